This is an optimization exercise on Yosys and OpenROAD, whose aim is small area and a short achievable clock period, not a production implementation.
In this exercise RTL edits were held to simulation tests only and were not proved equivalent to the original.
The runs stand in the order in which they began. Some may have run side by side, so a run need not build on the results above it, and the first need not be the original design.
Not every run is shown, and edits may drop behaviour that the tests do not exercise.
The flow treats the clock pin as an ideal source, which a real chip does not have.
No activity file was given, so power comes from the tool's default toggle rates.

==> run.sh <==
#!/bin/bash
# synth_recipe.tcl (not shown) runs the flow's synth.tcl, then flattens the netlist and writes it again
# the make line also repeats each setting of config.mk as NAME=value (left out here)
make -C /OpenROAD-flow-scripts/flow DESIGN_CONFIG=/design/flow/config.mk WORK_HOME=/design/flow/orfs CLKGATE_MAP_FILE= SYNTH_SCRIPT=/design/flow/synth_recipe.tcl finish
==> config.mk <==
export PLATFORM = sky130hd
export DESIGN_NAME = CPU_Top
export DESIGN_NICKNAME = CPU_Top
export VERILOG_FILES = /design/flow/design.v
export SDC_FILE = /design/flow/constraint.sdc
export NUM_CORES = 8
export LEC_CHECK = 0
export CAP_MARGIN = 20
export CORE_MARGIN = 2
export CORE_UTILIZATION = 40
export SLEW_MARGIN = 20
==> constraint.sdc <==
create_clock -name core_clock -period 20.0 [get_ports {clk}]
set_input_delay 4.0000 -clock core_clock [delete_from_list [all_inputs] [get_ports {clk}]]
set_output_delay 4.0000 -clock core_clock [all_outputs]
set_load 0.01 [all_outputs]
==> design.v <==
module Adder #(
    parameter ADDR_WIDTH = 32
) (
    input   [ADDR_WIDTH - 1 : 0]    in1,
    input   [ADDR_WIDTH - 1 : 0]    in2,
    output  [ADDR_WIDTH - 1 : 0]    adder_o
);
assign adder_o = in1 + in2;
endmodule
module AdderPC#(
    parameter ADDR_WIDTH = 32
) (
    input [ADDR_WIDTH - 1 : 0] PC_o,
    output [ADDR_WIDTH - 1 : 0] adder_o
);
assign adder_o = PC_o + 4;
endmodule
module ALU_Control #(
) (
    input   [1:0]   ALUOp,
    input           func7,
    input   [2:0]   func3,
    output  [3:0]   control_o
);
logic [3:0] control_o_reg;
always_comb begin
    case (ALUOp)
        2'b00: begin
            case (func3)
                3'b000: control_o_reg = 4'b0010;  
                3'b110: control_o_reg = 4'b0001;  
                3'b100: control_o_reg = 4'b0100;  
                3'b111: control_o_reg = 4'b0000;
                default: control_o_reg = 4'b1111;
            endcase
        end
        2'b01: control_o_reg = 4'b0110;  
        2'b10: begin
            case ({func7, func3})
                4'b0_000: control_o_reg = 4'b0010;  
                4'b1_000: control_o_reg = 4'b0110;  
                4'b0_111: control_o_reg = 4'b0000;  
                4'b0_110: control_o_reg = 4'b0001;  
                4'b0_100: control_o_reg = 4'b0100;  
                default:  control_o_reg = 4'b1111;
            endcase
        end
        default: control_o_reg = 4'b1111;
    endcase
end
assign control_o = control_o_reg;
endmodule
module ALU #(
) (
    input           [31:0]  in1,
    input           [31:0]  in2,
    input           [3:0]   control_i,
    output signed   [31:0]  ALU_o,
    output                  zero
);
logic   [31:0]  ALU_o_reg;
logic           zero_reg;
always @(control_i or in1 or in2) begin
    case (control_i)
        4'b0000: begin
            ALU_o_reg = in1 & in2;
            zero_reg = 0;
        end
        4'b0001: begin
            ALU_o_reg = in1 | in2;
            zero_reg = 0;
        end
        4'b0010: begin
            ALU_o_reg = in1 + in2;
            zero_reg = 0;
        end
        4'b0110: begin
            ALU_o_reg = in1 - in2;
            zero_reg = (in1 == in2) ? 1 : 0;
        end
        4'b0100: begin
            ALU_o_reg = in1 ^ in2;
            zero_reg = 0;
        end
        default: begin
            zero_reg = 0;
            ALU_o_reg = 0;
        end
    endcase
end
assign ALU_o = ALU_o_reg;
assign zero = zero_reg;
endmodule
module AND (
    input [2:0] func3,  
    input       jump,   
    input       branch,
    input       zero,
    output      and_o
);
assign and_o =  (func3 == 3'b000 & !jump) ? (branch & zero) :    
                (func3 == 3'b001 & !jump) ? (branch & !zero) :   
                (jump) ? 1'b1 : 1'b0;                            
endmodule
module Control_Unit#(
) (
    input  [6:0] instruction,
    output       Branch,
    output       MemRead,
    output       MemtoReg,
    output [1:0] ALUOp,
    output       MemWrite,
    output       ALUSrc,
    output       RegWrite,
    output       Jump            
);
logic        Branch_reg;
logic        MemRead_reg;
logic        MemtoReg_reg;
logic [1:0]  ALUOp_reg;
logic        MemWrite_reg;
logic        ALUSrc_reg;
logic        RegWrite_reg;
logic        Jump_reg;  
always_comb begin
    case (instruction)
        7'b0110011: begin
            {ALUSrc_reg, MemtoReg_reg, RegWrite_reg, MemRead_reg, MemWrite_reg, Branch_reg, ALUOp_reg[1], ALUOp_reg[0], Jump_reg} = 9'b001000100;
        end
        7'b0010011: begin
            {ALUSrc_reg, MemtoReg_reg, RegWrite_reg, MemRead_reg, MemWrite_reg, Branch_reg, ALUOp_reg[1], ALUOp_reg[0], Jump_reg} = 9'b101000000;
        end
        7'b0000011: begin
            {ALUSrc_reg, MemtoReg_reg, RegWrite_reg, MemRead_reg, MemWrite_reg, Branch_reg, ALUOp_reg[1], ALUOp_reg[0], Jump_reg} = 9'b111100000;
        end
        7'b0100011: begin
            {ALUSrc_reg, MemtoReg_reg, RegWrite_reg, MemRead_reg, MemWrite_reg, Branch_reg, ALUOp_reg[1], ALUOp_reg[0], Jump_reg} = 9'b100010000;
        end
        7'b1100011: begin
            {ALUSrc_reg, MemtoReg_reg, RegWrite_reg, MemRead_reg, MemWrite_reg, Branch_reg, ALUOp_reg[1], ALUOp_reg[0], Jump_reg} = 9'b000001010;
        end
        7'b1101111: begin
            {ALUSrc_reg, MemtoReg_reg, RegWrite_reg, MemRead_reg, MemWrite_reg, Branch_reg, ALUOp_reg[1], ALUOp_reg[0], Jump_reg} = 9'b001000001;
        end
        default: begin
            {ALUSrc_reg, MemtoReg_reg, RegWrite_reg, MemRead_reg, MemWrite_reg, Branch_reg, ALUOp_reg[1], ALUOp_reg[0], Jump_reg} = 9'b0;
        end
    endcase
end
assign Branch   = Branch_reg;
assign MemRead  = MemRead_reg;
assign MemtoReg = MemtoReg_reg;
assign ALUOp    = ALUOp_reg;
assign MemWrite = MemWrite_reg;
assign ALUSrc   = ALUSrc_reg;
assign RegWrite = RegWrite_reg;
assign Jump     = Jump_reg;
endmodule
module Data_Memory #(
    parameter ADDR_WIDTH = 32,
    parameter DAT_WIDTH = 32
) (
    input                           clk,
    input                           rst_n,
    input   [ADDR_WIDTH - 1 : 0]    addr,
    input   [DAT_WIDTH - 1 : 0]     wdata,
    input                           MemWrite,
    input                           MemRead,
    output  [DAT_WIDTH - 1 : 0]     rdata
);
reg [DAT_WIDTH - 1 : 0] cpu_mem [0 : 63];
always @(posedge clk or negedge rst_n) begin
    if (!rst_n) begin
        for (int i = 0; i < 64; i++) begin
            cpu_mem[i] <= i%64;
        end
    end else if (MemWrite) begin
        cpu_mem[addr%64] <= wdata;
    end
end
assign rdata = (MemRead) ? cpu_mem[addr%64] : 0;
endmodule
module Immediate_Generator#(
    parameter ADDR_WIDTH = 32
) (
    input   [ADDR_WIDTH - 1 : 0]    instruction,
    input   [6:0]                   opcode,
    output  [31:0]                  ImmExt
);
logic   [31:0]  ImmExt_reg;
always @(*) begin
    case (opcode)
        7'b0010011: begin
            ImmExt_reg = {{20{instruction[31]}}, instruction[31:20]};
        end 
        7'b0000011: begin
            ImmExt_reg = {{20{instruction[31]}}, instruction[31:20]};                     
        end
        7'b0100011: begin
            ImmExt_reg = {{20{instruction[31]}}, instruction[31:25], instruction[11:7]};  
        end
        7'b1100011: begin
            ImmExt_reg = {{19{instruction[31]}}, instruction[31], instruction[7], instruction[30:25], instruction[11:8], 1'b0};  
        end
        7'b1101111: begin
            ImmExt_reg = {{12{instruction[31]}}, instruction[19:12], instruction[20], instruction[30:21], 1'b0};
        end
        default: begin
            ImmExt_reg = 32'b0;
        end
    endcase
end
assign ImmExt = ImmExt_reg;
endmodule
module Mux #(
    parameter DAT_WIDTH = 32   
) (
    input                           sel,
    input       [DAT_WIDTH - 1 : 0] a,
    input       [DAT_WIDTH - 1 : 0] b,
    output      [DAT_WIDTH - 1 : 0] mux_o
);
assign mux_o = (!sel) ? a : b;
endmodule
module Mem_Mux #(
    parameter DAT_WIDTH = 32   
) (
    input       [1:0]               sel,
    input       [DAT_WIDTH - 1 : 0] a,
    input       [DAT_WIDTH - 1 : 0] b,
    input       [DAT_WIDTH - 1 : 0] c,
    output      [DAT_WIDTH - 1 : 0] mux_o
);
assign mux_o = (sel == 2'b00) ? a : (sel == 2'b01) ? b : c;
endmodule
module Program_Counter#(
    parameter ADDR_WIDTH = 32  
) (
    input                           clk,
    input                           rst_n,
    input   [ADDR_WIDTH - 1 : 0]    PC_i,
    output  [ADDR_WIDTH - 1 : 0]    PC_o
);
logic   [ADDR_WIDTH - 1 : 0]    PC_o_reg;
always @(posedge clk or negedge rst_n) begin
    if (!rst_n) begin
        PC_o_reg <= -4;
    end else begin
        PC_o_reg <= PC_i;
    end
end 
assign PC_o = PC_o_reg;
endmodule
module Register_File #(
    parameter ADDR_WIDTH = 32,
    parameter DAT_WIDTH = 32
) (
    input                       clk,
    input                       rst_n,
    input   [4:0]               rs1,
    input   [4:0]               rs2,
    input   [4:0]               rd,
    input                       RegWrite,
    input   [DAT_WIDTH - 1 : 0] wdata,
    output  [DAT_WIDTH - 1 : 0] rdata1, 
    output  [DAT_WIDTH - 1 : 0] rdata2 
);
logic [DAT_WIDTH - 1 : 0] reg_mem [0:31];
always @(posedge clk or negedge rst_n) begin
    if (!rst_n) begin
        for (int i = 0; i < 32; i++) begin
            reg_mem[i] <= i;
        end
    end else if (RegWrite) begin
        reg_mem[rd] <= wdata;
    end
end
assign rdata1 = reg_mem[rs1];
assign rdata2 = reg_mem[rs2];
endmodule
module CPU_Top #(
    parameter ADDR_WIDTH = 32,
    parameter DAT_WIDTH = 32
) (
    input   clk,
    input   rst_n,
    output  [ADDR_WIDTH - 1 : 0]    im_PC_o,
    output  [ADDR_WIDTH - 1 : 0]    im_next_PC_o,
    input   [ADDR_WIDTH - 1 : 0]    im_wdata_i,
    output  [4 : 0]                 rs1_o,
    output  [4 : 0]                 rs2_o,
    output  [4 : 0]                 rd_o,
    output  [ADDR_WIDTH - 1 : 0]    ALU_o,
    output  [ADDR_WIDTH - 1 : 0]    memory_data_o,
    output  [ADDR_WIDTH - 1 : 0]    store_data_o
);
logic   [ADDR_WIDTH - 1 : 0]    PC_top;
logic   [ADDR_WIDTH - 1 : 0]    im_top;
logic   [ADDR_WIDTH - 1 : 0]    ImmExt_top;
logic   [ADDR_WIDTH - 1 : 0]    adder1_o_top;
logic   [ADDR_WIDTH - 1 : 0]    adder2_o_top;
logic   [ADDR_WIDTH - 1 : 0]    ALU_o_top;
logic   [DAT_WIDTH - 1 : 0]     rdata1_top;
logic   [DAT_WIDTH - 1 : 0]     rdata2_top;
logic   [DAT_WIDTH - 1 : 0]     mux_o_ALU_top;
logic   [DAT_WIDTH - 1 : 0]     mux_o_PC_top;
logic   [DAT_WIDTH - 1 : 0]     rdata_mem_top;
logic   [DAT_WIDTH - 1 : 0]     mem_mux_data_o;
logic                           RegWrite_top;
logic                           ALUSrc_top;
logic                           zero_top;
logic                           and_o_top;
logic                           Branch_top;
logic                           MemRead_top;
logic                           MemWrite_top;
logic   [1:0]                   MemtoReg_top;
logic                           Jump_top;
logic   [1:0]                   ALUOp_top;
logic   [3:0]                   control_o_top;
Program_Counter PC (
    .clk(clk),
    .rst_n(rst_n),
    .PC_i(mux_o_PC_top),
    .PC_o(PC_top)
);
AdderPC Add1 (
    .PC_o(PC_top),
    .adder_o(adder1_o_top)
);
assign im_PC_o = PC_top;
assign im_next_PC_o = mux_o_PC_top;  
assign im_top = im_wdata_i;
Register_File Registers (
    .clk(clk),
    .rst_n(rst_n),
    .rs1(im_top[19:15]),
    .rs2(im_top[24:20]),
    .rd(im_top[11:7]),
    .RegWrite(RegWrite_top),
    .wdata(mem_mux_data_o),
    .rdata1(rdata1_top),
    .rdata2(rdata2_top)
);
assign store_data_o = rdata2_top;
assign rs1_o    = im_top[19:15];
assign rs2_o    = im_top[24:20];
assign rd_o     = im_top[11:7];
Immediate_Generator ImmGen (
    .instruction(im_top),
    .opcode(im_top[6:0]),
    .ImmExt(ImmExt_top)
);
Control_Unit Control(
    .instruction(im_top[6:0]),
    .Branch(Branch_top),
    .MemRead(MemRead_top),
    .MemtoReg(MemtoReg_top[0]),
    .ALUOp(ALUOp_top),
    .MemWrite(MemWrite_top),
    .ALUSrc(ALUSrc_top),
    .RegWrite(RegWrite_top),
    .Jump(MemtoReg_top[1])
);
ALU_Control ALU_Control(
    .ALUOp(ALUOp_top),
    .func7(im_top[30]),
    .func3(im_top[14:12]),
    .control_o(control_o_top)
);
ALU ALU(
    .in1(rdata1_top),
    .in2(mux_o_ALU_top),
    .control_i(control_o_top),
    .ALU_o(ALU_o_top),
    .zero(zero_top)
);
assign ALU_o = ALU_o_top;
assign memory_data_o = mem_mux_data_o;
Mux ALU_mux (
    .sel(ALUSrc_top),
    .a(rdata2_top),
    .b(ImmExt_top),
    .mux_o(mux_o_ALU_top)
);
Adder Add2 (
    .in1(PC_top),
    .in2(ImmExt_top),
    .adder_o(adder2_o_top)
);
AND AND (
    .func3(im_top[14:12]),
    .jump(MemtoReg_top[1]),
    .branch(Branch_top),
    .zero(zero_top),
    .and_o(and_o_top)
);
Mux Adder_mux (
    .sel(and_o_top),
    .a(adder1_o_top),
    .b(adder2_o_top),
    .mux_o(mux_o_PC_top)
);
Data_Memory Data_Memory (
    .clk(clk),
    .rst_n(rst_n),
    .addr(ALU_o_top),
    .wdata(rdata2_top),
    .MemWrite(MemWrite_top),
    .MemRead(MemRead_top),
    .rdata(rdata_mem_top)
);
Mem_Mux Memory_mux (
    .sel(MemtoReg_top),
    .a(ALU_o_top),
    .b(rdata_mem_top),
    .c(adder1_o_top),
    .mux_o(mem_mux_data_o)
);
endmodule
==> results of run 1 <==
## stage by stage
step / instance area (um2) / utilization [%] / std cells
after floorplan: 144500 / - / 15630
after global placement: 153900 / 42.81 / 19760
after detailed placement: 154000 / 42.83 / 19770
after CTS: 165500 / 46.03 / 20390
after global routing: 165700 / 46.09 / 20410
final: 165900 / 46.14 / 20480
## power by group through the flow
stage	sequential [W]	combinational (W)	clock, W
2_1_floorplan	0.00650	0.000430	0
5_1_grt	0.00641	0.00121	0.00687
3_3_place_gp	0.00652	0.00113	0
6_report	0.00641	0.00120	0.00666
4_1_cts	0.00641	0.00114	0.00661
3_5_place_dp	0.00652	0.00113	0
## metal layers
layer	share of wire (%)	routed length [um]	GRT usage, %	vias to the layer above
met4	12	96780	40.05	60
met1	34	279800	51.42	68040
met2	39	321500	59.76	13150
li1	-	-	-	55480
met3	15	127000	21.14	4762
met5	0.11	892	0.8362	-
## worst max-delay path by stage
stage | from | to
after global routing | im_wdata_i[22] | memory_data_o[23]
after global placement | im_wdata_i[22] | memory_data_o[6]
after detailed placement | im_wdata_i[22] | memory_data_o[26]
final | im_wdata_i[22] | memory_data_o[17]
after CTS | im_wdata_i[22] | memory_data_o[26]
after floorplan | im_wdata_i[23] | memory_data_o[1]
## logic make-up after synthesis
| logic type | synth area share, % |
|---|---|
| compound gates | 25.19 |
| simple gates | 13.80 |
| flops | 54.00 |
| buf+inv | 4.589 |
| fa+ha+maj | 1.148 |
| mux | 0.8449 |
| xor+xnor | 0.4181 |
## critical path: stages
cell	delay (ns)
clkdlybuf4s50_1	0.88
nand2b_1	0.62
nor2_4	0.95
buf_4	0.48
a221oi_1	0.16
nand4_1	0.23
o22ai_4	0.14
nand2_1	0.13
o21ai_0	0.11
a21o_1	0.23
ha_1	0.46
inv_1	0.19
nor2_1	0.06
o211ai_1	0.23
nand2_1	0.25
a21oi_4	0.27
clkinv_2	0.68
nand2_2	1.02
nor3_2	0.10
buf_4	0.35
a2111oi_0	0.51
o211ai_1	0.23
a221oi_1	0.75
nand4_1	0.87
o31ai_4	0.97
inv_1	0.11
clkdlybuf4s50_1	0.51
## final cells by class
cell class / instances / area share (%)
flip-flops and latches: 3104 / 47.05
well taps: 4773 / 3.600
repair buffers: 838 / 4.312
clock buffers: 503 / 6.043
diodes: 88 / 0.1328
multi-input cells: 10870 / 37.53
clock inverters: 118 / 0.8931
inverters: 189 / 0.4382
## cell usage after synthesis, types with 68 or more instances
cell type  count
clkbuf_1    1236
dfrtp_1     2802
nor2_1       297
buf_1         76
o21ai_0     3195
ha_1         127
nor3_1       103
mux2i_1       95
inv_1        181
and3_1        73
a221o_1       68
buf_2        118
a22oi_1      725
nand4_1      203
nand2_1     3600
dfstp_2      302
o22ai_1       75
nand3_1      213
a221oi_1     408
a21oi_1      252
a22o_1       444
==> run_results.csv, run 1 <==
group,metric,value,unit
run_status,status,"no timing/DRC/antenna violations",
critical_path,r2r-start,"Registers.reg_mem[19][2]$_DFFE_PN0P_",
hold_path,min_to,"Data_Memory.cpu_mem[23][31]$_DFFE_PN0P_",
clocking,cts_sinks,3104,
synthesis,yosys-top-cells-area,"dfrtp_1, o21ai_0, nand2_1",
layout,fillers,34750,
critical_path,endpoint_kind,"output pin",
global_routing,overflow,0,
global_routing,grt_pass1_wl,1118000,um
die,start_util,40.20,%
power,p_clk_share,46.7,%
clocking,path_clk_slew,0.06,ns
power,internal_power,0.01045,W
synthesis,yosysWarnings,9,
power,total_power,0.01427,W
sta,setup_ws,0.4201,ns
die,die_y,605.1,um
synthesis,synth.avg_cell_area,9.245,um2
layout,area_growth,14.77,%
global_routing,grt_max_degree,173,
critical_path,cp.arrival,15.58,ns
sta,hold_viol_final,0,
placement,portBuffers,208,
hold_path,hold_path.class,"flop to flop",
sta,hold-worst-slack,0.4746,ns
critical_path,reg2reg_to,"Registers.reg_mem[21][17]$_DFFE_PN0P_",
clocking,cts-buffers-inserted,336,
synthesis,yosysSeqAreaShare,54.00,%
sta,setup_tns,0,ns
detailed_routing,num_vias,141500,
critical_path,worstSetupStartpointType,"primary input",
clocking,post_cts_buffers,0,
layout,seq_area,78050,um2
synthesis,synth_top_area_share,48.51,%
synthesis,ys.flop_type,"dfrtp_1",
clocking,h-tree-depth,5,
synthesis,synthDistinctLibCells,106,
layout,drive_gt1_share,12.31,%
detailed_routing,via_per_inst,6.909,
power,power_frac_comb,8.4,%
layout,final_nets,15500,
sta,drv_slew,0,
synthesis,ys_ff_latch,3104,
detailed_routing,wl,826000,um
clocking,clk_latency,1.05,ns
layout,final_cell_mix,"nand2_1, o21ai_0, dfrtp_1",
layout,mostFrequentLayoutCell,"nand2_1",
placement,place.detailed.hpwl,530800,um
detailed_routing,detail_route.wl_per_cell,40.34,um
placement,place_ws,1.313,ns
power,power.leakage,70.37,nW
sta,max-slew-margin-rel,8.570,%
placement,routabilityCongestion,1.081,
critical_path,reg2regPathDepth,22,
synthesis,async_flop_share,100.0,%
synthesis,synth_area_leader_cell,"dfrtp_1",
die,core.rowCount,220,
global_routing,antenna_found_initial,110,
synthesis,synth_edf_count,0,
critical_path,required,16.00,ns
detailed_routing,dr.pass1.iters,11,
synthesis,syn-cell-area,144500,um2
die,dieArea,366100,um2
clocking,ctsResizeCount,0,
sta,fin_skew,0.1163,ns
detailed_routing,drc,0,
sta,max_freq,0.05107,GHz
synthesis,synthCells,15630,
sta,setup_violations,0,
global_routing,grt_pass1_vias,129700,
power,p_sw,0.003823,W
power,irDropWorstVdd,0.00006959,V
flow_run,drv_cap,0,
sta,layout_min_cycle_time,19.58,ns
power,seqPwrFrac,44.9,%
power,p_per_area,86.02,nW/um2
hold_path,worst_hold_startpoint,"Data_Memory.cpu_mem[23][31]$_DFFE_PN0P_",
sta,worst_pin_slew,1.371,ns
clocking,holdBufCountCts,0,
critical_path,ff2ff_setup_slack,9.94,ns
synthesis,syn_nets,15800,
die,io-pin-count,209,
clocking,clockBufferDepth,4,
layout,multi_input_area,62250,um2
power,sw_frac_of_total,26.79,%
detailed_routing,drt_first_iter_violations,25580,
clocking,cts_tree,"built",
clocking,root_buffer,"clkbuf_16",
hold_path,holdPathStages,2,
sta,post-route-period-util,97.90,%
critical_path,path_class,"primary input to output pin",
detailed_routing,ant_nets,0,
sta,rsz0062_at_grt,"false",
layout,largest_reg_flops,2048,
die,fp.dieW,605.1,um
die,coreArea,359500,um2
global_routing,grtUsageTotal,44.21,%
critical_path,path_max_fanout,27,
==> run 2: changes to the inputs <==
==> design.v (replaced) <==
module cpu_ks32 (
    input  [31:0] g,
    input  [31:0] p,
    input         cin,
    output [31:0] s
);
wire [31:0] G [0:5];
wire [31:0] P [0:5];
assign G[0] = g;
assign P[0] = p;
genvar l, i;
generate
    for (l = 0; l < 5; l++) begin : g_l
        localparam int D = 1 << l;
        for (i = 0; i < 32; i++) begin : g_i
            if (i >= D) begin : g_node
                if (l % 2 == 0) begin : g_inv
                    cpu_aoi21 ug (.a1(P[l][i]), .a2(G[l][i-D]), .b(G[l][i]), .y(G[l+1][i]));
                    if (i >= 2*D) begin : g_p
                        cpu_nand2 up (.a(P[l][i]), .b(P[l][i-D]), .y(P[l+1][i]));
                    end else begin : g_np
                        assign P[l+1][i] = 1'b1;
                    end
                end else begin : g_true
                    cpu_oai21 ug (.a1(P[l][i]), .a2(G[l][i-D]), .b(G[l][i]), .y(G[l+1][i]));
                    if (i >= 2*D) begin : g_p
                        cpu_nor2 up (.a(P[l][i]), .b(P[l][i-D]), .y(P[l+1][i]));
                    end else begin : g_np
                        assign P[l+1][i] = 1'b0;
                    end
                end
            end else begin : g_pass
                cpu_inv ug (.a(G[l][i]), .y(G[l+1][i]));
                assign P[l+1][i] = (l % 2 == 0) ? 1'b1 : 1'b0;
            end
        end
    end
endgenerate
cpu_xor2 us0 (.a(p[0]), .b(cin), .y(s[0]));
generate
    for (i = 1; i < 32; i++) begin : g_s
        cpu_xnor2 us (.a(p[i]), .b(G[5][i-1]), .y(s[i]));
    end
endgenerate
endmodule
module cpu_aoi222 (input a0, b0, a1, b1, a2, b2, output y);
assign y = ~((a0 & b0) | (a1 & b1) | (a2 & b2));
endmodule
module cpu_aoi22 (input a0, b0, a1, b1, output y);
assign y = ~((a0 & b0) | (a1 & b1));
endmodule
module cpu_aoi21 (input a1, a2, b, output y);
assign y = ~((a1 & a2) | b);
endmodule
module cpu_oai21 (input a1, a2, b, output y);
assign y = ~((a1 | a2) & b);
endmodule
module cpu_ao21 (input a1, a2, b, output y);
assign y = (a1 & a2) | b;
endmodule
module cpu_nand2 (input a, b, output y);
assign y = ~(a & b);
endmodule
module cpu_nand3 (input a, b, c, output y);
assign y = ~(a & b & c);
endmodule
module cpu_nand3_dup (input a, b, c, output y);
assign y = ~(a & b & c);
endmodule
module cpu_nand2_dup (input a, b, output y);
assign y = ~(a & b);
endmodule
module cpu_nand4 (input a, b, c, d, output y);
assign y = ~(a & b & c & d);
endmodule
module cpu_nand4_dup (input a, b, c, d, output y);
assign y = ~(a & b & c & d);
endmodule
module cpu_nor2 (input a, b, output y);
assign y = ~(a | b);
endmodule
module cpu_nor3 (input a, b, c, output y);
assign y = ~(a | b | c);
endmodule
module cpu_nor4 (input a, b, c, d, output y);
assign y = ~(a | b | c | d);
endmodule
module cpu_and2 (input a, b, output y);
assign y = a & b;
endmodule
module cpu_inv (input a, output y);
assign y = ~a;
endmodule
module cpu_xor2 (input a, b, output y);
assign y = a ^ b;
endmodule
module cpu_xnor2 (input a, b, output y);
assign y = ~(a ^ b);
endmodule
module cpu_mux2 (input d0, d1, s, output y);
assign y = s ? d1 : d0;
endmodule
module cpu_mux4 (input d0, d1, d2, d3, s0, s1, output y);
assign y = s1 ? (s0 ? d3 : d2) : (s0 ? d1 : d0);
endmodule
module cpu_hold (input we, nwe, d, q, output y);
assign y = (we & d) | (nwe & q);
endmodule
module cpu_rd32 #(
    parameter NRV = 16
) (
    input  [31:0] sel,
    input  [31:0] d,
    input  [15:0] rv,
    output        y,
    output        y2
);
wire [15:0] n;
wire [3:0]  o;
wire [1:0]  m;
wire        nx;
genvar k;
generate
    for (k = 0; k < 16; k++) begin : g_a
        cpu_aoi22 u (.a0(sel[2*k]), .b0(d[2*k]), .a1(sel[2*k+1]), .b1(d[2*k+1]), .y(n[k]));
    end
    for (k = 0; k < 4; k++) begin : g_o
        cpu_nand4 u (.a(n[4*k]), .b(n[4*k+1]), .c(n[4*k+2]), .d(n[4*k+3]), .y(o[k]));
    end
    for (k = 0; k < 2; k++) begin : g_m
        cpu_nor2 u (.a(o[2*k]), .b(o[2*k+1]), .y(m[k]));
    end
    if (NRV == 16) begin : g_rv
        wire [3:0] r1;
        wire [1:0] r2;
        for (k = 0; k < 4; k++) begin : g_r1
            cpu_nor4 u (.a(rv[4*k]), .b(rv[4*k+1]), .c(rv[4*k+2]), .d(rv[4*k+3]), .y(r1[k]));
        end
        for (k = 0; k < 2; k++) begin : g_r2
            cpu_nand2 u (.a(r1[2*k]), .b(r1[2*k+1]), .y(r2[k]));
        end
        cpu_nor2 u_nx (.a(r2[0]), .b(r2[1]), .y(nx));
        cpu_nand3     u_y  (.a(m[0]), .b(m[1]), .c(nx), .y(y));
        cpu_nand3_dup u_y2 (.a(m[0]), .b(m[1]), .c(nx), .y(y2));
    end else begin : g_norv
        cpu_nand2     u_y  (.a(m[0]), .b(m[1]), .y(y));
        cpu_nand2_dup u_y2 (.a(m[0]), .b(m[1]), .y(y2));
    end
endgenerate
endmodule
module cpu_rd64 #(
    parameter NRV = 32
) (
    input  [63:0] sel,
    input  [63:0] d,
    input  [31:0] rv,
    input         nx,
    output        y,
    output        y2
);
wire [21:0] n;
wire [5:0]  o;
wire [1:0]  m;
genvar k;
generate
    for (k = 0; k < 21; k++) begin : g_a
        cpu_aoi222 u (.a0(sel[3*k]), .b0(d[3*k]), .a1(sel[3*k+1]), .b1(d[3*k+1]),
                      .a2(sel[3*k+2]), .b2(d[3*k+2]), .y(n[k]));
    end
    for (k = 0; k < 5; k++) begin : g_o
        cpu_nand4 u (.a(n[4*k]), .b(n[4*k+1]), .c(n[4*k+2]), .d(n[4*k+3]), .y(o[k]));
    end
    for (k = 0; k < 2; k++) begin : g_m
        cpu_nor3 u (.a(o[3*k]), .b(o[3*k+1]), .c(o[3*k+2]), .y(m[k]));
    end
    if (NRV == 32) begin : g_rv
        wire [7:0] r1;
        wire [1:0] r2;
        wire       t;
        for (k = 0; k < 8; k++) begin : g_r1
            cpu_nor4 u (.a(rv[4*k]), .b(rv[4*k+1]), .c(rv[4*k+2]), .d(rv[4*k+3]), .y(r1[k]));
        end
        for (k = 0; k < 2; k++) begin : g_r2
            cpu_nand4 u (.a(r1[4*k]), .b(r1[4*k+1]), .c(r1[4*k+2]), .d(r1[4*k+3]), .y(r2[k]));
        end
        cpu_nor2 u_t (.a(r2[0]), .b(r2[1]), .y(t));
        cpu_nand4     u_y  (.a(m[0]), .b(m[1]), .c(t), .d(nx), .y(y));
        cpu_nand4_dup u_y2 (.a(m[0]), .b(m[1]), .c(t), .d(nx), .y(y2));
    end else begin : g_norv
        cpu_nand3     u_y  (.a(m[0]), .b(m[1]), .c(nx), .y(y));
        cpu_nand3_dup u_y2 (.a(m[0]), .b(m[1]), .c(nx), .y(y2));
    end
endgenerate
cpu_nand2 u_l  (.a(sel[63]), .b(d[63]), .y(n[21]));
cpu_nand2 u_o5 (.a(n[20]), .b(n[21]), .y(o[5]));
endmodule
module CPU_Top #(
    parameter ADDR_WIDTH = 32,
    parameter DAT_WIDTH = 32
) (
    input   clk,
    input   rst_n,
    output  [ADDR_WIDTH - 1 : 0]    im_PC_o,
    output  [ADDR_WIDTH - 1 : 0]    im_next_PC_o,
    input   [ADDR_WIDTH - 1 : 0]    im_wdata_i,
    output  [4 : 0]                 rs1_o,
    output  [4 : 0]                 rs2_o,
    output  [4 : 0]                 rd_o,
    output  [ADDR_WIDTH - 1 : 0]    ALU_o,
    output  [ADDR_WIDTH - 1 : 0]    memory_data_o,
    output  [ADDR_WIDTH - 1 : 0]    store_data_o
);
genvar gi, gb;
wire [31:0] instr  = im_wdata_i;
wire [6:0]  opcode = instr[6:0];
wire [2:0]  f3     = instr[14:12];
wire [4:0]  rs1    = instr[19:15];
wire [4:0]  rs2    = instr[24:20];
wire [4:0]  rd     = instr[11:7];
assign rs1_o = rs1;
assign rs2_o = rs2;
assign rd_o  = rd;
wire op_r  = opcode == 7'b0110011;
wire op_i  = opcode == 7'b0010011;
wire op_ld = opcode == 7'b0000011;
wire op_st = opcode == 7'b0100011;
wire op_br = opcode == 7'b1100011;
wire op_j  = opcode == 7'b1101111;
wire alu_src   = op_i | op_ld | op_st;
wire reg_write = op_r | op_i | op_ld | op_j;
wire [31:0] imm_i = {{20{instr[31]}}, instr[31:20]};
logic [31:0] imm;
always_comb begin
    case (1'b1)
        op_i, op_ld: imm = imm_i;
        op_st:       imm = {{20{instr[31]}}, instr[31:25], instr[11:7]};
        op_br:       imm = {{19{instr[31]}}, instr[31], instr[7], instr[30:25], instr[11:8], 1'b0};
        op_j:        imm = {{12{instr[31]}}, instr[19:12], instr[20], instr[30:21], 1'b0};
        default:     imm = 32'b0;
    endcase
end
logic alu_add, alu_sub, alu_and, alu_or, alu_xor;
always_comb begin
    {alu_add, alu_sub, alu_and, alu_or, alu_xor} = 5'b0;
    if (op_br) begin
        alu_sub = 1'b1;
    end else if (op_r) begin
        case ({instr[30], f3})
            4'b0000: alu_add = 1'b1;
            4'b1000: alu_sub = 1'b1;
            4'b0111: alu_and = 1'b1;
            4'b0110: alu_or  = 1'b1;
            4'b0100: alu_xor = 1'b1;
            default: ;
        endcase
    end else begin
        case (f3)
            3'b000: alu_add = 1'b1;
            3'b111: alu_and = 1'b1;
            3'b110: alu_or  = 1'b1;
            3'b100: alu_xor = 1'b1;
            default: ;
        endcase
    end
end
wire alu_arith = alu_add | alu_sub;
logic [31:0] pc;
wire  [31:0] pc_plus4 = pc + 32'd4;
wire  [31:0] pc_imm   = pc + imm;
logic [31:0] rf   [0:31];
logic [31:0] rf_v;
wire  [31:0] rf_wdata;
wire [31:0] rf_sel1 = 32'b1 << rs1;
wire [31:0] rf_sel2 = 32'b1 << rs2;
wire [31:0] rf_we   = reg_write ? (32'b1 << rd) : 32'b0;
generate
    for (gi = 0; gi < 32; gi++) begin : g_rf
        wire        nwe = ~rf_we[gi];
        wire [31:0] nxt;
        for (gb = 0; gb < 32; gb++) begin : g_h
            cpu_hold u (.we(rf_we[gi]), .nwe(nwe), .d(rf_wdata[gb]), .q(rf[gi][gb]), .y(nxt[gb]));
        end
        always_ff @(posedge clk) rf[gi] <= nxt;
        always_ff @(posedge clk or negedge rst_n) begin
            if (!rst_n)         rf_v[gi] <= 1'b0;
            else if (rf_we[gi]) rf_v[gi] <= 1'b1;
        end
    end
endgenerate
wire [31:0] rf_dsel1 = rf_sel1 & rf_v;
wire [31:0] rf_dsel2 = rf_sel2 & rf_v;
wire [31:0] rf_rsel1 = rf_sel1 & ~rf_v;
wire [31:0] rf_rsel2 = rf_sel2 & ~rf_v;
wire [31:0] rdata1, rdata2, rdata2_w, rdata1_unused;
generate
    for (gb = 0; gb < 32; gb++) begin : g_rd
        wire [31:0] col;
        for (gi = 0; gi < 32; gi++) begin : g_c
            assign col[gi] = rf[gi][gb];
        end
        if (gb < 5) begin : g_lo
            wire [15:0] rv1, rv2;
            for (gi = 0; gi < 16; gi++) begin : g_r
                localparam int W = ((gi >> gb) << (gb + 1)) | (1 << gb) | (gi & ((1 << gb) - 1));
                assign rv1[gi] = rf_rsel1[W];
                assign rv2[gi] = rf_rsel2[W];
            end
            cpu_rd32 #(.NRV(16)) u1 (.sel(rf_dsel1), .d(col), .rv(rv1), .y(rdata1[gb]), .y2(rdata1_unused[gb]));
            cpu_rd32 #(.NRV(16)) u2 (.sel(rf_dsel2), .d(col), .rv(rv2), .y(rdata2[gb]), .y2(rdata2_w[gb]));
        end else begin : g_hi
            cpu_rd32 #(.NRV(0)) u1 (.sel(rf_dsel1), .d(col), .rv(16'b0), .y(rdata1[gb]), .y2(rdata1_unused[gb]));
            cpu_rd32 #(.NRV(0)) u2 (.sel(rf_dsel2), .d(col), .rv(16'b0), .y(rdata2[gb]), .y2(rdata2_w[gb]));
        end
    end
endgenerate
assign store_data_o = rdata2;
wire [31:0] in2 = alu_src ? imm : rdata2;
wire [31:0] alu_b, alu_g, alu_p, alu_sum;
generate
    for (gb = 0; gb < 32; gb++) begin : g_gp
        wire e1 = alu_src ? imm[gb] ^ alu_sub : ~alu_sub;
        wire e0 = alu_src ? imm[gb] ^ alu_sub : alu_sub;
        cpu_mux2 ub (.d0(e0), .d1(e1), .s(rdata2[gb]), .y(alu_b[gb]));
        cpu_xor2 up (.a(rdata1[gb]), .b(alu_b[gb]), .y(alu_p[gb]));
        if (gb == 0) begin : g_0
            assign alu_g[0] = (rdata1[0] & alu_b[0]) | (alu_p[0] & alu_sub);
        end else begin : g_n
            cpu_and2 ug (.a(rdata1[gb]), .b(alu_b[gb]), .y(alu_g[gb]));
        end
    end
endgenerate
cpu_ks32 u_add (.g(alu_g), .p(alu_p), .cin(alu_sub), .s(alu_sum));
wire [31:0] alu_lg = alu_and ? (rdata1 & in2) :
                     alu_or  ? (rdata1 | in2) :
                     alu_xor ? (rdata1 ^ in2) : 32'b0;
wire [31:0] alu_res;
generate
    for (gb = 0; gb < 32; gb++) begin : g_res
        cpu_ao21 u (.a1(alu_arith), .a2(alu_sum[gb]), .b(alu_lg[gb]), .y(alu_res[gb]));
    end
endgenerate
assign ALU_o = alu_res;
logic [31:0] dm   [0:63];
logic [63:0] dm_v;
wire  [63:0] dm_we = op_st ? (64'b1 << alu_res[5:0]) : 64'b0;
generate
    for (gi = 0; gi < 64; gi++) begin : g_dm
        wire        nwe = ~dm_we[gi];
        wire [31:0] nxt;
        for (gb = 0; gb < 32; gb++) begin : g_h
            cpu_hold u (.we(dm_we[gi]), .nwe(nwe), .d(rdata2_w[gb]), .q(dm[gi][gb]), .y(nxt[gb]));
        end
        always_ff @(posedge clk) dm[gi] <= nxt;
        always_ff @(posedge clk or negedge rst_n) begin
            if (!rst_n)         dm_v[gi] <= 1'b0;
            else if (dm_we[gi]) dm_v[gi] <= 1'b1;
        end
    end
endgenerate
wire [5:0] la = rdata1[5:0];
wire [5:0] lb = imm_i[5:0];
wire ld_add = f3 == 3'b000;
wire ld_or  = f3 == 3'b110;
wire ld_xor = f3 == 3'b100;
wire ld_and = f3 == 3'b111;
wire [5:0] s1 = ld_add ? ~lb : ld_or ? 6'h3f : ld_xor ? ~lb : ld_and ? lb : 6'h00;
wire [5:0] s0 = (ld_add | ld_or | ld_xor) ? lb : 6'h00;
wire [5:0] g1 = {6{ld_add}} & lb;
wire [5:0] p1 = {6{ld_add}};
wire [5:0] p0 = {6{ld_add}} & lb;
logic [3:0] lt_d [0:5][0:3];    
always_comb begin
    for (int i = 0; i < 6; i++)
        for (int k = 0; k < 4; k++)
            for (int x = 0; x < 2; x++)
                for (int y = 0; y < 2; y++) begin
                    logic sx, sy, gy, py, c;
                    sx = x ? s1[i] : s0[i];
                    if (i == 0) begin
                        c = 1'b0;
                    end else begin
                        sy = y ? s1[i-1] : s0[i-1];
                        gy = y ? g1[i-1] : 1'b0;
                        py = y ? p1[i-1] : p0[i-1];
                        c  = gy | (py & (sy ^ k[0]));
                    end
                    lt_d[i][k][{x[0], y[0]}] = ~(sx ^ k[1] ^ c);
                end
end
wire [3:0] lt [0:5];
generate
    for (gi = 0; gi < 6; gi++) begin : g_lt
        for (gb = 0; gb < 4; gb++) begin : g_k
            if (gi == 0) begin : g_0
                if (gb < 2) begin : g_u
                    cpu_mux2 u (.d0(lt_d[0][2*gb][0]), .d1(lt_d[0][2*gb][2]), .s(la[0]), .y(lt[0][2*gb]));
                end
            end else begin : g_n
                cpu_mux4 u (.d0(lt_d[gi][gb][0]), .d1(lt_d[gi][gb][1]), .d2(lt_d[gi][gb][2]),
                            .d3(lt_d[gi][gb][3]), .s0(la[gi-1]), .s1(la[gi]), .y(lt[gi][gb]));
            end
        end
    end
endgenerate
wire [63:0] vld  = dm_v & {64{op_ld}};
wire [63:0] nvld = ~dm_v & {64{op_ld}};
wire [63:0] dm_dsel, dm_rsel;
generate
    for (gi = 0; gi < 64; gi++) begin : g_sel
        wire a, bd, br;
        cpu_nand4 ua (.a(lt[0][{gi[0], 1'b0}]), .b(lt[1][{gi[1], gi[0]}]),
                      .c(lt[2][{gi[2], gi[1]}]), .d(lt[3][{gi[3], gi[2]}]), .y(a));
        cpu_nand3 ud (.a(lt[4][{gi[4], gi[3]}]), .b(lt[5][{gi[5], gi[4]}]), .c(vld[gi]), .y(bd));
        cpu_nand3 ur (.a(lt[4][{gi[4], gi[3]}]), .b(lt[5][{gi[5], gi[4]}]), .c(nvld[gi]), .y(br));
        cpu_nor2  usd (.a(a), .b(bd), .y(dm_dsel[gi]));
        cpu_nor2  usr (.a(a), .b(br), .y(dm_rsel[gi]));
    end
endgenerate
wire        wb_a = ~op_ld & ~op_j & alu_arith;
wire [31:0] wb_b = op_ld ? 32'b0 : op_j ? pc_plus4 : alu_lg;
wire [31:0] wb_data;
generate
    for (gb = 0; gb < 32; gb++) begin : g_dmrd
        wire [63:0] col;
        for (gi = 0; gi < 64; gi++) begin : g_c
            assign col[gi] = dm[gi][gb];
        end
        wire nx;
        cpu_aoi21 ux (.a1(wb_a), .a2(alu_sum[gb]), .b(wb_b[gb]), .y(nx));
        if (gb < 6) begin : g_lo
            wire [31:0] rv;
            for (gi = 0; gi < 32; gi++) begin : g_r
                localparam int W = ((gi >> gb) << (gb + 1)) | (1 << gb) | (gi & ((1 << gb) - 1));
                assign rv[gi] = dm_rsel[W];
            end
            cpu_rd64 #(.NRV(32)) u (.sel(dm_dsel), .d(col), .rv(rv), .nx(nx), .y(wb_data[gb]), .y2(rf_wdata[gb]));
        end else begin : g_hi
            cpu_rd64 #(.NRV(0)) u (.sel(dm_dsel), .d(col), .rv(32'b0), .nx(nx), .y(wb_data[gb]), .y2(rf_wdata[gb]));
        end
    end
endgenerate
assign memory_data_o = wb_data;
wire [31:0] ne0;
wire [15:0] eq1;
wire [7:0]  ne2;
wire [3:0]  eq3;
wire [1:0]  ne4;
wire        eq;
generate
    for (gb = 0; gb < 32; gb++) begin : g_ne0
        cpu_xor2 u (.a(rdata1[gb]), .b(rdata2[gb]), .y(ne0[gb]));
    end
    for (gb = 0; gb < 16; gb++) begin : g_eq1
        cpu_nor2 u (.a(ne0[2*gb]), .b(ne0[2*gb+1]), .y(eq1[gb]));
    end
    for (gb = 0; gb < 8; gb++) begin : g_ne2
        cpu_nand2 u (.a(eq1[2*gb]), .b(eq1[2*gb+1]), .y(ne2[gb]));
    end
    for (gb = 0; gb < 4; gb++) begin : g_eq3
        cpu_nor2 u (.a(ne2[2*gb]), .b(ne2[2*gb+1]), .y(eq3[gb]));
    end
    for (gb = 0; gb < 2; gb++) begin : g_ne4
        cpu_nand2 u (.a(eq3[2*gb]), .b(eq3[2*gb+1]), .y(ne4[gb]));
    end
endgenerate
cpu_nor2 u_eq (.a(ne4[0]), .b(ne4[1]), .y(eq));
wire        tk1 = op_j | (op_br & f3 == 3'b000);
wire        tk0 = op_j | (op_br & f3 == 3'b001);
wire [31:0] npc1 = tk1 ? pc_imm : pc_plus4;
wire [31:0] npc0 = tk0 ? pc_imm : pc_plus4;
wire [31:0] next_pc;
generate
    for (gb = 0; gb < 32; gb++) begin : g_npc
        cpu_mux2 u (.d0(npc0[gb]), .d1(npc1[gb]), .s(eq), .y(next_pc[gb]));
    end
endgenerate
always_ff @(posedge clk or negedge rst_n) begin
    if (!rst_n) pc <= 32'hFFFF_FFFC;
    else        pc <= next_pc;
end
assign im_PC_o      = pc;
assign im_next_PC_o = next_pc;
endmodule
==> flow/run.sh (new file) <==
#!/bin/bash
# Layout flow: the standard synthesis unchanged, then the ORFS stages
# with stronger setup repair, a lighter clock tree (no dummy loads, larger
# sink clusters), footprint-free resizing, and combinational cells set to
# their smallest size before floorplanning (flow/downsize.tcl). Each stage's output goes to its
# own log file here; ORFS's own logs stay under orfs/logs.
set -euo pipefail
bash standard.sh synth > log_1_synth.txt 2>&1
EXTRA=(
  SETUP_SLACK_MARGIN=6
  MATCH_CELL_FOOTPRINT=0
  "PRE_FLOORPLAN_TCL=$PWD/flow/downsize.tcl"
  "BUFFER_PORTS_ARGS=-buffer_cell sky130_fd_sc_hd__buf_4"
  "CTS_ARGS=-sink_clustering_enable -repair_clock_nets -dont_use_dummy_load -sink_clustering_size 25 -sink_clustering_max_diameter 100"
)
STAGES=${FLOW_STAGES:-floorplan place cts route finish}
n=2
for s in $STAGES; do
  bash standard.sh "${EXTRA[@]}" $s > log_${n}_$s.txt 2>&1
  n=$((n+1))
done
==> flow/downsize.tcl (new file) <==
# Hook run before floorplanning (PRE_FLOORPLAN_TCL): set every combinational
# cell to the smallest-area variant of its function (the strongest one among
# equal areas). Synthesis sizes cells without knowing their real loads;
# repair_design and repair_timing upsize the ones that need it later.
set n_changed 0
set area_before 0.0
set area_after 0.0
set variants [dict create]
foreach lc [get_lib_cells sky130_fd_sc_hd__*] {
  set name [get_name $lc]
  if {![regexp {^sky130_fd_sc_hd__([a-z0-9]+)_([0-9]+)$} $name -> base size]} { continue }
  if {[regexp {^(df|edf|sdf|sed|dl|clk|conb|tap|fill|decap|probe|lpflow|diode|einv|ebuf|bufbuf|bufinv|dly|lp)} $base]} { continue }
  if {[get_property $lc dont_use]} { continue }
  dict lappend variants $base [list $size [get_property $lc area] $name]
}
foreach inst [get_cells *] {
  set m [get_property $inst ref_name]
  if {![regexp {^sky130_fd_sc_hd__([a-z0-9]+)_([0-9]+)$} $m -> base size]} { continue }
  if {![dict exists $variants $base]} { continue }
  set best ""
  set best_area 1e9
  set best_size -1
  foreach v [dict get $variants $base] {
    lassign $v vs va vn
    if {$va < $best_area - 1e-6 || ($va < $best_area + 1e-6 && $vs > $best_size)} {
      set best $vn; set best_area $va; set best_size $vs
    }
  }
  set cur_area [get_property [get_lib_cells $m] area]
  set area_before [expr {$area_before + $cur_area}]
  if {$best ne "" && $best ne $m && $best_area <= $cur_area + 1e-6} {
    replace_cell $inst $best
    incr n_changed
    set area_after [expr {$area_after + $best_area}]
  } else {
    set area_after [expr {$area_after + $cur_area}]
  }
}
puts "downsize: replaced $n_changed cells, combinational area $area_before -> $area_after"
==> standard.sh (new file) <==
#!/bin/bash
# synth_recipe.tcl (not shown) runs the flow's synth.tcl, then flattens the netlist and writes it again
# the make line also repeats each setting of config.mk as NAME=value (left out here)
make -C /OpenROAD-flow-scripts/flow DESIGN_CONFIG=/design/flow/config.mk WORK_HOME=/design/flow/orfs CLKGATE_MAP_FILE= SYNTH_SCRIPT=/design/flow/synth_recipe.tcl "${@:-finish}"
--- a/config.mk
+++ b/config.mk
@@ -5,7 +5,11 @@
 export SDC_FILE = /design/flow/constraint.sdc
 export NUM_CORES = 8
 export LEC_CHECK = 0
+export ABC_CLOCK_PERIOD_IN_PS = 3000
 export CAP_MARGIN = 20
 export CORE_MARGIN = 2
-export CORE_UTILIZATION = 40
+export CORE_UTILIZATION = 55
+export PLACE_DENSITY = 0.65
 export SLEW_MARGIN = 20
+export SYNTH_HIERARCHICAL = 1
+export SYNTH_MINIMUM_KEEP_SIZE = 0
removed: run.sh
==> run 2 against run 1 <==
Compared with the run above:
- still clean on timing, DRC and antenna
- wire length decreased by 28%
- cell area decreased by 16%
- register-to-register slack improved by 2.7 ns
- hold slack improved by 0.0036 ns
- fmax increased by 38%
- synthesized cell count decreased by 26%
- clock skew increased by 0.028 ns
- sequential power increased by 2%
- combinational power decreased by 18%
- via count decreased by 14%
- critical path depth decreased by 6
- core utilization increased by 15 points
- critical endpoint is now memory_data_o[5]
- largest power group is now registers
==> run_results.csv, run 2 <==
group,metric,value,unit
critical_path,path_max_fanout,32,
clocking,cts-buffers-inserted,150,
clocking,clk_latency,0.90,ns
global_routing,grt_max_degree,78,
placement,place.detailed.hpwl,366600,um
clocking,clockBufferDepth,3,
sta,rsz0062_at_grt,"true",
sta,hold_viol_final,0,
global_routing,grtUsageTotal,48.40,%
layout,drive_gt1_share,11.22,%
die,fp.dieW,483.5,um
synthesis,syn-cell-area,126500,um2
power,power.leakage,53.96,nW
layout,mostFrequentLayoutCell,"a22o_1",
layout,top_register,"dm",
synthesis,synthCells,11630,
hold_path,min_to,"dm[40][17]$_DFF_P_",
sta,layout_min_cycle_time,14.16,ns
critical_path,endpoint_kind,"output pin",
synthesis,syn_nets,11770,
layout,area_growth,10.72,%
placement,dp.cells,15090,
placement,dpl_cell_area,134800,um2
die,io-pin-count,209,
die,dieArea,233800,um2
sta,setup_violations,0,
placement,portBuffers,208,
hold_path,holdPathStages,1,
die,die_y,483.5,um
critical_path,ff2ff_setup_slack,12.63,ns
detailed_routing,wl_met2,237900,um
detailed_routing,met1_length,208500,um
synthesis,synth.avg_cell_area,10.87,um2
sta,max-slew-margin-rel,14.23,%
global_routing,grt_pass1_vias,113400,
clocking,path_clk_slew,0.09,ns
detailed_routing,wl_met3,88010,um
detailed_routing,ant_nets,0,
sta,worst_pin_slew,1.287,ns
layout,fin_area,140000,um2
power,total_power,0.01092,W
sta,drv_slew,0,
hold_path,hold_path.class,"flop to flop",
critical_path,required,16.00,ns
clocking,holdBufCountCts,0,
clocking,h-tree-depth,4,
detailed_routing,wl,595300,um
critical_path,cp.arrival,10.16,ns
critical_path,r2r-start,"rf_v[1]$_DFFE_PN0P_",
layout,final_nets,12400,
detailed_routing,num_vias,121300,
layout,largest_reg_flops,2048,
detailed_routing,drc,0,
detailed_routing,via_per_inst,7.923,
global_routing,overflow,0,
detailed_routing,drt_first_iter_violations,22890,
sta,max_freq,0.07061,GHz
die,start_util,55.17,%
power,irDropWorstVdd,0.0001126,V
die,core.rowCount,176,
die,coreArea,229200,um2
clocking,root_buffer,"clkbuf_16",
layout,fin_util,61.09,%
critical_path,reg2regPathDepth,21,
detailed_routing,dr.pass1.iters,13,
detailed_routing,top_layer,"met5",
global_routing,antenna_found_initial,19,
critical_path,worstSetupStartpointType,"primary input",
layout,final_cell_mix,"a22o_1, dfxtp_1, a22oi_1",
clocking,cts_sinks,3200,
sta,post-route-period-util,70.81,%
clocking,cts_tree,"built",
critical_path,path_class,"primary input to output pin",
sta,fin_skew,0.1442,ns
critical_path,reg2reg_to,"dm[24][8]$_DFF_P_",
detailed_routing,detail_route.wl_per_cell,38.90,um
power,p_per_area,77.98,nW/um2
layout,final_cells,15300,
sta,setup_tns,0,ns
hold_path,worst_hold_startpoint,"dm[40][17]$_DFF_P_",
global_routing,grt_pass1_wl,837800,um
synthesis,yosysWarnings,14,
run_status,status,"no timing/DRC/antenna violations",
flow_run,drv_cap,0,
placement,routabilityCongestion,1.088,
run 2: changes by cell type in the layout (fill, tap and decap cells not counted), moves of 257 or more:
cell      previous run  this run
dfstp_2            302        30
o21ai_0           3189         0
dfrtp_1           2802        98
a222oi_1            32       672
nand4_1            203       511
a22oi_1            725      1042
nand2_1           3509       554
a221oi_1           408         0
a22o_1             444      3080
inv_2                3       261
nor2_1             185       442
dfxtp_1              0      3072
run 2: worst max-delay path by stage:
stage | end | slack [ns] | startpoint | cells after the start
final | memory_data_o[5] | 5.84 | im_wdata_i[17] | 21
after global routing | memory_data_o[5] | 5.90 | im_wdata_i[17] | 21
after CTS | memory_data_o[5] | 5.92 | im_wdata_i[17] | 19
after detailed placement | memory_data_o[5] | 4.86 | im_wdata_i[18] | 17
after global placement | memory_data_o[18] | 4.59 | im_wdata_i[18] | 17
after floorplan | memory_data_o[0] | 7.39 | im_wdata_i[18] | 14
run 2: cell type report:
| class | count | area (um2) |
|---|---|---|
| Antenna cell | 13 | 32.53 |
| Sequential cell | 3200 | 64740 |
| Timing Repair Buffer | 601 | 4857 |
| Tap cell | 3026 | 3786 |
| Inverter | 261 | 979.7 |
| Multi-Input combinational cell | 8053 | 61900 |
| Fill cell | 18860 | 89200 |
| Clock buffer | 150 | 3754 |
run 2: timing repair:
action | in CTS | in global routing
endpoints found under the setup margin | 32 | 32
cloned | 7 | 3
setup buffers | 27 | 18
resized for setup | 65 | 71
pin swaps | 16 | 21
run 2: stage by stage:
step | hold WS (ns) | setup slack (ns)
3_3_place_gp | 0.4505 | 4.588
6_report | 0.4782 | 5.838
3_5_place_dp | 0.4515 | 4.859
2_1_floorplan | 0.4252 | 7.393
5_1_grt | 0.4872 | 5.901
4_1_cts | 0.4744 | 5.920
run 2: worst max-delay path, cell delays in order:
cell and delay, ns:
buf_4 0.16, nor2b_1 0.32, buf_4 0.29, and3_1 0.21, buf_6 0.32, a22oi_1 0.15, nand4_1 0.21, nor2_1 0.17
nand3_1 0.20, buf_6 0.28, mux4_2 0.58, buf_12 0.17, nand3_1 0.10, nor2_2 0.04, buf_4 0.32, a222oi_1 0.51
nand4_1 0.68, nor3_4 0.36, buf_4 0.18, nand4_1 0.44, buf_4 0.34
run 2: report_power, final:
group	internal [W]	switching (W)	total, W
clock	0.00134	0.00206	0.00340
sequential	0.00644	0.000101	0.00654
combinational	0.000318	0.000663	0.000981
run 2: metal layers:
layer	track usage [%]	vias up
li1	-	49530
met1	60.06	59240
met2	67.66	10360
met3	16.69	2117
met4	39.56	6
met5	0.8573	-
==> run 3: changes to the inputs <==
--- a/design.v
+++ b/design.v
@@ -55,6 +55,9 @@
 module cpu_oai21 (input a1, a2, b, output y);
 assign y = ~((a1 | a2) & b);
 endmodule
+module cpu_ao21_dup (input a1, a2, b, output y);
+assign y = (a1 & a2) | b;
+endmodule
 module cpu_ao21 (input a1, a2, b, output y);
 assign y = (a1 & a2) | b;
 endmodule
@@ -154,45 +157,42 @@
     input  [63:0] sel,
     input  [63:0] d,
     input  [31:0] rv,
-    input         nx,
+    input         wx,
+    input         nwx,
     output        y,
     output        y2
 );
-wire [21:0] n;
-wire [5:0]  o;
-wire [1:0]  m;
+wire [31:0] n;
+wire [7:0]  o;
+wire [2:0]  m;
+wire        tn;
 genvar k;
 generate
-    for (k = 0; k < 21; k++) begin : g_a
-        cpu_aoi222 u (.a0(sel[3*k]), .b0(d[3*k]), .a1(sel[3*k+1]), .b1(d[3*k+1]),
-                      .a2(sel[3*k+2]), .b2(d[3*k+2]), .y(n[k]));
+    for (k = 0; k < 32; k++) begin : g_a
+        cpu_aoi22 u (.a0(sel[2*k]), .b0(d[2*k]), .a1(sel[2*k+1]), .b1(d[2*k+1]), .y(n[k]));
     end
-    for (k = 0; k < 5; k++) begin : g_o
+    for (k = 0; k < 8; k++) begin : g_o
         cpu_nand4 u (.a(n[4*k]), .b(n[4*k+1]), .c(n[4*k+2]), .d(n[4*k+3]), .y(o[k]));
     end
-    for (k = 0; k < 2; k++) begin : g_m
-        cpu_nor3 u (.a(o[3*k]), .b(o[3*k+1]), .c(o[3*k+2]), .y(m[k]));
-    end
     if (NRV == 32) begin : g_rv
         wire [7:0] r1;
         wire [1:0] r2;
-        wire       t;
         for (k = 0; k < 8; k++) begin : g_r1
             cpu_nor4 u (.a(rv[4*k]), .b(rv[4*k+1]), .c(rv[4*k+2]), .d(rv[4*k+3]), .y(r1[k]));
         end
         for (k = 0; k < 2; k++) begin : g_r2
             cpu_nand4 u (.a(r1[4*k]), .b(r1[4*k+1]), .c(r1[4*k+2]), .d(r1[4*k+3]), .y(r2[k]));
         end
-        cpu_nor2 u_t (.a(r2[0]), .b(r2[1]), .y(t));
-        cpu_nand4     u_y  (.a(m[0]), .b(m[1]), .c(t), .d(nx), .y(y));
-        cpu_nand4_dup u_y2 (.a(m[0]), .b(m[1]), .c(t), .d(nx), .y(y2));
+        cpu_nor3 u_t (.a(r2[0]), .b(r2[1]), .c(wx), .y(tn));
     end else begin : g_norv
-        cpu_nand3     u_y  (.a(m[0]), .b(m[1]), .c(nx), .y(y));
-        cpu_nand3_dup u_y2 (.a(m[0]), .b(m[1]), .c(nx), .y(y2));
+        assign tn = nwx;
     end
 endgenerate
-cpu_nand2 u_l  (.a(sel[63]), .b(d[63]), .y(n[21]));
-cpu_nand2 u_o5 (.a(n[20]), .b(n[21]), .y(o[5]));
+cpu_nor3 u_m0 (.a(o[0]), .b(o[1]), .c(o[2]), .y(m[0]));
+cpu_nor3 u_m1 (.a(o[3]), .b(o[4]), .c(o[5]), .y(m[1]));
+cpu_nor2 u_m2 (.a(o[6]), .b(o[7]), .y(m[2]));
+cpu_nand4     u_y  (.a(m[0]), .b(m[1]), .c(m[2]), .d(tn), .y(y));
+cpu_nand4_dup u_y2 (.a(m[0]), .b(m[1]), .c(m[2]), .d(tn), .y(y2));
 endmodule
 module CPU_Top #(
     parameter ADDR_WIDTH = 32,
@@ -407,13 +407,12 @@
 wire [63:0] dm_dsel, dm_rsel;
 generate
     for (gi = 0; gi < 64; gi++) begin : g_sel
-        wire a, bd, br;
+        wire a, b;
         cpu_nand4 ua (.a(lt[0][{gi[0], 1'b0}]), .b(lt[1][{gi[1], gi[0]}]),
                       .c(lt[2][{gi[2], gi[1]}]), .d(lt[3][{gi[3], gi[2]}]), .y(a));
-        cpu_nand3 ud (.a(lt[4][{gi[4], gi[3]}]), .b(lt[5][{gi[5], gi[4]}]), .c(vld[gi]), .y(bd));
-        cpu_nand3 ur (.a(lt[4][{gi[4], gi[3]}]), .b(lt[5][{gi[5], gi[4]}]), .c(nvld[gi]), .y(br));
-        cpu_nor2  usd (.a(a), .b(bd), .y(dm_dsel[gi]));
-        cpu_nor2  usr (.a(a), .b(br), .y(dm_rsel[gi]));
+        cpu_nand2 ub (.a(lt[4][{gi[4], gi[3]}]), .b(lt[5][{gi[5], gi[4]}]), .y(b));
+        cpu_nor3  usd (.a(a), .b(b), .c(~vld[gi]), .y(dm_dsel[gi]));
+        cpu_nor3  usr (.a(a), .b(b), .c(~nvld[gi]), .y(dm_rsel[gi]));
     end
 endgenerate
 wire        wb_a = ~op_ld & ~op_j & alu_arith;
@@ -425,17 +424,23 @@
         for (gi = 0; gi < 64; gi++) begin : g_c
             assign col[gi] = dm[gi][gb];
         end
-        wire nx;
-        cpu_aoi21 ux (.a1(wb_a), .a2(alu_sum[gb]), .b(wb_b[gb]), .y(nx));
+        wire wx, nwx;
+        if (gb < 6) begin : g_wx
+            cpu_ao21_dup ux (.a1(wb_a), .a2(alu_sum[gb]), .b(wb_b[gb]), .y(wx));
+            assign nwx = 1'b1;
+        end else begin : g_nwx
+            cpu_aoi21 ux (.a1(wb_a), .a2(alu_sum[gb]), .b(wb_b[gb]), .y(nwx));
+            assign wx = 1'b0;
+        end
         if (gb < 6) begin : g_lo
             wire [31:0] rv;
             for (gi = 0; gi < 32; gi++) begin : g_r
                 localparam int W = ((gi >> gb) << (gb + 1)) | (1 << gb) | (gi & ((1 << gb) - 1));
                 assign rv[gi] = dm_rsel[W];
             end
-            cpu_rd64 #(.NRV(32)) u (.sel(dm_dsel), .d(col), .rv(rv), .nx(nx), .y(wb_data[gb]), .y2(rf_wdata[gb]));
+            cpu_rd64 #(.NRV(32)) u (.sel(dm_dsel), .d(col), .rv(rv), .wx(wx), .nwx(nwx), .y(wb_data[gb]), .y2(rf_wdata[gb]));
         end else begin : g_hi
-            cpu_rd64 #(.NRV(0)) u (.sel(dm_dsel), .d(col), .rv(32'b0), .nx(nx), .y(wb_data[gb]), .y2(rf_wdata[gb]));
+            cpu_rd64 #(.NRV(0)) u (.sel(dm_dsel), .d(col), .rv(32'b0), .wx(wx), .nwx(nwx), .y(wb_data[gb]), .y2(rf_wdata[gb]));
         end
     end
 endgenerate
==> flow/run.sh (replaced) <==
#!/bin/bash
# Layout flow: the standard synthesis unchanged, then the ORFS stages
# with these changes:
# - combinational cells set to their smallest size before floorplanning
#   (flow/downsize.tcl); repair_design and the sizing below grow them back
#   where timing needs it;
# - a lighter clock tree (no dummy loads, larger sink clusters);
# - ORFS's setup repair left at its default margin, and instead a greedy
#   sizing of the worst paths (flow/gsize.tcl) after CTS and after global
#   routing (flow/post_cts.tcl, flow/post_grt.tcl).
# Each stage's output goes to its own log file here; ORFS's own logs stay
# under orfs/logs.
set -euo pipefail
export FLOW_FLOW_DIR=$PWD/flow

bash standard.sh synth > log_1_synth.txt 2>&1
EXTRA=(
  MATCH_CELL_FOOTPRINT=0
  "PRE_FLOORPLAN_TCL=$PWD/flow/downsize.tcl"
  "POST_CTS_TCL=$PWD/flow/post_cts.tcl"
  "POST_GLOBAL_ROUTE_TCL=$PWD/flow/post_grt.tcl"
  "BUFFER_PORTS_ARGS=-buffer_cell sky130_fd_sc_hd__buf_4"
  "CTS_ARGS=-sink_clustering_enable -repair_clock_nets -dont_use_dummy_load -sink_clustering_size 25 -sink_clustering_max_diameter 100"
)
STAGES=${FLOW_STAGES:-floorplan place cts route finish}
n=2
for s in $STAGES; do
  bash standard.sh "${EXTRA[@]}" $s > log_${n}_$s.txt 2>&1
  n=$((n+1))
done
==> flow/gsize.tcl (new file) <==
# Greedy path sizing. Rounds over the endpoints whose slack is within a
# window of the worst one, worst first: for each, resize the one cell on its
# worst path that most improves that endpoint's slack without lowering the
# design's worst slack. Only changes a cell's size within its function.
# replace_cell drops the estimated parasitics of the nets on the cell's pins,
# so they are estimated again after every change.

if {![info exists ::gs_est_mode]} { set ::gs_est_mode -placement }

proc gs_variants {} {
  set vars [dict create]
  foreach lc [get_lib_cells sky130_fd_sc_hd__*] {
    set name [get_name $lc]
    if {![regexp {^sky130_fd_sc_hd__([a-z0-9]+)_([0-9]+)$} $name -> base size]} { continue }
    if {[regexp {^(df|edf|sdf|sed|dl|clk|conb|tap|fill|decap|probe|lpflow|diode|dly)} $base]} { continue }
    if {[get_property $lc dont_use]} { continue }
    dict lappend vars $base [list $size [get_property $lc area] $name]
  }
  return $vars
}

proc gs_est {n} {
  if {[catch {est::estimate_parasitic_net $n} err]} {
    estimate_parasitics $::gs_est_mode
  }
}

proc gs_replace {inst cell} {
  replace_cell $inst $cell
  foreach p [get_pins -of_objects $inst] {
    set n [get_nets -quiet -of_objects $p]
    if {$n ne {}} { gs_est $n }
  }
}

proc gs_area {} {
  set a 0
  foreach i [[ord::get_db_block] getInsts] {
    set m [$i getMaster]
    if {[$m getType] == "CORE"} { set a [expr {$a + [$m getWidth] * [$m getHeight] / 1e6}] }
  }
  return $a
}

proc gs_ep_slack {ep} {
  return [get_property [lindex [find_timing_paths -to $ep -path_delay max] 0] slack]
}

# Try to improve the worst path to endpoint ep by one resize; returns the gain.
proc gs_improve {vars ep} {
  set wns [sta::worst_slack -max]
  set path [lindex [find_timing_paths -to $ep -path_delay max] 0]
  set ep_slack [get_property $path slack]
  set insts {}
  foreach pt [get_property $path points] {
    set pin [get_property $pt pin]
    if {[get_property $pin direction] ne "output"} { continue }
    set inst [get_cells -quiet -of_objects $pin]
    if {$inst ne ""} { lappend insts [get_full_name $inst] }
  }
  set best_inst ""; set best_cell ""; set best_gain 0.0
  foreach iname $insts {
    set inst [get_cells $iname]
    set m [get_property $inst ref_name]
    if {![regexp {^sky130_fd_sc_hd__([a-z0-9]+)_([0-9]+)$} $m -> base size]} { continue }
    if {![dict exists $vars $base]} { continue }
    set cur_area [get_property [get_lib_cells $m] area]
    foreach v [dict get $vars $base] {
      lassign $v vs va vn
      if {$vn eq $m} { continue }
      if {$va <= $cur_area + 1e-6 && $vs <= $size} { continue }
      gs_replace $inst $vn
      set gain [expr {[gs_ep_slack $ep] - $ep_slack}]
      set w [sta::worst_slack -max]
      if {$w >= $wns - 1e-4 && $gain > $best_gain + 1e-3} {
        set best_gain $gain; set best_inst $iname; set best_cell $vn
      }
      gs_replace $inst $m
    }
  }
  if {$best_inst ne ""} { gs_replace [get_cells $best_inst] $best_cell }
  return $best_gain
}

proc gs_run {max_rounds max_area_frac window budget {npaths 400}} {
  set t0 [clock seconds]
  set vars [gs_variants]
  set a0 [gs_area]
  set moves 0
  for {set r 0} {$r < $max_rounds} {incr r} {
    set wns [sta::worst_slack -max]
    set eps {}
    foreach p [find_timing_paths -path_delay max -group_path_count $npaths -endpoint_path_count 1 -sort_by_slack] {
      set s [get_property $p slack]
      if {$s <= $wns + $window + 1e-6} { lappend eps [list $s [get_property $p endpoint]] }
    }
    set eps [lsort -real -index 0 $eps]
    set moved 0
    foreach e $eps {
      set ep [lindex $e 1]
      # several moves on the same endpoint while they keep helping
      for {set k 0} {$k < 8} {incr k} {
        set g [gs_improve $vars $ep]
        if {$g <= 0.0} { break }
        incr moved; incr moves
      }
      if {[clock seconds] - $t0 > $budget} { break }
      if {[gs_area] > $a0 * (1.0 + $max_area_frac)} { break }
    }
    puts "gsize: round $r: [llength $eps] endpoints, $moved moves, wns [format %.3f [sta::worst_slack -max]] area [format %.0f [gs_area]] time [expr {[clock seconds] - $t0}]"
    if {$moved == 0} { break }
    if {[clock seconds] - $t0 > $budget} { puts "gsize: time budget used"; break }
    if {[gs_area] > $a0 * (1.0 + $max_area_frac)} { puts "gsize: area limit"; break }
  }
  puts "gsize: done, $moves moves, wns [sta::worst_slack -max] area [gs_area]"
}
==> flow/post_cts.tcl (new file) <==
# Hook after CTS (POST_CTS_TCL): greedy sizing of the worst setup paths
# (flow/gsize.tcl) on placement parasitics, then re-legalize.
source $::env(FLOW_FLOW_DIR)/gsize.tcl
set ::gs_est_mode -placement
set_propagated_clock [all_clocks]
estimate_parasitics -placement
puts "post_cts: worst slack before sizing [sta::worst_slack -max]"
gs_run 300 0.10 0.0 1200
detailed_placement
check_placement -verbose
estimate_parasitics -placement
puts "post_cts: worst slack after sizing [sta::worst_slack -max]"
==> flow/post_grt.tcl (new file) <==
# Hook after global routing (POST_GLOBAL_ROUTE_TCL): greedy sizing of the
# paths near the worst one (flow/gsize.tcl) on global-route parasitics, then
# re-legalize and re-route the changed nets; twice, so the second pass sees
# the effect of the first one's legalization.
source $::env(FLOW_FLOW_DIR)/gsize.tcl
set ::gs_est_mode -global_routing
set_propagated_clock [all_clocks]
for {set pass 0} {$pass < 2} {incr pass} {
  global_route -start_incremental
  estimate_parasitics -global_routing
  puts "post_grt: pass $pass worst slack before sizing [sta::worst_slack -max]"
  gs_run 100 0.05 0.15 600
  detailed_placement
  global_route -end_incremental -congestion_report_file $::env(REPORTS_DIR)/congestion_post_gsize.rpt
  check_placement -verbose
  estimate_parasitics -global_routing
  puts "post_grt: pass $pass worst slack after sizing [sta::worst_slack -max]"
}
write_guides $::env(RESULTS_DIR)/route.guide
--- a/config.mk
+++ b/config.mk
@@ -8,8 +8,8 @@
 export ABC_CLOCK_PERIOD_IN_PS = 3000
 export CAP_MARGIN = 20
 export CORE_MARGIN = 2
-export CORE_UTILIZATION = 55
-export PLACE_DENSITY = 0.65
+export CORE_UTILIZATION = 65
+export PLACE_DENSITY = 0.72
 export SLEW_MARGIN = 20
 export SYNTH_HIERARCHICAL = 1
 export SYNTH_MINIMUM_KEEP_SIZE = 0
==> run 3 against run 2 <==
Compared with the run above:
- the layout now fails its checks (max-capacitance violations, max-slew violations)
- critical path type unchanged
- global-route usage grew 6.8 points
- fmax grew 6.2%
- clock power shrank 1%
- register-to-register slack gained 0.13 ns
- first-iteration DRC count grew 6.5%
- non-clock buffer count shrank 40
- largest power group unchanged
- via count grew 4.2%
==> run_results.csv, run 3 <==
group,metric,value,unit
run_status,status,"failed layout checks",
run_status,failed_checks,"max-capacitance violations, max-slew violations",
sta,max-slew-margin-rel,-0.3638,%
critical_path,required,16.00,ns
die,die_y,447.5,um
synthesis,syn_nets,12150,
hold_path,min_to,"dm[41][12]$_DFF_P_",
clocking,clk_latency,0.89,ns
global_routing,grt_max_degree,77,
detailed_routing,drc,0,
power,total_power,0.01078,W
hold_path,holdPathStages,1,
power,power_frac_comb,8.6,%
placement,place.detailed.hpwl,350500,um
die,coreArea,195200,um2
synthesis,yosysWarnings,14,
hold_path,worst_hold_startpoint,"dm[41][12]$_DFF_P_",
critical_path,worstSetupStartpointType,"primary input",
die,dieArea,200300,um2
global_routing,overflow,0,
layout,final_cell_mix,"a22o_1, dfxtp_1, a22oi_1",
critical_path,reg2regPathDepth,23,
clocking,cts_tree,"built",
sta,setup_tns,0,ns
sta,hold_viol_final,0,
detailed_routing,dr.pass1.iters,12,
detailed_routing,wl,582500,um
power,seqPwrFrac,60.3,%
layout,mostFrequentLayoutCell,"a22o_1",
layout,area_growth,15.21,%
global_routing,grt_pass1_wl,821000,um
layout,fillers,13200,
critical_path,r2r-start,"rf_v[22]$_DFFE_PN0P_",
flow_run,drv_cap,1,
detailed_routing,detail_route.wl_per_cell,38.26,um
critical_path,endpoint_kind,"output pin",
sta,max_freq,0.07499,GHz
sta,post-route-period-util,66.68,%
synthesis,synthCells,12020,
power,p_clk_share,31.1,%
global_routing,grt_pass1_vias,118700,
hold_path,hold_path.class,"flop to flop",
critical_path,reg2reg_to,"dm[6][26]$_DFF_P_",
die,fp.dieW,447.5,um
synthesis,synth.avg_cell_area,10.64,um2
layout,fin_util,75.47,%
power,p_per_area,73.20,nW/um2
detailed_routing,drt_first_iter_violations,24370,
die,start_util,65.51,%
global_routing,antenna_found_initial,33,
placement,portBuffers,208,
sta,drv_slew,1,
layout,largest_reg_flops,2048,
power,internal_power,0.008065,W
critical_path,ff2ff_setup_slack,12.76,ns
placement,routabilityCongestion,1.083,
power,irDropWorstVdd,0.0001041,V
power,power.leakage,56.07,nW
layout,drive_gt1_share,15.29,%
synthesis,syn-cell-area,127900,um2
sta,worst_pin_slew,1.499,ns
global_routing,grtUsageTotal,55.19,%
clocking,path_clk_slew,0.09,ns
clocking,cts_sinks,3200,
critical_path,path_class,"primary input to output pin",
sta,setup_violations,0,
die,io-pin-count,209,
layout,top_register,"dm",
detailed_routing,via_per_inst,8.299,
die,core.rowCount,162,
detailed_routing,num_vias,126400,
sta,hold-worst-slack,0.4758,ns
layout,final_cells,15230,
layout,final_nets,12730,
power,sw_frac_of_total,25.20,%
sta,layout_min_cycle_time,13.34,ns
critical_path,path_max_fanout,32,
placement,dp.cells,15060,
sta,fin_skew,0.09244,ns
critical_path,cp.arrival,9.34,ns
power,p_sw,0.002717,W
detailed_routing,ant_nets,0,
-- run 3: cell types whose count changed in the layout (fill, tap and decap cells not counted), sizes merged, moves of 40 or more --
| cell | before | now |
|---|---|---|
| nand2 | 586 | 669 |
| or3 | 2 | 65 |
| and2 | 107 | 58 |
| nand3 | 218 | 40 |
| nor2 | 536 | 403 |
| nand4 | 511 | 661 |
| a222oi | 672 | 0 |
| buf | 600 | 560 |
| nor3 | 85 | 220 |
| a22oi | 1042 | 2083 |
-- run 3: how the worst max path moves through the flow --
| stage | to | slack (ns) | start |
|---|---|---|---|
| 6_report | memory_data_o[22] | 6.66 | im_wdata_i[17] |
| 3_3_place_gp | memory_data_o[18] | 4.73 | im_wdata_i[16] |
| 3_5_place_dp | memory_data_o[2] | 5.34 | im_wdata_i[16] |
| 2_1_floorplan | memory_data_o[0] | 6.74 | im_wdata_i[18] |
-- run 3: per-layer routing --
metal / up-vias / share of wire [%] / global-route usage, %
met1: 60510 / 32 / 64.18
met5: - / 0.099 / 2.637
met4: 32 / 12 / 50.82
met2: 12020 / 39 / 75.71
li1: 50250 / - / -
met3: 3560 / 16 / 23.94
-- run 3: power by group through the flow --
stage,logic (W),registers (W),clock network [W]
6_report,0.000927,0.00650,0.00336
2_1_floorplan,0.000397,0.00661,0
3_5_place_dp,0.000753,0.00663,0
3_3_place_gp,0.000738,0.00663,0
-- run 3: critical path, cell delays in order --
cell     delay (ns)
buf_12         0.13
nor2b_4        0.13
buf_12         0.15
and3_1         0.20
buf_12         0.18
a22oi_1        0.20
nand4_1        0.30
nor2_1         1.01
nand2_1        0.48
xor2_1         0.58
nand2_1        0.25
nor2_1         0.30
nand2_1        0.14
nor2_1         0.16
a21oi_2        0.09
xnor2_2        0.20
a21oi_4        0.33
nand4_4        0.21
buf_8          0.21
-- run 3: area by class of cell --
class | instances | area, um2 | share of cell area, %
diodes | 9 | 22.52 | 0.01529
clock buffers | 149 | 3729 | 2.531
inverters | 226 | 863.3 | 0.5861
multi-input cells | 8458 | 68050 | 46.19
flip-flops and latches | 3200 | 64740 | 43.95
well taps | 2624 | 3283 | 2.229
repair buffers | 561 | 6628 | 4.499
-- run 3: through the flow --
step	setup slack [ns]	cell area, um2
6_report	6.664	147300
3_5_place_dp	5.343	135600
3_3_place_gp	4.732	135400
2_1_floorplan	6.740	127900
==> run 4: changes to the inputs <==
--- a/design.v
+++ b/design.v
@@ -2,7 +2,8 @@
     input  [31:0] g,
     input  [31:0] p,
     input         cin,
-    output [31:0] s
+    output [31:0] s,
+    output [31:0] nc
 );
 wire [31:0] G [0:5];
 wire [31:0] P [0:5];
@@ -36,6 +37,12 @@
         end
     end
 endgenerate
+assign nc[0] = ~cin;
+generate
+    for (i = 1; i < 32; i++) begin : g_nc
+        assign nc[i] = G[5][i-1];
+    end
+endgenerate
 cpu_xor2 us0 (.a(p[0]), .b(cin), .y(s[0]));
 generate
     for (i = 1; i < 32; i++) begin : g_s
@@ -194,6 +201,9 @@
 cpu_nand4     u_y  (.a(m[0]), .b(m[1]), .c(m[2]), .d(tn), .y(y));
 cpu_nand4_dup u_y2 (.a(m[0]), .b(m[1]), .c(m[2]), .d(tn), .y(y2));
 endmodule
+module cpu_mux2_dup (input d0, d1, s, output y);
+assign y = s ? d1 : d0;
+endmodule
 module CPU_Top #(
     parameter ADDR_WIDTH = 32,
     parameter DAT_WIDTH = 32
@@ -315,7 +325,7 @@
 endgenerate
 assign store_data_o = rdata2;
 wire [31:0] in2 = alu_src ? imm : rdata2;
-wire [31:0] alu_b, alu_g, alu_p, alu_sum;
+wire [31:0] alu_b, alu_g, alu_p, alu_sum, alu_nc;
 generate
     for (gb = 0; gb < 32; gb++) begin : g_gp
         wire e1 = alu_src ? imm[gb] ^ alu_sub : ~alu_sub;
@@ -329,14 +339,16 @@
         end
     end
 endgenerate
-cpu_ks32 u_add (.g(alu_g), .p(alu_p), .cin(alu_sub), .s(alu_sum));
+cpu_ks32 u_add (.g(alu_g), .p(alu_p), .cin(alu_sub), .s(alu_sum), .nc(alu_nc));
 wire [31:0] alu_lg = alu_and ? (rdata1 & in2) :
                      alu_or  ? (rdata1 | in2) :
                      alu_xor ? (rdata1 ^ in2) : 32'b0;
 wire [31:0] alu_res;
 generate
     for (gb = 0; gb < 32; gb++) begin : g_res
-        cpu_ao21 u (.a1(alu_arith), .a2(alu_sum[gb]), .b(alu_lg[gb]), .y(alu_res[gb]));
+        wire r1 = (alu_arith & ~alu_p[gb]) | alu_lg[gb];
+        wire r0 = (alu_arith & alu_p[gb]) | alu_lg[gb];
+        cpu_mux2 u (.d0(r1), .d1(r0), .s(alu_nc[gb]), .y(alu_res[gb]));
     end
 endgenerate
 assign ALU_o = alu_res;
@@ -425,11 +437,13 @@
             assign col[gi] = dm[gi][gb];
         end
         wire wx, nwx;
+        wire x1 = (wb_a & ~alu_p[gb]) | wb_b[gb];
+        wire x0 = (wb_a & alu_p[gb]) | wb_b[gb];
         if (gb < 6) begin : g_wx
-            cpu_ao21_dup ux (.a1(wb_a), .a2(alu_sum[gb]), .b(wb_b[gb]), .y(wx));
+            cpu_mux2_dup ux (.d0(x1), .d1(x0), .s(alu_nc[gb]), .y(wx));
             assign nwx = 1'b1;
         end else begin : g_nwx
-            cpu_aoi21 ux (.a1(wb_a), .a2(alu_sum[gb]), .b(wb_b[gb]), .y(nwx));
+            cpu_mux2_dup ux (.d0(~x1), .d1(~x0), .s(alu_nc[gb]), .y(nwx));
             assign wx = 1'b0;
         end
         if (gb < 6) begin : g_lo
--- a/flow/run.sh
+++ b/flow/run.sh
@@ -12,7 +12,7 @@
 # under orfs/logs.
 set -euo pipefail
 export FLOW_FLOW_DIR=$PWD/flow
-
+export FLOW_GS_ITER=${FLOW_GS_ITER:-800}
 bash standard.sh synth > log_1_synth.txt 2>&1
 EXTRA=(
   MATCH_CELL_FOOTPRINT=0
==> flow/post_cts.tcl (replaced) <==
# Hook after CTS (POST_CTS_TCL): greedy sizing of the worst setup paths
# (flow/gsize.tcl) on placement parasitics, repair of the slew and
# capacitance limits the larger cells may have broken, then re-legalize.
source $::env(FLOW_FLOW_DIR)/gsize.tcl
set ::gs_est_mode -placement
set_propagated_clock [all_clocks]
estimate_parasitics -placement
puts "post_cts: worst slack before sizing [sta::worst_slack -max]"
gs_run 300 0.10 0.0 1200
repair_design_helper
detailed_placement
check_placement -verbose
estimate_parasitics -placement
puts "post_cts: worst slack after sizing [sta::worst_slack -max]"
==> flow/post_grt.tcl (replaced) <==
# Hook after global routing (POST_GLOBAL_ROUTE_TCL): greedy sizing of the
# worst setup paths (flow/gsize.tcl) on global-route parasitics, repair of
# the slew and capacitance limits, then re-legalize and re-route the
# changed nets.
source $::env(FLOW_FLOW_DIR)/gsize.tcl
set ::gs_est_mode -global_routing
set_propagated_clock [all_clocks]
global_route -start_incremental
estimate_parasitics -global_routing
puts "post_grt: worst slack before sizing [sta::worst_slack -max]"
gs_run 100 0.05 0.0 400
repair_design_helper
detailed_placement
global_route -end_incremental -congestion_report_file $::env(REPORTS_DIR)/congestion_post_gsize.rpt
check_placement -verbose
estimate_parasitics -global_routing
puts "post_grt: worst slack after sizing [sta::worst_slack -max]"
report_check_types -max_slew -max_capacitance -violators
write_guides $::env(RESULTS_DIR)/route.guide
==> run 4 against run 3 <==
Compared with the run above:
- the run now fails in clock tree synthesis (4_1_cts)
- synthesized cell count up 0.72%
- area after synthesis up 0.60%
==> run_results.csv, run 4 <==
group,metric,value,unit
synthesis,syn-cell-area,128600,um2
die,core.rowCount,163,
run_status,stop_stage,"clock tree synthesis (4_1_cts)",
placement,place.detailed.hpwl,360200,um
placement,routabilityCongestion,1.090,
die,die_y,448.9,um
placement,portBuffers,208,
synthesis,syn_nets,12240,
placement,dp.cells,15140,
placement,dpl_cell_area,136200,um2
synthesis,yosysWarnings,14,
synthesis,synth.avg_cell_area,10.63,um2
synthesis,synthCells,12110,
run_status,tool.error,"[ERROR EST-0104] inconsistent parasitics state",
run_status,status,"aborted with a tool error",
die,fp.dieW,448.9,um
die,start_util,65.29,%
placement,place_ws,5.673,ns
die,io-pin-count,209,
[run 4: worst max-delay path by stage]
stage,to,slack [ns],depth (start not counted)
after floorplan,memory_data_o[0],6.74,14
after global placement,memory_data_o[23],5.78,17
after detailed placement,memory_data_o[31],5.67,17
[run 4: power groups by stage]
stage          Combinational (W)  Sequential, W  Clock [W]
2_1_floorplan           0.000480        0.00665          0
3_3_place_gp            0.000876        0.00666          0
3_5_place_dp            0.000888        0.00666          0
[run 4: through the flow]
| step | total power, W | util [%] |
|---|---|---|
| 2_1_floorplan | 0.007127 | - |
| 3_3_place_gp | 0.007539 | 69.13 |
| 3_5_place_dp | 0.007551 | 69.13 |
==> run 5: changes to the inputs <==
==> design.v: back to that of run 3 <==
==> run 5 against run 4 <==
Compared with the run above:
- the run again fails in clock tree synthesis (4_1_cts)
- area after synthesis is 0.60% lower
- synthesized cell count is 0.72% lower
==> run_results.csv, run 5 <==
group,metric,value,unit
placement,portBuffers,208,
placement,routabilityCongestion,1.083,
die,io-pin-count,209,
die,fp.dieW,447.5,um
placement,place.detailed.hpwl,350500,um
placement,dpl_cell_area,135600,um2
die,start_util,65.51,%
synthesis,synth.avg_cell_area,10.64,um2
synthesis,synthCells,12020,
synthesis,syn_nets,12150,
die,die_y,447.5,um
synthesis,syn-cell-area,127900,um2
die,core.rowCount,162,
run_status,tool.error,"[ERROR EST-0104] inconsistent parasitics state",
synthesis,yosysWarnings,14,
run_status,stop_stage,"clock tree synthesis (4_1_cts)",
run_status,status,"aborted with a tool error",
run 5: worst min path at each step:
| stage | start | to | cells after the start |
|---|---|---|---|
| 2_1_floorplan | dm_v[0]$_DFFE_PN0P_ | dm_v[0]$_DFFE_PN0P_ | 1 |
| 3_3_place_gp | dm[42][0]$_DFF_P_ | dm[42][0]$_DFF_P_ | 1 |
| 3_5_place_dp | dm[54][25]$_DFF_P_ | dm[54][25]$_DFF_P_ | 1 |
run 5: power by group through the flow:
| stage | clock, W | sequential (W) | combinational (W) |
|---|---|---|---|
| after detailed placement | 0 | 0.00663 | 0.000753 |
| after global placement | 0 | 0.00663 | 0.000738 |
| after floorplan | 0 | 0.00661 | 0.000397 |
run 5: metrics by stage:
stage	cells	setup WS, ns
floorplan	12020	6.740
global placement	15050	4.732
detailed placement	15060	5.343
==> run 6: changes to the inputs <==
==> design.v: back to that of run 4 <==
--- a/flow/post_cts.tcl
+++ b/flow/post_cts.tcl
@@ -7,6 +7,7 @@
 estimate_parasitics -placement
 puts "post_cts: worst slack before sizing [sta::worst_slack -max]"
 gs_run 300 0.10 0.0 1200
+estimate_parasitics $::gs_est_mode
 repair_design_helper
 detailed_placement
 check_placement -verbose
--- a/flow/post_grt.tcl
+++ b/flow/post_grt.tcl
@@ -9,6 +9,7 @@
 estimate_parasitics -global_routing
 puts "post_grt: worst slack before sizing [sta::worst_slack -max]"
 gs_run 100 0.05 0.0 400
+estimate_parasitics $::gs_est_mode
 repair_design_helper
 detailed_placement
 global_route -end_incremental -congestion_report_file $::env(REPORTS_DIR)/congestion_post_gsize.rpt
==> run 6 against run 5 <==
Compared with the run above:
- synthesized cell count grew 0.72%
- the run fails in global routing (5_1_grt)
- area after synthesis grew 0.60%
==> run_results.csv, run 6 <==
group,metric,value,unit
die,fp.dieW,448.9,um
die,die_y,448.9,um
global_routing,antenna_found_initial,38,
die,core.rowCount,163,
synthesis,synth.avg_cell_area,10.63,um2
die,start_util,65.29,%
placement,place_ws,5.673,ns
run_status,stop_stage,"global routing (5_1_grt)",
placement,routabilityCongestion,1.090,
global_routing,grt_max_degree,90,
run_status,status,"aborted with a tool error",
run_status,tool.error,"[ERROR EST-0104] inconsistent parasitics state",
die,io-pin-count,209,
synthesis,syn-cell-area,128600,um2
placement,place.detailed.hpwl,360200,um
placement,portBuffers,208,
synthesis,synthCells,12110,
synthesis,yosysWarnings,14,
synthesis,syn_nets,12240,
-- run 6: power by group through the flow --
stage | sequential (W) | combinational (W) | clock, W
after floorplan | 0.00665 | 0.000480 | 0
after detailed placement | 0.00666 | 0.000888 | 0
after global placement | 0.00666 | 0.000876 | 0
-- run 6: through the flow --
stage	hold slack [ns]	instances	area (um2)	utilization, %
global placement	0.4520	15140	136200	69.13
detailed placement	0.4528	15140	136200	69.13
floorplan	0.4394	12110	128600	-
-- run 6: worst max-delay path by stage --
| stage | start | to | slack, ns | cells past startpoint |
|---|---|---|---|---|
| 3_3_place_gp | im_wdata_i[15] | memory_data_o[23] | 5.78 | 17 |
| 2_1_floorplan | im_wdata_i[18] | memory_data_o[0] | 6.74 | 14 |
| 3_5_place_dp | im_wdata_i[15] | memory_data_o[31] | 5.67 | 17 |
==> run 7: changes to the inputs <==
==> design.v: back to that of run 3 <==
==> run 7 against run 6 <==
Compared with the run above:
- the run again fails in global routing (5_1_grt)
- synthesized cell count decreased by 0.72%
- area after synthesis decreased by 0.60%
==> run_results.csv, run 7 <==
group,metric,value,unit
placement,place.detailed.hpwl,350500,um
synthesis,syn_nets,12150,
global_routing,antenna_found_initial,33,
die,start_util,65.51,%
die,fp.dieW,447.5,um
synthesis,yosysWarnings,14,
synthesis,syn-cell-area,127900,um2
placement,portBuffers,208,
run_status,tool.error,"[ERROR EST-0104] inconsistent parasitics state",
run_status,stop_stage,"global routing (5_1_grt)",
synthesis,synth.avg_cell_area,10.64,um2
placement,routabilityCongestion,1.083,
die,io-pin-count,209,
die,core.rowCount,162,
die,die_y,447.5,um
run_status,status,"aborted with a tool error",
synthesis,synthCells,12020,
global_routing,grt_max_degree,77,
-- run 7: stage by stage --
step | cells | setup slack, ns | hold slack [ns] | total power, W | instance area [um2]
floorplan | 12020 | 6.740 | 0.4346 | 0.007010 | 127900
global placement | 15050 | 4.732 | 0.4519 | 0.007370 | 135400
detailed placement | 15060 | 5.343 | 0.4528 | 0.007386 | 135600
-- run 7: power groups by stage --
stage / Sequential (W) / Clock [W] / Combinational (W)
3_3_place_gp: 0.00663 / 0 / 0.000738
2_1_floorplan: 0.00661 / 0 / 0.000397
3_5_place_dp: 0.00663 / 0 / 0.000753
-- run 7: worst min path at each step --
stage | startpoint | to | cells after the start
floorplan | dm_v[0]$_DFFE_PN0P_ | dm_v[0]$_DFFE_PN0P_ | 1
global placement | dm[42][0]$_DFF_P_ | dm[42][0]$_DFF_P_ | 1
detailed placement | dm[54][25]$_DFF_P_ | dm[54][25]$_DFF_P_ | 1
==> run 8: changes to the inputs <==
==> flow/post_grt.tcl (replaced) <==
# Hook after global routing (POST_GLOBAL_ROUTE_TCL): greedy sizing of the
# worst setup paths (flow/gsize.tcl) on global-route parasitics, then
# re-legalize and re-route the changed nets, repair the slew and capacitance
# limits the larger cells may have broken, and re-legalize and re-route
# once more.
source $::env(FLOW_FLOW_DIR)/gsize.tcl
set ::gs_est_mode -global_routing
set_propagated_clock [all_clocks]
global_route -start_incremental
estimate_parasitics -global_routing
puts "post_grt: worst slack before sizing [sta::worst_slack -max]"
gs_run 100 0.05 0.0 400
detailed_placement
global_route -end_incremental -congestion_report_file $::env(REPORTS_DIR)/congestion_post_gsize.rpt
estimate_parasitics -global_routing
puts "post_grt: worst slack after sizing [sta::worst_slack -max]"
global_route -start_incremental
repair_design_helper
detailed_placement
global_route -end_incremental -congestion_report_file $::env(REPORTS_DIR)/congestion_post_gsize_rd.rpt
check_placement -verbose
estimate_parasitics -global_routing
puts "post_grt: worst slack after repair_design [sta::worst_slack -max]"
report_check_types -max_slew -max_capacitance -violators
write_guides $::env(RESULTS_DIR)/route.guide
==> run 8 against run 7 <==
Compared with the run above:
- the run again fails in global routing (5_1_grt)
- synthesized cell count unchanged
- area after synthesis unchanged
==> run_results.csv, run 8 <==
group,metric,value,unit
run_status,stop_stage,"global routing (5_1_grt)",
die,fp.dieW,447.5,um
synthesis,yosysWarnings,14,
synthesis,syn-cell-area,127900,um2
synthesis,synthCells,12020,
global_routing,grt_max_degree,77,
placement,place_ws,5.343,ns
placement,portBuffers,208,
run_status,tool.error,"[ERROR EST-0104] inconsistent parasitics state",
synthesis,synth.avg_cell_area,10.64,um2
placement,place.detailed.hpwl,350500,um
synthesis,syn_nets,12150,
die,io-pin-count,209,
die,core.rowCount,162,
global_routing,antenna_found_initial,33,
die,start_util,65.51,%
placement,routabilityCongestion,1.083,
die,die_y,447.5,um
run_status,status,"aborted with a tool error",
placement,dpl_cell_area,135600,um2
## run 8: worst min path at each step
stage	start	endpoint	cells after the start
3_3_place_gp	dm[42][0]$_DFF_P_	dm[42][0]$_DFF_P_	1
2_1_floorplan	dm_v[0]$_DFFE_PN0P_	dm_v[0]$_DFFE_PN0P_	1
3_5_place_dp	dm[54][25]$_DFF_P_	dm[54][25]$_DFF_P_	1
## run 8: metrics by stage
step | cells | hold slack [ns]
global placement | 15050 | 0.4519
detailed placement | 15060 | 0.4528
floorplan | 12020 | 0.4346
## run 8: power groups by stage
| stage | logic (W) | registers, W | clock network, W |
|---|---|---|---|
| 2_1_floorplan | 0.000397 | 0.00661 | 0 |
| 3_5_place_dp | 0.000753 | 0.00663 | 0 |
| 3_3_place_gp | 0.000738 | 0.00663 | 0 |
==> run 9: changes to the inputs <==
--- a/design.v
+++ b/design.v
@@ -88,6 +88,12 @@
 module cpu_nor4 (input a, b, c, d, output y);
 assign y = ~(a | b | c | d);
 endmodule
+module cpu_nor3_dup (input a, b, c, output y);
+assign y = ~(a | b | c);
+endmodule
+module cpu_nor2_dup (input a, b, output y);
+assign y = ~(a | b);
+endmodule
 module cpu_and2 (input a, b, output y);
 assign y = a & b;
 endmodule
@@ -191,8 +197,12 @@
 cpu_nor3 u_m0 (.a(o[0]), .b(o[1]), .c(o[2]), .y(m[0]));
 cpu_nor3 u_m1 (.a(o[3]), .b(o[4]), .c(o[5]), .y(m[1]));
 cpu_nor2 u_m2 (.a(o[6]), .b(o[7]), .y(m[2]));
-cpu_nand4     u_y  (.a(m[0]), .b(m[1]), .c(m[2]), .d(tn), .y(y));
-cpu_nand4_dup u_y2 (.a(m[0]), .b(m[1]), .c(m[2]), .d(tn), .y(y2));
+cpu_nand4 u_y (.a(m[0]), .b(m[1]), .c(m[2]), .d(tn), .y(y));
+wire [2:0] m2;
+cpu_nor3_dup  u_n0 (.a(o[0]), .b(o[1]), .c(o[2]), .y(m2[0]));
+cpu_nor3_dup  u_n1 (.a(o[3]), .b(o[4]), .c(o[5]), .y(m2[1]));
+cpu_nor2_dup  u_n2 (.a(o[6]), .b(o[7]), .y(m2[2]));
+cpu_nand4_dup u_y2 (.a(m2[0]), .b(m2[1]), .c(m2[2]), .d(tn), .y(y2));
 endmodule
 module CPU_Top #(
     parameter ADDR_WIDTH = 32,
==> run 9 against run 8 <==
Compared with the run above:
- the flow again stops in global routing (5_1_grt)
- synthesized cell count rose by 0.80%
- area after synthesis rose by 0.34%
==> run_results.csv, run 9 <==
group,metric,value,unit
die,start_util,65.19,%
global_routing,antenna_found_initial,13,
die,core.rowCount,163,
placement,portBuffers,208,
synthesis,syn-cell-area,128300,um2
placement,routabilityCongestion,1.074,
placement,place.detailed.hpwl,358100,um
synthesis,synth.avg_cell_area,10.59,um2
run_status,status,"aborted with a tool error",
synthesis,yosysWarnings,14,
die,io-pin-count,209,
placement,dpl_cell_area,136100,um2
die,die_y,448.3,um
run_status,tool.error,"[ERROR EST-0104] inconsistent parasitics state",
global_routing,grt_max_degree,70,
synthesis,syn_nets,12250,
run_status,stop_stage,"global routing (5_1_grt)",
die,fp.dieW,448.3,um
synthesis,synthCells,12120,
## run 9: power groups by stage
| stage | Sequential (W) | Combinational [W] | Clock, W |
|---|---|---|---|
| after detailed placement | 0.00663 | 0.000752 | 0 |
| after global placement | 0.00663 | 0.000736 | 0 |
| after floorplan | 0.00661 | 0.000397 | 0 |
## run 9: worst max path at each step
stage                        start  cells past startpoint                end
detailed placement  im_wdata_i[17]                     18  memory_data_o[21]
global placement    im_wdata_i[16]                     18   memory_data_o[9]
floorplan           im_wdata_i[18]                     14   memory_data_o[0]
## run 9: metrics by stage
stage / instances / setup slack [ns] / hold slack, ns
2_1_floorplan: 12120 / 6.722 / 0.4346
3_3_place_gp: 15180 / 5.159 / 0.4519
3_5_place_dp: 15180 / 5.214 / 0.4528
==> run 10: changes to the inputs <==
--- a/flow/gsize.tcl
+++ b/flow/gsize.tcl
@@ -78,7 +78,17 @@
       gs_replace $inst $m
     }
   }
-  if {$best_inst ne ""} { gs_replace [get_cells $best_inst] $best_cell }
+  if {$best_inst ne ""} {
+    set inst [get_cells $best_inst]
+    set old [get_property $inst ref_name]
+    gs_replace $inst $best_cell
+    # a larger cell loads its drivers more: keep no move that breaks a
+    # max-slew or max-capacitance limit
+    if {[sta::max_slew_violation_count] > $::gs_slew_viol || [sta::max_capacitance_violation_count] > $::gs_cap_viol} {
+      gs_replace $inst $old
+      return 0.0
+    }
+  }
   return $best_gain
 }
 
@@ -87,6 +97,8 @@
   set vars [gs_variants]
   set a0 [gs_area]
   set moves 0
+  set ::gs_slew_viol [sta::max_slew_violation_count]
+  set ::gs_cap_viol [sta::max_capacitance_violation_count]
   for {set r 0} {$r < $max_rounds} {incr r} {
     set wns [sta::worst_slack -max]
     set eps {}
==> flow/post_grt.tcl (replaced) <==
# Hook after global routing (POST_GLOBAL_ROUTE_TCL): greedy sizing of the
# worst setup paths (flow/gsize.tcl) on global-route parasitics, keeping the
# slew and capacitance limits, then re-legalize and re-route the changed
# nets.
source $::env(FLOW_FLOW_DIR)/gsize.tcl
set ::gs_est_mode -global_routing
set_propagated_clock [all_clocks]
global_route -start_incremental
estimate_parasitics -global_routing
puts "post_grt: worst slack before sizing [sta::worst_slack -max]"
gs_run 100 0.05 0.0 400
detailed_placement
global_route -end_incremental -congestion_report_file $::env(REPORTS_DIR)/congestion_post_gsize.rpt
check_placement -verbose
estimate_parasitics -global_routing
puts "post_grt: worst slack after sizing [sta::worst_slack -max]"
report_check_types -max_slew -max_capacitance -violators
write_guides $::env(RESULTS_DIR)/route.guide
==> run 10 against run 9 <==
Compared with the run above:
- the run now finishes clean
- area after synthesis unchanged
- synthesized cell count unchanged
==> run_results.csv, run 10 <==
group,metric,value,unit
run_status,status,"no timing/DRC/antenna violations",
power,p_sw,0.002699,W
clocking,clk_latency,0.91,ns
power,sw_frac_of_total,25.15,%
hold_path,holdPathStages,1,
clocking,cts_tree,"built",
die,start_util,65.19,%
power,p_per_area,74.58,nW/um2
sta,setup_violations,0,
sta,post-route-period-util,67.58,%
detailed_routing,via_per_inst,8.287,
flow_run,drv_cap,0,
placement,place_ws,5.214,ns
placement,portBuffers,208,
sta,setup_tns,0,ns
synthesis,yosysWarnings,14,
critical_path,required,16.00,ns
global_routing,use_met2,75.82,%
sta,hold_viol_final,0,
detailed_routing,drc,0,
power,power_frac_comb,8.0,%
clocking,path_clk_slew,0.06,ns
critical_path,reg2regPathDepth,21,
power,irDropWorstVdd,0.00009656,V
detailed_routing,dr.pass1.iters,13,
detailed_routing,num_vias,127100,
synthesis,synthCells,12120,
layout,final_cell_mix,"a22o_1, dfxtp_1, a22oi_1",
detailed_routing,ant_nets,0,
global_routing,grtUsageTotal,55.70,%
critical_path,endpoint_kind,"output pin",
die,core.rowCount,163,
critical_path,crit_chain,"buf_16 -> and3_4 -> and3_4 -> buf_12 -> a22oi_1 -> nand4_1 -> nor2_1 -> nand2_2 -> mux2_2 -> xor2_2 -> a21oi_1 -> o21ai_1 -> a21oi_2 -> o21ai_4 -> a21oi_2 -> xnor2_2 -> a21oi_4 -> nand4_4 -> buf_6",
critical_path,cp.arrival,9.52,ns
synthesis,synth.avg_cell_area,10.59,um2
critical_path,critical_path.top_delay_family,"simple AND/OR/NAND/NOR gates",
detailed_routing,wl,587200,um
critical_path,cpPeakStageDelay,1.04,ns
power,internal_power,0.008030,W
critical_path,crit_cells,19,
synthesis,syn_nets,12250,
die,io-pin-count,209,
global_routing,grt_use_met3,23.18,%
detailed_routing,drt_first_iter_violations,24360,
layout,top_register,"dm",
placement,routabilityCongestion,1.074,
global_routing,grt_max_degree,70,
placement,place.detailed.hpwl,358100,um
die,coreArea,196800,um2
die,die_y,448.3,um
global_routing,use_met1,66.46,%
synthesis,syn-cell-area,128300,um2
critical_path,cp_num_buf_inv,3,
global_routing,antenna_found_initial,13,
sta,max_freq,0.07398,GHz
detailed_routing,detail_route.wl_per_cell,38.28,um
sta,layout_min_cycle_time,13.52,ns
sta,worst_pin_slew,1.318,ns
layout,fillers,13820,
power,p_clk_share,31.5,%
sta,fin_skew,0.1070,ns
global_routing,grt_pass1_wl,830300,um
die,fp.dieW,448.3,um
global_routing,grt_pass1_vias,118500,
layout,area_growth,12.12,%
layout,mostFrequentLayoutCell,"a22o_1",
sta,setup_ws,6.484,ns
layout,final_nets,12830,
clocking,cts_sinks,3200,
power,power.leakage,54.34,nW
die,dieArea,201000,um2
sta,drv_slew,0,
layout,largest_reg_flops,2048,
power,seqPwrFrac,60.5,%
critical_path,cp_slowest_cell,"nor2_1",
critical_path,worstSetupStartpointType,"primary input",
layout,drive_gt1_share,12.24,%
critical_path,path_max_fanout,32,
global_routing,overflow,0,
sta,max-slew-margin-rel,11.94,%
hold_path,hold_path.class,"flop to flop",
global_routing,grt-busiest-layer,"met2",
critical_path,path_class,"primary input to output pin",
==> run 10: layout make-up <==
class	instances	area (um2)	area share, %
inverters	226	860.8	0.5984
multi-input cells	8554	65770	45.72
flip-flops and latches	3200	64740	45.00
well taps	2640	3303	2.296
repair buffers	561	5406	3.758
diodes	10	25.02	0.01740
clock buffers	150	3754	2.609
==> run 10: through the flow <==
step | instance area (um2) | hold WS, ns | utilization [%] | total power (W) | cells
floorplan | 128300 | 0.4346 | - | 0.007010 | 12120
global placement | 136000 | 0.4519 | 69.08 | 0.007368 | 15180
detailed placement | 136100 | 0.4528 | 69.14 | 0.007386 | 15180
finish | 143900 | 0.4755 | 73.09 | 0.01073 | 15340
==> run 10: path summary, 6_finish.rpt <==
kind	to	startpoint	slack (ns)
max in group asynchronous	dm_v[34]$_DFFE_PN0P_	rst_n	15.00
setup / recovery	memory_data_o[30]	im_wdata_i[21]	6.48
setup reg to reg	dm[51][17]$_DFF_P_	rf_v[21]$_DFFE_PN0P_	12.33
min in group asynchronous	rf_v[22]$_DFFE_PN0P_	rst_n	3.13
hold / removal	dm[14][6]$_DFF_P_	dm[14][6]$_DFF_P_	0.48
hold reg to reg	dm[14][6]$_DFF_P_	dm[14][6]$_DFF_P_	0.48
==> run 10: power by group through the flow <==
stage	clock (W)	combinational (W)	sequential [W]
2_1_floorplan	0	0.000397	0.00661
3_3_place_gp	0	0.000736	0.00663
3_5_place_dp	0	0.000752	0.00663
6_report	0.00338	0.000856	0.00649
==> run 10: worst reg2reg max path, stage by stage, from the launching register on <==
cell and delay (ns):
dfrtp_1 0.48, and3_4 0.20, buf_12 0.17, a22oi_1 0.24, nand4_1 0.21, nor2_2 0.55
nand3_1 0.58, mux2_2 0.46, xor2_1 0.40, nand2_2 0.17, o21ai_1 0.35, inv_2 0.09
inv_2 0.13, inv_2 0.05, xnor2_1 0.24, a21o_1 0.75, nand2b_1 0.27, nor2_1 0.73
nand2_1 0.13, buf_4 0.33, inv_2 0.77, a22o_1 0.28
==> run 10: layer usage <==
layer | vias up | wire, um
met3 | 3241 | 100800
met4 | 14 | 68590
li1 | 50610 | -
met5 | - | 422
met2 | 12630 | 227400
met1 | 60640 | 189900
==> run 11: changes to the inputs <==
--- a/design.v
+++ b/design.v
@@ -88,12 +88,6 @@
 module cpu_nor4 (input a, b, c, d, output y);
 assign y = ~(a | b | c | d);
 endmodule
-module cpu_nor3_dup (input a, b, c, output y);
-assign y = ~(a | b | c);
-endmodule
-module cpu_nor2_dup (input a, b, output y);
-assign y = ~(a | b);
-endmodule
 module cpu_and2 (input a, b, output y);
 assign y = a & b;
 endmodule
@@ -197,12 +191,8 @@
 cpu_nor3 u_m0 (.a(o[0]), .b(o[1]), .c(o[2]), .y(m[0]));
 cpu_nor3 u_m1 (.a(o[3]), .b(o[4]), .c(o[5]), .y(m[1]));
 cpu_nor2 u_m2 (.a(o[6]), .b(o[7]), .y(m[2]));
-cpu_nand4 u_y (.a(m[0]), .b(m[1]), .c(m[2]), .d(tn), .y(y));
-wire [2:0] m2;
-cpu_nor3_dup  u_n0 (.a(o[0]), .b(o[1]), .c(o[2]), .y(m2[0]));
-cpu_nor3_dup  u_n1 (.a(o[3]), .b(o[4]), .c(o[5]), .y(m2[1]));
-cpu_nor2_dup  u_n2 (.a(o[6]), .b(o[7]), .y(m2[2]));
-cpu_nand4_dup u_y2 (.a(m2[0]), .b(m2[1]), .c(m2[2]), .d(tn), .y(y2));
+cpu_nand4     u_y  (.a(m[0]), .b(m[1]), .c(m[2]), .d(tn), .y(y));
+cpu_nand4_dup u_y2 (.a(m[0]), .b(m[1]), .c(m[2]), .d(tn), .y(y2));
 endmodule
 module CPU_Top #(
     parameter ADDR_WIDTH = 32,
--- a/flow/run.sh
+++ b/flow/run.sh
@@ -6,8 +6,7 @@
 #   where timing needs it;
 # - a lighter clock tree (no dummy loads, larger sink clusters);
 # - ORFS's setup repair left at its default margin, and instead a greedy
-#   sizing of the worst paths (flow/gsize.tcl) after CTS and after global
-#   routing (flow/post_cts.tcl, flow/post_grt.tcl).
+#   sizing of the worst paths (flow/gsize.tcl) after CTS (flow/post_cts.tcl).
 # Each stage's output goes to its own log file here; ORFS's own logs stay
 # under orfs/logs.
 set -euo pipefail
@@ -18,7 +17,6 @@
   MATCH_CELL_FOOTPRINT=0
   "PRE_FLOORPLAN_TCL=$PWD/flow/downsize.tcl"
   "POST_CTS_TCL=$PWD/flow/post_cts.tcl"
-  "POST_GLOBAL_ROUTE_TCL=$PWD/flow/post_grt.tcl"
   "BUFFER_PORTS_ARGS=-buffer_cell sky130_fd_sc_hd__buf_4"
   "CTS_ARGS=-sink_clustering_enable -repair_clock_nets -dont_use_dummy_load -sink_clustering_size 25 -sink_clustering_max_diameter 100"
 )
--- a/flow/gsize.tcl
+++ b/flow/gsize.tcl
@@ -126,3 +126,53 @@
   }
   puts "gsize: done, $moves moves, wns [sta::worst_slack -max] area [gs_area]"
 }
+
+# Area recovery: set cells whose output has ample slack back to the smallest
+# variant of their function, keeping the worst slack, a slack margin on the
+# cell itself and the slew and capacitance limits.
+proc gs_recover {margin budget} {
+  set t0 [clock seconds]
+  set vars [gs_variants]
+  set wns [sta::worst_slack -max]
+  set sv [sta::max_slew_violation_count]
+  set cv [sta::max_capacitance_violation_count]
+  set a0 [gs_area]
+  set cands {}
+  foreach inst [get_cells *] {
+    set m [get_property $inst ref_name]
+    if {![regexp {^sky130_fd_sc_hd__([a-z0-9]+)_([0-9]+)$} $m -> base size]} { continue }
+    if {![dict exists $vars $base]} { continue }
+    set cur_area [get_property [get_lib_cells $m] area]
+    set best ""; set best_area $cur_area
+    foreach v [dict get $vars $base] {
+      lassign $v vs va vn
+      if {$va < $best_area - 1e-6} { set best $vn; set best_area $va }
+    }
+    if {$best eq ""} { continue }
+    set smin 1e9
+    foreach p [get_pins -of_objects $inst -filter "direction==output"] {
+      set s [get_property $p slack_max]
+      if {$s < $smin} { set smin $s }
+    }
+    if {$smin > $wns + 2.0 * $margin} { lappend cands [list $smin [get_full_name $inst] $best] }
+  }
+  set cands [lsort -real -decreasing -index 0 $cands]
+  set n 0
+  foreach c $cands {
+    if {[clock seconds] - $t0 > $budget} { break }
+    lassign $c s0 iname best
+    set inst [get_cells $iname]
+    set m [get_property $inst ref_name]
+    gs_replace $inst $best
+    set ok 1
+    if {[sta::worst_slack -max] < $wns - 1e-4} { set ok 0 }
+    if {$ok} {
+      foreach p [get_pins -of_objects $inst -filter "direction==output"] {
+        if {[get_property $p slack_max] < $wns + $margin} { set ok 0 }
+      }
+    }
+    if {$ok && ([sta::max_slew_violation_count] > $sv || [sta::max_capacitance_violation_count] > $cv)} { set ok 0 }
+    if {$ok} { incr n } else { gs_replace $inst $m }
+  }
+  puts "gs_recover: [llength $cands] candidates, $n downsized, area [format %.0f $a0] -> [format %.0f [gs_area]], wns [sta::worst_slack -max]"
+}
==> flow/post_cts.tcl (replaced) <==
# Hook after CTS (POST_CTS_TCL): greedy sizing of the worst setup paths
# (flow/gsize.tcl) on placement parasitics, repair of the slew and
# capacitance limits the larger cells may have broken, a recovery of area
# on cells with ample slack (gs_recover), then re-legalize.
source $::env(FLOW_FLOW_DIR)/gsize.tcl
set ::gs_est_mode -placement
set_propagated_clock [all_clocks]
estimate_parasitics -placement
puts "post_cts: worst slack before sizing [sta::worst_slack -max]"
gs_run 300 0.10 0.0 1200
estimate_parasitics $::gs_est_mode
repair_design_helper
gs_recover 0.5 600
detailed_placement
check_placement -verbose
estimate_parasitics -placement
puts "post_cts: worst slack after sizing [sta::worst_slack -max]"
removed: flow/post_grt.tcl
==> run 11 against run 10 <==
Compared with the run above:
- sequential share of layout area up 0.64 points
- via count down 1.2%
- combinational power down 2.9%
==> run_results.csv, run 11 <==
group,metric,value,unit
die,fp.dieW,447.5,um
layout,final_cell_mix,"a22o_1, dfxtp_1, a22oi_1",
synthesis,synthCells,12020,
synthesis,yosysWarnings,14,
placement,place.detailed.hpwl,350500,um
layout,mostFrequentLayoutCell,"a22o_1",
global_routing,grt_pass1_wl,821100,um
sta,max-slew-margin-rel,9.122,%
sta,hold_viol_final,0,
global_routing,grt_pass1_vias,118600,
sta,drv_slew,0,
layout,final_nets,12730,
global_routing,grt_max_degree,77,
layout,fillers,14110,
hold_path,worst_hold_startpoint,"dm[36][20]$_DFF_P_",
power,power.leakage,53.68,nW
critical_path,r2r-start,"rf_v[23]$_DFFE_PN0P_",
synthesis,syn_nets,12150,
critical_path,critical_path.top_delay_family,"simple AND/OR/NAND/NOR gates",
synthesis,synth.avg_cell_area,10.64,um2
placement,portBuffers,208,
hold_path,hold_path.class,"flop to flop",
critical_path,ff2ff_setup_slack,12.00,ns
critical_path,cp_slowest_cell,"mux4_2",
layout,final_cells,15230,
clocking,cts_tree,"built",
hold_path,min_to,"dm[36][20]$_DFF_P_",
power,p_per_area,75.32,nW/um2
die,io-pin-count,209,
placement,dp.cells,15060,
detailed_routing,wl,577200,um
layout,largest_reg_flops,2048,
layout,area_growth,10.93,%
die,dieArea,200300,um2
critical_path,reg2reg_to,"dm[6][26]$_DFF_P_",
placement,routabilityCongestion,1.083,
critical_path,path_common_cell,"nand4_1",
power,total_power,0.01068,W
layout,top_register,"dm",
power,irDropWorstVdd,0.0001022,V
detailed_routing,drc,0,
sta,fin_skew,0.1053,ns
global_routing,grtUsageTotal,55.17,%
critical_path,cp_num_buf_inv,4,
critical_path,path_max_fanout,32,
critical_path,required,16.00,ns
die,coreArea,195200,um2
sta,setup_tns,0,ns
detailed_routing,num_vias,125600,
sta,layout_min_cycle_time,13.56,ns
hold_path,holdPathStages,1,
sta,max_freq,0.07373,GHz
run_status,status,"no timing/DRC/antenna violations",
detailed_routing,dr.pass1.iters,17,
clocking,clk_latency,0.90,ns
global_routing,antenna_found_initial,27,
sta,rsz0062_at_grt,"false",
detailed_routing,via_per_inst,8.245,
critical_path,cpPeakStageDelay,0.82,ns
layout,drive_gt1_share,10.56,%
detailed_routing,drt_first_iter_violations,23360,
critical_path,reg2regPathDepth,23,
die,start_util,65.51,%
flow_run,drv_cap,0,
sta,setup_violations,0,
sta,worst_pin_slew,1.358,ns
clocking,path_clk_slew,0.05,ns
global_routing,overflow,0,
synthesis,syn-cell-area,127900,um2
die,core.rowCount,162,
critical_path,cp.arrival,9.56,ns
critical_path,path_class,"primary input to output pin",
critical_path,crit_chain,"buf_12 -> and2_4 -> and3_1 -> buf_4 -> a22oi_1 -> nand4_1 -> nor2_2 -> nand3_4 -> mux4_2 -> nand4_1 -> nor3_2 -> buf_4 -> a22oi_1 -> nand4_1 -> nor3_2 -> nand4_4 -> buf_6",
critical_path,worstSetupStartpointType,"primary input",
clocking,cts_sinks,3200,
sta,post-route-period-util,67.81,%
detailed_routing,detail_route.wl_per_cell,37.90,um
die,die_y,447.5,um
detailed_routing,ant_nets,0,
critical_path,endpoint_kind,"output pin",
## run 11: power breakdown
part	internal, W	switching [W]	total, W
Clock	0.00134	0.00202	0.00336
Combinational	0.000242	0.000589	0.000831
Sequential	0.00642	0.0000722	0.00650
## run 11: how the worst max path moves through the flow
stage,slack (ns),cells after the start,to,from
after floorplan,6.74,14,memory_data_o[0],im_wdata_i[18]
after global placement,4.73,17,memory_data_o[18],im_wdata_i[16]
after detailed placement,5.34,18,memory_data_o[2],im_wdata_i[16]
after global routing,6.58,17,memory_data_o[12],im_wdata_i[16]
final,6.44,17,memory_data_o[15],im_wdata_i[16]
## run 11: layer usage
layer | vias up | wire length (um) | share of wire [%] | track usage (%)
li1 | 50230 | - | - | -
met1 | 59870 | 186900 | 32 | 63.88
met2 | 11970 | 225300 | 39 | 75.82
met4 | 36 | 68300 | 12 | 50.62
met5 | - | 697 | 0.12 | 0.9035
met3 | 3486 | 96030 | 17 | 24.48
## run 11: through the flow
| step | cell area, um2 | hold slack [ns] | worst slack, ns | utilization (%) |
|---|---|---|---|---|
| finish | 141800 | 0.4748 | 6.437 | 72.66 |
| global route | 141800 | 0.4783 | 6.577 | 72.65 |
| detailed placement | 135600 | 0.4528 | 5.343 | 69.49 |
| global placement | 135400 | 0.4519 | 4.732 | 69.38 |
| floorplan | 127900 | 0.4346 | 6.740 | - |
## run 11: worst reg2reg max path, stage by stage (launching register included)
cell and delay, ns:
dfrtp_1 0.48, and3_1 0.19, buf_4 0.30, a22oi_1 0.30
nand4_1 0.27, nor2_1 0.50, nand3_2 0.31, mux2_2 0.37
xor2_1 0.22, a21oi_1 0.24, o21ai_1 0.13, a21oi_1 0.39
inv_2 0.09, inv_2 0.09, xnor2_1 0.11, a21o_1 0.30
nor2_1 0.13, and2_1 0.12, buf_1 0.89, nand2_2 0.83
buf_1 0.49, buf_6 0.26, inv_2 0.64, a22o_1 0.31
## run 11: cell type report
type | count | area, um2 | area share (%)
multi-input cells | 8458 | 64440 | 45.43
flip-flops and latches | 3200 | 64740 | 45.64
diodes | 15 | 37.54 | 0.02646
inverters | 226 | 860.8 | 0.6069
clock buffers | 149 | 3729 | 2.629
well taps | 2624 | 3283 | 2.315
repair buffers | 560 | 4747 | 3.347
==> run 12: changes to the inputs <==
--- a/design.v
+++ b/design.v
@@ -162,16 +162,17 @@
     output        y,
     output        y2
 );
-wire [31:0] n;
-wire [7:0]  o;
-wire [2:0]  m;
+wire [21:0] n;
+wire [5:0]  o;
+wire [1:0]  m;
 wire        tn;
 genvar k;
 generate
-    for (k = 0; k < 32; k++) begin : g_a
-        cpu_aoi22 u (.a0(sel[2*k]), .b0(d[2*k]), .a1(sel[2*k+1]), .b1(d[2*k+1]), .y(n[k]));
+    for (k = 0; k < 21; k++) begin : g_a
+        cpu_aoi222 u (.a0(sel[3*k]), .b0(d[3*k]), .a1(sel[3*k+1]), .b1(d[3*k+1]),
+                      .a2(sel[3*k+2]), .b2(d[3*k+2]), .y(n[k]));
     end
-    for (k = 0; k < 8; k++) begin : g_o
+    for (k = 0; k < 5; k++) begin : g_o
         cpu_nand4 u (.a(n[4*k]), .b(n[4*k+1]), .c(n[4*k+2]), .d(n[4*k+3]), .y(o[k]));
     end
     if (NRV == 32) begin : g_rv
@@ -188,11 +189,12 @@
         assign tn = nwx;
     end
 endgenerate
+cpu_nand2 u_l  (.a(sel[63]), .b(d[63]), .y(n[21]));
+cpu_nand2 u_o5 (.a(n[20]), .b(n[21]), .y(o[5]));
 cpu_nor3 u_m0 (.a(o[0]), .b(o[1]), .c(o[2]), .y(m[0]));
 cpu_nor3 u_m1 (.a(o[3]), .b(o[4]), .c(o[5]), .y(m[1]));
-cpu_nor2 u_m2 (.a(o[6]), .b(o[7]), .y(m[2]));
-cpu_nand4     u_y  (.a(m[0]), .b(m[1]), .c(m[2]), .d(tn), .y(y));
-cpu_nand4_dup u_y2 (.a(m[0]), .b(m[1]), .c(m[2]), .d(tn), .y(y2));
+cpu_nand3     u_y  (.a(m[0]), .b(m[1]), .c(tn), .y(y));
+cpu_nand3_dup u_y2 (.a(m[0]), .b(m[1]), .c(tn), .y(y2));
 endmodule
 module CPU_Top #(
     parameter ADDR_WIDTH = 32,
==> run 12 against run 11 <==
Compared with the run above:
- register-to-register slack got worse by 0.26 ns
- critical path depth rose by 2
- sequential power about the same
- cell area fell by 1.4%
- final cell count decreased by 3.5%
- critical path type unchanged
- critical endpoint is now ALU_o[31]
==> run_results.csv, run 12 <==
group,metric,value,unit
placement,place.detailed.hpwl,361000,um
detailed_routing,drc,0,
critical_path,crit_cells,19,
sta,max-slew-margin-rel,4.040,%
detailed_routing,via_per_inst,8.546,
layout,area_growth,10.63,%
placement,place_ws,5.212,ns
die,fp.dieW,444.9,um
sta,max_freq,0.07225,GHz
sta,fin_skew,0.08540,ns
die,dieArea,197900,um2
detailed_routing,drt_first_iter_violations,27700,
power,irDropWorstVdd,0.00009414,V
critical_path,required,16.00,ns
clocking,path_clk_slew,0.09,ns
critical_path,reg2regPathDepth,21,
sta,layout_min_cycle_time,13.84,ns
sta,setup_ws,6.158,ns
sta,worst_pin_slew,1.439,ns
die,io-pin-count,209,
layout,final_cell_mix,"a22o_1, dfxtp_1, a22oi_1",
layout,final_cells,14700,
global_routing,grt_max_degree,83,
clocking,cts_sinks,3200,
critical_path,startpoint,"im_wdata_i[23]",
sta,post-route-period-util,69.21,%
critical_path,cpPeakStageDelay,1.18,ns
die,core.rowCount,161,
sta,setup_violations,0,
sta,rsz0062_at_grt,"false",
die,die_y,444.9,um
critical_path,crit_chain,"buf_16 -> nor2b_4 -> buf_12 -> and3_1 -> buf_4 -> a22oi_1 -> nand4_1 -> nor2_1 -> nand2_1 -> mux2_2 -> xor2_1 -> nand2_1 -> nor2_1 -> nand2_1 -> o21ai_1 -> a21oi_1 -> xnor2_2 -> a21o_1 -> buf_4",
sta,hold-worst-slack,0.4767,ns
sta,drv_slew,0,
detailed_routing,detail_route.wl_per_cell,40.13,um
detailed_routing,ant_nets,0,
layout,drive_gt1_share,10.65,%
hold_path,hold_path.class,"flop to flop",
critical_path,reg2reg_to,"dm[1][2]$_DFF_P_",
synthesis,syn_nets,11740,
flow_run,drv_cap,0,
synthesis,synthCells,11600,
die,start_util,65.54,%
detailed_routing,dr.pass1.iters,16,
die,coreArea,192800,um2
power,p_per_area,76.39,nW/um2
detailed_routing,wl,589900,um
run_status,status,"no timing/DRC/antenna violations",
global_routing,grt_pass1_wl,834800,um
global_routing,antenna_found_initial,50,
sta,setup_tns,0,ns
critical_path,cp.arrival,9.84,ns
clocking,cts_tree,"built",
placement,dp.cells,14510,
layout,mostFrequentLayoutCell,"a22o_1",
critical_path,critical_path.top_delay_family,"simple AND/OR/NAND/NOR gates",
layout,final_nets,12280,
global_routing,grt_pass1_vias,118000,
critical_path,path_common_cell,"nand2_1",
critical_path,worstSetupStartpointType,"primary input",
critical_path,endpoint_kind,"output pin",
placement,portBuffers,208,
global_routing,grtUsageTotal,56.91,%
layout,fin_util,72.51,%
critical_path,endpoint,"ALU_o[31]",
global_routing,overflow,0,
synthesis,yosysWarnings,14,
sta,hold_viol_final,0,
detailed_routing,num_vias,125600,
placement,routabilityCongestion,1.103,
critical_path,r2r-start,"rf_v[18]$_DFFE_PN0P_",
critical_path,path_class,"primary input to output pin",
synthesis,syn-cell-area,126300,um2
power,power.leakage,53.41,nW
critical_path,cp_num_buf_inv,4,
layout,largest_reg_flops,2048,
layout,top_register,"dm",
critical_path,cp_slowest_cell,"nor2_1",
synthesis,synth.avg_cell_area,10.89,um2
clocking,clk_latency,0.92,ns
critical_path,path_max_fanout,32,
critical_path,ff2ff_setup_slack,11.74,ns
-- run 12: area by class of cell --
cell class	count	area [um2]
repair buffers	523	4385
flip-flops and latches	3200	64740
diodes	33	82.58
multi-input cells	8042	62840
clock buffers	149	3729
inverters	226	848.3
well taps	2526	3161
fillers	13850	53000
-- run 12: power by group --
| group | internal (W) | switching, W |
|---|---|---|
| Sequential | 0.00642 | 0.0000664 |
| Combinational | 0.000234 | 0.000593 |
| Clock | 0.00134 | 0.00202 |
-- run 12: metrics by stage --
step | power (W) | cell area [um2]
3_3_place_gp | 0.007377 | 133700
3_5_place_dp | 0.007395 | 133900
6_report | 0.01068 | 139800
5_1_grt | 0.01086 | 139700
2_1_floorplan | 0.007010 | 126300
-- run 12: routing by layer --
layer,GRT usage [%],share of wire (%),vias up
met3,31.46,19,3424
met1,67.07,32,60030
li1,-,-,49360
met2,74.31,37,12750
met4,46.52,11,48
met5,6.154,0.29,-
-- run 12: worst register-to-register path, delay by kind of cell (launching register included) --
family                 cells  cell delay, ns
AND/OR/NAND/NOR            7            3.10
AO/OA/AOI/OAI              5            1.25
XOR/XNOR                   2            0.64
buffers and inverters      6            2.27
multiplexers               1            0.48
flip-flops                 1            0.45
-- run 12: how the worst min path moves through the flow --
| stage | end | startpoint | slack, ns | depth (start not counted) |
|---|---|---|---|---|
| 2_1_floorplan | dm_v[0]$_DFFE_PN0P_ | dm_v[0]$_DFFE_PN0P_ | 0.43 | 1 |
| 3_3_place_gp | dm[48][23]$_DFF_P_ | dm[48][23]$_DFF_P_ | 0.45 | 1 |
| 3_5_place_dp | dm[9][7]$_DFF_P_ | dm[9][7]$_DFF_P_ | 0.45 | 1 |
| 5_1_grt | dm[37][28]$_DFF_P_ | dm[37][28]$_DFF_P_ | 0.48 | 1 |
| 6_report | dm[53][2]$_DFF_P_ | dm[53][2]$_DFF_P_ | 0.48 | 1 |
==> run 13: changes to the inputs <==
--- a/design.v
+++ b/design.v
@@ -162,17 +162,16 @@
     output        y,
     output        y2
 );
-wire [21:0] n;
-wire [5:0]  o;
-wire [1:0]  m;
+wire [31:0] n;
+wire [7:0]  o;
+wire [2:0]  m;
 wire        tn;
 genvar k;
 generate
-    for (k = 0; k < 21; k++) begin : g_a
-        cpu_aoi222 u (.a0(sel[3*k]), .b0(d[3*k]), .a1(sel[3*k+1]), .b1(d[3*k+1]),
-                      .a2(sel[3*k+2]), .b2(d[3*k+2]), .y(n[k]));
+    for (k = 0; k < 32; k++) begin : g_a
+        cpu_aoi22 u (.a0(sel[2*k]), .b0(d[2*k]), .a1(sel[2*k+1]), .b1(d[2*k+1]), .y(n[k]));
     end
-    for (k = 0; k < 5; k++) begin : g_o
+    for (k = 0; k < 8; k++) begin : g_o
         cpu_nand4 u (.a(n[4*k]), .b(n[4*k+1]), .c(n[4*k+2]), .d(n[4*k+3]), .y(o[k]));
     end
     if (NRV == 32) begin : g_rv
@@ -189,12 +188,11 @@
         assign tn = nwx;
     end
 endgenerate
-cpu_nand2 u_l  (.a(sel[63]), .b(d[63]), .y(n[21]));
-cpu_nand2 u_o5 (.a(n[20]), .b(n[21]), .y(o[5]));
 cpu_nor3 u_m0 (.a(o[0]), .b(o[1]), .c(o[2]), .y(m[0]));
 cpu_nor3 u_m1 (.a(o[3]), .b(o[4]), .c(o[5]), .y(m[1]));
-cpu_nand3     u_y  (.a(m[0]), .b(m[1]), .c(tn), .y(y));
-cpu_nand3_dup u_y2 (.a(m[0]), .b(m[1]), .c(tn), .y(y2));
+cpu_nor2 u_m2 (.a(o[6]), .b(o[7]), .y(m[2]));
+cpu_nand4     u_y  (.a(m[0]), .b(m[1]), .c(m[2]), .d(tn), .y(y));
+cpu_nand4_dup u_y2 (.a(m[0]), .b(m[1]), .c(m[2]), .d(tn), .y(y2));
 endmodule
 module CPU_Top #(
     parameter ADDR_WIDTH = 32,
==> flow/post_cts.tcl (replaced) <==
# Hook after CTS (POST_CTS_TCL): greedy sizing of the worst setup paths
# (flow/gsize.tcl), repair of the slew and capacitance limits the larger
# cells may have broken, a recovery of area on cells with ample slack
# (gs_recover), then re-legalize. The sizing sees signal wires 30% more
# resistive and capacitive than the placement estimate, which is about how
# much the routed wires come out worse.
source $::env(FLOW_FLOW_DIR)/gsize.tcl
set ::gs_est_mode -placement
set_propagated_clock [all_clocks]
set_wire_rc -signal -resistance [expr {8.929e-04 * 1.3}] -capacitance [expr {1.72375e-04 * 1.3}]
estimate_parasitics -placement
puts "post_cts: worst slack before sizing [sta::worst_slack -max]"
gs_run 300 0.10 0.0 1200
set_wire_rc -signal -layer met1
estimate_parasitics $::gs_est_mode
puts "post_cts: worst slack after sizing, usual wire model [sta::worst_slack -max]"
repair_design_helper
gs_recover 0.5 600
detailed_placement
check_placement -verbose
estimate_parasitics -placement
puts "post_cts: worst slack after sizing [sta::worst_slack -max]"
==> run 13 against run 12 <==
Compared with the run above:
- area after synthesis grew 1.2%
- first-iteration DRC count down 15%
- setup slack lost 1.1 ns
- fmax fell by 7.3%
- die area is 1.2% higher
- cell area is 0.17% lower
- still clean
- sequential power is essentially flat
- highest routed layer unchanged
- non-clock buffer count grew 40
==> run_results.csv, run 13 <==
group,metric,value,unit
run_status,status,"no timing/DRC/antenna violations",
synthesis,synth.avg_cell_area,10.64,um2
detailed_routing,dr.pass1.iters,12,
critical_path,startpoint,"im_wdata_i[15]",
layout,largest_reg_flops,2048,
synthesis,syn-cell-area,127900,um2
detailed_routing,detail_route.wl_per_cell,37.58,um
critical_path,path_common_cell,"nand4_1",
detailed_routing,num_vias,125400,
critical_path,required,16.00,ns
die,start_util,65.51,%
sta,max_freq,0.06697,GHz
sta,setup_ws,5.068,ns
clocking,cts_sinks,3200,
clocking,clk_latency,0.90,ns
detailed_routing,drt_first_iter_violations,23630,
die,core.rowCount,162,
critical_path,worstSetupStartpointType,"primary input",
placement,place_ws,5.343,ns
power,irDropWorstVdd,0.0001007,V
sta,post-route-period-util,74.66,%
hold_path,min_to,"dm[36][20]$_DFF_P_",
placement,dp.cells,15060,
synthesis,yosysWarnings,14,
die,die_y,447.5,um
layout,mostFrequentLayoutCell,"a22o_1",
global_routing,grt_max_degree,77,
layout,final_cells,15240,
synthesis,synthCells,12020,
hold_path,worst_hold_startpoint,"dm[36][20]$_DFF_P_",
layout,drive_gt1_share,8.987,%
critical_path,endpoint_kind,"output pin",
sta,layout_min_cycle_time,14.93,ns
synthesis,syn_nets,12150,
die,dieArea,200300,um2
power,p_per_area,76.30,nW/um2
global_routing,grt_pass1_wl,814600,um
critical_path,path_class,"primary input to output pin",
detailed_routing,wl,572700,um
placement,place.detailed.hpwl,350500,um
layout,top_register,"dm",
detailed_routing,via_per_inst,8.226,
global_routing,grtUsageTotal,54.77,%
sta,max-slew-margin-rel,6.267,%
critical_path,cp.arrival,10.93,ns
sta,worst_pin_slew,1.401,ns
global_routing,antenna_found_initial,27,
layout,fillers,14470,
critical_path,crit_cells,17,
clocking,path_clk_slew,0.05,ns
die,fp.dieW,447.5,um
placement,routabilityCongestion,1.083,
sta,drv_slew,0,
flow_run,drv_cap,0,
sta,fin_skew,0.1016,ns
critical_path,crit_chain,"buf_12 -> nor3b_1 -> and3_1 -> buf_4 -> a22oi_1 -> nand4_1 -> nor2_1 -> nand3_2 -> mux4_2 -> nand4_1 -> nor3_2 -> buf_4 -> a22oi_1 -> nand4_1 -> nor3_1 -> nand4_1 -> buf_4",
detailed_routing,ant_nets,0,
sta,setup_violations,0,
critical_path,cp_num_buf_inv,4,
layout,area_growth,9.136,%
critical_path,cpPeakStageDelay,1.01,ns
power,power.leakage,53.06,nW
critical_path,reg2reg_to,"dm[6][26]$_DFF_P_",
layout,final_nets,12730,
clocking,cts_tree,"built",
layout,final_cell_mix,"a22o_1, dfxtp_1, a22oi_1",
placement,portBuffers,208,
critical_path,ff2ff_setup_slack,11.56,ns
global_routing,overflow,0,
critical_path,cp_slowest_cell,"nor3_1",
sta,setup_tns,0,ns
die,coreArea,195200,um2
global_routing,grt_pass1_vias,117600,
critical_path,path_max_fanout,32,
critical_path,r2r-start,"rf_v[22]$_DFFE_PN0P_",
hold_path,holdPathStages,1,
die,io-pin-count,209,
hold_path,hold_path.class,"flop to flop",
sta,hold_viol_final,0,
sta,rsz0062_at_grt,"false",
critical_path,critical_path.top_delay_family,"simple AND/OR/NAND/NOR gates",
detailed_routing,drc,0,
layout,fin_util,71.49,%
critical_path,reg2regPathDepth,24,
run 13: worst register-to-register path, stage by stage, from the launching register on:
cell and delay [ns]:
dfrtp_1 0.49, and3_1 0.19, buf_4 0.29, a22oi_1 0.32, nand4_1 0.21, nor2_1 0.78, nand3_1 0.51, mux2_2 0.43
xor2_1 0.18, a22o_1 0.26, a21oi_1 0.33, inv_2 0.10, inv_2 0.08, inv_2 0.05, inv_2 0.08, xnor2_1 0.19
a21o_1 0.65, nand2b_1 0.42, nor3_1 0.23, buf_1 0.33, nand2_2 0.55, buf_1 0.48, buf_6 0.26, inv_2 0.64
a22o_1 0.31
run 13: cell type report:
cell class,instances,area (um2),share of cell area (%)
flip-flops and latches,3200,64740,46.39
inverters,226,848.3,0.6079
multi-input cells,8458,62820,45.02
repair buffers,563,4085,2.927
diodes,18,45.04,0.03228
well taps,2624,3283,2.353
clock buffers,149,3729,2.672
run 13: metrics by stage:
step | cell area (um2) | hold slack [ns] | power, W
2_1_floorplan | 127900 | 0.4346 | 0.007010
3_3_place_gp | 135400 | 0.4519 | 0.007370
3_5_place_dp | 135600 | 0.4528 | 0.007386
5_1_grt | 139500 | 0.4783 | 0.01085
6_report | 139500 | 0.4710 | 0.01065
run 13: where the power goes:
group	switching (W)	total [W]	internal (W)
Combinational	0.000575	0.000800	0.000225
Clock	0.00202	0.00335	0.00134
Sequential	0.0000703	0.00649	0.00642
Total	0.00266	0.0106	0.00799
run 13: how the worst max path moves through the flow:
stage	to
after floorplan	memory_data_o[0]
after global routing	memory_data_o[15]
after global placement	memory_data_o[18]
after detailed placement	memory_data_o[2]
final	memory_data_o[15]
run 13: layer usage:
metal / share of wire, % / track usage (%) / up-vias
met3: 16 / 22.80 / 3239
met4: 12 / 50.21 / 32
met2: 39 / 75.28 / 12010
met5: 0.18 / 3.297 / -
li1: - / - / 50250
met1: 33 / 64.21 / 59830
==> run 14: changes to the inputs <==
==> flow/post_cts.tcl (replaced) <==
# Hook after CTS (POST_CTS_TCL): greedy sizing of the worst setup paths
# (flow/gsize.tcl), repair of the slew and capacitance limits the larger
# cells may have broken, a recovery of area on cells with ample slack
# (gs_recover), then re-legalize. The sizing sees signal wires 60% more
# resistive and capacitive than the placement estimate, to allow for the
# routed wires coming out worse.
source $::env(FLOW_FLOW_DIR)/gsize.tcl
set ::gs_est_mode -placement
set_propagated_clock [all_clocks]
set_wire_rc -signal -resistance [expr {8.929e-04 * 1.6}] -capacitance [expr {1.72375e-04 * 1.6}]
estimate_parasitics -placement
puts "post_cts: worst slack before sizing [sta::worst_slack -max]"
gs_run 300 0.10 0.0 1200
set_wire_rc -signal -layer met1
estimate_parasitics $::gs_est_mode
puts "post_cts: worst slack after sizing, usual wire model [sta::worst_slack -max]"
repair_design_helper
gs_recover 0.5 600
detailed_placement
check_placement -verbose
estimate_parasitics -placement
puts "post_cts: worst slack after sizing [sta::worst_slack -max]"
==> run 14 against run 13 <==
Compared with the run above:
- clock skew up 0.0022 ns
- critical endpoint is now memory_data_o[31]
- via count is 0.35% higher
- critical path depth up 2
- non-clock buffer count shrank 1
- cell area is 1.5% higher
- core utilization rose by 1.0 points
- area after synthesis did not move
- total power increased by 0.22%
- hold slack improved by 0.0051 ns
==> run_results.csv, run 14 <==
group,metric,value,unit
run_status,status,"no timing/DRC/antenna violations",
clocking,clk_latency,0.89,ns
layout,multi_input_area,64360,um2
layout,drive_gt1_share,10.46,%
global_routing,grt_max_degree,77,
die,core.rowCount,162,
sta,hold-worst-slack,0.4762,ns
sta,drv_slew,0,
detailed_routing,drt_first_iter_violations,24420,
detailed_routing,ant_nets,0,
critical_path,ff2ff_setup_slack,11.68,ns
detailed_routing,num_vias,125800,
sta,worst_pin_slew,1.317,ns
synthesis,syn_nets,12150,
clocking,cts_tree,"built",
power,power_frac_comb,7.8,%
sta,layout_min_cycle_time,13.68,ns
synthesis,yosysWarnings,14,
sta,setup_violations,0,
sta,setup_tns,0,ns
detailed_routing,detail_route.wl_per_cell,37.78,um
power,sw_frac_of_total,25.03,%
layout,top_register,"dm",
hold_path,hold_path.class,"flop to flop",
die,fp.dieW,447.5,um
global_routing,grt_pass1_vias,118300,
die,die_y,447.5,um
power,seqPwrFrac,60.9,%
placement,portBuffers,208,
global_routing,antenna_found_initial,23,
critical_path,path_max_fanout,32,
die,coreArea,195200,um2
layout,fillers,14140,
power,p_per_area,75.37,nW/um2
critical_path,endpoint_kind,"output pin",
power,p_clk_share,31.4,%
die,dieArea,200300,um2
power,p_sw,0.002671,W
global_routing,overflow,0,
clocking,cts_sinks,3200,
layout,final_nets,12730,
sta,max_freq,0.07308,GHz
power,irDropWorstVdd,0.00009818,V
global_routing,grtUsageTotal,55.07,%
layout,seq_area,64740,um2
die,io-pin-count,209,
layout,mostFrequentLayoutCell,"a22o_1",
synthesis,synth.avg_cell_area,10.64,um2
power,total_power,0.01067,W
layout,final_cell_mix,"a22o_1, dfxtp_1, a22oi_1",
synthesis,synthCells,12020,
placement,routabilityCongestion,1.083,
detailed_routing,drc,0,
die,start_util,65.51,%
critical_path,required,16.00,ns
global_routing,grt_pass1_wl,819700,um
detailed_routing,dr.pass1.iters,15,
layout,largest_reg_flops,2048,
power,internal_power,0.008001,W
critical_path,worstSetupStartpointType,"primary input",
layout,area_growth,10.74,%
detailed_routing,wl,575500,um
clocking,path_clk_slew,0.09,ns
sta,max-slew-margin-rel,11.85,%
sta,hold_viol_final,0,
power,power.leakage,53.66,nW
critical_path,cp.arrival,9.68,ns
detailed_routing,via_per_inst,8.258,
sta,rsz0062_at_grt,"false",
sta,post-route-period-util,68.42,%
critical_path,path_class,"primary input to output pin",
flow_run,drv_cap,0,
synthesis,syn-cell-area,127900,um2
sta,fin_skew,0.1038,ns
placement,place.detailed.hpwl,350500,um
[run 14: stage by stage]
step	utilization, %	cell area, um2	instances	setup slack [ns]
final	72.54	141600	15230	6.316
after global routing	72.53	141600	15220	6.557
after detailed placement	69.49	135600	15060	5.343
after global placement	69.38	135400	15050	4.732
after floorplan	-	127900	12020	6.740
[run 14: routing by layer]
layer,part of all wire (%),GRT usage [%],vias up,wire (um)
li1,-,-,50270,-
met1,33,64.46,60130,187300
met2,39,75.63,12050,225200
met3,16,23.27,3323,94640
met4,12,50.60,20,67720
met5,0.11,1.929,-,624
[run 14: cell type report]
cell class | count | share of cell area (%)
Sequential cell | 3200 | 45.72
Multi-Input combinational cell | 8458 | 45.45
Timing Repair Buffer | 562 | 3.239
Clock buffer | 149 | 2.633
Tap cell | 2624 | 2.319
Inverter | 226 | 0.6080
Antenna cell | 14 | 0.02474
[run 14: path summary, 6_finish.rpt]
check,to,startpoint,cells after the start
max,memory_data_o[31],im_wdata_i[22],19
min,dm[2][9]$_DFF_P_,dm[2][9]$_DFF_P_,1
max reg2reg,dm[6][26]$_DFF_P_,rf_v[23]$_DFFE_PN0P_,24
min reg2reg,dm[2][9]$_DFF_P_,dm[2][9]$_DFF_P_,1
max in group asynchronous,dm_v[40]$_DFFE_PN0P_,rst_n,2
min in group asynchronous,pc[0]$_DFF_PN0_,rst_n,1
[run 14: power by group through the flow]
stage               sequential, W  clock [W]  combinational [W]
finish                    0.00649    0.00335           0.000827
global route              0.00650    0.00353           0.000838
detailed placement        0.00663          0           0.000753
global placement          0.00663          0           0.000738
floorplan                 0.00661          0           0.000397
[run 14: critical path: stages]
cell	delay [ns]
buf_12	0.15
and2_4	0.24
and3_1	0.19
buf_4	0.29
a22oi_1	0.25
nand4_1	0.31
nor2_1	1.09
nand2_1	0.43
mux2_2	0.42
xor2_1	0.21
a21oi_1	0.37
o21ai_1	0.18
a21oi_1	0.29
o21ai_2	0.13
a21oi_1	0.20
xnor2_1	0.17
a21oi_4	0.32
nand4_4	0.20
buf_6	0.19
==> run 15: changes to the inputs <==
==> flow/post_cts.tcl (replaced) <==
# Hook after CTS (POST_CTS_TCL): greedy sizing of the worst setup paths
# (flow/gsize.tcl) on placement parasitics, then of the paths within 0.1 ns
# of the worst, repair of the slew and
# capacitance limits the larger cells may have broken, a recovery of area
# on cells with ample slack (gs_recover), then re-legalize.
source $::env(FLOW_FLOW_DIR)/gsize.tcl
set ::gs_est_mode -placement
set_propagated_clock [all_clocks]
estimate_parasitics -placement
puts "post_cts: worst slack before sizing [sta::worst_slack -max]"
gs_run 300 0.10 0.0 1200
gs_run 40 0.03 0.1 600
estimate_parasitics $::gs_est_mode
repair_design_helper
gs_recover 0.5 600
detailed_placement
check_placement -verbose
estimate_parasitics -placement
puts "post_cts: worst slack after sizing [sta::worst_slack -max]"
==> run 15 against run 14 <==
Compared with the run above:
- still clean on timing, DRC and antenna
- die area unchanged
- clock power about the same
- count of clock-buffer cells in the layout did not move
- total power rose by 0.32%
- critical endpoint unchanged
==> run_results.csv, run 15 <==
group,metric,value,unit
critical_path,path_class,"primary input to output pin",
global_routing,antenna_found_initial,26,
die,dieArea,200300,um2
sta,layout_min_cycle_time,13.43,ns
die,io-pin-count,209,
power,power.leakage,54.46,nW
critical_path,cp.arrival,9.43,ns
clocking,path_clk_slew,0.05,ns
layout,largest_reg_flops,2048,
sta,rsz0062_at_grt,"false",
synthesis,yosysWarnings,14,
flow_run,drv_cap,0,
die,fp.dieW,447.5,um
run_status,status,"no timing/DRC/antenna violations",
placement,dpl_cell_area,135600,um2
layout,mostFrequentLayoutCell,"a22o_1",
die,die_y,447.5,um
die,core.rowCount,162,
synthesis,synth.avg_cell_area,10.64,um2
critical_path,cpPeakStageDelay,1.13,ns
clocking,clk_latency,0.90,ns
critical_path,reg2regPathDepth,23,
die,coreArea,195200,um2
global_routing,overflow,0,
sta,hold-worst-slack,0.4704,ns
power,irDropWorstVdd,0.0001012,V
sta,drv_slew,0,
critical_path,worstSetupStartpointType,"primary input",
layout,drive_gt1_share,12.75,%
sta,post-route-period-util,67.14,%
detailed_routing,ant_nets,0,
critical_path,path_max_fanout,32,
detailed_routing,drc,0,
critical_path,required,16.00,ns
hold_path,holdPathStages,1,
synthesis,syn_nets,12150,
critical_path,ff2ff_setup_slack,12.03,ns
critical_path,crit_chain,"buf_12 -> nor2b_4 -> buf_12 -> and3_4 -> buf_12 -> a22oi_1 -> nand4_1 -> nor2_1 -> nand2_1 -> xor2_1 -> a21oi_1 -> o21ai_1 -> a21oi_1 -> o21ai_1 -> a21oi_1 -> xnor2_1 -> a21oi_4 -> nand4_4 -> buf_6",
detailed_routing,wl,581900,um
layout,final_cell_mix,"a22o_1, dfxtp_1, a22oi_1",
placement,routabilityCongestion,1.083,
power,p_per_area,73.99,nW/um2
global_routing,grt_pass1_wl,828500,um
global_routing,grt_pass1_vias,119700,
hold_path,worst_hold_startpoint,"dm[36][20]$_DFF_P_",
clocking,cts_sinks,3200,
critical_path,r2r-start,"rf_v[22]$_DFFE_PN0P_",
sta,setup_tns,0,ns
placement,portBuffers,208,
hold_path,hold_path.class,"flop to flop",
placement,place.detailed.hpwl,350500,um
detailed_routing,dr.pass1.iters,17,
global_routing,grt_max_degree,77,
detailed_routing,num_vias,126000,
detailed_routing,via_per_inst,8.275,
sta,fin_skew,0.09907,ns
clocking,cts_tree,"built",
detailed_routing,detail_route.wl_per_cell,38.21,um
die,start_util,65.51,%
critical_path,cp_slowest_cell,"nor2_1",
sta,hold_viol_final,0,
layout,top_register,"dm",
layout,area_growth,13.17,%
detailed_routing,drt_first_iter_violations,24090,
layout,fin_area,144700,um2
global_routing,grtUsageTotal,55.71,%
critical_path,reg2reg_to,"dm[6][30]$_DFF_P_",
sta,max-slew-margin-rel,6.853,%
synthesis,synthCells,12020,
hold_path,min_to,"dm[36][20]$_DFF_P_",
sta,max_freq,0.07448,GHz
synthesis,syn-cell-area,127900,um2
sta,setup_violations,0,
layout,final_nets,12730,
critical_path,endpoint_kind,"output pin",
sta,worst_pin_slew,1.392,ns
==> run 15: final cells by class <==
| class | count | area (um2) |
|---|---|---|
| Antenna cell | 10 | 25.02 |
| Clock buffer | 149 | 3729 |
| Fill cell | 13730 | 50490 |
| Inverter | 226 | 865.8 |
| Multi-Input combinational cell | 8458 | 66210 |
| Sequential cell | 3200 | 64740 |
| Tap cell | 2624 | 3283 |
| Timing Repair Buffer | 561 | 5846 |
==> run 15: worst max-delay path by stage <==
stage | slack, ns | cells after the start | startpoint | end
5_1_grt | 6.88 | 17 | im_wdata_i[16] | memory_data_o[15]
2_1_floorplan | 6.74 | 14 | im_wdata_i[18] | memory_data_o[0]
3_5_place_dp | 5.34 | 18 | im_wdata_i[16] | memory_data_o[2]
3_3_place_gp | 4.73 | 17 | im_wdata_i[16] | memory_data_o[18]
6_report | 6.57 | 19 | im_wdata_i[17] | memory_data_o[31]
==> run 15: where the power goes <==
group          switching [W]  total [W]  internal [W]
registers          0.0000718    0.00650       0.00642
logic               0.000599   0.000850      0.000251
clock network        0.00202    0.00336       0.00134
total                0.00269     0.0107       0.00801
==> run 15: metrics by stage <==
stage | power (W) | setup WS [ns] | utilization [%] | std cells
floorplan | 0.007010 | 6.740 | - | 12020
global placement | 0.007370 | 4.732 | 69.38 | 15050
detailed placement | 0.007386 | 5.343 | 69.49 | 15060
global route | 0.01089 | 6.880 | 74.13 | 15230
finish | 0.01071 | 6.573 | 74.13 | 15230
==> run 15: per-layer routing <==
metal / GRT usage, % / wire length [um]
met1: 64.39 / 187900
met2: 76.57 / 228300
met3: 24.32 / 96310
met4: 51.78 / 68710
met5: 2.344 / 703
==> run 15: worst max-delay path, delay by kind of cell <==
kind | cells | cell delay [ns]
AO/OA/AOI/OAI | 7 | 1.30
buffers and inverters | 4 | 0.63
AND/OR/NAND/NOR | 6 | 2.70
XOR/XNOR | 2 | 0.73
==> run 16: changes to the inputs <==
--- a/design.v
+++ b/design.v
@@ -106,6 +106,12 @@
 module cpu_mux4 (input d0, d1, d2, d3, s0, s1, output y);
 assign y = s1 ? (s0 ? d3 : d2) : (s0 ? d1 : d0);
 endmodule
+module cpu_mux4_dup (input d0, d1, d2, d3, s0, s1, output y);
+assign y = s1 ? (s0 ? d3 : d2) : (s0 ? d1 : d0);
+endmodule
+module cpu_mux2_dup (input d0, d1, s, output y);
+assign y = s ? d1 : d0;
+endmodule
 module cpu_hold (input we, nwe, d, q, output y);
 assign y = (we & d) | (nwe & q);
 endmodule
@@ -387,17 +393,21 @@
                     lt_d[i][k][{x[0], y[0]}] = ~(sx ^ k[1] ^ c);
                 end
 end
-wire [3:0] lt [0:5];
+wire [3:0] lt_a [0:5];
+wire [3:0] lt_b [0:5];
 generate
     for (gi = 0; gi < 6; gi++) begin : g_lt
         for (gb = 0; gb < 4; gb++) begin : g_k
             if (gi == 0) begin : g_0
                 if (gb < 2) begin : g_u
-                    cpu_mux2 u (.d0(lt_d[0][2*gb][0]), .d1(lt_d[0][2*gb][2]), .s(la[0]), .y(lt[0][2*gb]));
+                    cpu_mux2     ua (.d0(lt_d[0][2*gb][0]), .d1(lt_d[0][2*gb][2]), .s(la[0]), .y(lt_a[0][2*gb]));
+                    cpu_mux2_dup ub (.d0(lt_d[0][2*gb][0]), .d1(lt_d[0][2*gb][2]), .s(la[0]), .y(lt_b[0][2*gb]));
                 end
             end else begin : g_n
-                cpu_mux4 u (.d0(lt_d[gi][gb][0]), .d1(lt_d[gi][gb][1]), .d2(lt_d[gi][gb][2]),
-                            .d3(lt_d[gi][gb][3]), .s0(la[gi-1]), .s1(la[gi]), .y(lt[gi][gb]));
+                cpu_mux4     ua (.d0(lt_d[gi][gb][0]), .d1(lt_d[gi][gb][1]), .d2(lt_d[gi][gb][2]),
+                                 .d3(lt_d[gi][gb][3]), .s0(la[gi-1]), .s1(la[gi]), .y(lt_a[gi][gb]));
+                cpu_mux4_dup ub (.d0(lt_d[gi][gb][0]), .d1(lt_d[gi][gb][1]), .d2(lt_d[gi][gb][2]),
+                                 .d3(lt_d[gi][gb][3]), .s0(la[gi-1]), .s1(la[gi]), .y(lt_b[gi][gb]));
             end
         end
     end
@@ -407,6 +417,10 @@
 wire [63:0] dm_dsel, dm_rsel;
 generate
     for (gi = 0; gi < 64; gi++) begin : g_sel
+        wire [3:0] lt [0:5];
+        for (gb = 0; gb < 6; gb++) begin : g_c
+            assign lt[gb] = (gi < 32) ? lt_a[gb] : lt_b[gb];
+        end
         wire a, b;
         cpu_nand4 ua (.a(lt[0][{gi[0], 1'b0}]), .b(lt[1][{gi[1], gi[0]}]),
                       .c(lt[2][{gi[2], gi[1]}]), .d(lt[3][{gi[3], gi[2]}]), .y(a));
==> flow/post_cts.tcl (replaced) <==
# Hook after CTS (POST_CTS_TCL): greedy sizing of the worst setup paths
# (flow/gsize.tcl) on placement parasitics, repair of the slew and
# capacitance limits the larger cells may have broken, a recovery of area
# on cells with ample slack (gs_recover), then re-legalize.
source $::env(FLOW_FLOW_DIR)/gsize.tcl
set ::gs_est_mode -placement
set_propagated_clock [all_clocks]
estimate_parasitics -placement
puts "post_cts: worst slack before sizing [sta::worst_slack -max]"
gs_run 300 0.10 0.0 1200
estimate_parasitics $::gs_est_mode
repair_design_helper
gs_recover 0.5 600
detailed_placement
check_placement -verbose
estimate_parasitics -placement
puts "post_cts: worst slack after sizing [sta::worst_slack -max]"
==> run 16 against run 15 <==
Compared with the run above:
- non-clock buffer count fell by 7
- critical endpoint is now memory_data_o[28]
- sequential share of layout area grew 0.71 points
- die area is 0.24% higher
- largest power group unchanged
- combinational power rose by 13%
- cell area shrank 1.6%
- largest cell class unchanged
- sequential cell count is the same
- via count hardly changed
- total power grew 1.2%
- setup slack got worse by 0.27 ns
- synthesized cell count barely moved
==> run_results.csv, run 16 <==
group,metric,value,unit
detailed_routing,num_vias,125900,
power,p_per_area,76.08,nW/um2
power,sw_frac_of_total,25.37,%
hold_path,hold_path.class,"flop to flop",
sta,max_freq,0.07299,GHz
clocking,cts_tree,"built",
layout,area_growth,11.14,%
sta,setup_violations,0,
critical_path,worstSetupStartpointType,"primary input",
layout,final_nets,12710,
global_routing,overflow,0,
sta,drv_slew,0,
detailed_routing,wl,588100,um
clocking,cts_sinks,3200,
run_status,status,"no timing/DRC/antenna violations",
power,power.leakage,53.71,nW
power,power_frac_comb,8.9,%
sta,hold_viol_final,0,
placement,dp.cells,15050,
critical_path,cp.arrival,9.70,ns
critical_path,required,16.00,ns
detailed_routing,drc,0,
die,core.rowCount,162,
sta,setup_tns,0,ns
clocking,path_clk_slew,0.05,ns
sta,hold-worst-slack,0.4737,ns
layout,final_cell_mix,"a22o_1, dfxtp_1, a22oi_1",
sta,rsz0062_at_grt,"false",
die,die_y,448.1,um
layout,final_cells,15210,
die,io-pin-count,209,
synthesis,synth.avg_cell_area,10.67,um2
global_routing,grt_pass1_vias,119400,
placement,place.detailed.hpwl,364600,um
detailed_routing,dr.pass1.iters,16,
detailed_routing,drt_first_iter_violations,24660,
power,p_sw,0.002750,W
layout,top_register,"dm",
detailed_routing,ant_nets,0,
die,start_util,65.60,%
synthesis,synthCells,12010,
sta,post-route-period-util,68.51,%
flow_run,drv_cap,0,
power,p_clk_share,31.0,%
die,dieArea,200800,um2
die,fp.dieW,448.1,um
layout,largest_reg_flops,2048,
detailed_routing,detail_route.wl_per_cell,38.66,um
die,coreArea,195400,um2
synthesis,yosysWarnings,14,
sta,worst_pin_slew,1.282,ns
synthesis,syn-cell-area,128200,um2
placement,place_ws,4.930,ns
global_routing,grt_max_degree,77,
placement,portBuffers,208,
synthesis,syn_nets,12140,
critical_path,endpoint_kind,"output pin",
layout,drive_gt1_share,11.38,%
critical_path,path_class,"primary input to output pin",
sta,layout_min_cycle_time,13.70,ns
power,seqPwrFrac,60.1,%
layout,mostFrequentLayoutCell,"a22o_1",
detailed_routing,via_per_inst,8.278,
placement,dpl_cell_area,135900,um2
sta,fin_skew,0.1429,ns
power,irDropWorstVdd,0.0001069,V
global_routing,grt_pass1_wl,833700,um
power,internal_power,0.008088,W
sta,max-slew-margin-rel,14.56,%
clocking,clk_latency,0.90,ns
sta,setup_ws,6.299,ns
layout,fin_area,142500,um2
global_routing,grtUsageTotal,56.03,%
critical_path,path_max_fanout,32,
placement,routabilityCongestion,1.103,
global_routing,antenna_found_initial,22,
==> run 16: cell types whose count changed in the layout (fill, tap and decap cells not counted), moves of 26 or more <==
| cell | before | now |
|---|---|---|
| a22oi_2 | 90 | 11 |
| buf_12 | 134 | 55 |
| buf_4 | 275 | 354 |
| a22oi_1 | 1984 | 2055 |
| nand4_1 | 513 | 572 |
| nand4_2 | 94 | 55 |
| inv_2 | 223 | 260 |
| a21oi_1 | 115 | 141 |
| and3_1 | 37 | 63 |
==> run 16: worst paths after layout <==
kind / from / to / slack (ns) / cells past startpoint
worst max-delay path: im_wdata_i[23] / memory_data_o[28] / 6.30 / 20
min in group asynchronous: rst_n / rf_v[12]$_DFFE_PN0P_ / 3.26 / 1
worst max register to register: rf_v[12]$_DFFE_PN0P_ / dm[54][10]$_DFF_P_ / 12.91 / 21
worst min register to register: dm[46][16]$_DFF_P_ / dm[46][16]$_DFF_P_ / 0.47 / 1
max in group asynchronous: rst_n / dm_v[52]$_DFFE_PN0P_ / 15.30 / 2
worst min-delay path: dm[46][16]$_DFF_P_ / dm[46][16]$_DFF_P_ / 0.47 / 1
==> run 16: worst max-delay path: stages <==
cell and delay [ns]:
buf_12 0.19, nor2_2 0.06, buf_4 0.20, and3_1 0.19, buf_4 0.28, a22oi_1 0.24, nand4_1 0.49, nor2_1 0.83
nand2_1 0.62, mux2_2 0.46, xor2_1 0.22, a21oi_1 0.35, o21ai_1 0.22, a21oi_1 0.16, o21ai_1 0.10, a21oi_2 0.26
xnor2_2 0.15, a21oi_4 0.26, nand4_4 0.13, buf_6 0.22
==> run 16: area by class of cell <==
type / count / area (um2)
multi-input combinational: 8412 / 64800
timing repair buffer: 554 / 4833
sequential: 3200 / 64740
fill: 13520 / 52940
clock buffer: 151 / 3779
tap: 2624 / 3283
inverter: 261 / 992.2
antenna: 11 / 27.53
==> run 16: metal layers <==
layer	wire, um	GRT usage (%)	vias to the layer above
met2	229900	77.53	12010
met5	334	0.8418	-
met4	73340	52.72	22
li1	-	-	50230
met1	186000	63.90	60120
met3	98540	25.04	3555
==> run 16: power groups by stage <==
stage                     clock (W)  sequential, W  combinational [W]
after floorplan                   0        0.00663           0.000483
after detailed placement          0        0.00666           0.000901
final                       0.00336        0.00652           0.000962
after global routing        0.00353        0.00652           0.000990
after global placement            0        0.00666           0.000888
==> run 16: stage by stage <==
| stage | power [W] | utilization [%] |
|---|---|---|
| 2_1_floorplan | 0.007117 | - |
| 3_3_place_gp | 0.007543 | 69.46 |
| 3_5_place_dp | 0.007558 | 69.55 |
| 5_1_grt | 0.01104 | 72.90 |
| 6_report | 0.01084 | 72.90 |
==> run 17: changes to the inputs <==
--- a/design.v
+++ b/design.v
@@ -106,12 +106,6 @@
 module cpu_mux4 (input d0, d1, d2, d3, s0, s1, output y);
 assign y = s1 ? (s0 ? d3 : d2) : (s0 ? d1 : d0);
 endmodule
-module cpu_mux4_dup (input d0, d1, d2, d3, s0, s1, output y);
-assign y = s1 ? (s0 ? d3 : d2) : (s0 ? d1 : d0);
-endmodule
-module cpu_mux2_dup (input d0, d1, s, output y);
-assign y = s ? d1 : d0;
-endmodule
 module cpu_hold (input we, nwe, d, q, output y);
 assign y = (we & d) | (nwe & q);
 endmodule
@@ -393,21 +387,17 @@
                     lt_d[i][k][{x[0], y[0]}] = ~(sx ^ k[1] ^ c);
                 end
 end
-wire [3:0] lt_a [0:5];
-wire [3:0] lt_b [0:5];
+wire [3:0] lt [0:5];
 generate
     for (gi = 0; gi < 6; gi++) begin : g_lt
         for (gb = 0; gb < 4; gb++) begin : g_k
             if (gi == 0) begin : g_0
                 if (gb < 2) begin : g_u
-                    cpu_mux2     ua (.d0(lt_d[0][2*gb][0]), .d1(lt_d[0][2*gb][2]), .s(la[0]), .y(lt_a[0][2*gb]));
-                    cpu_mux2_dup ub (.d0(lt_d[0][2*gb][0]), .d1(lt_d[0][2*gb][2]), .s(la[0]), .y(lt_b[0][2*gb]));
+                    cpu_mux2 u (.d0(lt_d[0][2*gb][0]), .d1(lt_d[0][2*gb][2]), .s(la[0]), .y(lt[0][2*gb]));
                 end
             end else begin : g_n
-                cpu_mux4     ua (.d0(lt_d[gi][gb][0]), .d1(lt_d[gi][gb][1]), .d2(lt_d[gi][gb][2]),
-                                 .d3(lt_d[gi][gb][3]), .s0(la[gi-1]), .s1(la[gi]), .y(lt_a[gi][gb]));
-                cpu_mux4_dup ub (.d0(lt_d[gi][gb][0]), .d1(lt_d[gi][gb][1]), .d2(lt_d[gi][gb][2]),
-                                 .d3(lt_d[gi][gb][3]), .s0(la[gi-1]), .s1(la[gi]), .y(lt_b[gi][gb]));
+                cpu_mux4 u (.d0(lt_d[gi][gb][0]), .d1(lt_d[gi][gb][1]), .d2(lt_d[gi][gb][2]),
+                            .d3(lt_d[gi][gb][3]), .s0(la[gi-1]), .s1(la[gi]), .y(lt[gi][gb]));
             end
         end
     end
@@ -417,10 +407,6 @@
 wire [63:0] dm_dsel, dm_rsel;
 generate
     for (gi = 0; gi < 64; gi++) begin : g_sel
-        wire [3:0] lt [0:5];
-        for (gb = 0; gb < 6; gb++) begin : g_c
-            assign lt[gb] = (gi < 32) ? lt_a[gb] : lt_b[gb];
-        end
         wire a, b;
         cpu_nand4 ua (.a(lt[0][{gi[0], 1'b0}]), .b(lt[1][{gi[1], gi[0]}]),
                       .c(lt[2][{gi[2], gi[1]}]), .d(lt[3][{gi[3], gi[2]}]), .y(a));
--- a/flow/run.sh
+++ b/flow/run.sh
@@ -6,7 +6,8 @@
 #   where timing needs it;
 # - a lighter clock tree (no dummy loads, larger sink clusters);
 # - ORFS's setup repair left at its default margin, and instead a greedy
-#   sizing of the worst paths (flow/gsize.tcl) after CTS (flow/post_cts.tcl).
+#   sizing of the worst paths (flow/gsize.tcl) after CTS (flow/post_cts.tcl);
+#   after global routing, ORFS's repair aims at 6.8 ns of setup slack.
 # Each stage's output goes to its own log file here; ORFS's own logs stay
 # under orfs/logs.
 set -euo pipefail
@@ -23,6 +24,9 @@
 STAGES=${FLOW_STAGES:-floorplan place cts route finish}
 n=2
 for s in $STAGES; do
-  bash standard.sh "${EXTRA[@]}" $s > log_${n}_$s.txt 2>&1
+  STAGE_EXTRA=()
+  # after global routing, ORFS's own setup repair aims at this slack
+  if [ "$s" = route ]; then STAGE_EXTRA=(SETUP_SLACK_MARGIN=6.8); fi
+  bash standard.sh "${EXTRA[@]}" "${STAGE_EXTRA[@]}" $s > log_${n}_$s.txt 2>&1
   n=$((n+1))
 done
==> run 17 against run 16 <==
Compared with the run above:
- clock skew decreased by 0.046 ns
- largest cell class is now sequential cells
- still clean
- synthesized cell count about the same
- non-clock buffer count increased by 9
==> run_results.csv, run 17 <==
group,metric,value,unit
layout,area_growth,11.00,%
critical_path,worstSetupStartpointType,"primary input",
sta,max_freq,0.07464,GHz
layout,fin_area,141900,um2
critical_path,endpoint_kind,"output pin",
critical_path,path_class,"primary input to output pin",
critical_path,cp_num_buf_inv,3,
layout,top_register,"dm",
detailed_routing,top_layer,"met5",
layout,final_nets,12730,
sta,drv_slew,0,
hold_path,worst_hold_startpoint,"dm[36][20]$_DFF_P_",
run_status,status,"no timing/DRC/antenna violations",
critical_path,ff2ff_setup_slack,11.96,ns
clocking,path_clk_slew,0.05,ns
sta,max-slew-margin-rel,7.350,%
die,fp.dieW,447.5,um
placement,portBuffers,208,
sta,fin_skew,0.09696,ns
die,dieArea,200300,um2
critical_path,cp_slowest_cell,"nor2_1",
detailed_routing,ant_nets,0,
layout,fin_util,72.71,%
critical_path,r2r-start,"rf_v[16]$_DFFE_PN0P_",
die,die_y,447.5,um
flow_run,drv_cap,0,
critical_path,cp.arrival,9.40,ns
layout,final_cell_mix,"a22o_1, dfxtp_1, a22oi_1",
critical_path,reg2reg_to,"dm[6][26]$_DFF_P_",
critical_path,cpPeakStageDelay,0.86,ns
global_routing,grtUsageTotal,55.17,%
global_routing,antenna_found_initial,24,
critical_path,path_max_fanout,32,
hold_path,holdPathStages,1,
sta,setup_violations,0,
critical_path,startpoint,"im_wdata_i[16]",
layout,largest_reg_flops,2048,
global_routing,grt_pass1_wl,821100,um
detailed_routing,via_per_inst,8.256,
sta,post-route-period-util,66.99,%
global_routing,grt_max_degree,77,
clocking,cts_sinks,3200,
critical_path,path_common_cell,"nand2_1",
global_routing,grt_pass1_vias,118600,
detailed_routing,met1_length,186300,um
detailed_routing,detail_route.wl_per_cell,37.85,um
clocking,clk_latency,0.89,ns
synthesis,syn-cell-area,127900,um2
sta,worst_pin_slew,1.385,ns
die,io-pin-count,209,
synthesis,yosysWarnings,14,
detailed_routing,dr.pass1.iters,15,
placement,dp.cells,15060,
placement,routabilityCongestion,1.083,
detailed_routing,drc,0,
layout,final_cells,15230,
power,irDropWorstVdd,0.0001000,V
sta,setup_tns,0,ns
layout,drive_gt1_share,10.63,%
power,power.leakage,53.73,nW
detailed_routing,wl_met2,225800,um
clocking,cts_tree,"built",
placement,place.detailed.hpwl,350500,um
critical_path,critical_path.top_delay_family,"simple AND/OR/NAND/NOR gates",
detailed_routing,wl_met3,96780,um
die,core.rowCount,162,
detailed_routing,wl,576600,um
critical_path,crit_cells,18,
synthesis,syn_nets,12150,
critical_path,crit_chain,"buf_12 -> and2_4 -> and3_1 -> buf_4 -> a22oi_1 -> nand4_1 -> nor2_1 -> nand2_1 -> xor2_1 -> nand2_1 -> nor2_1 -> nand2_1 -> o21ai_1 -> a21oi_1 -> xnor2_1 -> a21oi_2 -> nand4_4 -> buf_6",
hold_path,hold_path.class,"flop to flop",
global_routing,overflow,0,
detailed_routing,num_vias,125800,
sta,hold_viol_final,0,
power,total_power,0.01068,W
die,coreArea,195200,um2
synthesis,synthCells,12020,
synthesis,synth.avg_cell_area,10.64,um2
die,start_util,65.51,%
sta,layout_min_cycle_time,13.40,ns
critical_path,endpoint,"memory_data_o[19]",
critical_path,reg2regPathDepth,24,
placement,dpl_cell_area,135600,um2
layout,fillers,14090,
critical_path,required,16.00,ns
sta,rsz0062_at_grt,"true",
layout,mostFrequentLayoutCell,"a22o_1",
detailed_routing,drt_first_iter_violations,23330,
power,p_per_area,75.27,nW/um2
run 17: changes by cell type in the layout (fill, tap and decap cells not counted), sizes merged, moves of 16 or more:
| cell | delta |
|---|---|
| a21oi | -22 |
| a22o | +16 |
| a22oi | +17 |
| inv | -35 |
| mux4 | -16 |
| nand2 | +21 |
| nor2 | +30 |
| o21ai | +31 |
| o2bb2ai | -24 |
run 17: final cells by class:
cell class / instances / area, um2 / area share (%)
diodes: 14 / 35.03 / 0.02468
inverters: 226 / 860.8 / 0.6065
flip-flops and latches: 3200 / 64740 / 45.62
multi-input cells: 8458 / 64480 / 45.44
repair buffers: 563 / 4795 / 3.378
clock buffers: 149 / 3729 / 2.627
well taps: 2624 / 3283 / 2.313
run 17: stage by stage:
step / hold WS, ns / setup WS [ns]
2_1_floorplan: 0.4346 / 6.740
3_3_place_gp: 0.4519 / 4.732
3_5_place_dp: 0.4528 / 5.343
5_1_grt: 0.4783 / 6.754
6_report: 0.4744 / 6.603
run 17: how the worst min path moves through the flow:
stage                          endpoint  slack [ns]
global placement      dm[42][0]$_DFF_P_        0.45
detailed placement   dm[54][25]$_DFF_P_        0.45
global route         dm[36][20]$_DFF_P_        0.48
floorplan           dm_v[0]$_DFFE_PN0P_        0.43
finish               dm[36][20]$_DFF_P_        0.47
run 17: routing by layer:
metal / GRT usage (%) / vias up
met3: 24.48 / 3392
met4: 50.62 / 16
met5: 0.9035 / -
met1: 63.88 / 60100
li1: - / 50220
met2: 75.82 / 12040
run 17: power breakdown:
group          internal (W)  leakage, nW  switching, W  total, W
registers           0.00642         26.4     0.0000710   0.00649
logic              0.000242         25.5      0.000590  0.000832
clock network       0.00134         1.84       0.00202   0.00336
==> run 18: changes to the inputs <==
--- a/flow/run.sh
+++ b/flow/run.sh
@@ -7,7 +7,7 @@
 # - a lighter clock tree (no dummy loads, larger sink clusters);
 # - ORFS's setup repair left at its default margin, and instead a greedy
 #   sizing of the worst paths (flow/gsize.tcl) after CTS (flow/post_cts.tcl);
-#   after global routing, ORFS's repair aims at 6.8 ns of setup slack.
+#   after global routing, ORFS's repair aims at 7.3 ns of setup slack.
 # Each stage's output goes to its own log file here; ORFS's own logs stay
 # under orfs/logs.
 set -euo pipefail
@@ -26,7 +26,7 @@
 for s in $STAGES; do
   STAGE_EXTRA=()
   # after global routing, ORFS's own setup repair aims at this slack
-  if [ "$s" = route ]; then STAGE_EXTRA=(SETUP_SLACK_MARGIN=6.8); fi
+  if [ "$s" = route ]; then STAGE_EXTRA=(SETUP_SLACK_MARGIN=7.3); fi
   bash standard.sh "${EXTRA[@]}" "${STAGE_EXTRA[@]}" $s > log_${n}_$s.txt 2>&1
   n=$((n+1))
 done
==> run 18 against run 17 <==
Compared with the run above:
- largest cell class is now multi-input gates
- still clean on timing, DRC and antenna
- area after synthesis stayed put
- highest routed layer unchanged
- synthesized cell count stayed put
- clock power hardly changed
- sequential power hardly changed
- final cell count is 0.49% higher
- first-iteration DRC count is 4.4% higher
- clock skew is 0.00090 ns higher
- critical path type unchanged
==> run_results.csv, run 18 <==
group,metric,value,unit
sta,setup_ws,6.898,ns
layout,mostFrequentLayoutCell,"a22o_1",
layout,area_growth,12.50,%
layout,top_register,"dm",
sta,drv_slew,0,
global_routing,overflow,0,
placement,place_ws,5.343,ns
critical_path,endpoint_kind,"output pin",
global_routing,grt_max_degree,77,
power,sw_frac_of_total,25.17,%
sta,fin_skew,0.09786,ns
power,seqPwrFrac,60.5,%
synthesis,syn_nets,12150,
detailed_routing,dr.pass1.iters,14,
hold_path,hold_path.class,"flop to flop",
layout,final_nets,12810,
sta,max_freq,0.07632,GHz
layout,largest_reg_flops,2048,
global_routing,grt_pass1_wl,821100,um
sta,hold-worst-slack,0.4720,ns
clocking,clk_latency,0.89,ns
critical_path,reg2reg_to,"dm[6][18]$_DFF_P_",
die,coreArea,195200,um2
critical_path,required,16.00,ns
detailed_routing,via_per_inst,8.260,
power,power.leakage,54.51,nW
global_routing,grtUsageTotal,55.17,%
placement,dp.cells,15060,
detailed_routing,wl,581900,um
hold_path,holdPathStages,1,
detailed_routing,num_vias,126400,
synthesis,yosysWarnings,14,
sta,max-slew-margin-rel,19.06,%
hold_path,worst_hold_startpoint,"dm[36][20]$_DFF_P_",
flow_run,drv_cap,0,
critical_path,cp_slowest_cell,"mux4_2",
sta,rsz0062_at_grt,"true",
power,p_sw,0.002701,W
power,power_frac_comb,8.2,%
layout,drive_gt1_share,11.95,%
sta,worst_pin_slew,1.214,ns
die,dieArea,200300,um2
die,start_util,65.51,%
critical_path,reg2regPathDepth,23,
critical_path,r2r-start,"rf_v[23]$_DFFE_PN0P_",
critical_path,path_max_fanout,32,
critical_path,cp.arrival,9.10,ns
power,p_per_area,74.59,nW/um2
critical_path,cpPeakStageDelay,0.65,ns
sta,hold_viol_final,0,
placement,routabilityCongestion,1.083,
critical_path,worstSetupStartpointType,"primary input",
detailed_routing,drt_first_iter_violations,24360,
power,irDropWorstVdd,0.0001049,V
detailed_routing,detail_route.wl_per_cell,38.02,um
sta,post-route-period-util,65.51,%
die,fp.dieW,447.5,um
global_routing,grt_pass1_vias,118600,
placement,portBuffers,208,
critical_path,crit_chain,"buf_12 -> and2_4 -> and3_1 -> clkbuf_8 -> a22oi_1 -> nand4_1 -> nor2_1 -> nand3_2 -> buf_12 -> mux4_2 -> nand2_1 -> nor3_2 -> buf_4 -> a22oi_1 -> nand4_1 -> nor3_4 -> buf_12 -> nand4_4 -> buf_4",
hold_path,min_to,"dm[36][20]$_DFF_P_",
die,io-pin-count,209,
global_routing,antenna_found_initial,22,
synthesis,synthCells,12020,
synthesis,synth.avg_cell_area,10.64,um2
sta,setup_violations,0,
power,p_clk_share,31.3,%
layout,final_cells,15310,
power,internal_power,0.008028,W
clocking,cts_tree,"built",
detailed_routing,drc,0,
placement,place.detailed.hpwl,350500,um
clocking,path_clk_slew,0.05,ns
run_status,status,"no timing/DRC/antenna violations",
detailed_routing,ant_nets,0,
critical_path,path_common_cell,"buf_12",
synthesis,syn-cell-area,127900,um2
die,die_y,447.5,um
clocking,cts_sinks,3200,
critical_path,path_class,"primary input to output pin",
sta,layout_min_cycle_time,13.10,ns
sta,setup_tns,0,ns
die,core.rowCount,162,
layout,final_cell_mix,"a22o_1, dfxtp_1, a22oi_1",
critical_path,ff2ff_setup_slack,12.38,ns
## run 18: power by group through the flow
stage / Sequential (W) / Clock, W / Combinational [W]
6_report: 0.00650 / 0.00336 / 0.000877
3_3_place_gp: 0.00663 / 0 / 0.000738
2_1_floorplan: 0.00661 / 0 / 0.000397
5_1_grt: 0.00650 / 0.00354 / 0.000885
3_5_place_dp: 0.00663 / 0 / 0.000753
## run 18: per-layer routing
layer	share of wire (%)	track usage (%)	up-vias
li1	-	-	50440
met1	32	63.88	60420
met2	39	75.82	12090
met3	17	24.48	3480
met4	12	50.62	20
met5	0.050	0.9035	-
## run 18: area by class of cell
class	count	area, um2
Sequential cell	3200	64740
Fill cell	13870	51350
Clock buffer	149	3729
Inverter	226	860.8
Antenna cell	10	25.02
Multi-Input combinational cell	8468	65370
Timing Repair Buffer	631	5839
Tap cell	2624	3283
## run 18: worst max path at each step
stage	from	endpoint	slack [ns]	cells past startpoint
final	im_wdata_i[16]	memory_data_o[2]	6.90	19
after global placement	im_wdata_i[16]	memory_data_o[18]	4.73	17
after detailed placement	im_wdata_i[16]	memory_data_o[2]	5.34	18
after floorplan	im_wdata_i[18]	memory_data_o[0]	6.74	14
after global routing	im_wdata_i[16]	memory_data_o[2]	7.02	20
## run 18: worst max-delay path, delay by kind of cell
family,cells,cell delay [ns]
simple gates,10,2.45
buf+inv,6,1.24
compound gates,2,0.62
mux,1,0.65
## run 18: metrics by stage
| stage | instance area [um2] | util, % | total power (W) |
|---|---|---|---|
| global placement | 135400 | 69.38 | 0.007370 |
| detailed placement | 135600 | 69.49 | 0.007386 |
| global route | 143800 | 73.68 | 0.01092 |
| finish | 143800 | 73.69 | 0.01073 |
| floorplan | 127900 | - | 0.007010 |
==> run 19: changes to the inputs <==
--- a/flow/run.sh
+++ b/flow/run.sh
@@ -7,7 +7,7 @@
 # - a lighter clock tree (no dummy loads, larger sink clusters);
 # - ORFS's setup repair left at its default margin, and instead a greedy
 #   sizing of the worst paths (flow/gsize.tcl) after CTS (flow/post_cts.tcl);
-#   after global routing, ORFS's repair aims at 7.3 ns of setup slack.
+#   after global routing, ORFS's repair aims at 7.05 ns of setup slack.
 # Each stage's output goes to its own log file here; ORFS's own logs stay
 # under orfs/logs.
 set -euo pipefail
@@ -26,7 +26,7 @@
 for s in $STAGES; do
   STAGE_EXTRA=()
   # after global routing, ORFS's own setup repair aims at this slack
-  if [ "$s" = route ]; then STAGE_EXTRA=(SETUP_SLACK_MARGIN=7.3); fi
+  if [ "$s" = route ]; then STAGE_EXTRA=(SETUP_SLACK_MARGIN=7.05); fi
   bash standard.sh "${EXTRA[@]}" "${STAGE_EXTRA[@]}" $s > log_${n}_$s.txt 2>&1
   n=$((n+1))
 done
==> run 19 against run 18 <==
Compared with the run above:
- hold slack lost 0.0020 ns
- non-clock buffer count down 54
- synthesized cell count is the same
- core utilization down 0.75 points
- wire length down 0.85%
- clock power about the same
- first-iteration DRC count fell by 2.1%
- clock skew up 0.0051 ns
==> run_results.csv, run 19 <==
group,metric,value,unit
critical_path,path_class,"primary input to output pin",
global_routing,grt_pass1_wl,821100,um
die,start_util,65.51,%
global_routing,grtUsageTotal,55.17,%
sta,rsz0062_at_grt,"true",
layout,drive_gt1_share,10.97,%
sta,drv_slew,0,
sta,setup_violations,0,
hold_path,hold_path.class,"flop to flop",
layout,fillers,14040,
die,dieArea,200300,um2
synthesis,yosysWarnings,14,
critical_path,endpoint_kind,"output pin",
layout,top_register,"dm",
power,power.leakage,53.93,nW
sta,hold_viol_final,0,
global_routing,antenna_found_initial,22,
placement,dp.cells,15060,
critical_path,cp.arrival,9.19,ns
power,irDropWorstVdd,0.0001000,V
critical_path,worstSetupStartpointType,"primary input",
sta,setup_ws,6.814,ns
detailed_routing,ant_nets,0,
sta,layout_min_cycle_time,13.19,ns
clocking,path_clk_slew,0.05,ns
global_routing,grt_max_degree,77,
layout,largest_reg_flops,2048,
detailed_routing,via_per_inst,8.255,
clocking,cts_sinks,3200,
sta,max-slew-margin-rel,17.55,%
sta,hold-worst-slack,0.4700,ns
placement,place_ws,5.343,ns
power,p_per_area,75.12,nW/um2
sta,max_freq,0.07584,GHz
placement,portBuffers,208,
critical_path,required,16.00,ns
layout,final_nets,12750,
detailed_routing,drc,0,
synthesis,synthCells,12020,
sta,post-route-period-util,65.93,%
sta,fin_skew,0.1030,ns
synthesis,syn_nets,12150,
clocking,cts_tree,"built",
sta,worst_pin_slew,1.237,ns
clocking,clk_latency,0.89,ns
die,fp.dieW,447.5,um
placement,place.detailed.hpwl,350500,um
detailed_routing,detail_route.wl_per_cell,37.84,um
global_routing,grt_pass1_vias,118600,
layout,final_cells,15250,
detailed_routing,dr.pass1.iters,14,
layout,area_growth,11.35,%
global_routing,overflow,0,
die,die_y,447.5,um
detailed_routing,num_vias,125900,
layout,mostFrequentLayoutCell,"a22o_1",
critical_path,ff2ff_setup_slack,11.94,ns
die,core.rowCount,162,
sta,setup_tns,0,ns
flow_run,drv_cap,0,
critical_path,path_max_fanout,32,
run_status,status,"no timing/DRC/antenna violations",
synthesis,syn-cell-area,127900,um2
die,coreArea,195200,um2
die,io-pin-count,209,
synthesis,synth.avg_cell_area,10.64,um2
detailed_routing,drt_first_iter_violations,23840,
detailed_routing,wl,577000,um
layout,final_cell_mix,"a22o_1, dfxtp_1, a22oi_1",
placement,routabilityCongestion,1.083,
-- run 19: cell type report --
cell class              count  area, um2  share of cell area, %
diodes                     13      32.53                0.02285
repair buffers            577       5077                  3.566
clock buffers             149       3729                  2.619
flip-flops and latches   3200      64740                  45.47
multi-input cells        8459      64660                  45.41
inverters                 226      860.8                 0.6046
well taps                2624       3283                  2.306
-- run 19: stage by stage --
| stage | instance area, um2 | power [W] | utilization, % |
|---|---|---|---|
| final | 142400 | 0.01070 | 72.94 |
| after global routing | 142400 | 0.01088 | 72.93 |
| after detailed placement | 135600 | 0.007386 | 69.49 |
| after global placement | 135400 | 0.007370 | 69.38 |
| after floorplan | 127900 | 0.007010 | - |
-- run 19: power breakdown --
part | total [W] | switching, W | internal [W] | leakage (nW)
Sequential | 0.00649 | 0.0000703 | 0.00642 | 26.4
Clock | 0.00336 | 0.00202 | 0.00134 | 1.84
Combinational | 0.000843 | 0.000594 | 0.000249 | 25.7
Total | 0.0107 | 0.00269 | 0.00801 | 53.9
-- run 19: worst paths after layout --
check / to / startpoint / cells after the start
min in group asynchronous: rf_v[13]$_DFFE_PN0P_ / rst_n / 1
worst max-delay path: memory_data_o[12] / im_wdata_i[16] / 19
worst min-delay path: dm[36][20]$_DFF_P_ / dm[36][20]$_DFF_P_ / 1
max in group asynchronous: dm_v[40]$_DFFE_PN0P_ / rst_n / 2
worst max register to register: dm[6][18]$_DFF_P_ / rf_v[23]$_DFFE_PN0P_ / 23
worst min register to register: dm[36][20]$_DFF_P_ / dm[36][20]$_DFF_P_ / 1
-- run 19: worst max-delay path, cell delays in order --
cell and delay [ns]:
buf_12 0.12, nor2b_4 0.13, buf_12 0.14, and3_1 0.18, buf_4 0.28, a22oi_1 0.26
nand4_1 0.16, nor2_2 0.25, nand3_4 0.35, mux4_2 0.79, nand4_1 0.22, nor3_2 0.07
buf_4 0.28, a22oi_1 0.27, nand4_1 0.65, nor3_4 0.35, buf_4 0.26, nand4_4 0.13
buf_6 0.19
-- run 19: per-layer routing --
metal  track usage, %  routed length (um)
met1            63.88              186700
met2            75.82              225900
met3            24.48               96400
met4            50.62               67650
met5           0.9035                 335
==> run 20: changes to the inputs <==
--- a/flow/run.sh
+++ b/flow/run.sh
@@ -7,7 +7,7 @@
 # - a lighter clock tree (no dummy loads, larger sink clusters);
 # - ORFS's setup repair left at its default margin, and instead a greedy
 #   sizing of the worst paths (flow/gsize.tcl) after CTS (flow/post_cts.tcl);
-#   after global routing, ORFS's repair aims at 7.05 ns of setup slack.
+#   after global routing, ORFS's repair aims at 7.6 ns of setup slack.
 # Each stage's output goes to its own log file here; ORFS's own logs stay
 # under orfs/logs.
 set -euo pipefail
@@ -26,7 +26,7 @@
 for s in $STAGES; do
   STAGE_EXTRA=()
   # after global routing, ORFS's own setup repair aims at this slack
-  if [ "$s" = route ]; then STAGE_EXTRA=(SETUP_SLACK_MARGIN=7.05); fi
+  if [ "$s" = route ]; then STAGE_EXTRA=(SETUP_SLACK_MARGIN=7.6); fi
   bash standard.sh "${EXTRA[@]}" "${STAGE_EXTRA[@]}" $s > log_${n}_$s.txt 2>&1
   n=$((n+1))
 done
==> run 20 against run 19 <==
Compared with the run above:
- non-clock buffer count increased by 187
- sequential power about the same
- sequential share of layout area decreased by 1.7 points
- still clean on timing, DRC and antenna
- via count increased by 2.3%
- count of clock-buffer cells in the layout unchanged
- total power increased by 0.92%
- hold slack improved by 0.0073 ns
- wire length increased by 3.4%
- final cell count increased by 1.4%
- first-iteration DRC count increased by 9.0%
- area after synthesis unchanged
- fmax increased by 2.8%
==> run_results.csv, run 20 <==
group,metric,value,unit
run_status,status,"no timing/DRC/antenna violations",
power,seqPwrFrac,60.2,%
clocking,cts_sinks,3200,
power,p_per_area,73.02,nW/um2
layout,final_cell_mix,"a22o_1, dfxtp_1, a22oi_1",
critical_path,cpPeakStageDelay,0.78,ns
power,irDropWorstVdd,0.0001103,V
sta,setup_tns,0,ns
layout,mostFrequentLayoutCell,"a22o_1",
power,total_power,0.01079,W
critical_path,cp_slowest_cell,"nor2_2",
sta,layout_min_cycle_time,12.83,ns
sta,rsz0062_at_grt,"true",
layout,top_register,"dm",
synthesis,yosysWarnings,14,
critical_path,required,16.00,ns
die,io-pin-count,209,
global_routing,grt_pass1_wl,821100,um
layout,largest_reg_flops,2048,
flow_run,drv_cap,0,
synthesis,syn_nets,12150,
clocking,path_clk_slew,0.09,ns
critical_path,reg2reg_to,"dm[6][26]$_DFF_P_",
critical_path,endpoint_kind,"output pin",
global_routing,grtUsageTotal,55.17,%
placement,routabilityCongestion,1.083,
detailed_routing,ant_nets,0,
layout,final_cells,15460,
placement,place_ws,5.343,ns
power,p_sw,0.002737,W
layout,drive_gt1_share,14.68,%
sta,setup_ws,7.171,ns
critical_path,r2r-start,"rf_v[22]$_DFFE_PN0P_",
die,coreArea,195200,um2
sta,fin_skew,0.1039,ns
sta,hold_viol_final,0,
clocking,clk_latency,0.91,ns
hold_path,hold_path.class,"flop to flop",
global_routing,grt_max_degree,77,
detailed_routing,via_per_inst,8.332,
placement,portBuffers,208,
hold_path,holdPathStages,1,
sta,setup_violations,0,
global_routing,overflow,0,
power,sw_frac_of_total,25.35,%
power,power.leakage,55.99,nW
sta,drv_slew,0,
critical_path,cp_num_buf_inv,5,
die,die_y,447.5,um
detailed_routing,wl,596600,um
die,dieArea,200300,um2
placement,dpl_cell_area,135600,um2
critical_path,startpoint,"im_wdata_i[16]",
layout,fin_area,147800,um2
clocking,cts_tree,"built",
critical_path,ff2ff_setup_slack,12.36,ns
placement,dp.cells,15060,
critical_path,path_max_fanout,32,
hold_path,worst_hold_startpoint,"dm[5][5]$_DFF_P_",
sta,worst_pin_slew,1.275,ns
synthesis,synth.avg_cell_area,10.64,um2
power,p_clk_share,31.2,%
power,internal_power,0.008057,W
sta,max_freq,0.07795,GHz
critical_path,cp.arrival,8.83,ns
die,fp.dieW,447.5,um
detailed_routing,num_vias,128800,
critical_path,endpoint,"memory_data_o[15]",
global_routing,grt_pass1_vias,118600,
critical_path,path_class,"primary input to output pin",
detailed_routing,detail_route.wl_per_cell,38.60,um
synthesis,syn-cell-area,127900,um2
critical_path,crit_cells,19,
die,core.rowCount,162,
power,power_frac_comb,8.6,%
critical_path,crit_chain,"buf_12 -> nor2b_4 -> buf_12 -> and3_1 -> buf_12 -> a22oi_1 -> nand4_1 -> nor2_2 -> nand2_1 -> xor2_4 -> nand2_1 -> nor2_2 -> nand2_1 -> o21ai_2 -> inv_2 -> xnor2_1 -> a21oi_4 -> nand4_4 -> buf_6",
layout,final_nets,12950,
critical_path,worstSetupStartpointType,"primary input",
global_routing,antenna_found_initial,24,
placement,place.detailed.hpwl,350500,um
detailed_routing,drt_first_iter_violations,25990,
sta,post-route-period-util,64.15,%
detailed_routing,dr.pass1.iters,14,
detailed_routing,drc,0,
die,start_util,65.51,%
sta,max-slew-margin-rel,15.03,%
layout,area_growth,15.60,%
synthesis,synthCells,12020,
critical_path,critical_path.top_delay_family,"simple AND/OR/NAND/NOR gates",
critical_path,reg2regPathDepth,23,
## run 20: cell types whose count changed in the layout (fill, tap and decap cells not counted), sizes merged
cell	delta
clkbuf	+25
nor2b	+1
nand3	+2
or2	+1
diode	+7
buf	+162
nor2	+1
mux4	+9
## run 20: final cells by class
cell class                 count  area (um2)
antenna                       20       50.05
clock buffer                 149        3729
fill                       13280       47390
sequential                  3200       64740
inverter                     226       860.8
multi-input combinational   8473       66980
tap                         2624        3283
timing repair buffer         764        8168
## run 20: per-stage QoR
| stage | hold slack (ns) | util, % |
|---|---|---|
| after global placement | 0.4519 | 69.38 |
| after floorplan | 0.4346 | - |
| final | 0.4773 | 75.72 |
| after global routing | 0.4891 | 75.70 |
| after detailed placement | 0.4528 | 69.49 |
## run 20: worst min-delay path by stage
stage                     endpoint  slack, ns
2_1_floorplan  dm_v[0]$_DFFE_PN0P_       0.43
3_3_place_gp     dm[42][0]$_DFF_P_       0.45
3_5_place_dp    dm[54][25]$_DFF_P_       0.45
5_1_grt         dm[57][21]$_DFF_P_       0.49
6_report          dm[5][5]$_DFF_P_       0.48
## run 20: metal layers
layer	global-route usage, %	vias to the layer above	part of all wire (%)	wire (um)
met5	0.9035	-	0.11	672
met4	50.62	24	12	71010
met3	24.48	3717	17	103300
met2	75.82	12970	39	231600
met1	63.88	61350	32	190000
li1	-	50720	-	-
## run 20: worst register-to-register path, stage by stage (launching register included)
cell,delay (ns)
dfrtp_1,0.49
and3_1,0.24
buf_12,0.20
a22oi_1,0.28
nand4_1,0.21
nor2_2,0.46
nand3_1,0.34
mux2_2,0.40
xor2_2,0.26
nand2_1,0.11
nor2_1,0.21
a21oi_2,0.11
inv_2,0.08
inv_2,0.04
xnor2_1,0.15
a21o_1,0.29
nor2_1,0.13
and2_1,0.12
buf_1,0.92
nand2_2,0.83
buf_1,0.50
buf_6,0.27
inv_2,0.64
a22o_1,0.31
## run 20: power by group through the flow
stage	registers (W)	clock network, W	logic (W)
3_5_place_dp	0.00663	0	0.000753
5_1_grt	0.00650	0.00354	0.000936
6_report	0.00650	0.00336	0.000932
2_1_floorplan	0.00661	0	0.000397
3_3_place_gp	0.00663	0	0.000738

[static timing again, ports no longer ideal]
How much do the figures lean on ideal ports? The routed layouts below were timed once more, with nothing changed but the port constraints. Step 1: set_driving_cell puts a clkbuf_16 on clk and a buf_2 on each other input, an assumption about the parent block. Step 2 times the ports against the registers' clock, not the clock port: input delays grow and output delays shrink by t, the midpoint of the rising clock arrivals with the driver on. Three values: ideal, step 1, step 2; two values: the first two.
| run | t (ns) | setup WS [ns] | slew at the worst register clock pin (ns) | worst slew at a driven data input, ns | cell pins on the clock port's net |
|---|---|---|---|---|---|
| run 1 | 1.111 | 0.420 / 0.351 / 0.351 | 0.07 / 0.07 | 0.13 | 1 |
| run 2 | 0.934 | 5.838 / 5.810 / 5.810 | 0.11 / 0.11 | 0.26 | 1 |
| run 3 | 0.960 | 6.664 / 6.613 / 6.613 | 0.11 / 0.11 | 0.17 | 1 |
| run 10 | 0.969 | 6.484 / 6.418 / 6.418 | 0.11 / 0.11 | 0.11 | 1 |
| run 11 | 0.961 | 6.437 / 6.380 / 6.380 | 0.11 / 0.11 | 0.18 | 1 |
| run 12 | 0.981 | 6.158 / 6.097 / 6.097 | 0.10 / 0.10 | 0.21 | 1 |
| run 13 | 0.961 | 5.068 / 5.007 / 5.007 | 0.11 / 0.11 | 0.17 | 1 |
| run 14 | 0.944 | 6.316 / 6.253 / 6.253 | 0.11 / 0.11 | 0.17 | 1 |
| run 15 | 0.958 | 6.573 / 6.522 / 6.522 | 0.11 / 0.11 | 0.17 | 1 |
| run 16 | 0.932 | 6.299 / 6.232 / 6.232 | 0.11 / 0.11 | 0.25 | 1 |
| run 17 | 0.952 | 6.602 / 6.556 / 6.556 | 0.11 / 0.11 | 0.18 | 1 |
| run 18 | 0.953 | 6.898 / 6.850 / 6.850 | 0.11 / 0.11 | 0.19 | 1 |
| run 19 | 0.952 | 6.814 / 6.768 / 6.768 | 0.11 / 0.11 | 0.18 | 1 |
| run 20 | 0.968 | 7.171 / 7.124 / 7.124 | 0.11 / 0.11 | 0.36 | 1 |
The setup slack of run 1, which loses most, moves by -0.069 ns with the drivers and by -0.069 ns with both steps.
